Background: an optimization exercise with open tools, aiming at small area. Do not read the settings as production practice. The RTL was checked by simulation tests, not by an equivalence proof against the original design. Runs are listed by start time; runs that overlapped did not see each other's results, and the first one shown may already differ from the original design. Not every run is shown, and edits may drop behaviour that the tests do not exercise. No activity file was given, so power comes from the tool's default toggle rates.

`flow/config.mk`:
```
export PLATFORM = sky130hd
export DESIGN_NAME = Top
export DESIGN_NICKNAME = Top
export VERILOG_FILES = /design/flow/design.v
export SDC_FILE = /design/flow/constraint.sdc
export NUM_CORES = 4
export LEC_CHECK = 0
export CAP_MARGIN = 20
export CORE_MARGIN = 2
export CORE_UTILIZATION = 40
export SLEW_MARGIN = 20
```
`flow/constraint.sdc`:
```
create_clock -name core_clock -period 5.0 [get_ports {clock}]
set_input_delay 1.0000 -clock core_clock [delete_from_list [all_inputs] [get_ports {clock}]]
set_output_delay 1.0000 -clock core_clock [all_outputs]
set_load 0.01 [all_outputs]
```
`flow/design.v`:
```
module Transmitter(
  input         clock,
  input         reset,
  input         io_TOP_WR,
  input         io_TOP_RD,
  input  [3:0]  io_TOP_ADDRESS,
  input  [31:0] io_TOP_WDATA,
  output [31:0] io_TOP_RDATA,
  input  [3:0]  io_TOP_LENGTH,
  output        io_WR,
  output        io_RD,
  output [3:0]  io_ADDRESS,
  output [31:0] io_WDATA,
  input  [31:0] io_RDATA,
  input         io_RX_READY,
  input         io_RX_RDDATAVALID
);
  reg [3:0] r_len;  
  reg [3:0] r_address;  
  reg [31:0] r_wdata;  
  reg  r_wr;  
  reg  r_rd;  
  reg [2:0] r_transaction_cnt;  
  reg  read_wait;  
  wire  read_write = read_wait & io_RX_RDDATAVALID;  
  reg [1:0] state;  
  wire  _T_3 = 2'h0 == state;  
  wire  _T_5 = r_transaction_cnt == 3'h0;  
  wire [2:0] _T_8 = r_transaction_cnt + 3'h1;  
  wire  _T_12 = io_TOP_LENGTH > 4'h1;  
  wire  _GEN_17 = io_RX_READY | read_wait;  
  wire [31:0] _GEN_49 = read_write ? io_RDATA : 32'h0;  
  wire  _T_26 = 2'h1 == state;  
  wire  _T_27 = ~io_RD;  
  wire  _T_28 = io_RX_READY & _T_27;  
  wire  _T_29 = _T_28 | io_RX_RDDATAVALID;  
  wire  _T_31 = r_len > 4'h1;  
  wire [3:0] _T_33 = r_address + 4'h1;  
  wire [3:0] _T_35 = r_len - 4'h1;  
  wire  _GEN_55 = _T_31 & r_wr;  
  wire  _GEN_56 = _T_31 & r_rd;  
  wire [31:0] _GEN_74 = _T_26 ? _GEN_49 : 32'h0;  
  assign io_TOP_RDATA = _T_3 ? _GEN_49 : _GEN_74;  
  assign io_WR = r_wr;  
  assign io_RD = r_rd;  
  assign io_ADDRESS = r_address;  
  assign io_WDATA = r_wdata;  
  always @(posedge clock) begin
    if (reset) begin
      r_len <= 4'h0;
    end else if (_T_3) begin
      if (io_TOP_WR) begin
        if (_T_5) begin
          r_len <= io_TOP_LENGTH;
        end
      end else if (io_TOP_RD) begin
        if (_T_5) begin
          r_len <= io_TOP_LENGTH;
        end
      end
    end else if (_T_26) begin
      if (_T_29) begin
        if (_T_31) begin
          r_len <= _T_35;
        end else begin
          r_len <= 4'h0;
        end
      end
    end
    if (reset) begin
      r_address <= 4'h0;
    end else if (_T_3) begin
      if (io_TOP_WR) begin
        if (_T_5) begin
          r_address <= io_TOP_ADDRESS;
        end
      end else if (io_TOP_RD) begin
        if (_T_5) begin
          r_address <= io_TOP_ADDRESS;
        end
      end
    end else if (_T_26) begin
      if (_T_29) begin
        if (_T_31) begin
          r_address <= _T_33;
        end else begin
          r_address <= 4'h0;
        end
      end
    end
    if (reset) begin
      r_wdata <= 32'h0;
    end else if (_T_3) begin
      if (io_TOP_WR) begin
        if (_T_5) begin
          r_wdata <= io_TOP_WDATA;
        end
      end
    end else if (_T_26) begin
      if (_T_29) begin
        if (_T_31) begin
          r_wdata <= io_TOP_WDATA;
        end else begin
          r_wdata <= 32'h0;
        end
      end
    end
    if (reset) begin
      r_wr <= 1'h0;
    end else if (_T_3) begin
      if (io_TOP_WR) begin
        if (_T_12) begin
          r_wr <= io_TOP_WR;
        end else if (_T_5) begin
          r_wr <= io_TOP_WR;
        end
      end else if (io_TOP_RD) begin
        if (_T_12) begin
          r_wr <= io_TOP_WR;
        end else if (_T_5) begin
          r_wr <= io_TOP_WR;
        end
      end
    end else if (_T_26) begin
      if (_T_29) begin
        r_wr <= _GEN_55;
      end
    end
    if (reset) begin
      r_rd <= 1'h0;
    end else if (_T_3) begin
      if (io_TOP_WR) begin
        if (_T_12) begin
          r_rd <= io_TOP_RD;
        end else if (_T_5) begin
          r_rd <= io_TOP_RD;
        end
      end else if (io_TOP_RD) begin
        if (_T_12) begin
          r_rd <= io_TOP_RD;
        end else if (_T_5) begin
          r_rd <= io_TOP_RD;
        end
      end
    end else if (_T_26) begin
      if (_T_29) begin
        r_rd <= _GEN_56;
      end
    end
    if (reset) begin
      r_transaction_cnt <= 3'h0;
    end else if (_T_3) begin
      if (io_TOP_WR) begin
        if (_T_5) begin
          if (io_RX_READY) begin
            r_transaction_cnt <= 3'h0;
          end else begin
            r_transaction_cnt <= _T_8;
          end
        end else if (io_RX_READY) begin
          r_transaction_cnt <= 3'h0;
        end else begin
          r_transaction_cnt <= _T_8;
        end
      end else if (io_TOP_RD) begin
        if (_T_5) begin
          if (io_RX_READY) begin
            r_transaction_cnt <= 3'h0;
          end else begin
            r_transaction_cnt <= _T_8;
          end
        end else if (io_RX_READY) begin
          r_transaction_cnt <= 3'h0;
        end else begin
          r_transaction_cnt <= _T_8;
        end
      end
    end else if (_T_26) begin
      if (_T_29) begin
        r_transaction_cnt <= 3'h0;
      end else begin
        r_transaction_cnt <= _T_8;
      end
    end
    if (reset) begin
      read_wait <= 1'h0;
    end else if (_T_3) begin
      if (read_write) begin
        read_wait <= _T_12;
      end else if (!(io_TOP_WR)) begin
        if (io_TOP_RD) begin
          if (_T_5) begin
            read_wait <= _GEN_17;
          end else begin
            read_wait <= _GEN_17;
          end
        end
      end
    end else if (_T_26) begin
      if (_T_29) begin
        read_wait <= _T_31;
      end
    end
    if (reset) begin
      state <= 2'h0;
    end else if (_T_3) begin
      if (io_TOP_WR) begin
        if (_T_12) begin
          state <= 2'h1;
        end
      end else if (io_TOP_RD) begin
        if (_T_12) begin
          state <= 2'h1;
        end
      end else begin
        state <= 2'h0;
      end
    end else if (_T_26) begin
      if (_T_29) begin
        state <= {{1'd0}, _T_31};
      end
    end
  end
endmodule
module Receiver(
  input         clock,
  input         io_WR,
  input         io_RD,
  input  [3:0]  io_ADD,
  input  [31:0] io_WDATA,
  output [31:0] io_RDATA,
  input         io_TOP_READY,
  input         io_TOP_RDDATAVALID,
  output        io_READY,
  output        io_RDDATAVALID
);
  reg [31:0] rf [0:9];  
  wire [31:0] rf__T_10_data;  
  wire [3:0] rf__T_10_addr;  
  wire [31:0] rf__T_8_data;  
  wire [3:0] rf__T_8_addr;  
  wire  rf__T_8_mask;  
  wire  rf__T_8_en;  
  wire  _T_3 = ~io_RD;  
  wire  _T_4 = io_READY & _T_3;  
  wire  _T_5 = _T_4 | io_RDDATAVALID;  
  wire  r_wr = _T_5 & io_WR;  
  wire [31:0] _GEN_3 = io_RD ? rf__T_10_data : 32'h0;  
  wire  _GEN_12 = r_wr ? 1'h0 : io_RD;  
  wire [31:0] _GEN_13 = r_wr ? 32'h0 : _GEN_3;  
  assign rf__T_10_addr = _T_5 ? io_ADD : 4'h0;
  assign rf__T_10_data = rf__T_10_addr >= 4'ha ? 32'h0 : rf[rf__T_10_addr];  
  assign rf__T_8_data = _T_5 ? io_WDATA : 32'h0;
  assign rf__T_8_addr = _T_5 ? io_ADD : 4'h0;
  assign rf__T_8_mask = 1'h1;
  assign rf__T_8_en = _T_5 & r_wr;
  assign io_RDATA = _T_5 ? _GEN_13 : 32'h0;  
  assign io_READY = io_TOP_READY;  
  assign io_RDDATAVALID = io_TOP_RDDATAVALID;  
  always @(posedge clock) begin
    if(rf__T_8_en & rf__T_8_mask & rf__T_8_addr < 4'ha) begin
      rf[rf__T_8_addr] <= rf__T_8_data;  
    end
  end
endmodule
module Top(
  input         clock,
  input         reset,
  input         io_top_wr,
  input         io_top_rd,
  input  [3:0]  io_top_address,
  input  [31:0] io_top_wdata,
  output [31:0] io_top_rdata,
  input  [3:0]  io_top_length,
  input         io_top_ready,
  input         io_top_rddatavalid
);
  wire  Tx_clock;  
  wire  Tx_reset;  
  wire  Tx_io_TOP_WR;  
  wire  Tx_io_TOP_RD;  
  wire [3:0] Tx_io_TOP_ADDRESS;  
  wire [31:0] Tx_io_TOP_WDATA;  
  wire [31:0] Tx_io_TOP_RDATA;  
  wire [3:0] Tx_io_TOP_LENGTH;  
  wire  Tx_io_WR;  
  wire  Tx_io_RD;  
  wire [3:0] Tx_io_ADDRESS;  
  wire [31:0] Tx_io_WDATA;  
  wire [31:0] Tx_io_RDATA;  
  wire  Tx_io_RX_READY;  
  wire  Tx_io_RX_RDDATAVALID;  
  wire  Rx_clock;  
  wire  Rx_io_WR;  
  wire  Rx_io_RD;  
  wire [3:0] Rx_io_ADD;  
  wire [31:0] Rx_io_WDATA;  
  wire [31:0] Rx_io_RDATA;  
  wire  Rx_io_TOP_READY;  
  wire  Rx_io_TOP_RDDATAVALID;  
  wire  Rx_io_READY;  
  wire  Rx_io_RDDATAVALID;  
  Transmitter Tx (  
    .clock(Tx_clock),
    .reset(Tx_reset),
    .io_TOP_WR(Tx_io_TOP_WR),
    .io_TOP_RD(Tx_io_TOP_RD),
    .io_TOP_ADDRESS(Tx_io_TOP_ADDRESS),
    .io_TOP_WDATA(Tx_io_TOP_WDATA),
    .io_TOP_RDATA(Tx_io_TOP_RDATA),
    .io_TOP_LENGTH(Tx_io_TOP_LENGTH),
    .io_WR(Tx_io_WR),
    .io_RD(Tx_io_RD),
    .io_ADDRESS(Tx_io_ADDRESS),
    .io_WDATA(Tx_io_WDATA),
    .io_RDATA(Tx_io_RDATA),
    .io_RX_READY(Tx_io_RX_READY),
    .io_RX_RDDATAVALID(Tx_io_RX_RDDATAVALID)
  );
  Receiver Rx (  
    .clock(Rx_clock),
    .io_WR(Rx_io_WR),
    .io_RD(Rx_io_RD),
    .io_ADD(Rx_io_ADD),
    .io_WDATA(Rx_io_WDATA),
    .io_RDATA(Rx_io_RDATA),
    .io_TOP_READY(Rx_io_TOP_READY),
    .io_TOP_RDDATAVALID(Rx_io_TOP_RDDATAVALID),
    .io_READY(Rx_io_READY),
    .io_RDDATAVALID(Rx_io_RDDATAVALID)
  );
  assign io_top_rdata = Tx_io_TOP_RDATA;  
  assign Tx_clock = clock;
  assign Tx_reset = reset;
  assign Tx_io_TOP_WR = io_top_wr;  
  assign Tx_io_TOP_RD = io_top_rd;  
  assign Tx_io_TOP_ADDRESS = io_top_address;  
  assign Tx_io_TOP_WDATA = io_top_wdata;  
  assign Tx_io_TOP_LENGTH = io_top_length;  
  assign Tx_io_RDATA = Rx_io_RDATA;  
  assign Tx_io_RX_READY = Rx_io_READY;  
  assign Tx_io_RX_RDDATAVALID = Rx_io_RDDATAVALID;  
  assign Rx_clock = clock;
  assign Rx_io_WR = Tx_io_WR;  
  assign Rx_io_RD = Tx_io_RD;  
  assign Rx_io_ADD = Tx_io_ADDRESS;  
  assign Rx_io_WDATA = Tx_io_WDATA;  
  assign Rx_io_TOP_READY = io_top_ready;  
  assign Rx_io_TOP_RDDATAVALID = io_top_rddatavalid;  
endmodule
```
`flow/run.sh`:
```
#!/bin/bash
# synth_recipe.tcl (not shown) runs the flow's synth.tcl, then flattens the netlist and writes it again
# the make line also repeats each setting of config.mk as NAME=value (left out here)
make -C /OpenROAD-flow-scripts/flow DESIGN_CONFIG=/design/flow/config.mk WORK_HOME=/design/flow/orfs CLKGATE_MAP_FILE= SYNTH_SCRIPT=/design/flow/synth_recipe.tcl finish
```
==> run notes, run 1 <==
Total GRT Usage -> 19.4%
Sequential fraction of the synthesis area -> 69.0%
CP Class -> input port to primary output
Root buffer cell -> clkbuf_16
Post-route cell area -> 0.0181 mm^2
Final wirelength -> 37900 um
HPWL Detailed -> 22900 um
Data arrival time of the worst path -> 3.59 ns
CP Data Required Time -> 4.00 ns
Critical path endpoint category -> primary output
Worst Hold Class -> register to register
Async S/R FF share, synth -> 0%
Max Root-Sink Buffers -> 3
Clock-pin slew on the worst setup and hold paths -> 0.06 ns
RePlAce Congestion -> 0.802
Core area -> 0.0377 mm^2
Worst r2r src -> Tx.r_rd
Antenna Diode Count -> 0
DRC -> 0
Area fraction of the dominant cell type after synthesis -> 62.7%
Fill count -> 3285
Crit path cell chain -> clkdlybuf4s50_1 > nor2b_2 > nor2_4 > buf_4 > o22ai_1 > o21ai_0 > o2111a_1 > clkdlybuf4s50_1
Most common cell in the netlist -> edfxtp_1
VDD IR max -> 0.201 mV
Chip Width -> 200 um
Post-Synthesis Cells -> 1084
Synth warnings -> 2
Via/cell ratio -> 5.48
Final hold slack -> 0.447 ns
CTS resizes -> 0
FP Rows -> 71
Power density over the cells -> 410 mW/mm^2
Worst-Margin Slew -> 1.06 ns
Post-synth EDFFs -> 320
Final setup margin -> 0.411 ns
Fmax -> 218 MHz
DP Worst Slack -> 0.400 ns
Largest cells by area after synthesis -> edfxtp_1 63%, dfxtp_1 6.3%, mux2i_1 3.9%
Die ar. -> 0.0399 mm^2
Leading area contributor after synthesis -> edfxtp_1
WL/cell -> 22.1 um
Outcome -> complete, no violations
Initial antenna violation count -> 1
Die Span Y -> 200 um
Max capacitance violation total -> 0
Area growth from synthesis to layout -> 18.0%
Final setup fails -> 0
Post-synth top flop -> edfxtp_1
Vias in the first global route -> 9373
Library cells used by synthesis -> 61
Fin cells -> 1718
DRT iter0 DRCs -> 755
Final core occ -> 48.0%
Crit Path Max Fanout -> 34
Overflow after GRT -> 0
Relative slew margins -> 29.3%
Cell mode on critical path -> clkdlybuf4s50_1
TritonCTS Sinks -> 368
CP Launch Type -> input port
Routed via count -> 9419
HP Start -> Tx.r_wdata[16]
Synth Register Bits -> 368
Cell Area, Placed -> 0.0169 mm^2
Initial core utilization -> 40.7%
Total CTS buffers -> 39
Nets -> 1228
Hold-critical path depth -> 2
Flop-to-flop setup slack -> 2.43 ns
Antenna Nets Post-Route -> 0
Syn nets -> 1135
Most frequent cells after synthesis -> 320 x edfxtp_1, 88 x nand2_1, 71 x a21oi_1, 69 x o21ai_0, 59 x mux2i_1
IO Port Bufs -> 77
Area of the mapped netlist -> 0.0153 mm^2
Largest stage delay, worst path -> 0.55 ns
Final Hold Violating Endpoints -> 0
DR pass1 iterations -> 5
I/O Pins -> 78
Power Total -> 7.41 mW
Tcrit/Tclk final -> 91.8%
Leak pwr -> 6.21 nW
First-pass GRT wire length -> 57600 um
CTS Hold Bufs -> 0
H-tree depth -> 2
Clock Latency Late Sink -> 0.53 ns
Placed Cells -> 1647
Postcts setup bufs -> 0
Worst Hold Endpoint -> Tx.r_wdata[16]
Worst Skew -> 0.0176 ns
Worst r2r path cells -> 7
Layout cells sized above 1 -> 14.2%
TritonCTS clock tree -> built
Crit path time final -> 4.59 ns
Slew Viols, Final -> 0
Crit-path slowest cell -> clkdlybuf4s50_1
Synth Area per Inst -> 14.1 um^2
Setup TNS Final -> 0 ns
Largest net degree at the start of global routing -> 53
FF-to-FF End -> Rx.rf[6][4]
RSZ-0062 raised after global routing -> no
layout by cell type (no fill, tap or decap), types with 6 or more instances in the layout:
master,instances
nand3_1,34
clkbuf_1,22
o22ai_1,12
clkdlybuf4s50_1,76
and2_1,32
mux2_2,13
nand2b_1,16
mux2_1,6
o211a_1,8
nor2b_1,12
o221ai_1,8
edfxtp_1,320
nor3_2,8
a211oi_1,6
o2111a_1,7
clkbuf_8,6
a2bb2oi_1,7
o21ai_0,69
inv_1,10
a21oi_1,70
o211ai_1,20
buf_4,44
or2_2,13
a22oi_1,14
mux2i_1,59
nor2_1,33
clkbuf_16,41
and3_1,19
nand2_1,88
mux4_2,19
dfxtp_1,46
power breakdown:
group	switching [mW]	internal (mW)	leakage, nW
combinational	0.683	0.431	2.04
clock	1.13	1.61	0.582
sequential	0.101	3.46	3.58
total	1.92	5.50	6.21
cell type report:
| cell class | instances | area [um^2] | share of cell area, % |
|---|---|---|---|
| clock inverter | 2 | 10.0 | 0.0554 |
| sequential | 368 | 10600 | 58.5 |
| clock buffer | 69 | 1190 | 6.59 |
| inverter | 13 | 48.8 | 0.270 |
| multi-input combinational | 632 | 4470 | 24.7 |
| timing repair buffer | 123 | 1140 | 6.29 |
| tap | 511 | 639 | 3.54 |
per-layer routing:
metal	global-route usage (%)	share of wire [%]	vias to the layer above
met5	0	0	-
met4	4.58	1.8	0
met3	2.73	6.6	48
met2	32.1	48	321
met1	27.3	43	4706
li1	-	-	4344
worst max-delay path by stage:
stage	from	endpoint	slack [ns]	cells past startpoint
after global routing	io_top_ready	io_top_rdata[20]	0.20	8
after floorplan	io_top_ready	Rx.rf[4][0]	0.37	7
final	io_top_ready	io_top_rdata[20]	0.41	8
after CTS	io_top_ready	io_top_rdata[29]	0.40	8
after global placement	io_top_ready	io_top_rdata[29]	0.41	8
after detailed placement	io_top_ready	io_top_rdata[29]	0.40	8
worst max-delay path: cells and delay by family:
family,cells,cell delay (ns)
AOI/OAI and AO/OA,3,0.55
buffers and inverters,3,1.49
and+or+nand+nor,2,0.53
sequential cells by signal, summed over array words and instances (netlist names):
signal	cells
Tx.read_wait	1
Tx.r_wdata	32
Tx.r_wr	1
Tx.state	2
Rx.rf	320
Tx.r_address	4
Tx.r_transaction_cnt	3
Tx.r_rd	1
Tx.r_len	4
kinds of logic after synthesis:
| logic type | Yosys count | synth area share, % |
|---|---|---|
| adders and majority gates | 5 | 0.408 |
| xor gates and xnor gates | 3 | 0.172 |
| buffers and inverters | 84 | 2.43 |
| AOI/OAI and AO/OA | 252 | 10.8 |
| and+or+nand+nor | 275 | 9.12 |
| DFF | 368 | 69.0 |
| muxes | 97 | 8.04 |
==> run 2: changes to the inputs <==
==> flow/design.v (replaced) <==
module Top(
  input         clock,
  input         reset,
  input         io_top_wr,
  input         io_top_rd,
  input  [3:0]  io_top_address,
  input  [31:0] io_top_wdata,
  output [31:0] io_top_rdata,
  input  [3:0]  io_top_length,
  input         io_top_ready,
  input         io_top_rddatavalid
);
  reg        busy;         
  reg [3:0]  r_len;
  reg [3:0]  r_address;
  reg [31:0] r_wdata;
  reg        r_wr;
  reg        r_rd;
  reg        r_wr_n;       
  reg [2:0]  r_cnt;        
  reg        read_wait;
  reg [31:0] rf [0:9];
  wire cmd      = io_top_wr | io_top_rd;
  wire cnt0     = r_cnt == 3'd0;
  wire len_gt1  = |io_top_length[3:1];
  wire rlen_gt1 = |r_len[3:1];
  wire beat     = (io_top_ready & ~r_rd) | io_top_rddatavalid;
  wire step     = busy & beat;
  wire load     = ~busy & cmd & cnt0;
  wire load_en  = ~busy & cmd & (len_gt1 | cnt0);
  always @(posedge clock) begin
    if (reset) begin
      busy      <= 1'b0;
      r_len     <= 4'd0;
      r_address <= 4'd0;
      r_wr      <= 1'b0;
      r_wr_n    <= 1'b1;
      r_rd      <= 1'b0;
      r_cnt     <= 3'd0;
      read_wait <= 1'b0;
    end else begin
      if (busy)
        busy <= ~beat | rlen_gt1;
      else
        busy <= cmd & len_gt1;
      if (load)
        r_len <= io_top_length;
      else if (step)
        r_len <= (r_len == 4'd0) ? 4'd0 : r_len - 4'd1;
      if (load)
        r_address <= io_top_address;
      else if (step)
        r_address <= rlen_gt1 ? r_address + 4'd1 : 4'd0;
      if (load_en) begin
        r_wr <= io_top_wr;
        r_wr_n <= ~io_top_wr;
        r_rd <= io_top_rd;
      end else if (step) begin
        r_wr <= rlen_gt1 & r_wr;
        r_wr_n <= ~rlen_gt1 | r_wr_n;
        r_rd <= rlen_gt1 & r_rd;
      end
      if (busy | cmd)
        r_cnt <= (busy ? beat : io_top_ready) ? 3'd0 : r_cnt + 3'd1;
      if (busy) begin
        if (beat) read_wait <= rlen_gt1;
      end else if (read_wait & io_top_rddatavalid)
        read_wait <= len_gt1;
      else if (~io_top_wr & io_top_rd)
        read_wait <= io_top_ready | read_wait;
    end
  end
  wire wd_clr  = reset | (step & ~rlen_gt1);
  wire wd_load = (~busy & io_top_wr & cnt0) | (step & rlen_gt1);
  always @(posedge clock)
    r_wdata <= ({32{wd_load & ~wd_clr}} & io_top_wdata) |
               ({32{~wd_load & ~wd_clr}} & r_wdata);
  wire wen = beat & r_wr;
  wire wen_n = ~beat | r_wr_n;
  wire ren = read_wait & io_top_rddatavalid & r_rd & ~r_wr;
  wire [9:0] row;
  wire [9:0] we;
  wire [9:0] keep;
  wire [9:0] rs;
  genvar g;
  generate
    for (g = 0; g < 10; g = g + 1) begin : g_row
      assign row[g]  = r_address == g;
      assign we[g]   = wen & row[g];
      assign keep[g] = wen_n | ~row[g];
      assign rs[g]   = ren & row[g];
      always @(posedge clock)
        rf[g] <= ({32{we[g]}} & r_wdata) | ({32{keep[g]}} & rf[g]);
    end
  endgenerate
  wire [31:0] n0 = ~(({32{rs[0]}} & rf[0]) | ({32{rs[1]}} & rf[1]) | ({32{rs[2]}} & rf[2]));
  wire [31:0] n1 = ~(({32{rs[3]}} & rf[3]) | ({32{rs[4]}} & rf[4]) | ({32{rs[5]}} & rf[5]));
  wire [31:0] n2 = ~(({32{rs[6]}} & rf[6]) | ({32{rs[7]}} & rf[7]) | ({32{rs[8]}} & rf[8]));
  wire [31:0] n3 = ~({32{rs[9]}} & rf[9]);
  assign io_top_rdata = ~(n0 & n1 & n2 & n3);
endmodule
==> run 2 against run 1 <==
  * Fmax decreased by 4.4%
  * Sequential share of layout area is 14 points lower
  * Wire length up 24%
  * Clock skew fell by 0.0066 ns
  * Synthesized area fell by 8.9%
  * Total power grew 2.5%
  * Via count is 24% higher
  * Sequential power about the same
  * Critical path type is now register to primary output
  * Largest power group unchanged
==> run notes, run 2 <==
Outcome -> complete, no violations
Multi-input gate area in the final layout -> 0.00599 mm^2 (+34%)
IO Port Bufs -> 77 (unchanged)
TritonCTS Sinks -> 368 (unchanged)
Largest stage delay, worst path -> 0.94 ns (+0.39 ns)
I/O Pins -> 78 (unchanged)
Met2 WL -> 21000 um (+14%)
HPWL Detailed -> 26900 um (+18%)
First-pass GRT wire length -> 71300 um (+24%)
Synth warnings -> 2 (unchanged)
Area of the mapped netlist -> 0.0140 mm^2 (-8.9%)
Largest cells by area after synthesis -> dfxtp_1 53%, a22o_1 23%, a22oi_1 4.0%
Fill count -> 3169 (-3.5%)
Flop-to-flop setup slack -> 1.26 ns (-1.17 ns)
Worst-Margin Slew -> 1.21 ns (+0.149 ns)
Final wirelength -> 47000 um (+24%)
Post-Synthesis Cells -> 1315 (+21%)
Final setup fails -> 0 (unchanged)
DRT iter0 DRCs -> 1197 (+59%)
Sequential fraction of the synthesis area -> 52.8% (-16 points)
CP Data Required Time -> 4.00 ns (about the same)
Post-synth EDFFs -> 0 (-100%)
CTS resizes -> 0 (unchanged)
Final Hold Violating Endpoints -> 0 (unchanged)
Most frequent cells after synthesis -> 368 x dfxtp_1, 360 x a22o_1, 120 x clkbuf_1, 74 x a22oi_1, 69 x a21oi_1
Die Span Y -> 191 um (-4.5%)
Crit Path Max Fanout -> 27 (-21%)
Commonest non-fill, non-tap cells in the layout -> 366 x dfxtp_1, 360 x a22o_1, 77 x clkdlybuf4s50_1
Cell Area, Placed -> 0.0151 mm^2 (-11%)
Post-route cell area -> 0.0164 mm^2 (-9.3%)
RSZ-0062 raised after global routing -> no
CP Launch Type -> register
Leak pwr -> 5.91 nW (-4.8%)
Postcts setup bufs -> 0 (unchanged)
Initial antenna violation count -> 0 (-1)
Crit path cell chain -> inv_1 > ha_2 > and2_1 > a22oi_1 > a31oi_1 > clkdlybuf4s50_1
DP Worst Slack -> 0.836 ns (+0.435 ns)
VDD IR max -> 0.255 mV (+27%)
DR pass1 iterations -> 6 (+1)
Die ar. -> 0.0364 mm^2 (-8.7%)
Initial core utilization -> 40.5% (-0.17 points)
WL/cell -> 26.2 um (+18%)
TritonCTS clock tree -> built
Largest net degree at the start of global routing -> 47 (-11%)
Fmax -> 208 MHz (-4.4%)
Leading area contributor after synthesis -> dfxtp_1
Via/cell ratio -> 6.52 (+19%)
Synth Area per Inst -> 10.6 um^2 (-25%)
Layout cells sized above 1 -> 10.4% (-3.7 points)
Top layer in use -> met4
Antenna Diode Count -> 0 (unchanged)
Register area -> 0.00737 mm^2 (-30%)
CTS Hold Bufs -> 0 (unchanged)
Chip Width -> 191 um (-4.5%)
Data arrival time of the worst path -> 3.80 ns (+0.21 ns)
Crit path time final -> 4.80 ns (+0.210 ns)
Worst r2r path cells -> 6 (-1)
Clock-pin slew on the worst setup and hold paths -> 0.06 ns (about the same)
Final setup margin -> 0.200 ns (-0.210 ns)
Critical path endpoint category -> primary output
Root buffer cell -> clkbuf_16
Max Root-Sink Buffers -> 3 (unchanged)
Post-synth top flop -> dfxtp_1
FP Rows -> 68 (-4.2%)
Vias in the first global route -> 11400 (+21%)
Setup TNS Final -> 0 ns (unchanged)
Met1 wire length -> 21100 um (+29%)
Power Total -> 7.60 mW (+2.5%)
RePlAce Congestion -> 0.786 (-2.1%)
Core area -> 0.0345 mm^2 (-8.5%)
DRC -> 0 (unchanged)
H-tree depth -> 2 (unchanged)
Worst Hold Class -> register to register
Routed via count -> 11700 (+24%)
Antenna Nets Post-Route -> 0 (unchanged)
Synth Register Bits -> 368 (unchanged)
Largest regs -> rf x320, r_wdata x32
Slew Viols, Final -> 0 (unchanged)
CP Launch Point -> r_address[0]
Total GRT Usage -> 25.6% (+6.1 points)
FF-to-FF End -> rf[8][4]
Crit-path slowest cell -> and2_1
Most common cell after layout, fill and taps aside -> dfxtp_1
Setup crit end -> io_top_rdata[26]
Nets -> 1366 (+11%)
Library cells used by synthesis -> 56 (-8.2%)
Area fraction of the dominant cell type after synthesis -> 52.8% (-9.9 points)
Syn nets -> 1367 (+20%)
Top reg by flops -> rf
Total CTS buffers -> 40 (+2.6%)
Most common cell in the netlist -> dfxtp_1
Async S/R FF share, synth -> 0% (unchanged)
CP Class -> register to primary output
Hold-critical path depth -> 1 (-1)
Tcrit/Tclk final -> 96.0% (+4.2 points)
Met3 Wirelength -> 3640 um (+45%)
Worst r2r src -> r_address[0]
Power density over the cells -> 463 mW/mm^2 (+13%)
Clock Latency Late Sink -> 0.53 ns (about the same)
Overflow after GRT -> 0 (unchanged)
Max capacitance violation total -> 0 (unchanged)
Area growth from synthesis to layout -> 17.5%
Largest register FFs -> 320 (unchanged)
Worst Skew -> 0.0111 ns (-0.00656 ns)
Relative slew margins -> 19.4% (-9.8 points)
-- run 2: changes by cell type after synthesis, moves of 60 or more --
cell / change
dfxtp_1: +320
a22o_1: +360
edfxtp_1: -320
clkbuf_1: +79
o21ai_0: -60
a22oi_1: +60
-- run 2: where the power goes --
group	total, mW	internal (mW)	switching (mW)
registers	3.59	3.30	0.295
logic	1.11	0.502	0.603
clock network	2.90	1.71	1.18
total	7.60	5.51	2.08
-- run 2: critical path, delay by kind of cell (launching register included) --
kind	cells	cell delay, ns
buf+inv	2	0.72
fa+ha+maj	1	0.67
flops	1	0.35
compound gates	2	0.58
simple gates	1	0.94
-- run 2: cell families (layout without fill, tap and decap cells) --
kind of cell,Yosys count,in the layout,synth area share [%]
adders and majority gates,6,6,0.538
DFF,368,368,52.8
and+or+nand+nor,118,118,4.08
xor gates and xnor gates,3,3,0.188
muxes,20,20,1.48
AOI/OAI and AO/OA,625,625,35.9
buffers and inverters,175,202,5.03
-- run 2: cell type report --
type                       count  share of cell area [%]
sequential                   368                    45.0
multi-input combinational    772                    36.6
clock buffer                  61                    7.39
timing repair buffer         122                    6.96
tap                          455                    3.47
clock inverter                 9                   0.443
inverter                      10                   0.229
-- run 2: routing by layer --
layer | GRT usage [%] | up-vias
li1 | - | 5127
met1 | 35.6 | 5930
met2 | 39.4 | 556
met3 | 4.67 | 100
met4 | 9.24 | 0
met5 | 0 | -
-- run 2: per-stage QoR --
| step | utilization [%] | hold WS (ns) | cells |
|---|---|---|---|
| 3_5_place_dp | 43.8 | 0.461 | 1727 |
| 3_3_place_gp | 43.7 | 0.458 | 1726 |
| 5_1_grt | 47.6 | 0.491 | 1797 |
| 2_1_floorplan | - | 0.441 | 1315 |
| 4_1_cts | 47.6 | 0.479 | 1797 |
| 6_report | 47.6 | 0.479 | 1797 |
-- run 2: how the worst min path moves through the flow --
stage,startpoint,to,slack (ns)
6_report,rf[6][24],rf[6][24],0.48
2_1_floorplan,rf[5][17],rf[5][17],0.44
4_1_cts,rf[3][4],rf[3][4],0.48
3_3_place_gp,rf[5][17],rf[5][17],0.46
5_1_grt,rf[3][4],rf[3][4],0.49
3_5_place_dp,rf[5][17],rf[5][17],0.46
==> run 3: changes to the inputs <==
--- a/flow/config.mk
+++ b/flow/config.mk
@@ -9,3 +9,4 @@
 export CORE_MARGIN = 2
 export CORE_UTILIZATION = 40
+export CTS_BUF_LIST = sky130_fd_sc_hd__clkbuf_4
 export SLEW_MARGIN = 20
==> run 3 against run 2 <==
  * Still clean
  * Synthesized area unchanged
  * Cell count is 5.6% higher
  * Critical path depth did not move
  * Global-route usage is 0.52 points higher
  * Die area did not move
  * Cell area is 0.49% lower
  * Clock skew is 0.051 ns higher
  * Synthesized cell count stayed put
  * Total power fell by 4.2%
  * Clock power is 11% lower
  * Largest cell class unchanged
  * Largest power group unchanged
  * Highest routed layer unchanged
==> run notes, run 3 <==
P_int -> 5.13 mW (-7.0%)
CP Launch Type -> register
Cell Area, Placed -> 0.0151 mm^2 (unchanged)
Outcome -> complete, no violations
Hold-critical path depth -> 1 (unchanged)
Die ar. -> 0.0364 mm^2 (unchanged)
Initial core utilization -> 40.5% (unchanged)
DRT iter0 DRCs -> 1238 (+3.4%)
Final setup fails -> 0 (unchanged)
Routed via count -> 12000 (+2.7%)
DP Worst Slack -> 0.836 ns (unchanged)
Reg power frac -> 49.4% (+2.1 points)
Commonest non-fill, non-tap cells in the layout -> 366 x dfxtp_1, 360 x a22o_1, 140 x clkbuf_4
Async S/R FF share, synth -> 0% (unchanged)
Final Hold Violating Endpoints -> 0 (unchanged)
Worst Hold Class -> register to register
Critical path endpoint category -> primary output
CTS resizes -> 0 (unchanged)
Root buffer cell -> clkbuf_4
CTS Hold Bufs -> 0 (unchanged)
Relative slew margins -> 18.4% (-1.0 points)
Leak pwr -> 5.98 nW (+1.3%)
Crit path time final -> 4.74 ns (-0.0630 ns)
Clock Latency Late Sink -> 0.77 ns (+0.24 ns)
Vias in the first global route -> 11900 (+4.7%)
FP Rows -> 68 (unchanged)
IO Port Bufs -> 77 (unchanged)
VDD IR max -> 0.225 mV (-12%)
CP Data Required Time -> 4.00 ns (about the same)
Die Span Y -> 191 um (unchanged)
Worst-Margin Slew -> 1.22 ns (+0.0151 ns)
Total GRT Usage -> 26.1% (+0.52 points)
Final hold slack -> 0.480 ns (+0.000719 ns)
Tcrit/Tclk final -> 94.7% (-1.3 points)
Post-route cell area -> 0.0163 mm^2 (-0.49%)
Sw Ratio -> 29.5% (+2.1 points)
Via/cell ratio -> 6.34 (-2.7%)
Worst r2r path cells -> 6 (unchanged)
HP Start -> rf[5][17]
Synth Area per Inst -> 10.6 um^2 (unchanged)
Library cells used by synthesis -> 56 (unchanged)
Area of the mapped netlist -> 0.0140 mm^2 (unchanged)
DRC -> 0 (unchanged)
H-tree depth -> 3 (+1)
HPWL Detailed -> 26900 um (unchanged)
Net Sw Power -> 2.14 mW (+2.9%)
Clock-pin slew on the worst setup and hold paths -> 0.06 ns (about the same)
Max Root-Sink Buffers -> 3 (unchanged)
Top reg by flops -> rf
Final core occ -> 47.3% (-0.23 points)
Initial antenna violation count -> 1 (+1)
Synth Register Bits -> 368 (unchanged)
Postcts setup bufs -> 0 (unchanged)
Flop-to-flop setup slack -> 1.58 ns (+0.32 ns)
Final wirelength -> 47700 um (+1.5%)
Antenna Nets Post-Route -> 0 (unchanged)
Layout cells sized above 1 -> 15.8% (+5.3 points)
Worst r2r src -> r_address[3]
Worst Hold Endpoint -> rf[5][17]
Power density over the cells -> 446 mW/mm^2 (-3.8%)
Area growth from synthesis to layout -> 16.9%
Chip Width -> 191 um (unchanged)
Post-synth EDFFs -> 0 (unchanged)
Largest regs -> rf x320, r_wdata x32
Largest register FFs -> 320 (unchanged)
Largest cells by area after synthesis -> dfxtp_1 53%, a22o_1 23%, a22oi_1 4.0%
Worst Skew -> 0.0623 ns (+0.0512 ns)
Post-synth top flop -> dfxtp_1
Nets -> 1425 (+4.3%)
Synth warnings -> 2 (unchanged)
Max capacitance violation total -> 0 (unchanged)
Setup TNS Final -> 0 ns (unchanged)
Leading area contributor after synthesis -> dfxtp_1
I/O Pins -> 78 (unchanged)
Comb pwr share -> 15.3% (+0.7 points)
Largest net degree at the start of global routing -> 47 (unchanged)
Overflow after GRT -> 0 (unchanged)
Fmax -> 211 MHz (+1.3%)
First-pass GRT wire length -> 72500 um (+1.8%)
RePlAce Congestion -> 0.786 (unchanged)
Core area -> 0.0345 mm^2 (unchanged)
CP Class -> register to primary output
Total CTS buffers -> 98 (+150%)
Syn nets -> 1367 (unchanged)
Crit Path Max Fanout -> 27 (unchanged)
Area fraction of the dominant cell type after synthesis -> 52.8% (unchanged)
Slew Viols, Final -> 0 (unchanged)
WL/cell -> 25.1 um (-3.9%)
Most frequent cells after synthesis -> 368 x dfxtp_1, 360 x a22o_1, 120 x clkbuf_1, 74 x a22oi_1, 69 x a21oi_1
Most common cell after layout, fill and taps aside -> dfxtp_1
Data arrival time of the worst path -> 3.74 ns (-0.06 ns)
DR pass1 iterations -> 6 (unchanged)
TritonCTS Sinks -> 368 (unchanged)
Sequential fraction of the synthesis area -> 52.8% (unchanged)
Most common cell in the netlist -> dfxtp_1
FF-to-FF End -> rf[3][6]
TritonCTS clock tree -> built
Clock power share -> 35.4% (-2.8 points)
Post-Synthesis Cells -> 1315 (unchanged)
Final setup margin -> 0.263 ns (+0.0630 ns)
RSZ-0062 raised after global routing -> no
-- run 3: area by class of cell --
cell class	count	area, um^2
tap	455	569
fill	3265	18100
timing repair buffer	123	1160
clock buffer	140	1050
antenna	1	2.50
inverter	10	37.5
sequential	368	7370
multi-input combinational	772	5990
clock inverter	28	141
-- run 3: kinds of logic after synthesis --
group	count (synthesis)	synth area share [%]
buffers and inverters	175	5.03
AOI/OAI and AO/OA	625	35.9
DFF	368	52.8
adders and majority gates	6	0.538
and+or+nand+nor	118	4.08
xor gates and xnor gates	3	0.188
muxes	20	1.48
-- run 3: power by group through the flow --
stage	Sequential [mW]	Combinational, mW	Clock (mW)
6_report	3.59	1.11	2.57
5_1_grt	3.63	1.19	2.78
3_3_place_gp	3.63	1.07	0
2_1_floorplan	3.49	0.837	0
3_5_place_dp	3.64	1.09	0
4_1_cts	3.58	1.09	2.63
-- run 3: metrics by stage --
stage / instances / power, mW
3_3_place_gp: 1726 / 4.71
5_1_grt: 1897 / 7.61
4_1_cts: 1895 / 7.30
3_5_place_dp: 1727 / 4.73
2_1_floorplan: 1315 / 4.33
6_report: 1897 / 7.27
-- run 3: worst max-delay path by stage --
stage / start / to / slack (ns)
2_1_floorplan: r_address[0] / io_top_rdata[4] / 2.17
3_3_place_gp: io_top_rddatavalid / io_top_rdata[14] / 0.94
4_1_cts: r_address[0] / io_top_rdata[26] / 0.004
6_report: r_address[0] / io_top_rdata[26] / 0.26
3_5_place_dp: r_address[0] / io_top_rdata[26] / 0.84
5_1_grt: r_address[0] / io_top_rdata[16] / 0.16
-- run 3: critical path, cell delays in order (launching register included) --
cell and delay, ns:
dfxtp_1 0.35, inv_1 0.12, ha_2 0.67, and2_2 0.66
a22oi_1 0.18, a31oi_1 0.36, clkdlybuf4s50_1 0.60
-- run 3: metal layers --
metal | wire, um | vias to the layer above | track usage (%)
li1 | - | 5305 | -
met1 | 21000 | 6019 | 35.2
met2 | 21200 | 590 | 39.8
met3 | 3960 | 115 | 5.69
met4 | 1470 | 0 | 11.9
met5 | 0 | - | 0
==> run 4: changes to the inputs <==
--- a/flow/config.mk
+++ b/flow/config.mk
@@ -9,4 +9,6 @@
 export CORE_MARGIN = 2
 export CORE_UTILIZATION = 40
-export CTS_BUF_LIST = sky130_fd_sc_hd__clkbuf_4
+export CTS_BUF_LIST = sky130_fd_sc_hd__clkbuf_16
+export CTS_CLUSTER_DIAMETER = 100
+export CTS_CLUSTER_SIZE = 25
 export SLEW_MARGIN = 20
==> run 4 against run 3 <==
  * Via count fell by 4.1%
  * Die area did not move
  * Cell count fell by 7.9%
  * Utilization fell by 2.1 points
  * Global-route usage fell by 0.99 points
  * Synthesized area did not move
  * Register-to-register slack got worse by 0.30 ns
  * Wire length fell by 2.6%
  * Clock power fell by 37%
  * Clock skew fell by 0.044 ns
  * Hold slack improved by 0.0065 ns
==> run notes, run 4 <==
Area fraction of the dominant cell type after synthesis -> 52.8% (unchanged)
Tcrit/Tclk final -> 95.6% (+0.84 points)
CTS Hold Bufs -> 0 (unchanged)
Initial antenna violation count -> 0 (-1)
Relative slew margins -> 19.5% (+1.1 points)
CTS resizes -> 0 (unchanged)
Max capacitance violation total -> 0 (unchanged)
CP Class -> register to primary output
Post-synth EDFFs -> 0 (unchanged)
Power Total -> 6.32 mW (-13%)
Fill count -> 3235 (-0.92%)
First-pass GRT wire length -> 70300 um (-3.2%)
Largest stage delay, worst path -> 0.95 ns (+0.28 ns)
Die ar. -> 0.0364 mm^2 (unchanged)
Via/cell ratio -> 6.60 (+4.1%)
Fmax -> 209 MHz (-0.88%)
Worst r2r src -> r_address[0]
Worst-Margin Slew -> 1.20 ns (-0.0167 ns)
Antenna Nets Post-Route -> 0 (unchanged)
Total GRT Usage -> 25.1% (-0.99 points)
Final Hold Violating Endpoints -> 0 (unchanged)
Final setup fails -> 0 (unchanged)
Library cells used by synthesis -> 56 (unchanged)
Nets -> 1344 (-5.7%)
Largest regs -> rf x320, r_wdata x32
Postcts setup bufs -> 0 (unchanged)
Post-synth top flop -> dfxtp_1
RSZ-0062 raised after global routing -> no
Crit Path Max Fanout -> 27 (unchanged)
Sequential fraction of the synthesis area -> 52.8% (unchanged)
Vias in the first global route -> 11100 (-6.6%)
Syn nets -> 1367 (unchanged)
Antenna Diode Count -> 0 (-1)
Synth Register Bits -> 368 (unchanged)
Final wirelength -> 46500 um (-2.6%)
Overflow after GRT -> 0 (unchanged)
Worst Skew -> 0.0181 ns (-0.0442 ns)
Crit path cell chain -> inv_1 > ha_2 > and2_1 > a22oi_1 > a31oi_1 > clkdlybuf4s50_1
Routed via count -> 11500 (-4.1%)
Clock Latency Late Sink -> 0.53 ns (-0.24 ns)
Post-Synthesis Cells -> 1315 (unchanged)
Top reg by flops -> rf
CP Launch Type -> register
Layout cells sized above 1 -> 7.66% (-8.1 points)
Initial core utilization -> 40.5% (unchanged)
Crit path time final -> 4.78 ns (+0.0422 ns)
Chip Width -> 191 um (unchanged)
I/O Pins -> 78 (unchanged)
TritonCTS clock tree -> built
TritonCTS Sinks -> 368 (unchanged)
Synth Area per Inst -> 10.6 um^2 (unchanged)
Outcome -> complete, no violations
HPWL Detailed -> 26900 um (unchanged)
Die Span Y -> 191 um (unchanged)
Slew Viols, Final -> 0 (unchanged)
Most frequent cells after synthesis -> 368 x dfxtp_1, 360 x a22o_1, 120 x clkbuf_1, 74 x a22oi_1, 69 x a21oi_1
Data arrival time of the worst path -> 3.78 ns (+0.04 ns)
Largest register FFs -> 320 (unchanged)
Synth warnings -> 2 (unchanged)
Largest net degree at the start of global routing -> 47 (unchanged)
Max Root-Sink Buffers -> 3 (unchanged)
HP Start -> rf[5][5]
Most common cell after layout, fill and taps aside -> dfxtp_1
Final core occ -> 45.3% (-2.1 points)
Root buffer cell -> clkbuf_16
Delay-heaviest family, CP -> simple AND/OR/NAND/NOR gates
Leak pwr -> 5.51 nW (-7.9%)
VDD IR max -> 0.247 mV (+9.9%)
Area of the mapped netlist -> 0.0140 mm^2 (unchanged)
Commonest non-fill, non-tap cells in the layout -> 366 x dfxtp_1, 360 x a22o_1, 77 x clkdlybuf4s50_1
DR pass1 iterations -> 6 (unchanged)
H-tree depth -> 1 (-2)
DRC -> 0 (unchanged)
Crit path buf inv count -> 2 (unchanged)
Total CTS buffers -> 18 (-82%)
Worst Hold Class -> register to register
CP Data Required Time -> 4.00 ns (about the same)
RePlAce Congestion -> 0.786 (unchanged)
Power density over the cells -> 405 mW/mm^2 (-9.2%)
Setup TNS Final -> 0 ns (unchanged)
WL/cell -> 26.6 um (+5.8%)
Most common cell in the netlist -> dfxtp_1
Clock-pin slew on the worst setup and hold paths -> 0.10 ns (+0.04 ns)
Area growth from synthesis to layout -> 11.7%
Async S/R FF share, synth -> 0% (unchanged)
FP Rows -> 68 (unchanged)
Critical path endpoint category -> primary output
IO Port Bufs -> 77 (unchanged)
Crit-path slowest cell -> and2_1
Largest cells by area after synthesis -> dfxtp_1 53%, a22o_1 23%, a22oi_1 4.0%
Leading area contributor after synthesis -> dfxtp_1
DRT iter0 DRCs -> 1333 (+7.7%)
CP Launch Point -> r_address[0]
Core area -> 0.0345 mm^2 (unchanged)
run 4: cell families after synthesis:
group	Yosys count	synth area share (%)
compound gates	625	35.9
flops	368	52.8
mux	20	1.48
buf+inv	175	5.03
fa+ha+maj	6	0.538
simple gates	118	4.08
xor+xnor	3	0.188
run 4: final cells by class:
| type | count | area (um^2) | area share (%) |
|---|---|---|---|
| sequential | 368 | 7370 | 47.3 |
| multi-input combinational | 772 | 5990 | 38.4 |
| timing repair buffer | 122 | 1140 | 7.32 |
| tap | 455 | 569 | 3.65 |
| clock buffer | 19 | 475 | 3.05 |
| inverter | 10 | 37.5 | 0.241 |
| clock inverter | 1 | 8.76 | 0.0562 |
run 4: routing by layer:
layer  GRT usage [%]  part of all wire [%]
met1            35.4                    44
met2            39.6                    45
met3            3.94                   8.1
met4            7.13                   2.3
met5               0                     0
run 4: worst reg2reg max path, delay by kind of cell (launching register included):
| family | cells | cell delay [ns] |
|---|---|---|
| AOI/OAI and AO/OA | 1 | 0.28 |
| adders and majority gates | 1 | 0.64 |
| buffers and inverters | 2 | 0.59 |
| DFF | 1 | 0.36 |
| and+or+nand+nor | 2 | 1.74 |
run 4: path summary, 6_finish.rpt:
path / cells after the start / endpoint / slack, ns
setup reg to reg: 6 / rf[8][4] / 1.28
hold reg to reg: 1 / rf[5][5] / 0.49
setup / recovery: 6 / io_top_rdata[26] / 0.22
hold / removal: 1 / rf[5][5] / 0.49
run 4: power by group:
part	leakage, nW	switching, mW	internal [mW]	total, mW
Clock	0.239	0.941	0.688	1.63
Sequential	2.99	0.293	3.29	3.59
Combinational	2.28	0.600	0.502	1.10
run 4: through the flow:
step	worst slack, ns	hold slack [ns]	cells	instance area [um^2]
after global routing	0.0829	0.499	1747	15600
after CTS	0.261	0.485	1747	15600
after floorplan	2.17	0.441	1315	14000
after detailed placement	0.836	0.461	1727	15100
after global placement	0.935	0.458	1726	15100
final	0.221	0.486	1747	15600
==> run 5: changes to the inputs <==
--- a/flow/design.v
+++ b/flow/design.v
@@ -17,5 +17,4 @@
   reg        r_wr;
   reg        r_rd;
-  reg        r_wr_n;       
   reg [2:0]  r_cnt;        
   reg        read_wait;
@@ -35,5 +34,4 @@
       r_address <= 4'd0;
       r_wr      <= 1'b0;
-      r_wr_n    <= 1'b1;
       r_rd      <= 1'b0;
       r_cnt     <= 3'd0;
@@ -54,9 +52,7 @@
       if (load_en) begin
         r_wr <= io_top_wr;
-        r_wr_n <= ~io_top_wr;
         r_rd <= io_top_rd;
       end else if (step) begin
         r_wr <= rlen_gt1 & r_wr;
-        r_wr_n <= ~rlen_gt1 | r_wr_n;
         r_rd <= rlen_gt1 & r_rd;
       end
@@ -73,29 +69,95 @@
   wire wd_clr  = reset | (step & ~rlen_gt1);
   wire wd_load = (~busy & io_top_wr & cnt0) | (step & rlen_gt1);
+  wire [31:0] wd_next;
+  Ao22 #(.W(32)) u_wd (.a(wd_load & ~wd_clr), .b(io_top_wdata),
+                       .c(~wd_load & ~wd_clr), .d(r_wdata), .y(wd_next));
   always @(posedge clock)
-    r_wdata <= ({32{wd_load & ~wd_clr}} & io_top_wdata) |
-               ({32{~wd_load & ~wd_clr}} & r_wdata);
+    r_wdata <= wd_next;
   wire wen = beat & r_wr;
-  wire wen_n = ~beat | r_wr_n;
   wire ren = read_wait & io_top_rddatavalid & r_rd & ~r_wr;
-  wire [9:0] row;
-  wire [9:0] we;
-  wire [9:0] keep;
-  wire [9:0] rs;
+  wire [9:0] we, keep, rs;
+  RowDec u_dec (.addr(r_address), .wen(wen), .ren(ren), .we(we), .keep(keep), .rs(rs));
+  wire [31:0] rq [0:9];
+  genvar g, b;
+  generate
+    for (g = 0; g < 10; g = g + 1) begin : g_row
+      wire [31:0] d;
+      assign rq[g] = rf[g];
+      Ao22 #(.W(32)) u_next (.a(we[g]), .b(r_wdata), .c(keep[g]), .d(rf[g]), .y(d));
+      always @(posedge clock)
+        rf[g] <= d;
+    end
+    for (b = 0; b < 32; b = b + 1) begin : g_bit
+      RdSel u_sel (.s(rs), .d({rq[9][b], rq[8][b], rq[7][b], rq[6][b], rq[5][b],
+                               rq[4][b], rq[3][b], rq[2][b], rq[1][b], rq[0][b]}),
+                   .y(io_top_rdata[b]));
+    end
+  endgenerate
+endmodule
+module Ao22 #(parameter W = 1) (
+  input          a,
+  input  [W-1:0] b,
+  input          c,
+  input  [W-1:0] d,
+  output [W-1:0] y
+);
+  genvar i;
+  generate
+    for (i = 0; i < W; i = i + 1) begin : g
+      Ao22Bit u (.a(a), .b(b[i]), .c(c), .d(d[i]), .y(y[i]));
+    end
+  endgenerate
+endmodule
+module Ao22Bit(
+  input  a, b, c, d,
+  output y
+);
+  assign y = (a & b) | (c & d);
+endmodule
+module RowDec(
+  input  [3:0] addr,
+  input        wen,
+  input        ren,
+  output [9:0] we,
+  output [9:0] keep,
+  output [9:0] rs
+);
   genvar g;
   generate
     for (g = 0; g < 10; g = g + 1) begin : g_row
-      assign row[g]  = r_address == g;
-      assign we[g]   = wen & row[g];
-      assign keep[g] = wen_n | ~row[g];
-      assign rs[g]   = ren & row[g];
-      always @(posedge clock)
-        rf[g] <= ({32{we[g]}} & r_wdata) | ({32{keep[g]}} & rf[g]);
+      assign we[g]   = wen & (addr == g);
+      assign keep[g] = ~we[g];
+      assign rs[g]   = ren & (addr == g);
     end
   endgenerate
-  wire [31:0] n0 = ~(({32{rs[0]}} & rf[0]) | ({32{rs[1]}} & rf[1]) | ({32{rs[2]}} & rf[2]));
-  wire [31:0] n1 = ~(({32{rs[3]}} & rf[3]) | ({32{rs[4]}} & rf[4]) | ({32{rs[5]}} & rf[5]));
-  wire [31:0] n2 = ~(({32{rs[6]}} & rf[6]) | ({32{rs[7]}} & rf[7]) | ({32{rs[8]}} & rf[8]));
-  wire [31:0] n3 = ~({32{rs[9]}} & rf[9]);
-  assign io_top_rdata = ~(n0 & n1 & n2 & n3);
 endmodule
+module RdSel(
+  input  [9:0] s,
+  input  [9:0] d,
+  output       y
+);
+  wire n0, n1, n2, n3;
+  Aoi222 u0 (.a(s[0]), .b(d[0]), .c(s[1]), .d(d[1]), .e(s[2]), .f(d[2]), .y(n0));
+  Aoi222 u1 (.a(s[3]), .b(d[3]), .c(s[4]), .d(d[4]), .e(s[5]), .f(d[5]), .y(n1));
+  Aoi222 u2 (.a(s[6]), .b(d[6]), .c(s[7]), .d(d[7]), .e(s[8]), .f(d[8]), .y(n2));
+  Nand2 u3 (.a(s[9]), .b(d[9]), .y(n3));
+  Nand4 u4 (.a(n0), .b(n1), .c(n2), .d(n3), .y(y));
+endmodule
+module Aoi222(
+  input  a, b, c, d, e, f,
+  output y
+);
+  assign y = ~((a & b) | (c & d) | (e & f));
+endmodule
+module Nand2(
+  input  a, b,
+  output y
+);
+  assign y = ~(a & b);
+endmodule
+module Nand4(
+  input  a, b, c, d,
+  output y
+);
+  assign y = ~(a & b & c & d);
+endmodule
--- a/flow/config.mk
+++ b/flow/config.mk
@@ -13,2 +13,3 @@
 export CTS_CLUSTER_SIZE = 25
 export SLEW_MARGIN = 20
+export SYNTH_HIERARCHICAL = 1
==> run 5 against run 4 <==
  * Utilization grew 2.9 points
  * Clock skew fell by 0.0090 ns
  * Via count down 12%
  * Fmax grew 7.1%
  * Synthesized cell count down 23%
  * Sequential power down 2%
  * Die area fell by 9.8%
  * First-iteration DRC count is 3.5% higher
  * Critical endpoint is now io_top_rdata[22]
  * Largest cell class unchanged
  * Highest routed layer unchanged
==> run notes, run 5 <==
Synth Area in XOR/XNOR -> 0.209% (+0.021 points)
CP Class -> input port to primary output
Critical path endpoint category -> primary output
Routed via count -> 10200 (-12%)
Post-synthesis mux area share -> 0.259% (-1.2 points)
Fmax -> 224 MHz (+7.1%)
Syn nets -> 1067 (-22%)
Overflow after GRT -> 0 (unchanged)
First-pass GRT wire length -> 60500 um (-14%)
Initial core utilization -> 40.8% (+0.32 points)
Outcome -> complete, no violations
Cell mode on critical path -> clkdlybuf4s50_1
Max Root-Sink Buffers -> 3 (unchanged)
DRT iter0 DRCs -> 1380 (+3.5%)
DRC -> 0 (unchanged)
Postcts setup bufs -> 0 (unchanged)
Initial antenna violation count -> 0 (unchanged)
I/O Pins -> 78 (unchanged)
Layout cells sized above 1 -> 7.94% (+0.28 points)
Crit path time final -> 4.46 ns (-0.317 ns)
RePlAce Congestion -> 0.760 (-3.3%)
CTS Hold Bufs -> 0 (unchanged)
Worst-Margin Slew -> 1.08 ns (-0.125 ns)
VDD IR max -> 0.252 mV (+2.2%)
Synth Area per Inst -> 12.3 um^2 (+16%)
Max capacitance violation total -> 0 (unchanged)
Library cells used by synthesis -> 47 (-16%)
Largest stage delay, worst path -> 0.58 ns (-0.37 ns)
Post-route cell area -> 0.0148 mm^2 (-5.1%)
TritonCTS Sinks -> 367 (-0.27%)
Crit-path slowest cell -> clkdlybuf4s50_1
Relative slew margins -> 27.9% (+8.3 points)
IO Port Bufs -> 77 (unchanged)
Via/cell ratio -> 6.61 (+0.21%)
Final setup margin -> 0.538 ns (+0.317 ns)
Worst Hold Class -> register to register
Leak pwr -> 5.43 nW (-1.5%)
Commonest non-fill, non-tap cells in the layout -> 367 x dfxtp_1, 352 x a22o_1, 96 x a222oi_1
Cell Area, Placed -> 0.0143 mm^2 (-5.4%)
Most common cell in the netlist -> dfxtp_1
CP Launch Type -> input port
Synth Register Bits -> 367 (-0.27%)
Post-Synthesis Cells -> 1018 (-23%)
Fraction of the mapped netlist area in adder cells -> 0.299% (-0.24 points)
Leading area contributor after synthesis -> dfxtp_1
Core area -> 0.0307 mm^2 (-11%)
Largest cells by area after synthesis -> dfxtp_1 59%, a22o_1 25%, a222oi_1 7.7%
Sequential fraction of the synthesis area -> 58.5% (+5.7 points)
Die ar. -> 0.0328 mm^2 (-9.8%)
RSZ-0062 raised after global routing -> no
Largest regs -> rf x320, r_wdata x32
Post-synth top flop -> dfxtp_1
Final core occ -> 48.1% (+2.9 points)
Tcrit/Tclk final -> 89.2% (-6.3 points)
Chip Width -> 181 um (-5.0%)
Crit path cell chain -> clkdlybuf4s50_1 > and4b_1 > or3b_4 > nor2_2 > buf_12 > a222oi_1 > nand4_1 > clkdlybuf4s50_1
Synth Area in Compound Gates -> 34.1% (-1.8 points)
Async S/R FF share, synth -> 0% (unchanged)
CTS resizes -> 0 (unchanged)
Largest register FFs -> 320 (unchanged)
Antenna Diode Count -> 0 (unchanged)
Vias in the first global route -> 9836 (-12%)
Simple-Gate Fraction of Synth Area -> 6.24% (+2.2 points)
Final setup fails -> 0 (unchanged)
FP Rows -> 64 (-5.9%)
Total CTS buffers -> 18 (unchanged)
Antenna Nets Post-Route -> 0 (unchanged)
WL/cell -> 25.8 um (-3.1%)
Worst Skew -> 0.00915 ns (-0.00896 ns)
Total GRT Usage -> 23.5% (-1.6 points)
DP Worst Slack -> 0.548 ns (-0.288 ns)
Data arrival time of the worst path -> 3.46 ns (-0.32 ns)
Crit Path Max Fanout -> 32 (+19%)
Post-synth EDFFs -> 0 (unchanged)
HPWL Detailed -> 21300 um (-21%)
Most common cell after layout, fill and taps aside -> dfxtp_1
Setup TNS Final -> 0 ns (unchanged)
Clock-pin slew on the worst setup and hold paths -> 0.09 ns (about the same)
CP Data Required Time -> 4.00 ns (about the same)
Power density over the cells -> 381 mW/mm^2 (-5.9%)
Top reg by flops -> rf
DR pass1 iterations -> 7 (+1)
TritonCTS clock tree -> built
Largest net degree at the start of global routing -> 33 (-30%)
Final Hold Violating Endpoints -> 0 (unchanged)
H-tree depth -> 1 (unchanged)
Die Span Y -> 181 um (-5.0%)
Area growth from synthesis to layout -> 17.9%
Slew Viols, Final -> 0 (unchanged)
Clock Latency Late Sink -> 0.52 ns (about the same)
Synth warnings -> 9 (+7)
Root buffer cell -> clkbuf_16
Placed Cells -> 1520 (-12%)
Combinational family with the most area after synthesis -> compound AO/OA/AOI/OAI gates
Area of the mapped netlist -> 0.0126 mm^2 (-10%)
Final wirelength -> 39700 um (-14%)
Fin cells -> 1542 (-12%)
Most frequent cells after synthesis -> 367 x dfxtp_1, 352 x a22o_1, 96 x a222oi_1, 49 x nand2_1
Area fraction of the dominant cell type after synthesis -> 58.5% (+5.7 points)
Nets -> 1194 (-11%)
[run 5: cell type report]
cell class,instances,area [um^2]
clock inverters,2,12.5
inverters,2,7.51
multi-input cells,643,5280
clock buffers,19,475
fillers,2791,15900
well taps,396,495
flip-flops and latches,367,7350
repair buffers,113,1190
[run 5: report_power, final]
part | switching [mW] | internal (mW) | total (mW)
Clock | 0.901 | 0.686 | 1.59
Combinational | 0.223 | 0.300 | 0.523
Sequential | 0.271 | 3.26 | 3.53
[run 5: per-layer routing]
layer  GRT usage (%)  part of all wire [%]  up-vias  wire length [um]
met5               0                     0        -                 0
met4            6.70                   2.5        0               983
met3            2.96                   7.9       64              3130
met2            36.7                    44      483             17700
met1            34.1                    45     5069             18000
li1                -                     -     4584                 -
[run 5: per-module statistics from Yosys, one instance, submodules excluded, a selection]
module | flops+latches | cell area, um^2
Aoi222 | 0 | 10.0
Top | 367 | 7950
Ao22Bit | 0 | 8.76
Nand2 | 0 | 3.75
RowDec | 0 | 245
Nand4 | 0 | 6.26
[run 5: worst max-delay path, delay by kind of cell]
family | cells | cell delay (ns)
buf+inv | 3 | 1.31
compound gates | 1 | 0.15
simple gates | 4 | 1.00
[run 5: path summary, 6_finish.rpt]
path                      start          endpoint  slack, ns  cells past startpoint
max          io_top_rddatavalid  io_top_rdata[22]       0.54                      8
min                    rf[8][5]          rf[8][5]       0.48                      1
max reg2reg                r_rd         rf[4][25]       2.30                      6
min reg2reg            rf[8][5]          rf[8][5]       0.48                      1
[run 5: kinds of logic after synthesis]
kind of cell / Yosys count
AOI/OAI and AO/OA: 481
DFF: 367
and+or+nand+nor: 153
buffers and inverters: 8
xor gates and xnor gates: 3
muxes: 3
adders and majority gates: 3
[run 5: stage by stage]
stage	hold slack, ns	power, mW
floorplan	0.438	3.89
global placement	0.451	4.09
detailed placement	0.452	4.10
CTS	0.480	5.67
global route	0.489	5.89
finish	0.476	5.64
==> run 6: changes to the inputs <==
==> flow/flow/run.sh (new file) <==
#!/bin/bash
# Own layout flow: the standard layout (standard.sh, unchanged synthesis) with two
# make settings added:
#  - the port buffers are sky130_fd_sc_hd__buf_1 (one buffer on every input and output)
#  - the clock tree is built from clkbuf_8 clusters of up to 16 sinks, without dummy loads
# make's output goes to standard_flow.log; each ORFS step logs to orfs/logs/.
set -euo pipefail
bash standard.sh \
  "BUFFER_PORTS_ARGS=-buffer_cell sky130_fd_sc_hd__buf_1" \
  "CTS_ARGS=-sink_clustering_enable -repair_clock_nets -buf_list sky130_fd_sc_hd__clkbuf_8 -sink_clustering_size 16 -sink_clustering_max_diameter 80 -dont_use_dummy_load" \
  finish > standard_flow.log 2>&1
==> flow/standard.sh (new file) <==
#!/bin/bash
# synth_recipe.tcl (not shown) runs the flow's synth.tcl, then flattens the netlist and writes it again
# the make line also repeats each setting of config.mk as NAME=value (left out here)
make -C /OpenROAD-flow-scripts/flow DESIGN_CONFIG=/design/flow/config.mk WORK_HOME=/design/flow/orfs CLKGATE_MAP_FILE= SYNTH_SCRIPT=/design/flow/synth_recipe.tcl "${@:-finish}"
removed: flow/run.sh
==> run 6 against run 5 <==
  * Still clean
  * Global-route usage decreased by 0.31 points
  * Cell count is 0.32% lower
  * Fmax rose by 5.8%
  * Non-clock buffer count decreased by 10
  * Critical endpoint is now io_top_rdata[1]
==> run notes, run 6 <==
Outcome -> complete, no violations
Antenna Nets Post-Route -> 0 (unchanged)
Worst Skew -> 0.0659 ns (+0.0567 ns)
Setup TNS Final -> 0 ns (unchanged)
Relative slew margins -> 23.8% (-4.1 points)
DRC -> 0 (unchanged)
Most common cell after layout, fill and taps aside -> dfxtp_1
Total GRT Usage -> 23.2% (-0.31 points)
Largest net degree at the start of global routing -> 33 (unchanged)
Largest register FFs -> 320 (unchanged)
Final setup margin -> 0.783 ns (+0.245 ns)
Most frequent cells after synthesis -> 367 x dfxtp_1, 352 x a22o_1, 96 x a222oi_1, 49 x nand2_1
FP Rows -> 64 (unchanged)
Root buffer cell -> clkbuf_8
Leading area contributor after synthesis -> dfxtp_1
Data arrival time of the worst path -> 3.22 ns (-0.24 ns)
CP Data Required Time -> 4.00 ns (about the same)
WL/cell -> 25.3 um (-1.8%)
Fmax -> 237 MHz (+5.8%)
Core area -> 0.0307 mm^2 (unchanged)
Worst-Margin Slew -> 1.14 ns (+0.0609 ns)
Tcrit/Tclk final -> 84.3% (-4.9 points)
Commonest non-fill, non-tap cells in the layout -> 367 x dfxtp_1, 352 x a22o_1, 96 x a222oi_1
Area growth from synthesis to layout -> 12.2%
Synth Area per Inst -> 12.3 um^2 (unchanged)
Clock Latency Late Sink -> 0.62 ns (+0.10 ns)
Final wirelength -> 38900 um (-2.1%)
Chip Width -> 181 um (unchanged)
DP Worst Slack -> 0.800 ns (+0.252 ns)
HPWL Detailed -> 21700 um (+1.9%)
Library cells used by synthesis -> 47 (unchanged)
Power density over the cells -> 384 mW/mm^2 (+0.72%)
Area of the mapped netlist -> 0.0126 mm^2 (unchanged)
Async S/R FF share, synth -> 0% (unchanged)
Initial antenna violation count -> 0 (unchanged)
Die Span Y -> 181 um (unchanged)
Die ar. -> 0.0328 mm^2 (unchanged)
Via/cell ratio -> 6.57 (-0.65%)
Largest regs -> rf x320, r_wdata x32
Final Hold Violating Endpoints -> 0 (unchanged)
CTS resizes -> 0 (unchanged)
Layout cells sized above 1 -> 7.71% (-0.23 points)
CP Class -> input port to primary output
Post-synth EDFFs -> 0 (unchanged)
Syn nets -> 1067 (unchanged)
VDD IR max -> 0.209 mV (-17%)
Post-route cell area -> 0.0141 mm^2 (-4.9%)
Power Total -> 5.41 mW (-4.2%)
Crit path time final -> 4.22 ns (-0.245 ns)
Sequential fraction of the synthesis area -> 58.5% (unchanged)
Crit Path Max Fanout -> 14 (-56%)
CTS Hold Bufs -> 0 (unchanged)
H-tree depth -> 1 (unchanged)
Vias in the first global route -> 9880 (+0.45%)
IO Port Bufs -> 77 (unchanged)
Fill count -> 2877 (+3.1%)
First-pass GRT wire length -> 60400 um (-0.16%)
I/O Pins -> 78 (unchanged)
Worst Hold Class -> register to register
Initial core utilization -> 40.8% (unchanged)
Synth Register Bits -> 367 (unchanged)
Total CTS buffers -> 26 (+8)
Antenna Diode Count -> 0 (unchanged)
DRT iter0 DRCs -> 1340 (-2.9%)
Max Root-Sink Buffers -> 3 (unchanged)
Nets -> 1192 (-0.17%)
Routed via count -> 10100 (-0.97%)
TritonCTS clock tree -> built
Largest cells by area after synthesis -> dfxtp_1 59%, a22o_1 25%, a222oi_1 7.7%
Post-synth top flop -> dfxtp_1
Clock-pin slew on the worst setup and hold paths -> 0.10 ns (about the same)
Postcts setup bufs -> 0 (unchanged)
Slew Viols, Final -> 0 (unchanged)
Cell Area, Placed -> 0.0137 mm^2 (-4.1%)
Top reg by flops -> rf
Leak pwr -> 5.11 nW (-5.8%)
Overflow after GRT -> 0 (unchanged)
Synth warnings -> 9 (unchanged)
RePlAce Congestion -> 0.775 (+1.9%)
Max capacitance violation total -> 0 (unchanged)
Area fraction of the dominant cell type after synthesis -> 58.5% (unchanged)
RSZ-0062 raised after global routing -> no
CP Launch Type -> input port
Post-Synthesis Cells -> 1018 (unchanged)
Critical path endpoint category -> primary output
Final setup fails -> 0 (unchanged)
DR pass1 iterations -> 6 (-1)
TritonCTS Sinks -> 367 (unchanged)
Final core occ -> 45.8% (-2.3 points)
Most common cell in the netlist -> dfxtp_1
-- run 6: layer usage --
metal  up-vias  global-route usage [%]  wire length [um]
met5         -                       0                 0
met4         0                    6.08               667
met3        49                    3.25              2800
met2       405                    36.1             17400
met1      5080                    33.8             18100
li1       4567                       -                 -
-- run 6: power breakdown --
group / switching, mW / total, mW / internal, mW
Clock: 0.910 / 1.38 / 0.466
Sequential: 0.276 / 3.54 / 3.26
Combinational: 0.222 / 0.493 / 0.271
-- run 6: cell families after synthesis --
family / share of synthesized area (%)
buffers and inverters: 0.339
AND/OR/NAND/NOR: 6.24
flip-flops: 58.5
multiplexers: 0.259
adder cells (fa/ha/maj): 0.299
AO/OA/AOI/OAI: 34.1
XOR/XNOR: 0.209
-- run 6: worst paths after layout --
kind	from	to	slack, ns	cells after the start
setup / recovery	io_top_rddatavalid	io_top_rdata[1]	0.78	8
hold / removal	rf[1][15]	rf[1][15]	0.48	1
setup reg to reg	r_rd	rf[2][28]	2.24	6
hold reg to reg	rf[1][15]	rf[1][15]	0.48	1
-- run 6: modules after synthesis, one instance, submodules excluded, a selection --
module / flip-flops and latches / cells / area (um^2) / copies in the design
Aoi222: 0 / 1 / 10.0 / 96
Nand2: 0 / 1 / 3.75 / 32
RowDec: 0 / 48 / 245 / 1
Nand4: 0 / 1 / 6.26 / 32
Top: 367 / 458 / 7950 / 1
Ao22Bit: 0 / 1 / 8.76 / 352
-- run 6: area by class of cell --
| class | instances | area (um^2) | area share (%) |
|---|---|---|---|
| sequential | 367 | 7350 | 52.2 |
| multi-input combinational | 643 | 5320 | 37.8 |
| timing repair buffer | 103 | 554 | 3.94 |
| tap | 396 | 495 | 3.52 |
| clock buffer | 26 | 358 | 2.54 |
| inverter | 2 | 7.51 | 0.0533 |
-- run 6: critical path, stage by stage --
cell	delay [ns]
buf_1	0.27
and4b_1	0.32
or3b_4	0.45
nor2_4	0.40
buf_4	0.30
a222oi_1	0.14
nand4_1	0.16
buf_1	0.16
-- run 6: stage by stage --
| step | hold slack (ns) | cells |
|---|---|---|
| after floorplan | 0.438 | 1018 |
| after detailed placement | 0.452 | 1510 |
| after CTS | 0.482 | 1536 |
| after global routing | 0.491 | 1537 |
| after global placement | 0.451 | 1510 |
| final | 0.478 | 1537 |
==> run 7: changes to the inputs <==
--- a/flow/design.v
+++ b/flow/design.v
@@ -20,60 +20,28 @@
   reg        read_wait;
   reg [31:0] rf [0:9];
-  wire cmd      = io_top_wr | io_top_rd;
-  wire cnt0     = r_cnt == 3'd0;
-  wire len_gt1  = |io_top_length[3:1];
-  wire rlen_gt1 = |r_len[3:1];
-  wire beat     = (io_top_ready & ~r_rd) | io_top_rddatavalid;
-  wire step     = busy & beat;
-  wire load     = ~busy & cmd & cnt0;
-  wire load_en  = ~busy & cmd & (len_gt1 | cnt0);
+  wire        busy_d, r_wr_d, r_rd_d, read_wait_d, wd_ld, wd_hold, wen, ren;
+  wire [3:0]  r_len_d, r_address_d;
+  wire [2:0]  r_cnt_d;
+  Ctrl u_ctrl (
+    .reset(reset), .wr(io_top_wr), .rd(io_top_rd), .address(io_top_address),
+    .length(io_top_length), .ready(io_top_ready), .rddatavalid(io_top_rddatavalid),
+    .busy(busy), .r_len(r_len), .r_address(r_address), .r_wr(r_wr), .r_rd(r_rd),
+    .r_cnt(r_cnt), .read_wait(read_wait),
+    .busy_d(busy_d), .r_len_d(r_len_d), .r_address_d(r_address_d), .r_wr_d(r_wr_d),
+    .r_rd_d(r_rd_d), .r_cnt_d(r_cnt_d), .read_wait_d(read_wait_d),
+    .wd_ld(wd_ld), .wd_hold(wd_hold), .wen(wen), .ren(ren));
   always @(posedge clock) begin
-    if (reset) begin
-      busy      <= 1'b0;
-      r_len     <= 4'd0;
-      r_address <= 4'd0;
-      r_wr      <= 1'b0;
-      r_rd      <= 1'b0;
-      r_cnt     <= 3'd0;
-      read_wait <= 1'b0;
-    end else begin
-      if (busy)
-        busy <= ~beat | rlen_gt1;
-      else
-        busy <= cmd & len_gt1;
-      if (load)
-        r_len <= io_top_length;
-      else if (step)
-        r_len <= (r_len == 4'd0) ? 4'd0 : r_len - 4'd1;
-      if (load)
-        r_address <= io_top_address;
-      else if (step)
-        r_address <= rlen_gt1 ? r_address + 4'd1 : 4'd0;
-      if (load_en) begin
-        r_wr <= io_top_wr;
-        r_rd <= io_top_rd;
-      end else if (step) begin
-        r_wr <= rlen_gt1 & r_wr;
-        r_rd <= rlen_gt1 & r_rd;
-      end
-      if (busy | cmd)
-        r_cnt <= (busy ? beat : io_top_ready) ? 3'd0 : r_cnt + 3'd1;
-      if (busy) begin
-        if (beat) read_wait <= rlen_gt1;
-      end else if (read_wait & io_top_rddatavalid)
-        read_wait <= len_gt1;
-      else if (~io_top_wr & io_top_rd)
-        read_wait <= io_top_ready | read_wait;
-    end
+    busy      <= busy_d;
+    r_len     <= r_len_d;
+    r_address <= r_address_d;
+    r_wr      <= r_wr_d;
+    r_rd      <= r_rd_d;
+    r_cnt     <= r_cnt_d;
+    read_wait <= read_wait_d;
   end
-  wire wd_clr  = reset | (step & ~rlen_gt1);
-  wire wd_load = (~busy & io_top_wr & cnt0) | (step & rlen_gt1);
   wire [31:0] wd_next;
-  Ao22 #(.W(32)) u_wd (.a(wd_load & ~wd_clr), .b(io_top_wdata),
-                       .c(~wd_load & ~wd_clr), .d(r_wdata), .y(wd_next));
+  Ao22 #(.W(32)) u_wd (.a(wd_ld), .b(io_top_wdata), .c(wd_hold), .d(r_wdata), .y(wd_next));
   always @(posedge clock)
     r_wdata <= wd_next;
-  wire wen = beat & r_wr;
-  wire ren = read_wait & io_top_rddatavalid & r_rd & ~r_wr;
   wire [9:0] we, keep, rs;
   RowDec u_dec (.addr(r_address), .wen(wen), .ren(ren), .we(we), .keep(keep), .rs(rs));
@@ -123,10 +91,24 @@
   output [9:0] rs
 );
+  wire [3:0] nlo;
+  Or2    g_l0 (.a(addr[1]), .b(addr[0]), .y(nlo[0]));
+  Nand2b g_l1 (.an(addr[1]), .b(addr[0]), .y(nlo[1]));
+  Nand2b g_l2 (.an(addr[0]), .b(addr[1]), .y(nlo[2]));
+  Nand2  g_l3 (.a(addr[1]), .b(addr[0]), .y(nlo[3]));
+  wire [2:0] hi;
+  Nor2   g_h0 (.a(addr[3]), .b(addr[2]), .y(hi[0]));
+  AndN   g_h1 (.a(addr[2]), .b(addr[3]), .y(hi[1]));
+  AndN   g_h2 (.a(addr[3]), .b(addr[2]), .y(hi[2]));
+  wire [2:0] nwh, nrh;
   genvar g;
   generate
+    for (g = 0; g < 3; g = g + 1) begin : g_hi
+      Nand2 g_w (.a(wen), .b(hi[g]), .y(nwh[g]));
+      Nand2 g_r (.a(ren), .b(hi[g]), .y(nrh[g]));
+    end
     for (g = 0; g < 10; g = g + 1) begin : g_row
-      assign we[g]   = wen & (addr == g);
-      assign keep[g] = ~we[g];
-      assign rs[g]   = ren & (addr == g);
+      Nor2 g_we (.a(nwh[g / 4]), .b(nlo[g % 4]), .y(we[g]));
+      Or2  g_kp (.a(nwh[g / 4]), .b(nlo[g % 4]), .y(keep[g]));
+      Nor2 g_rs (.a(nrh[g / 4]), .b(nlo[g % 4]), .y(rs[g]));
     end
   endgenerate
@@ -162,2 +144,126 @@
   assign y = ~(a & b & c & d);
 endmodule
+module Ctrl(
+  input        reset,
+  input        wr,
+  input        rd,
+  input  [3:0] address,
+  input  [3:0] length,
+  input        ready,
+  input        rddatavalid,
+  input        busy,
+  input  [3:0] r_len,
+  input  [3:0] r_address,
+  input        r_wr,
+  input        r_rd,
+  input  [2:0] r_cnt,
+  input        read_wait,
+  output       busy_d,
+  output [3:0] r_len_d,
+  output [3:0] r_address_d,
+  output       r_wr_d,
+  output       r_rd_d,
+  output [2:0] r_cnt_d,
+  output       read_wait_d,
+  output       wd_ld,
+  output       wd_hold,
+  output       wen,
+  output       ren
+);
+  wire ncmd, cnt0, nlg, nrg, rdy_nr, nbeat, beat, nbusy;
+  Nor2  g_ncmd (.a(wr), .b(rd), .y(ncmd));                       
+  Nor3  g_cnt0 (.a(r_cnt[0]), .b(r_cnt[1]), .c(r_cnt[2]), .y(cnt0));
+  Nor3  g_nlg  (.a(length[1]), .b(length[2]), .c(length[3]), .y(nlg));    
+  Nor3  g_nrg  (.a(r_len[1]), .b(r_len[2]), .c(r_len[3]), .y(nrg));       
+  AndN  g_rdnr (.a(ready), .b(r_rd), .y(rdy_nr));                
+  Nor2  g_nbt  (.a(rdy_nr), .b(rddatavalid), .y(nbeat));         
+  Inv   g_beat (.a(nbeat), .y(beat));
+  Inv   g_nb   (.a(busy), .y(nbusy));
+  wire stay, go, busy_m;
+  Nand2 g_stay (.a(beat), .b(nrg), .y(stay));
+  Nor2  g_go   (.a(ncmd), .b(nlg), .y(go));
+  Mux2i g_bm   (.s(busy), .a0(go), .a1(stay), .y(busy_m));
+  Nor2  g_bd   (.a(reset), .b(busy_m), .y(busy_d));
+  wire x_ie, nie, en_ld, en_hm, en_hold;
+  AndN  g_xie  (.a(nlg), .b(cnt0), .y(x_ie));                    
+  Or2   g_nie  (.a(ncmd), .b(x_ie), .y(nie));
+  Nor3  g_enld (.a(reset), .b(busy), .c(nie), .y(en_ld));
+  Mux2i g_enhm (.s(busy), .a0(nie), .a1(stay), .y(en_hm));
+  Nor2  g_enh  (.a(reset), .b(en_hm), .y(en_hold));
+  Ao22Bit g_wr (.a(en_hold), .b(r_wr), .c(en_ld), .d(wr), .y(r_wr_d));
+  Ao22Bit g_rd (.a(en_hold), .b(r_rd), .c(en_ld), .d(rd), .y(r_rd_d));
+  wire ncc, ld_i, ld_b, sel, ld_h;
+  Nand2b g_ncc (.an(ncmd), .b(cnt0), .y(ncc));                   
+  Nor3  g_ldi  (.a(reset), .b(busy), .c(ncc), .y(ld_i));
+  Nor4  g_ldb  (.a(reset), .b(nbusy), .c(nbeat), .d(nrg), .y(ld_b));
+  Mux2i g_sel  (.s(busy), .a0(ncc), .a1(nbeat), .y(sel));        
+  Nor2  g_ldh  (.a(reset), .b(sel), .y(ld_h));
+  wire [3:0] dec, inc;
+  wire n01, n012, a01, a012;
+  Inv   g_d0   (.a(r_len[0]), .y(dec[0]));
+  Xnor2 g_d1   (.a(r_len[1]), .b(r_len[0]), .y(dec[1]));
+  Nor2  g_n01  (.a(r_len[1]), .b(r_len[0]), .y(n01));
+  Xor2  g_d2   (.a(r_len[2]), .b(n01), .y(dec[2]));
+  Nor3  g_n012 (.a(r_len[2]), .b(r_len[1]), .c(r_len[0]), .y(n012));
+  Xor2  g_d3   (.a(r_len[3]), .b(n012), .y(dec[3]));
+  Inv   g_i0   (.a(r_address[0]), .y(inc[0]));
+  Xor2  g_i1   (.a(r_address[1]), .b(r_address[0]), .y(inc[1]));
+  And2  g_a01  (.a(r_address[1]), .b(r_address[0]), .y(a01));
+  Xor2  g_i2   (.a(r_address[2]), .b(a01), .y(inc[2]));
+  And3  g_a012 (.a(r_address[2]), .b(r_address[1]), .c(r_address[0]), .y(a012));
+  Xor2  g_i3   (.a(r_address[3]), .b(a012), .y(inc[3]));
+  genvar i;
+  generate
+    for (i = 0; i < 4; i = i + 1) begin : g_la
+      wire nl, na;
+      Aoi222 g_l (.a(ld_b), .b(dec[i]), .c(ld_i), .d(length[i]), .e(ld_h), .f(r_len[i]), .y(nl));
+      Inv    g_li (.a(nl), .y(r_len_d[i]));
+      Aoi222 g_a (.a(ld_b), .b(inc[i]), .c(ld_i), .d(address[i]), .e(ld_h), .f(r_address[i]), .y(na));
+      Inv    g_ai (.a(na), .y(r_address_d[i]));
+    end
+  endgenerate
+  wire nrdy_c, c_im, c_inc, c_hold, c1x, c01, c2x;
+  Nor2  g_nrc  (.a(ncmd), .b(ready), .y(nrdy_c));                
+  Mux2i g_cim  (.s(busy), .a0(nrdy_c), .a1(nbeat), .y(c_im));
+  Nor2  g_cinc (.a(reset), .b(c_im), .y(c_inc));
+  Nor3b g_chld (.a(reset), .b(busy), .cn(ncmd), .y(c_hold));     
+  Mux2  g_c0   (.s(r_cnt[0]), .a0(c_inc), .a1(c_hold), .y(r_cnt_d[0]));
+  Xor2  g_c1x  (.a(r_cnt[1]), .b(r_cnt[0]), .y(c1x));
+  Ao22Bit g_c1 (.a(c_inc), .b(c1x), .c(c_hold), .d(r_cnt[1]), .y(r_cnt_d[1]));
+  And2  g_c01  (.a(r_cnt[1]), .b(r_cnt[0]), .y(c01));
+  Xor2  g_c2x  (.a(r_cnt[2]), .b(c01), .y(c2x));
+  Ao22Bit g_c2 (.a(c_inc), .b(c2x), .c(c_hold), .d(r_cnt[2]), .y(r_cnt_d[2]));
+  wire t_v, q1, rdo, go_on, q0, q_m;
+  Nand2 g_tv   (.a(rddatavalid), .b(nlg), .y(t_v));
+  Mux2  g_q1   (.s(busy), .a0(t_v), .a1(stay), .y(q1));
+  And3b g_rdo  (.an(wr), .b(rd), .c(ready), .y(rdo));
+  Nor2  g_gon  (.a(nbeat), .b(nrg), .y(go_on));                  
+  Mux2  g_q0   (.s(busy), .a0(rdo), .a1(go_on), .y(q0));
+  Mux2i g_qm   (.s(read_wait), .a0(q0), .a1(q1), .y(q_m));
+  Nor2  g_qd   (.a(reset), .b(q_m), .y(read_wait_d));
+  wire wc, nwc, wl_m, wh_m;
+  And2  g_wc   (.a(wr), .b(cnt0), .y(wc));
+  Inv   g_nwc  (.a(wc), .y(nwc));
+  Mux2i g_wlm  (.s(busy), .a0(wc), .a1(go_on), .y(wl_m));
+  Nor2  g_wl   (.a(reset), .b(wl_m), .y(wd_ld));
+  Mux2i g_whm  (.s(busy), .a0(nwc), .a1(nbeat), .y(wh_m));
+  Nor2  g_wh   (.a(reset), .b(wh_m), .y(wd_hold));
+  And2  g_wen  (.a(beat), .b(r_wr), .y(wen));
+  And4b g_ren  (.an(r_wr), .b(read_wait), .c(rddatavalid), .d(r_rd), .y(ren));
+endmodule
+module Inv(input a, output y);                 assign y = ~a; endmodule
+module And2(input a, b, output y);             assign y = a & b; endmodule
+module And3(input a, b, c, output y);          assign y = a & b & c; endmodule
+module AndN(input a, b, output y);             assign y = a & ~b; endmodule
+module And3b(input an, b, c, output y);        assign y = ~an & b & c; endmodule
+module And4b(input an, b, c, d, output y);     assign y = ~an & b & c & d; endmodule
+module Or2(input a, b, output y);              assign y = a | b; endmodule
+module Nor2(input a, b, output y);             assign y = ~(a | b); endmodule
+module Nor3(input a, b, c, output y);          assign y = ~(a | b | c); endmodule
+module Nor3b(input a, b, cn, output y);        assign y = ~(a | b) & cn; endmodule
+module Nor4(input a, b, c, d, output y);       assign y = ~(a | b | c | d); endmodule
+module Nand2b(input an, b, output y);          assign y = an | ~b; endmodule
+module Xor2(input a, b, output y);             assign y = a ^ b; endmodule
+module Xnor2(input a, b, output y);            assign y = ~(a ^ b); endmodule
+module Mux2(input s, a0, a1, output y);        assign y = s ? a1 : a0; endmodule
+module Mux2i(input s, a0, a1, output y);       assign y = ~(s ? a1 : a0); endmodule
==> run 7 against run 6 <==
  * Still clean on timing, DRC and antenna
  * Sequential power shrank 2%
  * Utilization is essentially flat
  * Combinational power shrank 9.7%
  * Via count shrank 1.3%
  * Cell area shrank 0.20%
  * Sequential share of layout area grew 0.10 points
  * Global-route usage shrank 0.054 points
  * Fmax grew 1.6%
  * Clock power is essentially flat
  * Critical endpoint is now io_top_rdata[2]
  * Largest cell class unchanged
  * Largest power group unchanged
==> run notes, run 7 <==
Cell mode on critical path -> buf_1
Worst r2r src -> r_rd
CP Data Required Time -> 4.00 ns (about the same)
Postcts setup bufs -> 0 (unchanged)
Tcrit/Tclk final -> 83.0% (-1.3 points)
Clock-pin slew on the worst setup and hold paths -> 0.10 ns (about the same)
Most common cell after layout, fill and taps aside -> dfxtp_1
Top reg by flops -> rf
WL/cell -> 25.7 um (+1.6%)
Largest stage delay, worst path -> 0.76 ns (+0.31 ns)
Initial antenna violation count -> 0 (unchanged)
Most frequent cells after synthesis -> 367 x dfxtp_1, 356 x a22o_1, 104 x a222oi_1, 41 x nand2_1, 34 x nor2_1
DR pass1 iterations -> 6 (unchanged)
CP Launch Type -> input port
Routed via count -> 9970 (-1.3%)
Critical path endpoint category -> primary output
Die ar. -> 0.0327 mm^2 (-0.38%)
Crit Path Max Fanout -> 25 (+11)
Root buffer cell -> clkbuf_8
Fill count -> 2823 (-1.9%)
DRC -> 0 (unchanged)
Worst Hold Endpoint -> rf[4][1]
HP Start -> rf[4][1]
Met3 Wirelength -> 3070 um (+9.8%)
TritonCTS Sinks -> 367 (unchanged)
RePlAce Congestion -> 0.736 (-5.0%)
Syn nets -> 1045 (-2.1%)
Library cells used by synthesis -> 21 (-55%)
Die Span Y -> 181 um (-0.19%)
Leading area contributor after synthesis -> dfxtp_1
Fmax -> 241 MHz (+1.6%)
Relative slew margins -> 21.2% (-2.6 points)
FF-to-FF End -> rf[0][13]
FP Rows -> 64 (unchanged)
Power density over the cells -> 376 mW/mm^2 (-2.1%)
Largest regs -> rf x320, r_wdata x32
Placed Cells -> 1495 (-0.99%)
Total CTS buffers -> 26 (unchanged)
Worst-Margin Slew -> 1.18 ns (+0.0390 ns)
Cell Area, Placed -> 0.0136 mm^2 (-0.55%)
Post-route cell area -> 0.0141 mm^2 (-0.20%)
Worst r2r path cells -> 8 (+2)
Final core occ -> 45.8% (about the same)
Async S/R FF share, synth -> 0% (unchanged)
IO Port Bufs -> 77 (unchanged)
Final setup fails -> 0 (unchanged)
Met2 WL -> 17600 um (+1.4%)
Area growth from synthesis to layout -> 12.4%
Worst Skew -> 0.0132 ns (-0.0527 ns)
Area of the mapped netlist -> 0.0125 mm^2 (-0.39%)
Power Total -> 5.28 mW (-2.2%)
Synth Area per Inst -> 12.5 um^2 (+1.5%)
Vias in the first global route -> 9715 (-1.7%)
Chip Width -> 181 um (-0.19%)
Total GRT Usage -> 23.2% (-0.054 points)
Setup TNS Final -> 0 ns (unchanged)
DRT iter0 DRCs -> 1419 (+5.9%)
Synth warnings -> 9 (unchanged)
Largest register FFs -> 320 (unchanged)
Max capacitance violation total -> 0 (unchanged)
Top layer in use -> met4
Via/cell ratio -> 6.54 (-0.45%)
Largest cells by area after synthesis -> dfxtp_1 59%, a22o_1 25%, a222oi_1 8.3%
Met1 wire length -> 17700 um (-2.0%)
Leak pwr -> 5.20 nW (+1.7%)
Antenna Diode Count -> 0 (unchanged)
Area fraction of the dominant cell type after synthesis -> 58.7% (+0.23 points)
CTS Hold Bufs -> 0 (unchanged)
Max Root-Sink Buffers -> 3 (unchanged)
I/O Pins -> 78 (unchanged)
Outcome -> complete, no violations
CP Class -> input port to primary output
TritonCTS clock tree -> built
Crit-path slowest cell -> nor2_4
Clock Latency Late Sink -> 0.58 ns (-0.04 ns)
Layout cells sized above 1 -> 7.89% (+0.18 points)
Commonest non-fill, non-tap cells in the layout -> 367 x dfxtp_1, 356 x a22o_1, 104 x a222oi_1
Core area -> 0.0307 mm^2 (-0.26%)
Post-Synthesis Cells -> 999 (-1.9%)
Antenna Nets Post-Route -> 0 (unchanged)
Largest net degree at the start of global routing -> 33 (unchanged)
Data arrival time of the worst path -> 3.15 ns (-0.07 ns)
HPWL Detailed -> 21900 um (+1.0%)
H-tree depth -> 1 (unchanged)
Final wirelength -> 39200 um (+0.77%)
CTS resizes -> 0 (unchanged)
VDD IR max -> 0.227 mV (+8.5%)
Crit path time final -> 4.15 ns (-0.0650 ns)
Nets -> 1176 (-1.3%)
Initial core utilization -> 40.8% (-0.053 points)
Crit path cell chain -> buf_1 > and4b_1 > nand2_1 > nor2_4 > buf_4 > a222oi_1 > nand4_1 > buf_1
Slew Viols, Final -> 0 (unchanged)
Fin cells -> 1524 (-0.85%)
Flop-to-flop setup slack -> 2.11 ns (-0.13 ns)
Post-synth EDFFs -> 0 (unchanged)
Hold-critical path depth -> 1 (unchanged)
Post-synth top flop -> dfxtp_1
Worst Hold Class -> register to register
Final Hold Violating Endpoints -> 0 (unchanged)
RSZ-0062 raised after global routing -> no
First-pass GRT wire length -> 60300 um (-0.23%)
Sequential fraction of the synthesis area -> 58.7% (+0.23 points)
Most common cell in the netlist -> dfxtp_1
Synth Register Bits -> 367 (unchanged)
Overflow after GRT -> 0 (unchanged)
==> run 7: cell types whose count changed after synthesis, moves of 5 or more <==
cell / delta
a222oi_1: +8
inv_1: +11
xor2_1: +7
a21oi_1: -8
nor2b_1: -5
nand2_1: -8
nor3_2: +6
nand3b_1: -5
mux2i_1: +6
o21ai_0: -5
nand3_1: -8
or2_1: +11
==> run 7: worst max-delay path: cells and delay by family <==
family,cells,cell delay [ns]
AOI/OAI and AO/OA,1,0.10
and+or+nand+nor,4,1.40
buffers and inverters,3,0.62
==> run 7: how the worst max path moves through the flow <==
stage                     slack (ns)          startpoint               end
after global placement          0.89  io_top_rddatavalid  io_top_rdata[11]
after floorplan                 1.23  io_top_rddatavalid   io_top_rdata[0]
after global routing            0.75  io_top_rddatavalid  io_top_rdata[10]
after CTS                       0.89  io_top_rddatavalid  io_top_rdata[11]
after detailed placement        0.89  io_top_rddatavalid  io_top_rdata[11]
final                           0.85  io_top_rddatavalid   io_top_rdata[2]
==> run 7: cell type report <==
| cell class | count | area, um^2 | area share, % |
|---|---|---|---|
| flip-flops and latches | 367 | 7350 | 52.3 |
| inverters | 13 | 48.8 | 0.347 |
| clock buffers | 26 | 358 | 2.55 |
| multi-input cells | 619 | 5270 | 37.5 |
| well taps | 396 | 495 | 3.53 |
| repair buffers | 103 | 537 | 3.82 |
==> run 7: layer usage <==
metal	global-route usage (%)	up-vias
met5	0	-
met4	6.35	0
met3	3.12	62
met2	35.6	440
met1	34.0	4983
li1	-	4485
==> run 7: modules after synthesis, one instance, submodules excluded, a selection <==
| module | copies in the design | area, um^2 | flip-flops and latches | cells inside |
|---|---|---|---|---|
| Xnor2 | 1 | 8.76 | 0 | 1 |
| Aoi222 | 104 | 10.0 | 0 | 1 |
| AndN | 4 | 13.8 | 0 | 1 |
| And3b | 1 | 8.76 | 0 | 1 |
| Nor4 | 1 | 12.5 | 0 | 1 |
| Xor2 | 7 | 8.76 | 0 | 1 |
| Top | 1 | 7350 | 367 | 367 |
| Nand2 | 41 | 3.75 | 0 | 1 |
| Ao22Bit | 356 | 8.76 | 0 | 1 |
| Nor3 | 6 | 10.0 | 0 | 1 |
| And4b | 1 | 10.0 | 0 | 1 |
| And3 | 1 | 6.26 | 0 | 1 |
| And2 | 4 | 6.26 | 0 | 1 |
| Nor3b | 1 | 12.5 | 0 | 1 |
==> run 7: stage by stage <==
stage,hold WS [ns],setup slack [ns]
after floorplan,0.438,1.23
after global routing,0.488,0.749
after detailed placement,0.453,0.887
final,0.476,0.848
after global placement,0.451,0.892
after CTS,0.482,0.891
==> run 7: power breakdown <==
group	total, mW	switching, mW	internal [mW]
clock	1.37	0.901	0.467
combinational	0.445	0.193	0.252
sequential	3.47	0.256	3.22
total	5.28	1.35	3.93
==> run 7: kinds of logic (layout without fill, tap and decap cells) <==
family | after synthesis | after routing | share of synthesized area, %
compound gates | 460 | 460 | 33.3
flops | 367 | 367 | 58.7
simple gates | 141 | 141 | 6.12
buf+inv | 13 | 142 | 0.390
mux | 10 | 10 | 0.920
xor+xnor | 8 | 8 | 0.560
==> run 8: changes to the inputs <==
--- a/flow/config.mk
+++ b/flow/config.mk
@@ -6,5 +6,5 @@
 export NUM_CORES = 4
 export LEC_CHECK = 0
-export CAP_MARGIN = 20
+export CAP_MARGIN = 0
 export CORE_MARGIN = 2
 export CORE_UTILIZATION = 40
@@ -12,4 +12,4 @@
 export CTS_CLUSTER_DIAMETER = 100
 export CTS_CLUSTER_SIZE = 25
-export SLEW_MARGIN = 20
+export SLEW_MARGIN = 0
 export SYNTH_HIERARCHICAL = 1
==> run 8 against run 7 <==
  * Combinational power decreased by 3%
  * Total power fell by 0.28%
  * Highest routed layer unchanged
  * Synthesized cell count unchanged
  * Die area stayed put
  * Largest power group unchanged
  * Largest cell class unchanged
==> run notes, run 8 <==
First-pass GRT wire length -> 60300 um (unchanged)
Fmax -> 240 MHz (-0.30%)
Power density over the cells -> 377 mW/mm^2 (+0.25%)
Root buffer cell -> clkbuf_8
Largest register FFs -> 320 (unchanged)
Area fraction of the dominant cell type after synthesis -> 58.7% (unchanged)
Sequential fraction of the synthesis area -> 58.7% (unchanged)
Net Sw Power -> 1.35 mW (-0.36%)
Comb pwr share -> 8.2% (-0.2 points)
Library cells used by synthesis -> 21 (unchanged)
Initial core utilization -> 40.8% (unchanged)
Die ar. -> 0.0327 mm^2 (unchanged)
Routed via count -> 10000 (+0.42%)
Overflow after GRT -> 0 (unchanged)
Via/cell ratio -> 6.58 (+0.62%)
Clock power share -> 25.9% (about the same)
Final Hold Violating Endpoints -> 0 (unchanged)
CTS resizes -> 0 (unchanged)
I/O Pins -> 78 (unchanged)
FP Rows -> 64 (unchanged)
TritonCTS Sinks -> 367 (unchanged)
Initial antenna violation count -> 0 (unchanged)
Slew Viols, Final -> 0 (unchanged)
Cell Area, Placed -> 0.0136 mm^2 (unchanged)
Data arrival time of the worst path -> 3.16 ns (about the same)
Final setup fails -> 0 (unchanged)
TritonCTS clock tree -> built
Final wirelength -> 39200 um (about the same)
RePlAce Congestion -> 0.736 (unchanged)
Worst Skew -> 0.00984 ns (-0.00334 ns)
IO Port Bufs -> 77 (unchanged)
Die Span Y -> 181 um (unchanged)
H-tree depth -> 1 (unchanged)
Crit path time final -> 4.16 ns (+0.0124 ns)
Vias in the first global route -> 9715 (unchanged)
Max Root-Sink Buffers -> 3 (unchanged)
Multi-input gate area in the final layout -> 0.00527 mm^2 (unchanged)
Crit Path Max Fanout -> 25 (unchanged)
CTS Hold Bufs -> 0 (unchanged)
Largest regs -> rf x320, r_wdata x32
CP Class -> input port to primary output
Post-route cell area -> 0.0140 mm^2 (-0.53%)
Most frequent cells after synthesis -> 367 x dfxtp_1, 356 x a22o_1, 104 x a222oi_1, 41 x nand2_1, 34 x nor2_1
Reg power frac -> 65.9% (+0.2 points)
Leak pwr -> 5.16 nW (-0.62%)
Top reg by flops -> rf
Relative slew margins -> 20.8% (-0.45 points)
Critical path endpoint category -> primary output
Total CTS buffers -> 26 (unchanged)
Sw Ratio -> 25.5% (about the same)
HPWL Detailed -> 21900 um (unchanged)
Worst-Margin Slew -> 1.19 ns (+0.00668 ns)
Synth Register Bits -> 367 (unchanged)
RSZ-0062 raised after global routing -> no
Postcts setup bufs -> 0 (unchanged)
Power Total -> 5.27 mW (-0.28%)
Syn nets -> 1045 (unchanged)
Max capacitance violation total -> 0 (unchanged)
Area of the mapped netlist -> 0.0125 mm^2 (unchanged)
Core area -> 0.0307 mm^2 (unchanged)
Largest cells by area after synthesis -> dfxtp_1 59%, a22o_1 25%, a222oi_1 8.3%
Total GRT Usage -> 23.2% (unchanged)
DR pass1 iterations -> 7 (+1)
Commonest non-fill, non-tap cells in the layout -> 367 x dfxtp_1, 356 x a22o_1, 104 x a222oi_1
Most common cell after layout, fill and taps aside -> dfxtp_1
Post-synth top flop -> dfxtp_1
WL/cell -> 25.7 um (+0.12%)
DRT iter0 DRCs -> 1341 (-5.5%)
Antenna Diode Count -> 0 (unchanged)
DRC -> 0 (unchanged)
Fill count -> 2834 (+0.39%)
Outcome -> complete, no violations
Synth warnings -> 9 (unchanged)
P_int -> 3.92 mW (-0.25%)
CP Data Required Time -> 4.00 ns (about the same)
Clock Latency Late Sink -> 0.58 ns (about the same)
CP Launch Type -> input port
Layout cells sized above 1 -> 7.64% (-0.25 points)
Most common cell in the netlist -> dfxtp_1
Leading area contributor after synthesis -> dfxtp_1
Clock-pin slew on the worst setup and hold paths -> 0.10 ns (about the same)
Setup TNS Final -> 0 ns (unchanged)
Register area -> 0.00735 mm^2 (unchanged)
Tcrit/Tclk final -> 83.3% (+0.25 points)
VDD IR max -> 0.226 mV (-0.42%)
Worst Hold Class -> register to register
Area growth from synthesis to layout -> 11.8%
Nets -> 1173 (-0.26%)
Chip Width -> 181 um (unchanged)
Synth Area per Inst -> 12.5 um^2 (unchanged)
Post-synth EDFFs -> 0 (unchanged)
Post-Synthesis Cells -> 999 (unchanged)
Async S/R FF share, synth -> 0% (unchanged)
Largest net degree at the start of global routing -> 33 (unchanged)
Flop-to-flop setup slack -> 2.11 ns (about the same)
Antenna Nets Post-Route -> 0 (unchanged)
run 8: cell types whose count changed in the layout (fill, tap and decap cells not counted), sizes merged:
cell | previous run | this run
buf | 103 | 100
run 8: path summary, 6_finish.rpt:
| kind | from | to | cells past startpoint |
|---|---|---|---|
| worst min register to register | rf[4][1] | rf[4][1] | 1 |
| worst max register to register | r_rd | rf[0][13] | 8 |
| worst max-delay path | io_top_rddatavalid | io_top_rdata[2] | 8 |
| worst min-delay path | rf[4][1] | rf[4][1] | 1 |
run 8: power by group through the flow:
stage          combinational (mW)  sequential, mW  clock (mW)
2_1_floorplan               0.326            3.45           0
3_3_place_gp                0.420            3.53           0
3_5_place_dp                0.435            3.52           0
4_1_cts                     0.435            3.46        1.40
5_1_grt                     0.479            3.51        1.50
6_report                    0.433            3.47        1.37
run 8: cell families (layout without fill, tap and decap cells):
| group | Yosys count | in the layout | share of synthesized area [%] |
|---|---|---|---|
| flops | 367 | 367 | 58.7 |
| mux | 10 | 10 | 0.920 |
| simple gates | 141 | 141 | 6.12 |
| compound gates | 460 | 460 | 33.3 |
| buf+inv | 13 | 139 | 0.390 |
| xor+xnor | 8 | 8 | 0.560 |
run 8: per-stage QoR:
step                      hold WS (ns)  worst slack [ns]  std cells  util, %
after detailed placement         0.453             0.887       1495     44.4
after floorplan                  0.438              1.23        999        -
after global placement           0.451             0.892       1495     44.4
after CTS                        0.482             0.891       1521     45.6
final                            0.477             0.836       1521     45.6
after global routing             0.488             0.759       1521     45.6
run 8: area by class of cell:
class	instances	share of cell area (%)
well taps	396	3.54
flip-flops and latches	367	52.6
clock buffers	26	2.56
repair buffers	100	3.30
inverters	13	0.349
multi-input cells	619	37.7
run 8: metal layers:
layer	global-route usage, %	wire, um	share of wire [%]	vias to the layer above
li1	-	-	-	4481
met1	34.0	17600	45	5042
met2	35.6	17700	45	429
met3	3.12	3020	7.7	60
met4	6.35	889	2.3	0
met5	0	0	0	-
run 8: modules after synthesis, one instance, submodules excluded, a selection:
module | flip-flops and latches | cells inside
Nor3b | 0 | 1
Mux2i | 0 | 1
Aoi222 | 0 | 1
Nand4 | 0 | 1
Top | 367 | 367
And3 | 0 | 1
And4b | 0 | 1
run 8: worst max-delay path, stage by stage:
cell and delay (ns):
buf_1 0.14, and4b_1 0.26, nand2_1 0.23, nor2_4 0.78, buf_4 0.30, a222oi_1 0.10
nand4_1 0.15, buf_1 0.17
==> run 9: changes to the inputs <==
==> flow/run.sh (new file) <==
#!/bin/bash
# synth_recipe.tcl (not shown) runs the flow's synth.tcl, then flattens the netlist and writes it again
# the make line also repeats each setting of config.mk as NAME=value (left out here)
make -C /OpenROAD-flow-scripts/flow DESIGN_CONFIG=/design/flow/config.mk WORK_HOME=/design/flow/orfs CLKGATE_MAP_FILE= SYNTH_SCRIPT=/design/flow/synth_recipe.tcl finish
--- a/flow/config.mk
+++ b/flow/config.mk
@@ -9,7 +9,7 @@
 export CORE_MARGIN = 2
 export CORE_UTILIZATION = 40
-export CTS_BUF_LIST = sky130_fd_sc_hd__clkbuf_16
-export CTS_CLUSTER_DIAMETER = 100
-export CTS_CLUSTER_SIZE = 25
+export CTS_BUF_LIST = sky130_fd_sc_hd__clkbuf_8
+export CTS_CLUSTER_DIAMETER = 80
+export CTS_CLUSTER_SIZE = 16
 export SLEW_MARGIN = 0
 export SYNTH_HIERARCHICAL = 1
removed: flow/flow/run.sh
removed: flow/standard.sh
==> run 9 against run 8 <==
  * Fmax decreased by 12%
  * Die area stayed put
  * Register-to-register slack better by 0.22 ns
  * Cell count grew 1.2%
  * Cell area up 4.9%
  * Sequential share of layout area shrank 2.4 points
  * Critical path depth is 1 higher
  * Synthesized cell count unchanged
  * Largest cell class unchanged
  * Largest power group unchanged
  * Setup slack worse by 0.59 ns
  * Critical endpoint is now io_top_rdata[24]
==> run notes, run 9 <==
Outcome -> complete, no violations
Post-synthesis mux area share -> 0.920% (unchanged)
Overflow after GRT -> 0 (unchanged)
Power density over the cells -> 363 mW/mm^2 (-3.8%)
Post-route cell area -> 0.0147 mm^2 (+4.9%)
WL/cell -> 26.0 um (+0.82%)
Synth warnings -> 9 (unchanged)
CTS resizes -> 1 (+1)
Slew Viols, Final -> 0 (unchanged)
Data arrival time of the worst path -> 3.75 ns (+0.59 ns)
Post-Synthesis Cells -> 999 (unchanged)
FP Rows -> 64 (unchanged)
Max Root-Sink Buffers -> 3 (unchanged)
Initial antenna violation count -> 0 (unchanged)
Largest register FFs -> 320 (unchanged)
Via/cell ratio -> 6.54 (-0.71%)
Leading area contributor after synthesis -> dfxtp_1
HPWL Detailed -> 22000 um (+0.75%)
First-pass GRT wire length -> 61200 um (+1.5%)
Largest cells by area after synthesis -> dfxtp_1 59%, a22o_1 25%, a222oi_1 8.3%
Antenna Nets Post-Route -> 0 (unchanged)
Max capacitance violation total -> 0 (unchanged)
CTS Hold Bufs -> 0 (unchanged)
Area growth from synthesis to layout -> 17.2%
RSZ-0062 raised after global routing -> no
Antenna Diode Count -> 0 (unchanged)
Crit Path Max Fanout -> 12 (-52%)
Most frequent cells after synthesis -> 367 x dfxtp_1, 356 x a22o_1, 104 x a222oi_1, 41 x nand2_1, 34 x nor2_1
Synth Register Bits -> 367 (unchanged)
DRC -> 0 (unchanged)
Top reg by flops -> rf
Clock-pin slew on the worst setup and hold paths -> 0.10 ns (about the same)
Die Span Y -> 181 um (unchanged)
Final core occ -> 47.8% (+2.2 points)
Commonest non-fill, non-tap cells in the layout -> 367 x dfxtp_1, 356 x a22o_1, 104 x a222oi_1
Vias in the first global route -> 9902 (+1.9%)
Final hold slack -> 0.480 ns (+0.00282 ns)
RePlAce Congestion -> 0.773 (+4.9%)
Layout cells sized above 1 -> 9.09% (+1.4 points)
Area fraction of the dominant cell type after synthesis -> 58.7% (unchanged)
Core area -> 0.0307 mm^2 (unchanged)
Library cells used by synthesis -> 21 (unchanged)
Final setup margin -> 0.247 ns (-0.588 ns)
Fin cells -> 1540 (+1.2%)
TritonCTS clock tree -> built
Cell Area, Placed -> 0.0143 mm^2 (+4.8%)
Routed via count -> 10100 (+0.53%)
Largest regs -> rf x320, r_wdata x32
Placed Cells -> 1512 (+1.1%)
Fill count -> 2770 (-2.3%)
Tcrit/Tclk final -> 95.1% (+12 points)
Fmax -> 210 MHz (-12%)
Initial core utilization -> 40.8% (unchanged)
CP Data Required Time -> 4.00 ns (about the same)
DR pass1 iterations -> 6 (-1)
DP Worst Slack -> -0.0118 ns (-0.898 ns)
Post-synth EDFFs -> 0 (unchanged)
Final wirelength -> 40000 um (+2.1%)
VDD IR max -> 0.223 mV (-1.3%)
TritonCTS Sinks -> 367 (unchanged)
Chip Width -> 181 um (unchanged)
Final Hold Violating Endpoints -> 0 (unchanged)
Async S/R FF share, synth -> 0% (unchanged)
Combinational family with the most area after synthesis -> compound AO/OA/AOI/OAI gates
Power Total -> 5.32 mW (+0.88%)
CP Class -> input port to primary output
Setup TNS Final -> 0 ns (unchanged)
I/O Pins -> 78 (unchanged)
Most common cell after layout, fill and taps aside -> dfxtp_1
IO Port Bufs -> 77 (unchanged)
Fraction of the mapped netlist area in adder cells -> 0% (unchanged)
Synth Area in XOR/XNOR -> 0.560% (unchanged)
Critical path endpoint category -> primary output
Die ar. -> 0.0327 mm^2 (unchanged)
Total GRT Usage -> 23.7% (+0.55 points)
CP Launch Type -> input port
Clock Latency Late Sink -> 0.59 ns (about the same)
Relative slew margins -> 21.0% (+0.23 points)
Root buffer cell -> clkbuf_8
Most common cell in the netlist -> dfxtp_1
Worst-Margin Slew -> 1.18 ns (-0.00340 ns)
Worst Skew -> 0.0196 ns (+0.00977 ns)
Crit path time final -> 4.75 ns (+0.588 ns)
Total CTS buffers -> 26 (unchanged)
Synth Area in Compound Gates -> 33.3% (unchanged)
H-tree depth -> 1 (unchanged)
Simple-Gate Fraction of Synth Area -> 6.12% (unchanged)
Synth Area per Inst -> 12.5 um^2 (unchanged)
DRT iter0 DRCs -> 1328 (-0.97%)
Postcts setup bufs -> 0 (unchanged)
Worst Hold Class -> register to register
Sequential fraction of the synthesis area -> 58.7% (unchanged)
Area of the mapped netlist -> 0.0125 mm^2 (unchanged)
Syn nets -> 1045 (unchanged)
Nets -> 1190 (+1.4%)
Largest net degree at the start of global routing -> 33 (unchanged)
Final setup fails -> 0 (unchanged)
Post-synth top flop -> dfxtp_1
Leak pwr -> 5.50 nW (+6.5%)
==> run 9: cell counts after synthesis <==
No cell type changed its count.
==> run 9: final timing paths <==
check / from / endpoint / slack, ns / cells past startpoint
setup / recovery: io_top_rddatavalid / io_top_rdata[24] / 0.25 / 9
hold / removal: rf[1][17] / rf[1][17] / 0.48 / 1
setup reg to reg: r_rd / rf[7][23] / 2.33 / 8
hold reg to reg: rf[1][17] / rf[1][17] / 0.48 / 1
==> run 9: per-module statistics from Yosys, one instance, submodules excluded, excerpt <==
| module | cell area, um^2 | copies in the design | cells inside |
|---|---|---|---|
| Nor3 | 10.0 | 6 | 1 |
| And2 | 6.26 | 4 | 1 |
| And4b | 10.0 | 1 | 1 |
| Aoi222 | 10.0 | 104 | 1 |
| Ao22Bit | 8.76 | 356 | 1 |
| Nand4 | 6.26 | 32 | 1 |
==> run 9: critical path: stages <==
cell and delay [ns]:
clkdlybuf4s50_1 0.51, and4b_1 0.25, buf_4 0.12, nand2_1 0.14
nor2_2 0.51, buf_4 0.34, a222oi_1 0.14, nand4_1 0.17
clkdlybuf4s50_1 0.56
==> run 9: cells by family (layout without fill, tap and decap cells) <==
family                    count (synthesis)  count (layout)
and+or+nand+nor                         141             141
xor gates and xnor gates                  8               8
DFF                                     367             367
muxes                                    10              10
buffers and inverters                    13             158
AOI/OAI and AO/OA                       460             460
==> run 9: cell type report <==
| type | instances | area (um^2) | area share (%) |
|---|---|---|---|
| clock buffers | 27 | 372 | 2.53 |
| clock inverters | 1 | 3.75 | 0.0256 |
| inverters | 13 | 48.8 | 0.333 |
| multi-input cells | 619 | 5210 | 35.5 |
| flip-flops and latches | 367 | 7350 | 50.1 |
| well taps | 396 | 495 | 3.38 |
| repair buffers | 117 | 1180 | 8.07 |
==> run 9: power breakdown <==
part | leakage (nW) | switching (mW) | total (mW) | internal, mW
Sequential | 2.98 | 0.249 | 3.46 | 3.22
Combinational | 2.32 | 0.191 | 0.461 | 0.271
Clock | 0.199 | 0.906 | 1.39 | 0.484
==> run 9: metal layers <==
layer / part of all wire [%] / track usage [%] / routed length [um]
met5: 0 / 0 / 0
met4: 2.4 / 6.06 / 951
met3: 8.2 / 3.59 / 3290
met2: 44 / 35.7 / 17500
met1: 46 / 35.4 / 18300
==> run 10: changes to the inputs <==
==> flow/flow/run.sh (new file) <==
#!/bin/bash
# Own layout flow: the standard layout (standard.sh, unchanged synthesis) with these
# additions:
#  - the port buffers are sky130_fd_sc_hd__buf_1 (one buffer on every input and output)
#  - the clock tree is built from clkbuf_8 clusters of up to 16 sinks, without dummy loads
#  - after placement, flow/downsize.tcl sets cells that placement upsized back to a
#    smaller drive where slew, capacitance and setup slack allow
# Each tool's output goes to its own log here: standard_place.log, downsize.log,
# standard_finish.log; each ORFS step also logs to orfs/logs/.
set -euo pipefail
ARGS=(
  "BUFFER_PORTS_ARGS=-buffer_cell sky130_fd_sc_hd__buf_1"
  "CTS_ARGS=-sink_clustering_enable -repair_clock_nets -buf_list sky130_fd_sc_hd__clkbuf_8 -sink_clustering_size 16 -sink_clustering_max_diameter 80 -dont_use_dummy_load"
)
bash standard.sh "${ARGS[@]}" place > standard_place.log 2>&1
RESULTS=$PWD/orfs/results/$FLOW_PLATFORM/Top/base openroad -no_init -exit flow/downsize.tcl > downsize.log 2>&1
bash standard.sh "${ARGS[@]}" finish > standard_finish.log 2>&1
==> flow/flow/downsize.tcl (new file) <==
# Area recovery after placement: cells that the timing-driven placement upsized
# (or buffers it inserted) are set back to a smaller drive strength of the same
# function when that keeps every pin's slew under 1.25 ns (the library allows 1.5 ns),
# adds no max-capacitance violation and leaves at least 0.5 ns of setup slack.
# Flip-flops and clock cells are not touched. Placement stays legal: a smaller
# drive of the same cell is never wider.
set results $::env(RESULTS)
read_liberty $::env(FLOW_HOME)/platforms/sky130hd/lib/sky130_fd_sc_hd__tt_025C_1v80.lib
read_db $results/3_place.odb
read_sdc $results/3_place.sdc
source $::env(FLOW_HOME)/platforms/sky130hd/setRC.tcl
set_max_transition 1.25 [current_design]
estimate_parasitics -placement
set v0 [sta::max_slew_violation_count]
set c0 [sta::max_capacitance_violation_count]
puts "before: slew violations $v0, cap violations $c0, worst setup slack [sta::worst_slack_cmd max]"
report_design_area
foreach inst [get_cells *] {
  set m [get_property $inst ref_name]
  if {[regexp {df|clkbuf|clkinv} $m]} continue
  if {![regexp {^(sky130_fd_sc_hd__\w+)_([248])$} $m -> base sz]} continue
  foreach s {1 2} {
    if {$s >= $sz} continue
    set new ${base}_$s
    if {[catch {replace_cell $inst $new}]} continue
    estimate_parasitics -placement
    if {[sta::max_slew_violation_count] > $v0 || [sta::max_capacitance_violation_count] > $c0
        || [sta::worst_slack_cmd max] < 0.5e-9} {
      replace_cell $inst $m
    } else {
      puts "resized [get_full_name $inst] $m -> $new"
      break
    }
  }
}
estimate_parasitics -placement
puts "after: worst setup slack [sta::worst_slack_cmd max]"
report_design_area
check_placement
write_db $results/3_place.odb
==> flow/standard.sh (new file) <==
#!/bin/bash
# synth_recipe.tcl (not shown) runs the flow's synth.tcl, then flattens the netlist and writes it again
# the make line also repeats each setting of config.mk as NAME=value (left out here)
make -C /OpenROAD-flow-scripts/flow DESIGN_CONFIG=/design/flow/config.mk WORK_HOME=/design/flow/orfs CLKGATE_MAP_FILE= SYNTH_SCRIPT=/design/flow/synth_recipe.tcl "${@:-finish}"
--- a/flow/config.mk
+++ b/flow/config.mk
@@ -9,7 +9,7 @@
 export CORE_MARGIN = 2
 export CORE_UTILIZATION = 40
-export CTS_BUF_LIST = sky130_fd_sc_hd__clkbuf_8
-export CTS_CLUSTER_DIAMETER = 80
-export CTS_CLUSTER_SIZE = 16
+export CTS_BUF_LIST = sky130_fd_sc_hd__clkbuf_16
+export CTS_CLUSTER_DIAMETER = 100
+export CTS_CLUSTER_SIZE = 25
 export SLEW_MARGIN = 0
 export SYNTH_HIERARCHICAL = 1
removed: flow/run.sh
==> run 10 against run 9 <==
  * Non-clock buffer count is 17 lower
  * Global-route usage shrank 0.51 points
  * Count of clock-buffer cells in the layout fell by 1
  * Critical path depth down 3
  * Die area is the same
  * Largest cell class unchanged
==> run notes, run 10 <==
HPWL Detailed -> 21900 um (-0.75%)
Post-synth EDFFs -> 0 (unchanged)
Most common cell after layout, fill and taps aside -> dfxtp_1
Area of the mapped netlist -> 0.0125 mm^2 (unchanged)
TritonCTS clock tree -> built
CP Class -> register to primary output
Delay-heaviest family, CP -> simple AND/OR/NAND/NOR gates
Tcrit/Tclk final -> 91.0% (-4.1 points)
Total CTS buffers -> 26 (unchanged)
H-tree depth -> 1 (unchanged)
Final Hold Violating Endpoints -> 0 (unchanged)
Leak pwr -> 5.09 nW (-7.4%)
TritonCTS Sinks -> 367 (unchanged)
Core area -> 0.0307 mm^2 (unchanged)
Worst Hold Class -> register to register
RSZ-0062 raised after global routing -> no
Largest net degree at the start of global routing -> 33 (unchanged)
Largest stage delay, worst path -> 0.85 ns (+0.29 ns)
Leading area contributor after synthesis -> dfxtp_1
WL/cell -> 25.8 um (-0.72%)
Layout cells sized above 1 -> 5.24% (-3.8 points)
Worst Skew -> 0.00920 ns (-0.0104 ns)
Max capacitance violation total -> 0 (unchanged)
Overflow after GRT -> 0 (unchanged)
Antenna Nets Post-Route -> 0 (unchanged)
CTS resizes -> 0 (-1)
DR pass1 iterations -> 6 (unchanged)
Final wirelength -> 39200 um (-1.9%)
Clock Latency Late Sink -> 0.58 ns (about the same)
Sequential fraction of the synthesis area -> 58.7% (unchanged)
Max Root-Sink Buffers -> 3 (unchanged)
Power density over the cells -> 381 mW/mm^2 (+5.1%)
Commonest non-fill, non-tap cells in the layout -> 367 x dfxtp_1, 356 x a22o_1, 104 x a222oi_1
Largest register FFs -> 320 (unchanged)
Critical path endpoint category -> primary output
Vias in the first global route -> 9737 (-1.7%)
DRC -> 0 (unchanged)
Crit-path slowest cell -> nor2_2
Initial core utilization -> 40.8% (unchanged)
VDD IR max -> 0.221 mV (-0.97%)
Fmax -> 220 MHz (+4.5%)
Crit path cell chain -> nand2b_1 > nor2_2 > buf_1 > a222oi_1 > nand4_1 > buf_1
Most frequent cells after synthesis -> 367 x dfxtp_1, 356 x a22o_1, 104 x a222oi_1, 41 x nand2_1, 34 x nor2_1
Clock-pin slew on the worst setup and hold paths -> 0.10 ns (about the same)
Die Span Y -> 181 um (unchanged)
Post-synth top flop -> dfxtp_1
Die ar. -> 0.0327 mm^2 (unchanged)
Top reg by flops -> rf
Postcts setup bufs -> 0 (unchanged)
Final setup margin -> 0.450 ns (+0.203 ns)
Cell mode on critical path -> buf_1
Root buffer cell -> clkbuf_8
Syn nets -> 1045 (unchanged)
Largest regs -> rf x320, r_wdata x32
Data arrival time of the worst path -> 3.55 ns (-0.20 ns)
Async S/R FF share, synth -> 0% (unchanged)
Via/cell ratio -> 6.59 (+0.88%)
Nets -> 1173 (-1.4%)
Setup TNS Final -> 0 ns (unchanged)
Synth warnings -> 9 (unchanged)
Largest cells by area after synthesis -> dfxtp_1 59%, a22o_1 25%, a222oi_1 8.3%
Crit Path Max Fanout -> 13 (+1)
Chip Width -> 181 um (unchanged)
Slew Viols, Final -> 0 (unchanged)
Total GRT Usage -> 23.2% (-0.51 points)
First-pass GRT wire length -> 60300 um (-1.3%)
Post-Synthesis Cells -> 999 (unchanged)
FP Rows -> 64 (unchanged)
Antenna Diode Count -> 0 (unchanged)
CP Launch Type -> register
DRT iter0 DRCs -> 1305 (-1.7%)
CP Data Required Time -> 4.00 ns (about the same)
Library cells used by synthesis -> 21 (unchanged)
Most common cell in the netlist -> dfxtp_1
Relative slew margins -> 10.9% (-10 points)
Final setup fails -> 0 (unchanged)
Outcome -> complete, no violations
CP Launch Point -> r_address[0]
CTS Hold Bufs -> 0 (unchanged)
Area fraction of the dominant cell type after synthesis -> 58.7% (unchanged)
Worst r2r src -> r_rd
Initial antenna violation count -> 0 (unchanged)
DP Worst Slack -> 0.887 ns (+0.898 ns)
Area growth from synthesis to layout -> 10.3%
Crit path buf inv count -> 2 (-2)
Worst-Margin Slew -> 1.34 ns (+0.154 ns)
Crit path time final -> 4.55 ns (-0.203 ns)
I/O Pins -> 78 (unchanged)
RePlAce Congestion -> 0.736 (-4.7%)
Synth Register Bits -> 367 (unchanged)
HP Start -> rf[9][19]
IO Port Bufs -> 77 (unchanged)
Routed via count -> 10000 (-0.37%)
Synth Area per Inst -> 12.5 um^2 (unchanged)
-- run 10: report_power, final --
group	total (mW)	internal [mW]	switching (mW)
registers	3.47	3.22	0.252
clock network	1.37	0.467	0.902
logic	0.419	0.233	0.187
total	5.26	3.91	1.34
-- run 10: layout make-up --
type	count	area, um^2
Clock buffer	26	358
Fill cell	2863	16900
Inverter	13	48.8
Multi-Input combinational cell	619	5150
Sequential cell	367	7350
Tap cell	396	495
Timing Repair Buffer	100	394
-- run 10: worst paths after layout --
| path | end | cells past startpoint | slack, ns |
|---|---|---|---|
| max reg2reg | rf[6][10] | 8 | 1.62 |
| min | rf[9][19] | 1 | 0.48 |
| min reg2reg | rf[9][19] | 1 | 0.48 |
| max | io_top_rdata[23] | 6 | 0.45 |
-- run 10: kinds of logic (layout without fill, tap and decap cells) --
family / Yosys count / count (layout) / share of synthesized area [%]
buf+inv: 13 / 139 / 0.390
xor+xnor: 8 / 8 / 0.560
simple gates: 141 / 141 / 6.12
flops: 367 / 367 / 58.7
compound gates: 460 / 460 / 33.3
mux: 10 / 10 / 0.920
-- run 10: metrics by stage --
stage	power [mW]	hold WS [ns]	std cells	area [um^2]	utilization (%)
finish	5.26	0.477	1521	13800	45.0
global placement	3.95	0.451	1495	13600	44.4
global route	5.47	0.488	1521	13800	45.0
detailed placement	3.96	0.453	1495	13600	44.4
floorplan	3.78	0.438	999	12500	-
CTS	5.28	0.482	1521	13800	45.0
-- run 10: metal layers --
| metal | wire, um | GRT usage, % | up-vias |
|---|---|---|---|
| li1 | - | - | 4484 |
| met1 | 17800 | 34.1 | 5039 |
| met4 | 895 | 6.48 | 0 |
| met5 | 0 | 0 | - |
| met2 | 17600 | 35.6 | 437 |
| met3 | 2940 | 3.12 | 68 |
-- run 10: Yosys stat by module (local to each module, per instance), excerpt --
| module | cells inside | area [um^2] |
|---|---|---|
| Aoi222 | 1 | 10.0 |
| Top | 367 | 7350 |
| Mux2i | 1 | 10.0 |
| Ao22Bit | 1 | 8.76 |
| Xnor2 | 1 | 8.76 |
| And3b | 1 | 8.76 |
| Or2 | 1 | 6.26 |
| Nand2 | 1 | 3.75 |
| Xor2 | 1 | 8.76 |
| Nor3 | 1 | 10.0 |
| And3 | 1 | 6.26 |
| AndN | 1 | 13.8 |
| And2 | 1 | 6.26 |
| Nand4 | 1 | 6.26 |
| Nor2 | 1 | 3.75 |
==> run 11: changes to the inputs <==
--- a/flow/flow/downsize.tcl
+++ b/flow/flow/downsize.tcl
@@ -2,5 +2,6 @@
 # (or buffers it inserted) are set back to a smaller drive strength of the same
 # function when that keeps every pin's slew under 1.25 ns (the library allows 1.5 ns),
-# adds no max-capacitance violation and leaves at least 0.5 ns of setup slack.
+# every driver's load under 80% of its max capacitance, and at least 0.5 ns of
+# setup slack.
 # Flip-flops and clock cells are not touched. Placement stays legal: a smaller
 # drive of the same cell is never wider.
@@ -13,6 +14,6 @@
 estimate_parasitics -placement
 set v0 [sta::max_slew_violation_count]
-set c0 [sta::max_capacitance_violation_count]
-puts "before: slew violations $v0, cap violations $c0, worst setup slack [sta::worst_slack_cmd max]"
+set c0 [expr {min(0.2, [sta::max_capacitance_check_slack_limit])}]
+puts "before: slew violations $v0, worst cap slack/limit [sta::max_capacitance_check_slack_limit], worst setup slack [sta::worst_slack_cmd max]"
 report_design_area
 foreach inst [get_cells *] {
@@ -25,5 +26,5 @@
     if {[catch {replace_cell $inst $new}]} continue
     estimate_parasitics -placement
-    if {[sta::max_slew_violation_count] > $v0 || [sta::max_capacitance_violation_count] > $c0
+    if {[sta::max_slew_violation_count] > $v0 || [sta::max_capacitance_check_slack_limit] < $c0
         || [sta::worst_slack_cmd max] < 0.5e-9} {
       replace_cell $inst $m
@@ -35,5 +36,5 @@
 }
 estimate_parasitics -placement
-puts "after: worst setup slack [sta::worst_slack_cmd max]"
+puts "after: worst cap slack/limit [sta::max_capacitance_check_slack_limit], worst setup slack [sta::worst_slack_cmd max]"
 report_design_area
 check_placement
==> run 11 against run 10 <==
  * Highest routed layer unchanged
  * Utilization is essentially flat
  * Clock power is essentially flat
  * Non-clock buffer count is the same
  * Wire length grew 0.11%
  * Still clean
  * Clock skew shrank 0.0016 ns
  * Sequential cell count is the same
  * Synthesized cell count is the same
==> run notes, run 11 <==
Final hold slack -> 0.478 ns (+0.000237 ns)
WL/cell -> 25.8 um (+0.11%)
Final wirelength -> 39200 um (+0.11%)
HPWL Detailed -> 21900 um (unchanged)
Fill count -> 2861 (-0.070%)
Fmax -> 218 MHz (-0.85%)
Area growth from synthesis to layout -> 10.3% (about the same)
Critical path endpoint category -> primary output
Cell mode on critical path -> buf_1
Gr busiest metal -> met2
CTS Hold Bufs -> 0 (unchanged)
Crit-path slowest cell -> nor2_2
Via/cell ratio -> 6.60 (about the same)
Synth Area per Inst -> 12.5 um^2 (unchanged)
Crit path buf inv count -> 2 (unchanged)
Postcts setup bufs -> 0 (unchanged)
Tcrit/Tclk final -> 91.8% (+0.78 points)
Area of the mapped netlist -> 0.0125 mm^2 (unchanged)
Synth warnings -> 9 (unchanged)
Worst-Margin Slew -> 1.34 ns (-0.00147 ns)
Antenna Diode Count -> 0 (unchanged)
Met1 usage -> 34.1% (about the same)
DR pass1 iterations -> 6 (unchanged)
I/O Pins -> 78 (unchanged)
Fraction of the mapped netlist area in adder cells -> 0% (unchanged)
Largest net degree at the start of global routing -> 33 (unchanged)
Total CTS buffers -> 26 (unchanged)
First-pass GRT wire length -> 60300 um (about the same)
Largest regs -> rf x320, r_wdata x32
Crit path cell chain -> nand2b_1 > nor2_2 > buf_1 > a222oi_1 > nand4_1 > buf_1
CP Launch Type -> register
Largest stage delay, worst path -> 0.86 ns (about the same)
Final Hold Violating Endpoints -> 0 (unchanged)
Crit Path Max Fanout -> 13 (unchanged)
Worst Hold Class -> register to register
Most common cell in the netlist -> dfxtp_1
Simple-Gate Fraction of Synth Area -> 6.12% (unchanged)
Delay-heaviest family, CP -> simple AND/OR/NAND/NOR gates
Initial core utilization -> 40.8% (unchanged)
Combinational family with the most area after synthesis -> compound AO/OA/AOI/OAI gates
Post-synth EDFFs -> 0 (unchanged)
Core area -> 0.0307 mm^2 (unchanged)
Routed via count -> 10000 (+0.070%)
Leading area contributor after synthesis -> dfxtp_1
Outcome -> complete, no violations
CP Class -> register to primary output
Commonest non-fill, non-tap cells in the layout -> 367 x dfxtp_1, 356 x a22o_1, 104 x a222oi_1
Setup TNS Final -> 0 ns (unchanged)
Post-synth top flop -> dfxtp_1
Post-route cell area -> 0.0138 mm^2 (about the same)
Max Root-Sink Buffers -> 3 (unchanged)
Global-route met2 utilization -> 35.6% (unchanged)
Most common cell after layout, fill and taps aside -> dfxtp_1
Clock-pin slew on the worst setup and hold paths -> 0.10 ns (about the same)
VDD IR max -> 0.220 mV (-0.54%)
Synth Register Bits -> 367 (unchanged)
Initial antenna violation count -> 0 (unchanged)
RePlAce Congestion -> 0.736 (unchanged)
DRC -> 0 (unchanged)
Vias in the first global route -> 9734 (-0.031%)
Async S/R FF share, synth -> 0% (unchanged)
Clock Latency Late Sink -> 0.58 ns (about the same)
Worst Skew -> 0.00763 ns (-0.00157 ns)
Layout cells sized above 1 -> 5.33% (+0.089 points)
RSZ-0062 raised after global routing -> no
Slew Viols, Final -> 0 (unchanged)
DRT iter0 DRCs -> 1341 (+2.8%)
Library cells used by synthesis -> 21 (unchanged)
Chip Width -> 181 um (unchanged)
Top reg by flops -> rf
Crit path time final -> 4.59 ns (+0.0391 ns)
Data arrival time of the worst path -> 3.59 ns (+0.04 ns)
Sequential fraction of the synthesis area -> 58.7% (unchanged)
Post-synthesis mux area share -> 0.920% (unchanged)
H-tree depth -> 1 (unchanged)
Syn nets -> 1045 (unchanged)
Largest register FFs -> 320 (unchanged)
FP Rows -> 64 (unchanged)
Area fraction of the dominant cell type after synthesis -> 58.7% (unchanged)
Power density over the cells -> 381 mW/mm^2 (about the same)
Largest cells by area after synthesis -> dfxtp_1 59%, a22o_1 25%, a222oi_1 8.3%
CP Data Required Time -> 4.00 ns (about the same)
Root buffer cell -> clkbuf_8
Grt met3 use -> 3.12% (unchanged)
Overflow after GRT -> 0 (unchanged)
Cell Area, Placed -> 0.0136 mm^2 (unchanged)
TritonCTS clock tree -> built
Final setup fails -> 0 (unchanged)
Die Span Y -> 181 um (unchanged)
Antenna Nets Post-Route -> 0 (unchanged)
Power Total -> 5.26 mW (about the same)
Synth Area in XOR/XNOR -> 0.560% (unchanged)
Nets -> 1173 (unchanged)
Max capacitance violation total -> 0 (unchanged)
Most frequent cells after synthesis -> 367 x dfxtp_1, 356 x a22o_1, 104 x a222oi_1, 41 x nand2_1, 34 x nor2_1
Relative slew margins -> 11.0% (+0.098 points)
TritonCTS Sinks -> 367 (unchanged)
Leak pwr -> 5.09 nW (about the same)
Total GRT Usage -> 23.2% (about the same)
CTS resizes -> 0 (unchanged)
Die ar. -> 0.0327 mm^2 (unchanged)
Post-Synthesis Cells -> 999 (unchanged)
Synth Area in Compound Gates -> 33.3% (unchanged)
IO Port Bufs -> 77 (unchanged)
==> run 11: cell counts after synthesis <==
Identical to the previous run, type by type.
==> run 11: worst reg2reg max path, delay by kind of cell (launching register included) <==
family / cells / cell delay, ns
buffers and inverters: 2 / 1.15
AND/OR/NAND/NOR: 5 / 1.55
AO/OA/AOI/OAI: 1 / 0.27
flip-flops: 1 / 0.39
==> run 11: layer usage <==
metal	vias to the layer above	part of all wire [%]
met2	426	45
met4	0	2.3
li1	4481	-
met3	64	7.5
met1	5064	46
met5	-	0
==> run 11: path summary, 6_finish.rpt <==
path	start	end	slack, ns	cells past startpoint
worst max register to register	r_rd	rf[6][10]	1.59	8
worst max-delay path	r_address[0]	io_top_rdata[23]	0.41	6
worst min register to register	rf[9][19]	rf[9][19]	0.48	1
worst min-delay path	rf[9][19]	rf[9][19]	0.48	1
==> run 11: per-module statistics from Yosys (local to each module, per instance), excerpt <==
module | flip-flops and latches | cells inside | cell area [um^2] | times used
And3 | 0 | 1 | 6.26 | 1
Nor2 | 0 | 1 | 3.75 | 34
AndN | 0 | 1 | 13.8 | 4
Nand2b | 0 | 1 | 6.26 | 3
Mux2i | 0 | 1 | 10.0 | 7
Or2 | 0 | 1 | 6.26 | 12
Aoi222 | 0 | 1 | 10.0 | 104
Nand4 | 0 | 1 | 6.26 | 32
And4b | 0 | 1 | 10.0 | 1
Top | 367 | 367 | 7350 | 1
Ao22Bit | 0 | 1 | 8.76 | 356
Nor3b | 0 | 1 | 12.5 | 1
==> run 11: layout make-up <==
class                           instances  area [um^2]  area share, %
Sequential cell                       367         7350           53.3
Timing Repair Buffer                  100          394           2.86
Inverter                               13         48.8          0.354
Clock buffer                           26          358           2.59
Multi-Input combinational cell        619         5150           37.4
Tap cell                              396          495           3.59
==> run 11: power by group <==
part           internal [mW]  switching [mW]  total (mW)
Clock                  0.467           0.901        1.37
Combinational          0.233           0.188       0.421
Sequential              3.22           0.252        3.47
==> run 11: cells by family after synthesis <==
kind of cell           count (synthesis)
buffers and inverters                 13
flip-flops                           367
XOR/XNOR                               8
multiplexers                          10
AO/OA/AOI/OAI                        460
AND/OR/NAND/NOR                      141
==> run 11: metrics by stage <==
| step | cells | utilization, % | setup WS (ns) |
|---|---|---|---|
| 2_1_floorplan | 999 | - | 1.23 |
| 6_report | 1521 | 45.0 | 0.411 |
| 3_5_place_dp | 1495 | 44.4 | 0.887 |
| 5_1_grt | 1521 | 45.0 | 0.268 |
| 4_1_cts | 1521 | 45.0 | 0.503 |
| 3_3_place_gp | 1495 | 44.4 | 0.892 |
==> run 12: changes to the inputs <==
--- a/flow/config.mk
+++ b/flow/config.mk
@@ -6,5 +6,5 @@
 export NUM_CORES = 4
 export LEC_CHECK = 0
-export CAP_MARGIN = 0
+export CAP_MARGIN = 10
 export CORE_MARGIN = 2
 export CORE_UTILIZATION = 40
@@ -12,4 +12,4 @@
 export CTS_CLUSTER_DIAMETER = 100
 export CTS_CLUSTER_SIZE = 25
-export SLEW_MARGIN = 0
+export SLEW_MARGIN = 5
 export SYNTH_HIERARCHICAL = 1
==> run 12 against run 11 <==
  * Clock skew unchanged
  * Clock power hardly changed
  * Sequential cell count stayed put
  * Sequential power about the same
==> run notes, run 12 <==
Placed Cells -> 1495 (unchanged)
TritonCTS clock tree -> built
Fin cells -> 1521 (unchanged)
Root buffer cell -> clkbuf_8
Cell Area, Placed -> 0.0136 mm^2 (unchanged)
Top reg by flops -> rf
FF-to-FF End -> rf[6][10]
Critical path endpoint category -> primary output
Crit path time final -> 4.59 ns (unchanged)
IO Port Bufs -> 77 (unchanged)
Routed via count -> 10000 (unchanged)
Vias in the first global route -> 9734 (unchanged)
TritonCTS Sinks -> 367 (unchanged)
Synth warnings -> 9 (unchanged)
Die Span Y -> 181 um (unchanged)
Leading area contributor after synthesis -> dfxtp_1
Synth Register Bits -> 367 (unchanged)
CP Launch Point -> r_address[0]
Fmax -> 218 MHz (unchanged)
Chip Width -> 181 um (unchanged)
Sequential fraction of the synthesis area -> 58.7% (unchanged)
Async S/R FF share, synth -> 0% (unchanged)
Crit Path Max Fanout -> 13 (unchanged)
Total CTS buffers -> 26 (unchanged)
Most common cell in the netlist -> dfxtp_1
Outcome -> complete, no violations
Power density over the cells -> 381 mW/mm^2 (unchanged)
CP Launch Type -> register
Worst Hold Endpoint -> rf[9][19]
Flop-to-flop setup slack -> 1.59 ns (about the same)
Core area -> 0.0307 mm^2 (unchanged)
I/O Pins -> 78 (unchanged)
Final Hold Violating Endpoints -> 0 (unchanged)
DRT iter0 DRCs -> 1341 (unchanged)
Largest cells by area after synthesis -> dfxtp_1 59%, a22o_1 25%, a222oi_1 8.3%
Largest register FFs -> 320 (unchanged)
Setup TNS Final -> 0 ns (unchanged)
Postcts setup bufs -> 0 (unchanged)
Worst r2r src -> r_rd
Commonest non-fill, non-tap cells in the layout -> 367 x dfxtp_1, 356 x a22o_1, 104 x a222oi_1
CTS resizes -> 0 (unchanged)
CP Class -> register to primary output
Final wirelength -> 39200 um (unchanged)
Post-route cell area -> 0.0138 mm^2 (unchanged)
Tcrit/Tclk final -> 91.8% (unchanged)
Area fraction of the dominant cell type after synthesis -> 58.7% (unchanged)
Final setup fails -> 0 (unchanged)
Data arrival time of the worst path -> 3.59 ns (about the same)
Initial core utilization -> 40.8% (unchanged)
Area of the mapped netlist -> 0.0125 mm^2 (unchanged)
Worst Hold Class -> register to register
Worst Skew -> 0.00763 ns (unchanged)
Hold-critical path depth -> 1 (unchanged)
DRC -> 0 (unchanged)
HP Start -> rf[9][19]
Area growth from synthesis to layout -> 10.3% (unchanged)
Slew Viols, Final -> 0 (unchanged)
Max Root-Sink Buffers -> 3 (unchanged)
Largest net degree at the start of global routing -> 33 (unchanged)
DR pass1 iterations -> 6 (unchanged)
Antenna Nets Post-Route -> 0 (unchanged)
Max capacitance violation total -> 0 (unchanged)
H-tree depth -> 1 (unchanged)
Library cells used by synthesis -> 21 (unchanged)
Post-synth EDFFs -> 0 (unchanged)
CP Data Required Time -> 4.00 ns (about the same)
RSZ-0062 raised after global routing -> no
Worst r2r path cells -> 8 (unchanged)
Post-Synthesis Cells -> 999 (unchanged)
Clock Latency Late Sink -> 0.58 ns (about the same)
Antenna Diode Count -> 0 (unchanged)
Leak pwr -> 5.09 nW (unchanged)
HPWL Detailed -> 21900 um (unchanged)
Most common cell after layout, fill and taps aside -> dfxtp_1
Die ar. -> 0.0327 mm^2 (unchanged)
Largest regs -> rf x320, r_wdata x32
WL/cell -> 25.8 um (unchanged)
RePlAce Congestion -> 0.736 (unchanged)
Synth Area per Inst -> 12.5 um^2 (unchanged)
Overflow after GRT -> 0 (unchanged)
Clock-pin slew on the worst setup and hold paths -> 0.10 ns (about the same)
Initial antenna violation count -> 0 (unchanged)
First-pass GRT wire length -> 60300 um (unchanged)
Syn nets -> 1045 (unchanged)
Layout cells sized above 1 -> 5.33% (unchanged)
Via/cell ratio -> 6.60 (unchanged)
Total GRT Usage -> 23.2% (unchanged)
FP Rows -> 64 (unchanged)
CTS Hold Bufs -> 0 (unchanged)
Nets -> 1173 (unchanged)
VDD IR max -> 0.220 mV (unchanged)
Relative slew margins -> 11.0% (unchanged)
Post-synth top flop -> dfxtp_1
Worst-Margin Slew -> 1.34 ns (unchanged)
Most frequent cells after synthesis -> 367 x dfxtp_1, 356 x a22o_1, 104 x a222oi_1, 41 x nand2_1, 34 x nor2_1
-- run 12: routing by layer --
metal,up-vias,part of all wire (%),track usage (%)
li1,4481,-,-
met1,5064,46,34.1
met2,426,45,35.6
met3,64,7.5,3.12
met4,0,2.3,6.48
met5,-,0,0
-- run 12: cell type report --
cell class / instances / area [um^2]
inverters: 13 / 48.8
flip-flops and latches: 367 / 7350
well taps: 396 / 495
repair buffers: 100 / 394
fillers: 2861 / 16900
clock buffers: 26 / 358
multi-input cells: 619 / 5150
-- run 12: critical path, stage by stage, from the launching register on --
cell,delay [ns]
dfxtp_1,0.49
nand2b_1,0.40
nor2_2,0.86
buf_1,0.70
a222oi_1,0.21
nand4_1,0.18
buf_1,0.16
-- run 12: logic make-up (layout without fill, tap and decap cells) --
logic type,Yosys count,count (layout),share of synthesized area (%)
AOI/OAI and AO/OA,460,460,33.3
xor gates and xnor gates,8,8,0.560
buffers and inverters,13,139,0.390
DFF,367,367,58.7
muxes,10,10,0.920
and+or+nand+nor,141,141,6.12
-- run 12: how the worst max path moves through the flow --
| stage | end | cells after the start |
|---|---|---|
| CTS | io_top_rdata[23] | 6 |
| global placement | io_top_rdata[11] | 8 |
| floorplan | io_top_rdata[0] | 5 |
| finish | io_top_rdata[23] | 6 |
| global route | io_top_rdata[10] | 6 |
| detailed placement | io_top_rdata[11] | 8 |
-- run 12: per-stage QoR --
step / hold WS (ns) / util [%] / power, mW / setup WS, ns
floorplan: 0.438 / - / 3.78 / 1.23
global placement: 0.451 / 44.4 / 3.95 / 0.892
detailed placement: 0.453 / 44.4 / 3.96 / 0.887
CTS: 0.482 / 45.0 / 5.28 / 0.503
global route: 0.488 / 45.0 / 5.47 / 0.268
finish: 0.478 / 45.0 / 5.26 / 0.411
-- run 12: where the power goes --
part / total, mW / internal, mW / leakage (nW) / switching (mW)
Combinational: 0.421 / 0.233 / 1.93 / 0.188
Sequential: 3.47 / 3.22 / 2.98 / 0.252
Clock: 1.37 / 0.467 / 0.187 / 0.901
-- run 12: per-module statistics from Yosys, one instance, submodules excluded, excerpt --
module	flops+latches	times used
Nor3b	0	1
Nand4	0	32
Nor2	0	34
And2	0	4
Nor4	0	1
And4b	0	1
Xnor2	0	1
Nand2b	0	3
==> run 13: changes to the inputs <==
--- a/flow/flow/downsize.tcl
+++ b/flow/flow/downsize.tcl
@@ -1,6 +1,6 @@
 # Area recovery after placement: cells that the timing-driven placement upsized
 # (or buffers it inserted) are set back to a smaller drive strength of the same
-# function when that keeps every pin's slew under 1.25 ns (the library allows 1.5 ns),
-# every driver's load under 80% of its max capacitance, and at least 0.5 ns of
+# function when that keeps every pin's slew under 1.2 ns (the library allows 1.5 ns),
+# every driver's load under 60% of its max capacitance, and at least 0.5 ns of
 # setup slack.
 # Flip-flops and clock cells are not touched. Placement stays legal: a smaller
@@ -11,8 +11,8 @@
 read_sdc $results/3_place.sdc
 source $::env(FLOW_HOME)/platforms/sky130hd/setRC.tcl
-set_max_transition 1.25 [current_design]
+set_max_transition 1.2 [current_design]
 estimate_parasitics -placement
 set v0 [sta::max_slew_violation_count]
-set c0 [expr {min(0.2, [sta::max_capacitance_check_slack_limit])}]
+set c0 [expr {min(0.4, [sta::max_capacitance_check_slack_limit])}]
 puts "before: slew violations $v0, worst cap slack/limit [sta::max_capacitance_check_slack_limit], worst setup slack [sta::worst_slack_cmd max]"
 report_design_area
--- a/flow/config.mk
+++ b/flow/config.mk
@@ -6,5 +6,5 @@
 export NUM_CORES = 4
 export LEC_CHECK = 0
-export CAP_MARGIN = 10
+export CAP_MARGIN = 0
 export CORE_MARGIN = 2
 export CORE_UTILIZATION = 40
@@ -12,4 +12,4 @@
 export CTS_CLUSTER_DIAMETER = 100
 export CTS_CLUSTER_SIZE = 25
-export SLEW_MARGIN = 5
+export SLEW_MARGIN = 0
 export SYNTH_HIERARCHICAL = 1
==> run 13 against run 12 <==
  * Fmax decreased by 0.45%
  * First-iteration DRC count decreased by 0.15%
  * Highest routed layer unchanged
  * Die area unchanged
  * Critical path type unchanged
  * Largest cell class unchanged
  * Setup slack got worse by 0.021 ns
  * Synthesized cell count unchanged
  * Clock skew about the same
  * Utilization about the same
  * Wire length about the same
  * Count of clock-buffer cells in the layout unchanged
  * Sequential share of layout area about the same
  * Still clean on timing, DRC and antenna
  * Cell area about the same
==> run notes, run 13 <==
Outcome -> complete, no violations
TritonCTS Sinks -> 367 (unchanged)
Commonest non-fill, non-tap cells in the layout -> 367 x dfxtp_1, 356 x a22o_1, 104 x a222oi_1
Total CTS buffers -> 26 (unchanged)
CTS Hold Bufs -> 0 (unchanged)
Tcrit/Tclk final -> 92.2% (+0.41 points)
Synth warnings -> 9 (unchanged)
Gr busiest metal -> met2
Die Span Y -> 181 um (unchanged)
Post-synth EDFFs -> 0 (unchanged)
Area fraction of the dominant cell type after synthesis -> 58.7% (unchanged)
CP Class -> register to primary output
Worst r2r src -> r_rd
Setup TNS Final -> 0 ns (unchanged)
Core area -> 0.0307 mm^2 (unchanged)
Largest cells by area after synthesis -> dfxtp_1 59%, a22o_1 25%, a222oi_1 8.3%
CP Launch Point -> r_address[0]
Global-route met2 utilization -> 35.6% (unchanged)
HP Start -> rf[9][19]
I/O Pins -> 78 (unchanged)
Largest net degree at the start of global routing -> 33 (unchanged)
Die ar. -> 0.0327 mm^2 (unchanged)
Routed via count -> 10000 (-0.32%)
Initial core utilization -> 40.8% (unchanged)
Via/cell ratio -> 6.58 (-0.32%)
Top reg by flops -> rf
H-tree depth -> 1 (unchanged)
Largest regs -> rf x320, r_wdata x32
Relative slew margins -> 20.1% (+9.1 points)
Chip Width -> 181 um (unchanged)
Clock-pin slew on the worst setup and hold paths -> 0.10 ns (about the same)
Async S/R FF share, synth -> 0% (unchanged)
Library cells used by synthesis -> 21 (unchanged)
IO Port Bufs -> 77 (unchanged)
RePlAce Congestion -> 0.736 (unchanged)
Post-Synthesis Cells -> 999 (unchanged)
Max capacitance violation total -> 0 (unchanged)
Crit Path Max Fanout -> 13 (unchanged)
HPWL Detailed -> 21900 um (unchanged)
Worst-Margin Slew -> 1.20 ns (-0.140 ns)
DRC -> 0 (unchanged)
Max Root-Sink Buffers -> 3 (unchanged)
First-pass GRT wire length -> 60300 um (unchanged)
WL/cell -> 25.8 um (about the same)
Area growth from synthesis to layout -> 10.4% (about the same)
VDD IR max -> 0.221 mV (+0.40%)
Layout cells sized above 1 -> 5.42% (+0.089 points)
Power density over the cells -> 381 mW/mm^2 (about the same)
Postcts setup bufs -> 0 (unchanged)
DRT iter0 DRCs -> 1339 (-0.15%)
Fill count -> 2859 (-0.070%)
Total GRT Usage -> 23.2% (unchanged)
Antenna Diode Count -> 0 (unchanged)
Most common cell in the netlist -> dfxtp_1
CTS resizes -> 0 (unchanged)
Leak pwr -> 5.09 nW (about the same)
Final setup fails -> 0 (unchanged)
Worst Skew -> 0.00781 ns (+0.000181 ns)
CP Launch Type -> register
Root buffer cell -> clkbuf_8
Crit path time final -> 4.61 ns (+0.0206 ns)
Largest register FFs -> 320 (unchanged)
Clock Latency Late Sink -> 0.58 ns (about the same)
Synth Register Bits -> 367 (unchanged)
Critical path endpoint category -> primary output
Fmax -> 217 MHz (-0.45%)
Syn nets -> 1045 (unchanged)
DR pass1 iterations -> 6 (unchanged)
Sequential fraction of the synthesis area -> 58.7% (unchanged)
RSZ-0062 raised after global routing -> no
Most common cell after layout, fill and taps aside -> dfxtp_1
Final hold slack -> 0.478 ns (-0.0000190 ns)
Initial antenna violation count -> 0 (unchanged)
Met1 usage -> 34.1% (unchanged)
Final wirelength -> 39300 um (about the same)
TritonCTS clock tree -> built
Post-synth top flop -> dfxtp_1
Data arrival time of the worst path -> 3.61 ns (+0.02 ns)
Nets -> 1173 (unchanged)
Vias in the first global route -> 9734 (unchanged)
Area of the mapped netlist -> 0.0125 mm^2 (unchanged)
Grt met3 use -> 3.12% (unchanged)
FP Rows -> 64 (unchanged)
Leading area contributor after synthesis -> dfxtp_1
Most frequent cells after synthesis -> 367 x dfxtp_1, 356 x a22o_1, 104 x a222oi_1, 41 x nand2_1, 34 x nor2_1
Synth Area per Inst -> 12.5 um^2 (unchanged)
Final Hold Violating Endpoints -> 0 (unchanged)
CP Data Required Time -> 4.00 ns (about the same)
Slew Viols, Final -> 0 (unchanged)
Antenna Nets Post-Route -> 0 (unchanged)
Worst Hold Class -> register to register
Overflow after GRT -> 0 (unchanged)
-- run 13: metal layers --
metal | wire (um) | share of wire, %
met5 | 0 | 0
met4 | 904 | 2.3
met3 | 2970 | 7.6
met2 | 17500 | 45
met1 | 17900 | 46
-- run 13: worst paths after layout --
path / to / slack (ns) / depth (start not counted)
max: io_top_rdata[25] / 0.39 / 6
min: rf[9][19] / 0.48 / 1
max reg2reg: rf[2][3] / 1.66 / 8
min reg2reg: rf[9][19] / 0.48 / 1
-- run 13: per-module statistics from Yosys (local to each module, per instance), excerpt --
module	cells inside	flip-flops and latches
And3b	1	0
And3	1	0
Top	367	367
Xor2	1	0
Inv	1	0
Or2	1	0
AndN	1	0
Nor3	1	0
Mux2i	1	0
Nand4	1	0
-- run 13: area by class of cell --
type | instances | area (um^2) | share of cell area (%)
Sequential cell | 367 | 7350 | 53.2
Multi-Input combinational cell | 619 | 5160 | 37.4
Tap cell | 396 | 495 | 3.59
Timing Repair Buffer | 100 | 394 | 2.85
Clock buffer | 26 | 358 | 2.59
Inverter | 13 | 48.8 | 0.353
-- run 13: per-stage QoR --
| step | power, mW | instance area (um^2) | setup slack, ns | std cells | utilization, % |
|---|---|---|---|---|---|
| floorplan | 3.78 | 12500 | 1.23 | 999 | - |
| global placement | 3.95 | 13600 | 0.892 | 1495 | 44.4 |
| detailed placement | 3.96 | 13600 | 0.887 | 1495 | 44.4 |
| CTS | 5.28 | 13800 | 0.524 | 1521 | 45.0 |
| global route | 5.47 | 13800 | 0.268 | 1521 | 45.0 |
| finish | 5.26 | 13800 | 0.390 | 1521 | 45.0 |
-- run 13: logic make-up after synthesis --
kind of cell | share of synthesized area, %
multiplexers | 0.920
buffers and inverters | 0.390
AND/OR/NAND/NOR | 6.12
AO/OA/AOI/OAI | 33.3
XOR/XNOR | 0.560
flip-flops | 58.7
-- run 13: worst max-delay path, stage by stage, from the launching register on --
cell and delay (ns):
dfxtp_1 0.49, nand2b_1 0.40, nor2_2 0.87, buf_1 0.72
a222oi_1 0.24, nand4_1 0.15, buf_1 0.16
-- run 13: report_power, final --
| part | switching (mW) | internal [mW] |
|---|---|---|
| logic | 0.188 | 0.233 |
| registers | 0.252 | 3.22 |
| clock network | 0.903 | 0.467 |

what the ideal ports hide:
In the flow no input, the clock included, has a driving cell. The finished layouts below were timed again as built, in two steps. Step 1, drivers: a clkbuf_16 drives clock and a buf_2 each remaining input, both assumed. Step 2 adds t to the input delays and takes it off the output delays; t is the mean of the earliest and latest rising clock arrival at the registers after step 1. Input paths then give back, and output paths get back, about the clock's delay inside the block. Slacks: no drivers / after step 1 / after step 2; pairs: no drivers / after step 1.
| run | t (ns) | setup slack, ns | worst setup path after step 2 | clock arrival spread, ns |
|---|---|---|---|---|
| run 1 | 0.573 | 0.411 / 0.387 / 0.387 | input to output | 0.019 / 0.019 |
| run 2 | 0.577 | 0.200 / 0.149 / 0.726 | register to output | 0.013 / 0.013 |
| run 3 | 0.786 | 0.263 / 0.214 / 0.873 | input to output | 0.068 / 0.067 |
| run 4 | 0.572 | 0.221 / 0.171 / 0.743 | register to output | 0.018 / 0.019 |
| run 5 | 0.562 | 0.538 / 0.516 / 0.516 | input to output | 0.011 / 0.010 |
| run 6 | 0.631 | 0.783 / 0.762 / 0.762 | input to output | 0.068 / 0.068 |
| run 7 | 0.624 | 0.848 / 0.825 / 0.825 | input to output | 0.020 / 0.020 |
| run 8 | 0.623 | 0.836 / 0.812 / 0.812 | input to output | 0.013 / 0.014 |
| run 9 | 0.630 | 0.247 / 0.222 / 0.222 | input to output | 0.020 / 0.020 |
| run 10 | 0.621 | 0.450 / 0.401 / 0.444 | input to output | 0.015 / 0.014 |
| run 11 | 0.623 | 0.411 / 0.362 / 0.417 | input to output | 0.011 / 0.011 |
| run 12 | 0.623 | 0.411 / 0.362 / 0.417 | input to output | 0.011 / 0.011 |
| run 13 | 0.622 | 0.390 / 0.342 / 0.371 | input to output | 0.011 / 0.010 |
After both steps setup and hold are still met in every run listed. The setup slack of run 9, which loses most, moves by -0.025 ns with the drivers and by -0.025 ns with both steps.
